From an optimization exercise on the open Yosys and OpenROAD flow, aimed at small area; shortcuts taken in it are not production practice.
Only simulation tests tie the RTL to the original design; equivalence was not proved.
Runs are listed by start time; runs that overlapped did not see each other's results, and the first one shown may already differ from the original design.
The series may have gaps, and a smaller design here may also do less where the tests do not look.
Power and IR drop assume default switching activity.

--- flow/constraint.sdc ---
create_clock -name core_clock -period 10.0 [get_ports {clk}]
set_input_delay 2.0000 -clock core_clock [delete_from_list [all_inputs] [get_ports {clk}]]
set_output_delay 2.0000 -clock core_clock [all_outputs]
set_load 0.01 [all_outputs]
--- flow/design.v ---
`timescale 1ns / 1ps
module CurrentSensor(input clk1,
input rst,
input KS_Circuit_out,
input KS_Circuit_outer,
	input btn,
	input indusensor,
	input indie,
	input turner,
	input superturner,
	input indusoff,
   output IN_1,
	output IN_2,
	output IN_3,
	output IN_4,
	output reg rotation,
	output reg tune
	);
	reg  temp_IN1;
	reg  temp_IN2;
	reg  temp_IN3;
	reg  temp_IN4;
	reg  [25:0] x;
	reg  flag;
	reg jaja;
	reg [27:0] jeje;
	reg flaga;
	reg figi;
	reg [19:0] counter;
	reg [25:0] conte;
  assign IN_2=temp_IN2;
  assign IN_1=temp_IN1;
  assign IN_3=temp_IN3;
  assign IN_4=temp_IN4;
always @ (posedge clk1) 
if (rst) begin
	x<=0;
	flag<=0;
	flaga<=0;
	jaja<=0;
	jeje<=0;
	figi<=0;
	temp_IN1<=0;
	temp_IN2<=0;
	temp_IN3<=0;
	temp_IN4<=1;
	conte <=0;
	rotation<=0;
	tune<=0;
	counter<=0;
end else
begin
	 if ((KS_Circuit_out==0)&&(KS_Circuit_outer==0))   
	  flag<=0;
	 else if((KS_Circuit_out==1)||(KS_Circuit_outer==1))
	 begin
	 if (conte==45000) 
	 begin
		flag<=1;
		conte<=0;
	end
    else if(conte<45000)
	 begin
		flag<=0;
		conte<= conte +1;
		end
	end
	 if ((indusensor==0)&&(indie==0))
	 figi<=0;
	 else if ((indusensor==1)||(indie==1))
	 begin
	 if (counter==1000)
	 begin
	 counter<=0;
		if (indusoff==1)
				 begin
					figi<=0;
				end
		else if (indusoff==0)
					begin
						figi<=1;
					end
	end
    else if(counter<1000)
	 begin
		figi<=0;
		counter<= counter +1;
		end
	end
	 if (figi==1) 
	 begin 		
	 jaja<=1;
	 jeje<=28'd1;
		end
	 else if (figi==0) 
	 begin
		if (jaja==0)
		jeje<=0;
		else if (jaja>0)
		jaja<=jaja+0;
	end
 if (jaja==0)
 begin
		if (flag==1) begin
		   if (x<=26'd49_999)
							begin 	 
							temp_IN1 <=1;
							temp_IN2 <=1;
							temp_IN4 <=1;
			            temp_IN3 <=1;
						   x<=x+1;
							flag<=1;
							end
	     else if (x==26'd49_999) 
	     begin
			flag<=0;
			x<=0;
			end
	 end
 else if (flag==0)
	begin  
		if (turner==0)
		  begin
			 temp_IN1 <=1;
			 temp_IN2 <=0;
			 temp_IN4 <=1;
			temp_IN3 <=0;
	       x<=0;
			 tune<=0;
		  end
	else if (turner ==1)
		begin
			if (superturner==0)  
			begin
			temp_IN1 <=0;
			 temp_IN2 <=1;
			 temp_IN4 <=1;
			temp_IN3 <=0;
	       x<=0;
			end
			else if (superturner==1)  
			begin
			temp_IN1 <=1;
			 temp_IN2 <=0;
			 temp_IN4 <=0;
			temp_IN3 <=1;
	       x<=0;
			end
     end
   end	
end
else  if (jaja>0)
begin	
	if (jeje==1)  
		flaga<=1;		
	else if (jeje==28'd250000)  
	flaga<=0;
		 if (flaga==1)
		 begin  
		temp_IN1 <=1;
		temp_IN2 <=1;
		temp_IN4 <=1;
		temp_IN3 <=1;
		 jeje<=jeje+1;
		 end
		 else if(flaga==0)
		 begin      
		 flaga<=1;
		 jeje<=1;
		 end		
end
if (btn==1)
begin
jaja<=0;
jeje<=0;
tune<=1;
 rotation<=1; 
end
else if (btn==0)
rotation<=0;
end
	endmodule
	`timescale 1ns / 1ps
	module Frequency_Counter( 
	input clk4,
	input rst,
	input freq,
	input freq1,
	input [16:0] angle,
	input rotation,
	output LED1,
	output LED2,
	output LED3,
	output LED4,
	output LED5,
	output LED6,
	output LED7,
	output LED8,
	output RED,
	output BLUE,
	output GREEN,
	output PWMout_L,
	output PWMout_R,
	output reg holder,
	output reg [16:0] lock,
	output reg turner,
	output reg superturner,
	output reg indusoff
		 );
	 reg tempLED1;
	 reg tempLED2;
	 reg tempLED3;
	 reg tempLED4;
	 reg tempLED5;
	 reg tempLED6;
	 reg tempLED7;
	 reg tempLED8;
	 reg currentvalue;
	 reg prevalue;
	 reg [15:0]count;
	 reg [3:0] ref_cnt;
	 reg [23:0] refer;
	 reg flag;
	 reg [3:0]count9;
	 reg [3:0]count10;
	 reg [3:0]count11;
	 reg [3:0]count12;
	 reg [2:0]count99;
	 reg [2:0]count100;
	 reg [2:0]count110;
	 reg [2:0]count120;
	 reg currentvalue1;
	 reg prevalue1;
	 reg [15:0]count1;
	 reg flag1;
	 reg [3:0]count9k;
	 reg [3:0]count10k;
	 reg [3:0]count11k;
	 reg [3:0]count12k;
	 reg [2:0]count99k;
	 reg [2:0]count100k;
	 reg [2:0]count110k;
	 reg [2:0]count120k;
	 reg [15:0] width_l;
	 reg [15:0] width_r;
	 reg  tempPWM_L;
	 reg  tempPWM_R;
	 reg [15:0] counter;
	 reg flaga;
	 reg [27:0] delay;
	 reg stopfreq;
	 reg stopfreq1;
	 reg [27:0] timer;
	 reg speedo;
	 reg [2:0] countRED;
	 reg [2:0] countBLUE;
	 reg [2:0] countGREEN;
	 reg tempRED;
	 reg tempBLUE;
	 reg tempGREEN;
	 reg [27:0] countLED;
	 reg [8:0] spot;
	 assign LED1=tempLED1;
	 assign LED2=tempLED2;
	 assign LED3=tempLED3;
	 assign LED4=tempLED4;
	 assign LED5=tempLED5;
	 assign LED6=tempLED6;
	 assign LED7=tempLED7;
	 assign LED8=tempLED8;
	 always @ (posedge clk4)
	 if (rst) begin
	  width_l<=0;
		width_r<=0;
     tempPWM_L<=0;
	 tempPWM_R<=0;	
	 tempLED1 <=0;
	 tempLED2 <=0;
	 tempLED3 <=0;
	 tempLED4 <=0;
	 tempLED5 <=0;
	 tempLED6 <=0;
	 tempLED7 <=0;
	 tempLED8 <=0;
	 currentvalue<=0;
	 prevalue <=0;
	 count <=0;
	 flag<=1;
	 flaga<=0;
	 ref_cnt<=0;
	 refer<=0;
	 count9<=0;
	 count10<=0;
	 count11<=0;
	 count12<=0;
	 count99<=0;
	 count100<=0;
	 count110<=0;
	 count120<=0;
	 currentvalue1<=0;
	 prevalue1 <=0;
	 count1 <=0;
	 flag1<=1;
	 count9k<=0;
	 count10k<=0;
	 count11k<=0;
	 count12k<=0;
	 count99k<=0;
	 count100k<=0;
	 count110k<=0;
	 count120k<=0;
	 delay<=0;
	 counter<=0;
	 stopfreq<=0;
	 stopfreq1<=0;
	 lock<=0;
	speedo<=0;
	timer<=0;
countRED<=0;
countBLUE<=0;
countGREEN<=0;
countLED<=0;
tempRED<=0;
tempGREEN<=0;
tempBLUE<=0;
spot<=0;
	 holder<=0;
	 turner<=0;
	 superturner<=0;
	 indusoff<=0;
	 end else
	 begin
	 if (freq==1)
	 begin
	    if (stopfreq==1)
			 begin
			 currentvalue<=0;
			 end
	    else if (stopfreq==0)
				begin
					currentvalue<=1;
				end
	end
	else if (freq==0)
	begin
	 currentvalue<=0;
	end
	if (freq1==1)
	 begin
	    if (stopfreq1==1)
			 begin
			 currentvalue1<=0;
			 end
	    else if (stopfreq1==0)
				begin
					currentvalue1<=1;
				end
	end
	else if (freq==0)
	begin
	 currentvalue1<=0;
	end
		if ((currentvalue==0)&&(prevalue==0)) begin  
			count<=0;
			prevalue<=currentvalue;
			flag<=1;
			end
		else if ((currentvalue==1)&&(prevalue==1)) begin  
			prevalue<=currentvalue;
			flag<=1;
			end
		else if ((prevalue==0)&&(currentvalue==1)) begin  
		prevalue<=currentvalue;
		flag<=1;
		end
		else if ((prevalue==1)&&(currentvalue==0)) begin  
		count<=count+0;
		prevalue<=currentvalue;
		flag<=0;
		end
	if (flag==0) begin
		 if (count>5559) begin  
		 tempLED1 <=0;
		 tempLED2 <=0;
		 tempLED3 <=0;
		 tempLED4 <=0;
		 count<=0;
		 end
		 else if((count<=5559)&&(count>5552))begin  
		 tempLED1 <=1;
		 tempLED2 <=0;
		 tempLED3 <=0;
		 tempLED4 <=0;
			stopfreq1<=1;
		 count<=0;
		 count9<=count9+1;
		 end
		  else if((count<=5552)&&(count>5003))begin  
		 tempLED1 <=0;
		 tempLED2 <=0;
		 tempLED3 <=0;
		 tempLED4 <=0;
		 count<=0;
		 end
		 else if((count<=5003)&&(count>4998)) begin  
		 tempLED1 <=1;
		 tempLED2 <=1;
		 tempLED3 <=0;
		 tempLED4 <=0;
			stopfreq1<=1;
		 count<=0;
		  count10<=count10+1;
		 end
		 else if((count<=4998)&&(count>4548)) begin  
		  tempLED1 <=0;
		 tempLED2 <=0;
		 tempLED3 <=0;
		 tempLED4 <=0;
		 count<=0;
		 end
		 else if((count<=4548)&&(count>4543)) begin  
		 tempLED1 <=1;
		 tempLED2 <=1;
		 tempLED3 <=1;
		 tempLED4 <=0;
			stopfreq1<=1;
		 count<=0;
		  count11<=count11+1;
		 end
		 else if((count<=4543)&&(count>4168)) begin  
		  tempLED1 <=0;
		 tempLED2 <=0;
		 tempLED3 <=0;
		 tempLED4 <=0;
		 count<=0;
		 end
		 else if((count<=4168)&&(count>3845)) begin  
		 tempLED1 <=1;
		 tempLED2 <=1;
		 tempLED3 <=1;
		 tempLED4 <=1;
		stopfreq1<=1;
		 count<=0;
		  count12<=count12+1;
		 end
		 else if (count<=3845) begin  
		 tempLED1 <=0;
		 tempLED2 <=0;
		 tempLED3 <=0;
		 tempLED4 <=0;
		 count<=0;
		 end
		 end
	else if (flag==1)
		count<=count+1;
if (count9==4) begin
	count99<=count99+1;
	stopfreq1<=1;
	count9<=0;
	ref_cnt<=ref_cnt+1;
	end
else if (count10==4) begin
	count100<=count100+1;
	count10<=0;
		stopfreq1<=1;
	ref_cnt<=ref_cnt+1;
	end
else if (count11==4) begin
	count110<=count110+1;
	count11<=0;
		stopfreq1<=1;
	ref_cnt<=ref_cnt+1;
	end
else if (count12==4) begin
	count120<=count120+1;
	count12<=0;
	ref_cnt<=ref_cnt+1;
		stopfreq1<=1;
	end
if (ref_cnt==5) begin  
		refer<=100000;
		ref_cnt<=0;
		end
if (refer>0) begin  
	 refer<=refer-1;
	 	stopfreq1<=1;
		stopfreq<=1;
			 if ((count99>count100)&&(count99>count110)&&(count99>count120))
			 begin
			 tempLED5 <=1;
			 speedo<=0;
			 countBLUE<=countBLUE+1;
			 spot<=spot+1;
			 end
			else if ((count100>count99)&&(count100>count110)&&(count100>count120))
		  begin
		 tempLED6 <=1;
		 speedo<=0;
		 countRED<=countRED+1;
		 spot<=spot+1;
			end
			else if ((count110>count99)&&(count110>count100)&&(count110>count120))
		begin
		 tempLED7 <=1;
		 speedo<=0;
		 countGREEN<=countGREEN+1;
		 spot<=spot+1;
		 end
			else if ((count120>count99)&&(count120>count110)&&(count120>count100))
			begin
		 tempLED8 <=1;
		 speedo<=0;
		 end
		 			else if ((count99k>count100k)&&(count99k>count110k)&&(count99k>count120k))
					begin
					speedo<=1;
			 tempLED5 <=1;
			 end
			else if ((count100k>count99k)&&(count100k>count110k)&&(count100k>count120k))
		  begin
		 tempLED6 <=1;
		 speedo<=1;
		 end
			else if ((count110k>count99k)&&(count110k>count100k)&&(count110k>count120k))
		begin
		 tempLED7 <=1;
		 speedo<=1;
		 end
			else if ((count120k>count99k)&&(count120k>count110k)&&(count120k>count100k))
			begin
		 tempLED8 <=1;
			speedo<=1;
			end
end
else if (refer==0)
begin
count99<=0;
	 count100<=0;
	 count110<=0;
	 count120<=0;
	 count99k<=0;
	 count100k<=0;
	 count110k<=0;
	 count120k<=0;
	 tempLED5 <=0;
	 tempLED6 <=0;
	 tempLED7 <=0;
	 tempLED8 <=0;
end
	if ((currentvalue1==0)&&(prevalue1==0)) begin  
			count1<=0;
			prevalue1<=currentvalue1;
			flag1<=1;
			end
		else if ((currentvalue1==1)&&(prevalue1==1)) begin  
			prevalue1<=currentvalue1;
			flag1<=1;
			end
		else if ((prevalue1==0)&&(currentvalue1==1)) begin  
		prevalue1<=currentvalue1;
		flag1<=1;
		end
		else if ((prevalue1==1)&&(currentvalue1==0)) begin  
		count1<=count1+0;
		prevalue1<=currentvalue1;
		flag1<=0;
		end
	if (flag1==0) begin
		 if (count1>5559) begin  
		 tempLED1 <=0;
		 tempLED2 <=0;
		 tempLED3 <=0;
		 tempLED4 <=0;
		 count<=0;
		 end
		 else if((count1<=5559)&&(count1>5552))begin  
		 tempLED1 <=1;
		 tempLED2 <=0;
		 tempLED3 <=0;
		 tempLED4 <=0;
			stopfreq<=1;
		 count1<=0;
		 count9k<=count9k+1;
		 end
		  else if((count1<=5552)&&(count1>5003))begin  
		 tempLED1 <=0;
		 tempLED2 <=0;
		 tempLED3 <=0;
		 tempLED4 <=0;
		 count1<=0;
		 end
		 else if((count1<=5003)&&(count1>4998)) begin  
		 tempLED1 <=1;
		 tempLED2 <=1;
		 tempLED3 <=0;
		 tempLED4 <=0;
			stopfreq<=1;
		 count1<=0;
		  count10k<=count10k+1;
		 end
		 else if((count1<=4998)&&(count1>4548)) begin  
		  tempLED1 <=0;
		 tempLED2 <=0;
		 tempLED3 <=0;
		 tempLED4 <=0;
		 count1<=0;
		 end
		 else if((count1<=4548)&&(count1>4543)) begin  
		 tempLED1 <=1;
		 tempLED2 <=1;
		 tempLED3 <=1;
		 tempLED4 <=0;
		stopfreq<=1;
		 count1<=0;
		  count11k<=count11k+1;
		 end
		 else if((count1<=4543)&&(count1>4168)) begin  
		  tempLED1 <=0;
		 tempLED2 <=0;
		 tempLED3 <=0;
		 tempLED4 <=0;
		 count1<=0;
		 end
		 else if((count1<=4168)&&(count1>3845)) begin  
		 tempLED1 <=1;
		 tempLED2 <=1;
		 tempLED3 <=1;
		 tempLED4 <=1;
			stopfreq<=1;
		 count1<=0;
		  count12k<=count12k+1;
		 end
		 else if (count1<=3845) begin  
		 tempLED1 <=0;
		 tempLED2 <=0;
		 tempLED3 <=0;
		 tempLED4 <=0;
		 count1<=0;
		 end
		 end
	else if (flag1==1)
		count1<=count1+1;
if (count9k==10) begin
	count99k<=count99k+1;
	count9k<=0;
	stopfreq<=1;
	ref_cnt<=ref_cnt+1;
	end
else if (count10k==10) begin
	count100k<=count100k+1;
	count10k<=0;
	stopfreq<=1;
	ref_cnt<=ref_cnt+1;
	end
else if (count11k==10) begin
	count110k<=count110k+1;
	count11k<=0;
	stopfreq<=1;
	ref_cnt<=ref_cnt+1;
	end
else if (count12k==10) begin
	count120k<=count120k+1;
	count12k<=0;
	stopfreq<=1;
	ref_cnt<=ref_cnt+1;
	end
 if (rotation==1)
 begin
 flaga<=1;
 tempLED5<=1;
 speedo<=1;
 delay<=0;
 holder<=0;
 end
if ((tempLED5==1)||(tempLED6==1)||(tempLED7==1)||(tempLED8==1)||(flaga==1)) 
begin
flaga<=1;
holder<=1;
stopfreq<=1;
stopfreq1<=1;
end
else 
begin
flaga<=0;
holder<=0;
stopfreq<=0;
stopfreq1<=0;
end
			counter<=counter+1;			
			if(counter<width_l)
			tempPWM_L <=1;
			else
			tempPWM_L <=0;
	if(counter<width_r)
	tempPWM_R <=1;
	else
	tempPWM_R <=0;
if (flaga==1)  
begin
		  if (angle<=23000)  
				  begin
				  if (speedo==1)
						timer<=90000;
				 else if (speedo==0)
						timer<=100000;
					if ((delay<timer)&&(timer==90000))
						begin
							delay<=delay+1;
							width_l<=50000;
							width_r<=63000;
							flaga<=1;
							holder<=1;
							stopfreq<=1;
							stopfreq1<=1;
							lock<=angle;
							turner<=1;
							superturner<=0;
						end
					else	if ((delay<timer)&&(timer==100000))
						begin
							delay<=delay+1;
							width_l<=63000;
							width_r<=50000;
							flaga<=1;
							holder<=1;
							stopfreq<=1;
							stopfreq1<=1;
							lock<=angle;
							turner<=1;
							superturner<=1;
						end
					else if (delay>=timer)
								begin
								delay<=0;
					flaga<=0;
					holder<=1;
					stopfreq<=0;
					stopfreq1<=0;
					lock<=75002;
					turner<=0;
					superturner<=0;
							end
			 end
	else if (angle==28778)  
				  begin
				  if (speedo==1)
						timer<=90000;
				 else if (speedo==0)
						timer<=88889;
					if ((delay<timer)&&(timer==90000))
						begin
							delay<=delay+1;
							width_l<=50000;
							width_r<=63000;
							flaga<=1;
							holder<=1;
							stopfreq<=1;
							stopfreq1<=1;
							lock<=angle;
							turner<=1;
							superturner<=0;
						end
					else	if ((delay<timer)&&(timer==88889))
						begin
							delay<=delay+1;
							width_l<=63000;
							width_r<=50000;
							flaga<=1;
							holder<=1;
							stopfreq<=1;
							stopfreq1<=1;
							lock<=angle;
							turner<=1;
							superturner<=1;
						end
					else if (delay>=timer)
								begin
								delay<=0;
					flaga<=0;
					holder<=1;
					stopfreq<=0;
					stopfreq1<=0;
					lock<=75002;
					turner<=0;
					superturner<=0;
							end
			 end
	else if (angle==34556)  
				  begin
				  if (speedo==1)
						timer<=90000;
				 else if (speedo==0)
						timer<=77778;
					if ((delay<timer)&&(timer==90000))
						begin
							delay<=delay+1;
							width_l<=50000;
							width_r<=63000;
							flaga<=1;
							holder<=1;
							stopfreq<=1;
							stopfreq1<=1;
							lock<=angle;
							turner<=1;
							superturner<=0;
						end
					else	if ((delay<timer)&&(timer==77778))
						begin
							delay<=delay+1;
							width_l<=63000;
							width_r<=50000;
							flaga<=1;
							holder<=1;
							stopfreq<=1;
							stopfreq1<=1;
							lock<=angle;
							turner<=1;
							superturner<=1;
						end
					else if (delay>=timer)
								begin
								delay<=0;
					flaga<=0;
					holder<=1;
					stopfreq<=0;
					stopfreq1<=0;
					lock<=75002;
					turner<=0;
					superturner<=0;
							end
			 end
	else if (angle==40334)  
				  begin
				    if (speedo==1)
						timer<=120000;
				 else if (speedo==0)
						timer<=66667;
					if (delay<timer) 
						begin
							delay<=delay+1;
							width_l<=63000;
							width_r<=50000;
							flaga<=1;
							holder<=1;
							stopfreq<=1;
							stopfreq1<=1;
							lock<=angle;
							turner<=1;
							superturner<=1;
						end
					else if (delay>=timer)
					begin
					delay<=0;
					flaga<=0;
					holder<=1;
					stopfreq<=0;
					stopfreq1<=0;
					lock<=75002;
					turner<=0;
					superturner<=0;
					end
			 end
	else if (angle==46112)  
				  begin
				  if (speedo==1)
						timer<=130000;
				 else if (speedo==0)
						timer<=55556;
					if (delay<timer) 
						begin
							delay<=delay+1;
							width_l<=63000;
							width_r<=50000;
							flaga<=1;
							holder<=1;
							stopfreq<=1;
							stopfreq1<=1;
							lock<=angle;
							turner<=1;
							superturner<=1;
						end
					else if (delay>=timer)
					begin
					delay<=0;
					flaga<=0;
					holder<=1;
					stopfreq<=0;
					stopfreq1<=0;
					lock<=75002;
					turner<=0;
					superturner<=0;
					end
			 end
else if (angle==51890)  
				  begin
				   if (speedo==1)
						timer<=140000;
				 else if (speedo==0)
						timer<=44444;
				if (delay<timer) 
						begin
							delay<=delay+1;
							width_l<=63000;
							width_r<=50000;
							flaga<=1;
							holder<=1;
							stopfreq<=1;
							stopfreq1<=1;
							lock<=angle;
							turner<=1;
							superturner<=1;
						end
					else if (delay>=timer)
					begin
					delay<=0;
					flaga<=0;
					holder<=1;
					stopfreq<=0;
					stopfreq1<=0;
					lock<=75002;
					turner<=0;
					superturner<=0;
					end
			 end
else if (angle==57668)  
				  begin
				   if (speedo==1)
						timer<=150000;
				 else if (speedo==0)
						timer<=33333;
				  if (delay<timer) 
						begin
							delay<=delay+1;
							width_l<=63000;
							width_r<=50000;
							flaga<=1;
							holder<=1;
							stopfreq<=1;
							stopfreq1<=1;
							lock<=angle;
							turner<=1;
							superturner<=1;
						end
					else if (delay>=timer)
					begin
					delay<=0;
					flaga<=0;
					holder<=1;
					stopfreq<=0;
					stopfreq1<=0;
					lock<=75002;
					turner<=0;
					superturner<=0;
					end
			 end
else if (angle==63446)  
				  begin
				  if (speedo==1)
						timer<=160000;
				 else if (speedo==0)
						timer<=22222;
					if (delay<timer) 
						begin
							delay<=delay+1;
							width_l<=63000;
							width_r<=50000;
							flaga<=1;
							holder<=1;
							stopfreq<=1;
							stopfreq1<=1;
							lock<=angle;
							turner<=1;
							superturner<=1;
						end
					else if (delay>=timer)
					begin
					delay<=0;
					flaga<=0;
					holder<=1;
					stopfreq<=0;
					stopfreq1<=0;
					lock<=75002;
					turner<=0;
					superturner<=0;
					end
			 end
else if (angle==69224)  
				  begin
				  if (speedo==1)
						timer<=180000;
				 else if (speedo==0)
						timer<=11111;
					if (delay<timer) 
						begin
							delay<=delay+1;
							width_l<=63000;
							width_r<=50000;
							flaga<=1;
							holder<=1;
							stopfreq<=1;
							stopfreq1<=1;
							lock<=angle;
							turner<=1;
							superturner<=1;
						end
					else if (delay>=timer)
					begin
					delay<=0;
					flaga<=0;
					holder<=1;
					stopfreq<=0;
					stopfreq1<=0;
					lock<=75002;
					turner<=0;
					superturner<=0;
					end
			 end
    else if ((angle>74900)&&(angle<75200))  
		begin
					if (speedo==1)
						timer<=180000;
				 else if (speedo==0)
						timer<=90000;
					if ((delay<timer)&&(timer==180000))
						begin
							delay<=delay+1;
							width_l<=50000;
							width_r<=63000;
							flaga<=1;
							holder<=1;
							stopfreq<=1;
							stopfreq1<=1;
							lock<=angle;
							turner<=1;
					     superturner<=1;
						  indusoff<=1;
						end
					else	if ((delay<timer)&&(timer==90000))
						begin
							delay<=delay+1;
							width_l<=36000;
							width_r<=36000;
							flaga<=1;
							holder<=1;
							stopfreq<=0;
							stopfreq1<=1;
							lock<=angle;
							turner<=0;
					    superturner<=0;
						end
					else if (delay>=timer)
								begin
								delay<=0;
					flaga<=0;
					holder<=0;
					stopfreq<=0;
					stopfreq1<=0;
					turner<=0;
					indusoff<=0;
					superturner<=0;
							end
	end
		else if (angle==80780)  
				  begin
				  if (speedo==1)
						timer<=140000;
				 else if (speedo==0)
						timer<=11111;
					if (delay<timer) 
						begin
							delay<=delay+1;
							width_l<=50000;
							width_r<=63000;
							flaga<=1;
							holder<=1;
							stopfreq<=1;
							stopfreq1<=1;
							lock<=angle;
							turner<=1;
					    superturner<=0;
						end
					else if (delay>=timer)
					begin
					delay<=0;
					flaga<=0;
					holder<=1;
					stopfreq<=0;
					stopfreq1<=0;
					lock<=75002;
					turner<=0;
					superturner<=0;
					end
			 end
		else if (angle==86558)  
				  begin
				  if (speedo==1)
						timer<=130000;
				 else if (speedo==0)
						timer<=22222;
					if (delay<timer) 
						begin
							delay<=delay+1;
							width_l<=50000;
							width_r<=63000;
							flaga<=1;
							holder<=1;
							stopfreq<=1;
							stopfreq1<=1;
							lock<=angle;
							turner<=1;
					      superturner<=0;
						end
					else if (delay>=timer)
					begin
					delay<=0;
					flaga<=0;
					holder<=1;
					stopfreq<=0;
					stopfreq1<=0;
					lock<=75002;
					turner<=0;
					superturner<=0;
					end
			 end
		else if (angle==92336)  
				  begin
				  if (speedo==1)
						timer<=120000;
				 else if (speedo==0)
						timer<=33333;
					if (delay<timer) 
						begin
							delay<=delay+1;
							width_l<=50000;
							width_r<=63000;
							flaga<=1;
							holder<=1;
							stopfreq<=1;
							stopfreq1<=1;
							lock<=angle;
							turner<=1;
					superturner<=0;
						end
					else if (delay>=timer)
					begin
					lock<=75002;
					delay<=0;
					flaga<=0;
					holder<=1;
					stopfreq<=0;
					stopfreq1<=0;
					turner<=0;
					superturner<=0;
					end
			 end
	else if (angle==98114)  
				  begin
				    if (speedo==1)
						timer<=110000;
				 else if (speedo==0)
						timer<=44444;
					if (delay<timer) 
						begin
							delay<=delay+1;
							width_l<=50000;
							width_r<=63000;
							flaga<=1;
							holder<=1;
							stopfreq<=1;
							stopfreq1<=1;
							lock<=angle;
							turner<=1;
					superturner<=0;
						end
					else if (delay>=timer)
					begin
					delay<=0;
					flaga<=0;
					holder<=1;
					stopfreq<=0;
					stopfreq1<=0;
					lock<=75002;
					turner<=0;
					superturner<=0;
					end
			 end
	else if (angle==103892)  
				  begin
				  if (speedo==1)
						timer<=100000;
				 else if (speedo==0)
						timer<=55556;
					if (delay<timer) 
						begin
							delay<=delay+1;
							width_l<=50000;
							width_r<=63000;
							flaga<=1;
							holder<=1;
							stopfreq<=1;
							stopfreq1<=1;
							lock<=angle;
							turner<=1;
					superturner<=0;
						end
					else if (delay>=timer)
					begin
					delay<=0;
					flaga<=0;
					holder<=1;
					stopfreq<=0;
					stopfreq1<=0;
					lock<=75002;
					turner<=0;
					superturner<=0;
					end
			 end
		else if (angle==109670)  
				  begin
				  if (speedo==1)
						timer<=95000;
				 else if (speedo==0)
						timer<=66667;
					if (delay<timer) 
						begin
							delay<=delay+1;
							width_l<=50000;
							width_r<=63000;
							flaga<=1;
							holder<=1;
							stopfreq<=1;
							stopfreq1<=1;
							lock<=angle;
							turner<=1;
					superturner<=0;
						end
					else if (delay>=timer)
					begin
					delay<=0;
					flaga<=0;
					holder<=1;
					stopfreq<=0;
					stopfreq1<=0;
					lock<=75002;
					turner<=0;
					superturner<=0;
					end
			 end
			else if (angle==115448)  
				  begin
				  if (speedo==1)
						timer<=90000;
				 else if (speedo==0)
						timer<=77778;
					if ((delay<timer)&&(timer==90000))
						begin
							delay<=delay+1;
							width_l<=63000;
							width_r<=50000;
							flaga<=1;
							holder<=1;
							stopfreq<=1;
							stopfreq1<=1;
							lock<=angle;
							turner<=1;
					superturner<=1;
						end
					else	if ((delay<timer)&&(timer==77778))
						begin
							delay<=delay+1;
							width_l<=50000;
							width_r<=63000;
							flaga<=1;
							holder<=1;
							stopfreq<=1;
							stopfreq1<=1;
							lock<=angle;
							turner<=1;
					superturner<=0;
						end
					else if (delay>=timer)
								begin
								delay<=0;
					flaga<=0;
					holder<=1;
					stopfreq<=0;
					stopfreq1<=0;
					lock<=75002;
					turner<=0;
					superturner<=0;
							end
			 end
else if (angle==121226)  
				  begin
				    if (speedo==1)
						timer<=90000;
				 else if (speedo==0)
						timer<=88889;
					if ((delay<timer)&&(timer==90000))
						begin
							delay<=delay+1;
							width_l<=63000;
							width_r<=50000;
							flaga<=1;
							holder<=1;
							stopfreq<=1;
							stopfreq1<=1;
							lock<=angle;
							turner<=1;
					superturner<=0;
						end
					else	if ((delay<timer)&&(timer==88889))
						begin
							delay<=delay+1;
							width_l<=50000;
							width_r<=63000;
							flaga<=1;
							holder<=1;
							stopfreq<=1;
							stopfreq1<=1;
							lock<=angle;
							turner<=1;
					superturner<=1;
						end
					else if (delay>=timer)
								begin
								delay<=0;
					flaga<=0;
					holder<=1;
					stopfreq<=0;
					stopfreq1<=0;
					lock<=75002;
					turner<=0;
					superturner<=0;
							end
			 end
		else if (angle>=127000)  
		begin
				if (speedo==1)
						timer<=90000;
				 else if (speedo==0)
						timer<=100000;
					if ((delay<timer)&&(timer==90000))
						begin
							delay<=delay+1;
							width_l<=63000;
							width_r<=50000;
							flaga<=1;
							holder<=1;
							stopfreq<=1;
							stopfreq1<=1;		
							lock<=angle;
						end
					else	if ((delay<timer)&&(timer==100000))
						begin
							delay<=delay+1;
							width_l<=50000;
							width_r<=63000;
							flaga<=1;
							holder<=1;
							stopfreq<=1;
							stopfreq1<=1;
							lock<=angle;
							turner<=1;
					superturner<=0;
						end
					else if (delay>=timer)
								begin
								delay<=0;
					flaga<=0;
					holder<=1;
					stopfreq<=0;
					stopfreq1<=0;
					lock<=75002;
					turner<=0;
					superturner<=0;
							end
		end
end
else if (flaga==0)
begin
holder<=0;
width_l<=0;
width_r<=0;
turner<=0;
superturner<=0;
end
if (spot==100)
countLED<=250000;
if (countLED>0)
begin 
countLED<=countLED-1;
if ((countRED>countGREEN)&&(countRED>countBLUE))
begin
tempRED<=1;
tempGREEN<=0;
tempBLUE<=0;
end
else if ((countBLUE>countRED)&&(countBLUE>countGREEN))
begin
tempRED<=0;
tempGREEN<=0;
tempBLUE<=1;
end
else if((countGREEN>countRED)&&(countGREEN>countBLUE))
begin
tempRED<=0;
tempGREEN<=1;
tempBLUE<=0;
end
end
else if(count==0)
begin
tempRED<=0;
tempGREEN<=0;
tempBLUE<=0;
countRED<=0;
countGREEN<=0;
countBLUE<=0;
spot<=0;
end
end
assign PWMout_L= tempPWM_L;
assign PWMout_R= tempPWM_R;
assign RED=tempRED;
assign GREEN=tempGREEN;
assign BLUE=tempBLUE;
endmodule
`timescale 1ns / 1ps
module Servo_Motor_PWM(
input clk3,
input rst,
input holder,
input tune,
input [16:0] lock,
output PWM_servo,
output reg [16:0] angle
	 );
	 reg [19:0] counter;
	 reg PWM;
   reg [26:0] val;
	reg flag;
	 assign PWM_servo= PWM;  
	 always @ (posedge clk3)
	 if (rst) begin
	 angle<=23000;
	 val<=0;
	 flag<=1;
	 counter<=0;
	 PWM<=0;
	 end else
	 begin
	 counter<=counter+1;
	 if (counter==1000000)  
		counter<=0;
	if (angle>=127000)  
		flag<=0;		
	else if (angle<=23000)  
	flag<=1;
if (holder==0) 
begin	
	if (val==30000)
	begin  
	    val<=0;
		 if (flag==1) 
		 begin 
		if (tune==0)
		 angle<=angle+5778;
		else if (tune==1)
		angle<=75002; 
		end
		 else if(flag==0)
		 begin
		 if (tune==0)
		 angle<=23000;
		else if (tune==1)
		angle<=75002; 
		end
	end
	else if (val<30000) 
	begin  
		 if (tune==0)
		 val<=val+1;
		else if (tune==1)
		begin
		angle<=75002;
		val<=0; 
		end
	end
end
else if (holder==1)
begin
if (tune==0)
begin
val<=0;
angle<=lock;
end
else if (tune==1)
begin
val<=0;
angle<=75002;
end
end
	if(counter<angle)
			PWM <=1;
			else
			PWM <=0;
		end
	endmodule
`timescale 1ns / 1ps
module Motor(
	input clk,
	input rst,
	input KS_Circuit_out1,
	input KS_Circuit_out2,
	input btn3,
	input freq1,
	input freq,
	input indus,
	input indie,
	output PWM_out_L,
	output PWM_out_R,
	output GREEN,
	output RED,
	output BLUE,
	output IN1,
	output IN2,
	output IN3,
	output IN4,
	output servo,
	output LD1,
	output LD2,
	output LD3,
	output LD4,
	output LD5,
	output LD6,
	output LD7,
	output LD8
	);
wire [16:0] angleval;
wire hold;
wire [16:0] locker;
wire turner;
wire superturner;
wire rotation;
wire indusoff;
wire tune;
CurrentSensor inst(.clk1(clk), .rst(rst), .KS_Circuit_out(KS_Circuit_out1), .KS_Circuit_outer(KS_Circuit_out2), .btn(btn3), .indusensor(indus), .indie(indie), .turner(turner), .superturner(superturner) , .indusoff(indusoff), .IN_1(IN1), .IN_2(IN2), .IN_3(IN3), .IN_4(IN4), .rotation(rotation), .tune(tune));	
Servo_Motor_PWM inst2( .clk3(clk), .rst(rst), .holder(hold), .tune(tune), .lock(locker),  .PWM_servo(servo), .angle(angleval));
Frequency_Counter inst3(.clk4(clk), .rst(rst), .freq(freq), .freq1(freq1), .angle(angleval), .rotation(rotation), .LED1(LD1), .LED2(LD2), .LED3(LD3), .LED4(LD4), .LED5(LD5), .LED6(LD6), .LED7(LD7), .LED8(LD8), .RED(RED), .BLUE(BLUE), .GREEN(GREEN), .PWMout_L(PWM_out_L), .PWMout_R(PWM_out_R), .holder(hold), .lock(locker), .turner(turner), .superturner(superturner), .indusoff(indusoff));
endmodule
--- flow/run.sh ---
#!/bin/bash
# synth_recipe.tcl (not shown) runs the flow's synth.tcl, then flattens the netlist and writes it again
# the make line also repeats each setting of config.mk as NAME=value (left out here)
make -C /OpenROAD-flow-scripts/flow DESIGN_CONFIG=/design/flow/config.mk WORK_HOME=/design/flow/orfs CLKGATE_MAP_FILE= SYNTH_SCRIPT=/design/flow/synth_recipe.tcl finish
--- flow/config.mk ---
export PLATFORM = sky130hd
export DESIGN_NAME = Motor
export DESIGN_NICKNAME = Motor
export VERILOG_FILES = /design/flow/design.v
export SDC_FILE = /design/flow/constraint.sdc
export NUM_CORES = 4
export LEC_CHECK = 0
export CAP_MARGIN = 20
export CORE_MARGIN = 2
export CORE_UTILIZATION = 40
export SLEW_MARGIN = 20
==> results by group, run 1 <==
Run status
  – Status: complete, no violations

Hold path
  – Hold Path Depth: 2
  – HP Class: register to register
  – Hold Path End: inst3.width_r[2]
  – Hold path start: inst3.width_r[2]

Synthesis
  – Avg Inst Size Synth: 7.53 sq um
  – Top post-synthesis cells by area: dfxtp_1 (31%), nor2_1 (7.1%), ha_1 (7.0%)
  – Post-Synthesis Cells: 4045
  – Synth Cell Area: 30500 sq um
  – FF+latch count, synth: 475
  – Seq/Total Area, Yosys: 31.2%
  – Cell taking the most area after synthesis: dfxtp_1
  – Syn Nets: 4225
  – Synth top area share: 31.2%
  – Synth async-reset ratio: 0%
  – Number of flops mapped to enable cells by yosys: 0
  – Netlist cell types: 93
  – Synthesis Warnings: 3
  – Predominant post-synthesis flop cell: dfxtp_1

Drt
  – Number of DRC markers in iteration 0: 3089
  – # DRC: 0
  – Routed wl met2: 45000 um
  – DRT antenna net count: 0
  – DRT Pass-1 Iters: 6
  – Routed length per instance: 21.4 um
  – Metal-1 WL: 46100 um
  – Via-per-instance ratio: 6.09
  – Total wire length: 107000 um
  – Detail Route met3 WL: 10500 um
  – Via count: 30515
  – Top layer in use: met5

Global route
  – GRT Residual Overflow: 0
  – Vias in the first global route: 28984
  – Largest net degree at the start of global routing: 81
  – Tot GR Track Use: 26.8%
  – First-pass GRT wire length: 167000 um
  – Antenna violations before repair: 3

Critical path
  – Crit path launch: inst3.delay[5]
  – CP max stage delay: 840 ps
  – CP Buf/Inv Count: 1
  – Slowest stage cell, crit path: a21oi_1
  – CP arrival: 5180 ps
  – Crit Reg-Reg Startpoint: inst3.delay[5]
  – Reg-to-reg slack, setup: 5270 ps
  – CP cell instances: ha_1, a21oi_1, o21ai_0, a221oi_1, a21o_1, nand3_1, buf_4, a21oi_1, o21ai_0, o211ai_1, a22o_1, o21ai_0
  – Crit path required time: 10450 ps
  – FF-to-FF path depth: 12
  – R2r endpoint: inst3.delay[17]
  – Max FO, Critical Path: 32
  – Critical Path Source Type: register
  – Cell family with most CP delay: compound AO/OA/AOI/OAI gates
  – Top cell by count, worst path: o21ai_0
  – CP endpoint kind: register
  – Crit Path Class: register to register

Pwr
  – Comb pwr share: 29.7%
  – Flop pwr share: 35.0%
  – Sw Ratio: 37.2%
  – VDD IR max: 180 uV
  – Switching pwr: 2.31 mW
  – Pint: 3.90 mW
  – Pwr Total: 6.22 mW
  – Leak: 12.7 nW
  – Clk pwr share: 35.4%
  – Power Dens Cells: 185 nW/um^2

Clocking
  – Clock Sinks: 475
  – Num CTS Buffers: 55
  – CTS Hold Bufs: 0
  – Clock slew at reported path FFs: 70 ps
  – Cts repair resizes: 0
  – TritonCTS clock tree: yes
  – CTS H-tree depth: 2
  – Clock Latency Late Sink: 660 ps
  – Postcts setup bufs: 0
  – CTS Root Cell: clkbuf_16
  – Clock tree buffer depth: 3

Floorplan
  – # rows: 101
  – Core area: 75700 sq um
  – Num ports: 27
  – Die X: 280 um
  – Die Y: 280 um
  – DIE AREA: 78400 sq um
  – Initial core utilization: 40.3%

STA
  – Max Slew Vio Count: 0
  – Tightest Pin Transition: 1210 ps
  – Tmin final: 4730 ps
  – Setup TNS: 0 ps
  – Setup violations, final: 0
  – Fin crit share: 47.3%
  – Max Freq: 0.211 GHz
  – Clock Skew: 39.8 ps
  – Unrepaired setup endpoints after global routing: false
  – Rel. slew slack: 18.4%
  – Final hold vios: 0

Final layout
  – Area growth syn-to-layout: 10.5%
  – Register area: 9510 sq um
  – Most frequent cells in the layout: nor2_1 (578), dfxtp_1 (475), nand2_1 (298), a21oi_1 (290), o21ai_0 (237)
  – Fillers: 7623
  – Multi-input gate area: 19600 sq um
  – Layout Nets: 4163
  – Most common cell after layout, fill and taps aside: nor2_1
  – Layout cells sized above 1: 5.49%

Place
  – Port-buffer cells: 26
  – GP Congestion: 1.05
  – DP HPWL: 75800 um

Flow run
  – Max Cap Violations: 0
per-layer routing:
layer / vias to the layer above / track usage [%]
li1: 14484 / -
met1: 14192 / 35.3
met2: 1441 / 40.5
met3: 396 / 6.80
met4: 2 / 13.6
met5: - / 0
synthesized netlist by cell type (15+ instances only):
cell type / n
and3_1: 97
and2_1: 40
nor2b_1: 37
nand2b_1: 58
nand2_1: 299
xnor2_1: 91
mux2i_1: 39
nand3_1: 168
inv_1: 165
or4_1: 29
and4_1: 23
clkbuf_1: 166
a21oi_1: 290
a211oi_1: 54
a21o_1: 39
nor4_1: 68
or2_2: 19
or3_1: 52
xor2_1: 115
dfxtp_1: 475
o211ai_1: 51
a31oi_1: 39
o21ai_0: 239
ha_1: 171
buf_1: 22
o21a_1: 21
a221oi_1: 15
nor2_1: 578
nor3_1: 151
nand4_1: 86
buf_2: 19
nand3b_1: 25
o22ai_1: 18
a22oi_1: 37
logic make-up (layout without fill, tap and decap cells):
logic type,count (synthesis),in the layout,synth area share (%)
simple gates,1799,1799,29.5
compound gates,974,974,20.1
flops,475,475,31.2
buf+inv,375,357,4.70
xor+xnor,206,206,5.92
fa+ha+maj,171,171,7.02
mux,45,45,1.50
other cells,0,2,0
worst max path at each step:
stage,to,cells after the start,slack [ps]
after detailed placement,inst3.width_l[11],13,5570
after CTS,inst3.delay[4],13,5490
final,inst3.delay[17],12,5270
after global placement,inst3.delay[8],13,5570
after floorplan,inst.counter[8],10,6470
after global routing,inst3.delay[17],13,5050
through the flow:
step | hold WS (ps) | instances | setup WS (ps) | util (%) | instance area, sq um
floorplan | 372 | 4045 | 6470 | - | 30500
global placement | 438 | 4904 | 5570 | 41.9 | 31700
detailed placement | 439 | 4904 | 5570 | 41.9 | 31700
CTS | 453 | 5005 | 5490 | 44.5 | 33700
global route | 466 | 5005 | 5050 | 44.5 | 33700
finish | 446 | 5007 | 5270 | 44.5 | 33700
sequential cells by signal (all words and copies together) (netlist names), 17 cells and up:
signal	cells
inst.jeje	28
inst3.refer	24
inst2.angle	17
inst.x	26
inst2.val	27
inst3.countLED	28
inst3.delay	28
inst3.lock	17
inst2.counter	20
inst.counter	20
inst3.timer	18
inst.conte	26
worst min-delay path: stages, from the launching register on:
cell	delay (ps)
dfxtp_1	300
inv_1	60
nor3_1	50
layout make-up:
type                    count  share of cell area, %
repair buffers             89                   2.18
clock inverters            33                   1.47
diodes                      2                 0.0149
flip-flops and latches    475                   28.2
inverters                 167                   1.86
multi-input cells        3195                   58.2
well taps                 978                   3.63
clock buffers              68                   4.38
power groups by stage:
| stage | clock (mW) | combinational (mW) | sequential, mW |
|---|---|---|---|
| 5_1_grt | 2.32 | 1.98 | 2.19 |
| 2_1_floorplan | 0 | 1.27 | 2.14 |
| 6_report | 2.20 | 1.84 | 2.17 |
| 4_1_cts | 2.25 | 1.77 | 2.17 |
| 3_5_place_dp | 0 | 1.77 | 2.21 |
| 3_3_place_gp | 0 | 1.76 | 2.20 |
==> run 2: changes to the inputs <==
==> flow/design.v (replaced) <==
`timescale 1ns / 1ps
module CurrentSensor(input clk1,
input rst,
input KS_Circuit_out,
input KS_Circuit_outer,
	input btn,
	input indusensor,
	input indie,
	input turner,
	input superturner,
	input indusoff,
   output IN_1,
	output IN_2,
	output IN_3,
	output IN_4,
	output reg rotation,
	output reg tune
	);
	reg  temp_IN1;
	reg  temp_IN2;
	reg  temp_IN3;
	reg  temp_IN4;
	reg  [15:0] x;        
	reg  flag;
	reg  jaja;
	reg  [17:0] jeje;     
	reg  flaga;
	reg  figi;
	reg  [9:0] counter;   
	reg  [15:0] conte;    
  assign IN_2=temp_IN2;
  assign IN_1=temp_IN1;
  assign IN_3=temp_IN3;
  assign IN_4=temp_IN4;
always @ (posedge clk1)
if (rst) begin
	x<=0;
	flag<=0;
	flaga<=0;
	jaja<=0;
	jeje<=0;
	figi<=0;
	temp_IN1<=0;
	temp_IN2<=0;
	temp_IN3<=0;
	temp_IN4<=1;
	conte <=0;
	rotation<=0;
	tune<=0;
	counter<=0;
end else begin
	if (!KS_Circuit_out && !KS_Circuit_outer)
		flag<=0;
	else if (conte==16'd45000) begin
		flag<=1;
		conte<=0;
	end else begin
		flag<=0;
		conte<=conte+1'b1;
	end
	if (!indusensor && !indie)
		figi<=0;
	else if (counter==10'd1000) begin
		counter<=0;
		figi<=!indusoff;
	end else begin
		figi<=0;
		counter<=counter+1'b1;
	end
	if (figi) begin
		jaja<=1;
		jeje<=18'd1;
	end else if (!jaja)
		jeje<=0;
	if (!jaja) begin
		if (flag) begin
			if (x<=16'd49999) begin
				temp_IN1<=1;
				temp_IN2<=1;
				temp_IN4<=1;
				temp_IN3<=1;
				x<=x+1'b1;
				flag<=1;
			end
		end else begin
			x<=0;
			if (!turner) begin
				temp_IN1<=1;
				temp_IN2<=0;
				temp_IN4<=1;
				temp_IN3<=0;
				tune<=0;
			end else if (!superturner) begin
				temp_IN1<=0;
				temp_IN2<=1;
				temp_IN4<=1;
				temp_IN3<=0;
			end else begin
				temp_IN1<=1;
				temp_IN2<=0;
				temp_IN4<=0;
				temp_IN3<=1;
			end
		end
	end else begin
		if (jeje==18'd1)
			flaga<=1;
		else if (jeje==18'd250000)
			flaga<=0;
		if (flaga) begin
			temp_IN1<=1;
			temp_IN2<=1;
			temp_IN4<=1;
			temp_IN3<=1;
			jeje<=jeje+1'b1;
		end else begin
			flaga<=1;
			jeje<=18'd1;
		end
	end
	if (btn) begin
		jaja<=0;
		jeje<=0;
		tune<=1;
		rotation<=1;
	end else
		rotation<=0;
end
endmodule
`timescale 1ns / 1ps
module Frequency_Counter(
	input clk4,
	input rst,
	input freq,
	input freq1,
	input ang_a,
	input [4:0] ang_j,
	input rotation,
	output LED1,
	output LED2,
	output LED3,
	output LED4,
	output LED5,
	output LED6,
	output LED7,
	output LED8,
	output RED,
	output BLUE,
	output GREEN,
	output PWMout_L,
	output PWMout_R,
	output reg holder,
	output reg lock_a,
	output reg [4:0] lock_j,
	output reg turner,
	output reg superturner,
	output reg indusoff
	);
	reg tempLED1, tempLED2, tempLED3, tempLED4;
	reg tempLED5, tempLED6, tempLED7, tempLED8;
	reg currentvalue;
	reg prevalue;
	reg [15:0] count;
	reg flag;
	reg [3:0] count9, count10, count11, count12;
	reg [2:0] count99, count100, count110, count120;
	reg currentvalue1;
	reg prevalue1;
	reg [15:0] count1;
	reg flag1;
	reg [3:0] count9k, count10k, count11k, count12k;
	reg [2:0] count99k, count100k, count110k, count120k;
	reg [3:0] ref_cnt;
	reg [16:0] refer;       
	reg [1:0] wsel;
	reg tempPWM_L;
	reg tempPWM_R;
	reg [15:0] counter;
	reg flaga;
	reg [17:0] delay;       
	reg stopfreq;
	reg stopfreq1;
	reg [4:0] timer;
	reg speedo;
	reg [2:0] countRED;
	reg [2:0] countBLUE;
	reg [2:0] countGREEN;
	reg tempRED;
	reg tempBLUE;
	reg tempGREEN;
	reg [17:0] countLED;    
	reg [8:0] spot;
	assign LED1=tempLED1;
	assign LED2=tempLED2;
	assign LED3=tempLED3;
	assign LED4=tempLED4;
	assign LED5=tempLED5;
	assign LED6=tempLED6;
	assign LED7=tempLED7;
	assign LED8=tempLED8;
	assign PWMout_L=tempPWM_L;
	assign PWMout_R=tempPWM_R;
	assign RED=tempRED;
	assign GREEN=tempGREEN;
	assign BLUE=tempBLUE;
	localparam [4:0] T_0=0, T_11111=1, T_22222=2, T_33333=3, T_44444=4,
		T_55556=5, T_66667=6, T_77778=7, T_88889=8, T_90000=9, T_95000=10,
		T_100000=11, T_110000=12, T_120000=13, T_130000=14, T_140000=15,
		T_150000=16, T_160000=17, T_180000=18;
	reg [17:0] tval;
	always @* begin
		case (timer)
			T_11111:  tval = 18'd11111;
			T_22222:  tval = 18'd22222;
			T_33333:  tval = 18'd33333;
			T_44444:  tval = 18'd44444;
			T_55556:  tval = 18'd55556;
			T_66667:  tval = 18'd66667;
			T_77778:  tval = 18'd77778;
			T_88889:  tval = 18'd88889;
			T_90000:  tval = 18'd90000;
			T_95000:  tval = 18'd95000;
			T_100000: tval = 18'd100000;
			T_110000: tval = 18'd110000;
			T_120000: tval = 18'd120000;
			T_130000: tval = 18'd130000;
			T_140000: tval = 18'd140000;
			T_150000: tval = 18'd150000;
			T_160000: tval = 18'd160000;
			T_180000: tval = 18'd180000;
			default:  tval = 18'd0;
		endcase
	end
	wire run = delay < tval;
	reg [4:0] cls;
	always @* begin
		if (ang_a) begin
			if (ang_j>=5'd3 && ang_j<=5'd21) cls = ang_j - 5'd3;
			else cls = 5'd31;
		end else begin
			if (ang_j<=5'd3) cls = 5'd0;
			else if (ang_j==5'd13) cls = 5'd9;
			else if (ang_j==5'd22) cls = 5'd18;
			else cls = 5'd31;
		end
	end
	reg [4:0] t1, t0;
	always @* begin
		case (cls)
			5'd0:  begin t1=T_90000;  t0=T_100000; end
			5'd1:  begin t1=T_90000;  t0=T_88889;  end
			5'd2:  begin t1=T_90000;  t0=T_77778;  end
			5'd3:  begin t1=T_120000; t0=T_66667;  end
			5'd4:  begin t1=T_130000; t0=T_55556;  end
			5'd5:  begin t1=T_140000; t0=T_44444;  end
			5'd6:  begin t1=T_150000; t0=T_33333;  end
			5'd7:  begin t1=T_160000; t0=T_22222;  end
			5'd8:  begin t1=T_180000; t0=T_11111;  end
			5'd9:  begin t1=T_180000; t0=T_90000;  end
			5'd10: begin t1=T_140000; t0=T_11111;  end
			5'd11: begin t1=T_130000; t0=T_22222;  end
			5'd12: begin t1=T_120000; t0=T_33333;  end
			5'd13: begin t1=T_110000; t0=T_44444;  end
			5'd14: begin t1=T_100000; t0=T_55556;  end
			5'd15: begin t1=T_95000;  t0=T_66667;  end
			5'd16: begin t1=T_90000;  t0=T_77778;  end
			5'd17: begin t1=T_90000;  t0=T_88889;  end
			default: begin t1=T_90000; t0=T_100000; end
		endcase
	end
	wire twoway = (cls<=5'd2) || (cls>=5'd16 && cls<=5'd18);
	wire hit1 = run && (timer==t1);
	wire hit0 = run && (timer==t0);
	wire act = tempLED5 | tempLED6 | tempLED7 | tempLED8 | flaga;
	always @ (posedge clk4)
	if (rst) begin
		wsel<=0;
		tempPWM_L<=0;
		tempPWM_R<=0;
		tempLED1<=0;
		tempLED2<=0;
		tempLED3<=0;
		tempLED4<=0;
		tempLED5<=0;
		tempLED6<=0;
		tempLED7<=0;
		tempLED8<=0;
		currentvalue<=0;
		prevalue<=0;
		count<=0;
		flag<=1;
		flaga<=0;
		ref_cnt<=0;
		refer<=0;
		count9<=0;
		count10<=0;
		count11<=0;
		count12<=0;
		count99<=0;
		count100<=0;
		count110<=0;
		count120<=0;
		currentvalue1<=0;
		prevalue1<=0;
		count1<=0;
		flag1<=1;
		count9k<=0;
		count10k<=0;
		count11k<=0;
		count12k<=0;
		count99k<=0;
		count100k<=0;
		count110k<=0;
		count120k<=0;
		delay<=0;
		counter<=0;
		stopfreq<=0;
		stopfreq1<=0;
		lock_a<=0;
		lock_j<=0;
		speedo<=0;
		timer<=T_0;
		countRED<=0;
		countBLUE<=0;
		countGREEN<=0;
		countLED<=0;
		tempRED<=0;
		tempGREEN<=0;
		tempBLUE<=0;
		spot<=0;
		holder<=0;
		turner<=0;
		superturner<=0;
		indusoff<=0;
	end else begin
		currentvalue <= freq & ~stopfreq;
		if (freq1)
			currentvalue1 <= ~stopfreq1;
		else if (!freq)
			currentvalue1 <= 0;
		prevalue <= currentvalue;
		flag <= ~(prevalue & ~currentvalue);
		if (!flag) begin
			count <= 0;
			if (count>16'd5559) begin
				{tempLED1,tempLED2,tempLED3,tempLED4} <= 4'b0000;
			end else if (count>16'd5552) begin
				{tempLED1,tempLED2,tempLED3,tempLED4} <= 4'b1000;
				count9<=count9+1'b1;
			end else if (count>16'd5003) begin
				{tempLED1,tempLED2,tempLED3,tempLED4} <= 4'b0000;
			end else if (count>16'd4998) begin
				{tempLED1,tempLED2,tempLED3,tempLED4} <= 4'b1100;
				count10<=count10+1'b1;
			end else if (count>16'd4548) begin
				{tempLED1,tempLED2,tempLED3,tempLED4} <= 4'b0000;
			end else if (count>16'd4543) begin
				{tempLED1,tempLED2,tempLED3,tempLED4} <= 4'b1110;
				count11<=count11+1'b1;
			end else if (count>16'd4168) begin
				{tempLED1,tempLED2,tempLED3,tempLED4} <= 4'b0000;
			end else if (count>16'd3845) begin
				{tempLED1,tempLED2,tempLED3,tempLED4} <= 4'b1111;
				count12<=count12+1'b1;
			end else begin
				{tempLED1,tempLED2,tempLED3,tempLED4} <= 4'b0000;
			end
		end else
			count <= count+1'b1;
		if (count9==4'd4) begin
			count99<=count99+1'b1;
			count9<=0;
			ref_cnt<=ref_cnt+1'b1;
		end else if (count10==4'd4) begin
			count100<=count100+1'b1;
			count10<=0;
			ref_cnt<=ref_cnt+1'b1;
		end else if (count11==4'd4) begin
			count110<=count110+1'b1;
			count11<=0;
			ref_cnt<=ref_cnt+1'b1;
		end else if (count12==4'd4) begin
			count120<=count120+1'b1;
			count12<=0;
			ref_cnt<=ref_cnt+1'b1;
		end
		if (ref_cnt==4'd5) begin
			refer<=17'd100000;
			ref_cnt<=0;
		end
		if (refer!=0) begin
			refer<=refer-1'b1;
			if ((count99>count100)&&(count99>count110)&&(count99>count120)) begin
				tempLED5<=1;
				speedo<=0;
				countBLUE<=countBLUE+1'b1;
				spot<=spot+1'b1;
			end else if ((count100>count99)&&(count100>count110)&&(count100>count120)) begin
				tempLED6<=1;
				speedo<=0;
				countRED<=countRED+1'b1;
				spot<=spot+1'b1;
			end else if ((count110>count99)&&(count110>count100)&&(count110>count120)) begin
				tempLED7<=1;
				speedo<=0;
				countGREEN<=countGREEN+1'b1;
				spot<=spot+1'b1;
			end else if ((count120>count99)&&(count120>count110)&&(count120>count100)) begin
				tempLED8<=1;
				speedo<=0;
			end else if ((count99k>count100k)&&(count99k>count110k)&&(count99k>count120k)) begin
				speedo<=1;
				tempLED5<=1;
			end else if ((count100k>count99k)&&(count100k>count110k)&&(count100k>count120k)) begin
				tempLED6<=1;
				speedo<=1;
			end else if ((count110k>count99k)&&(count110k>count100k)&&(count110k>count120k)) begin
				tempLED7<=1;
				speedo<=1;
			end else if ((count120k>count99k)&&(count120k>count110k)&&(count120k>count100k)) begin
				tempLED8<=1;
				speedo<=1;
			end
		end else begin
			count99<=0;
			count100<=0;
			count110<=0;
			count120<=0;
			count99k<=0;
			count100k<=0;
			count110k<=0;
			count120k<=0;
			tempLED5<=0;
			tempLED6<=0;
			tempLED7<=0;
			tempLED8<=0;
		end
		prevalue1 <= currentvalue1;
		flag1 <= ~(prevalue1 & ~currentvalue1);
		if (!currentvalue1 && !prevalue1)
			count1 <= 0;
		if (!flag1) begin
			if (count1>16'd5559) begin
				{tempLED1,tempLED2,tempLED3,tempLED4} <= 4'b0000;
				count <= 0;
			end else if (count1>16'd5552) begin
				{tempLED1,tempLED2,tempLED3,tempLED4} <= 4'b1000;
				count1<=0;
				count9k<=count9k+1'b1;
			end else if (count1>16'd5003) begin
				{tempLED1,tempLED2,tempLED3,tempLED4} <= 4'b0000;
				count1<=0;
			end else if (count1>16'd4998) begin
				{tempLED1,tempLED2,tempLED3,tempLED4} <= 4'b1100;
				count1<=0;
				count10k<=count10k+1'b1;
			end else if (count1>16'd4548) begin
				{tempLED1,tempLED2,tempLED3,tempLED4} <= 4'b0000;
				count1<=0;
			end else if (count1>16'd4543) begin
				{tempLED1,tempLED2,tempLED3,tempLED4} <= 4'b1110;
				count1<=0;
				count11k<=count11k+1'b1;
			end else if (count1>16'd4168) begin
				{tempLED1,tempLED2,tempLED3,tempLED4} <= 4'b0000;
				count1<=0;
			end else if (count1>16'd3845) begin
				{tempLED1,tempLED2,tempLED3,tempLED4} <= 4'b1111;
				count1<=0;
				count12k<=count12k+1'b1;
			end else begin
				{tempLED1,tempLED2,tempLED3,tempLED4} <= 4'b0000;
				count1<=0;
			end
		end else
			count1 <= count1+1'b1;
		if (count9k==4'd10) begin
			count99k<=count99k+1'b1;
			count9k<=0;
			ref_cnt<=ref_cnt+1'b1;
		end else if (count10k==4'd10) begin
			count100k<=count100k+1'b1;
			count10k<=0;
			ref_cnt<=ref_cnt+1'b1;
		end else if (count11k==4'd10) begin
			count110k<=count110k+1'b1;
			count11k<=0;
			ref_cnt<=ref_cnt+1'b1;
		end else if (count12k==4'd10) begin
			count120k<=count120k+1'b1;
			count12k<=0;
			ref_cnt<=ref_cnt+1'b1;
		end
		if (rotation) begin
			tempLED5<=1;
			speedo<=1;
			delay<=0;
		end
		flaga<=act;
		holder<=act;
		stopfreq<=act;
		stopfreq1<=act;
		counter<=counter+1'b1;
		case (wsel)
			2'd1: begin tempPWM_L <= counter<16'd50000; tempPWM_R <= counter<16'd63000; end
			2'd2: begin tempPWM_L <= counter<16'd63000; tempPWM_R <= counter<16'd50000; end
			2'd3: begin tempPWM_L <= counter<16'd36000; tempPWM_R <= counter<16'd36000; end
			default: begin tempPWM_L <= 0; tempPWM_R <= 0; end
		endcase
		if (flaga) begin
			if (cls!=5'd31) begin
				timer <= speedo ? t1 : t0;
				if (!run) begin
					delay<=0;
					flaga<=0;
					stopfreq<=0;
					stopfreq1<=0;
					turner<=0;
					superturner<=0;
					if (cls==5'd9) begin
						holder<=0;
						indusoff<=0;
					end else begin
						holder<=1;
						lock_a<=1;
						lock_j<=5'd12;
					end
				end else if (!twoway && cls!=5'd9) begin
					delay<=delay+1'b1;
					flaga<=1;
					holder<=1;
					stopfreq<=1;
					stopfreq1<=1;
					lock_a<=ang_a;
					lock_j<=ang_j;
					turner<=1;
					if (cls<=5'd8) begin
						wsel<=2'd2;
						superturner<=1;
					end else begin
						wsel<=2'd1;
						superturner<=0;
					end
				end else if (hit1 || hit0) begin
					delay<=delay+1'b1;
					flaga<=1;
					holder<=1;
					stopfreq1<=1;
					lock_a<=ang_a;
					lock_j<=ang_j;
					stopfreq<=1;
					case (cls)
						5'd9: if (hit1) begin
							wsel<=2'd1; turner<=1; superturner<=1; indusoff<=1;
						end else begin
							wsel<=2'd3; turner<=0; superturner<=0; stopfreq<=0;
						end
						5'd16: if (hit1) begin
							wsel<=2'd2; turner<=1; superturner<=1;
						end else begin
							wsel<=2'd1; turner<=1; superturner<=0;
						end
						5'd17: if (hit1) begin
							wsel<=2'd2; turner<=1; superturner<=0;
						end else begin
							wsel<=2'd1; turner<=1; superturner<=1;
						end
						5'd18: if (hit1) begin
							wsel<=2'd2;
						end else begin
							wsel<=2'd1; turner<=1; superturner<=0;
						end
						default: if (hit1) begin    
							wsel<=2'd1; turner<=1; superturner<=0;
						end else begin
							wsel<=2'd2; turner<=1; superturner<=1;
						end
					endcase
				end
			end
		end else begin
			holder<=0;
			wsel<=0;
			turner<=0;
			superturner<=0;
		end
		if (spot==9'd100)
			countLED<=18'd250000;
		if (countLED!=0) begin
			countLED<=countLED-1'b1;
			if ((countRED>countGREEN)&&(countRED>countBLUE)) begin
				tempRED<=1;
				tempGREEN<=0;
				tempBLUE<=0;
			end else if ((countBLUE>countRED)&&(countBLUE>countGREEN)) begin
				tempRED<=0;
				tempGREEN<=0;
				tempBLUE<=1;
			end else if ((countGREEN>countRED)&&(countGREEN>countBLUE)) begin
				tempRED<=0;
				tempGREEN<=1;
				tempBLUE<=0;
			end
		end else if (count==0) begin
			tempRED<=0;
			tempGREEN<=0;
			tempBLUE<=0;
			countRED<=0;
			countGREEN<=0;
			countBLUE<=0;
			spot<=0;
		end
	end
endmodule
`timescale 1ns / 1ps
module Servo_Motor_PWM(
input clk3,
input rst,
input holder,
input tune,
input lock_a,
input [4:0] lock_j,
output PWM_servo,
output reg ang_a,
output reg [4:0] ang_j
	 );
	reg [7:0] cnt_m;    
	reg [12:0] cnt_r;   
	reg PWM;
	reg [14:0] val;     
	reg flag;
	assign PWM_servo = PWM;
	always @ (posedge clk3)
	if (rst) begin
		ang_a<=1;
		ang_j<=5'd3;
		val<=0;
		flag<=1;
		cnt_m<=0;
		cnt_r<=0;
		PWM<=0;
	end else begin
		if (cnt_m==8'd173 && cnt_r==13'd406) begin
			cnt_m<=0;
			cnt_r<=0;
		end else if (cnt_r==13'd5777) begin
			cnt_m<=cnt_m+1'b1;
			cnt_r<=0;
		end else
			cnt_r<=cnt_r+1'b1;
		if (ang_a ? (ang_j==5'd21) : (ang_j==5'd22))
			flag<=0;
		else if (ang_a ? (ang_j==5'd3) : (ang_j<=5'd3))
			flag<=1;
		if (holder || tune)
			val<=0;
		else if (val==15'd30000)
			val<=0;
		else
			val<=val+1'b1;
		if (tune) begin
			ang_a<=1;
			ang_j<=5'd12;
		end else if (holder) begin
			ang_a<=lock_a;
			ang_j<=lock_j;
		end else if (val==15'd30000) begin
			if (flag)
				ang_j<=ang_j+1'b1;
			else begin
				ang_a<=1;
				ang_j<=5'd3;
			end
		end
		PWM <= (cnt_m < {3'b000, ang_j}) ||
		       (ang_a && cnt_m == {3'b000, ang_j} && cnt_r < 13'd5666);
	end
endmodule
`timescale 1ns / 1ps
module Motor(
	input clk,
	input rst,
	input KS_Circuit_out1,
	input KS_Circuit_out2,
	input btn3,
	input freq1,
	input freq,
	input indus,
	input indie,
	output PWM_out_L,
	output PWM_out_R,
	output GREEN,
	output RED,
	output BLUE,
	output IN1,
	output IN2,
	output IN3,
	output IN4,
	output servo,
	output LD1,
	output LD2,
	output LD3,
	output LD4,
	output LD5,
	output LD6,
	output LD7,
	output LD8
	);
wire ang_a;
wire [4:0] ang_j;
wire hold;
wire lock_a;
wire [4:0] lock_j;
wire turner;
wire superturner;
wire rotation;
wire indusoff;
wire tune;
CurrentSensor inst(.clk1(clk), .rst(rst), .KS_Circuit_out(KS_Circuit_out1), .KS_Circuit_outer(KS_Circuit_out2), .btn(btn3), .indusensor(indus), .indie(indie), .turner(turner), .superturner(superturner), .indusoff(indusoff), .IN_1(IN1), .IN_2(IN2), .IN_3(IN3), .IN_4(IN4), .rotation(rotation), .tune(tune));
Servo_Motor_PWM inst2(.clk3(clk), .rst(rst), .holder(hold), .tune(tune), .lock_a(lock_a), .lock_j(lock_j), .PWM_servo(servo), .ang_a(ang_a), .ang_j(ang_j));
Frequency_Counter inst3(.clk4(clk), .rst(rst), .freq(freq), .freq1(freq1), .ang_a(ang_a), .ang_j(ang_j), .rotation(rotation), .LED1(LD1), .LED2(LD2), .LED3(LD3), .LED4(LD4), .LED5(LD5), .LED6(LD6), .LED7(LD7), .LED8(LD8), .RED(RED), .BLUE(BLUE), .GREEN(GREEN), .PWMout_L(PWM_out_L), .PWMout_R(PWM_out_R), .holder(hold), .lock_a(lock_a), .lock_j(lock_j), .turner(turner), .superturner(superturner), .indusoff(indusoff));
endmodule
==> results by group, run 2 <==
Place
  – Port-buffer cells: 26 (unchanged)
  – DP HPWL: 30100 um (-60%)
  – Placed cell areas: 19800 sq um (-38%)
  – Pre-CTS setup slack: 5200 ps (-368 ps)
  – GP Congestion: 0.865 (-18%)

STA
  – Tightest Pin Transition: 994 ps (-219 ps)
  – Final hold vios: 0 (unchanged)
  – Max Slew Vio Count: 0 (unchanged)
  – Rel. slew slack: 33.3% (+15 points)
  – Max Freq: 0.204 GHz (-3.4%)
  – Tmin final: 4900 ps (+168 ps)
  – Unrepaired setup endpoints after global routing: false
  – Fin crit share: 49.0% (+1.7 points)
  – Setup violations, final: 0 (unchanged)
  – Setup ws final: 5100 ps (-168 ps)
  – Clock Skew: 17.5 ps (-22.4 ps)
  – Setup TNS: 0 ps (unchanged)

Critical path
  – Critical Path Stages: 14 (+2)
  – CP arrival: 5340 ps (+160 ps)
  – Top cell by count, worst path: ha_1
  – Crit path launch: inst2.ang_j[0]
  – Critical Path Source Type: register
  – Cell family with most CP delay: compound AO/OA/AOI/OAI gates
  – CP max stage delay: 740 ps (-100 ps)
  – Max FO, Critical Path: 12 (-63%)
  – R2r endpoint: inst3.tval[12]
  – Slowest stage cell, crit path: a32oi_1
  – Crit Reg-Reg Startpoint: inst2.ang_j[0]
  – CP cell instances: ha_1, nand3b_1, a21bo_1, a32oi_1, o21ai_1, a32o_1, nor3_1, o22ai_1, nor2_1, inv_1, ha_1, nand2_1, a31o_1, or3_1
  – CP endpoint kind: register
  – CP Buf/Inv Count: 1 (unchanged)
  – Crit path required time: 10440 ps (about the same)
  – Reg-to-reg slack, setup: 5100 ps (-170 ps)
  – Crit Path Class: register to register
  – FF-to-FF path depth: 14 (+2)
  – Crit path capture: inst3.tval[12]

Final layout
  – Most common cell after layout, fill and taps aside: nor2_1
  – Layout Nets: 2484 (-40%)
  – Most frequent cells in the layout: nor2_1 (360), dfxtp_1 (350), nand2_1 (181), ha_1 (139), a21oi_1 (127)
  – Layout cells sized above 1: 5.45% (-0.033 points)
  – Finished Core Util: 45.3% (+0.85 points)
  – Design Area, Final: 21200 sq um (-37%)
  – Ant diodes: 0 (-2)
  – Multi-input gate area: 11200 sq um (-43%)
  – Area growth syn-to-layout: 11.2%
  – Register area: 7010 sq um (-26%)
  – Fillers: 4575 (-40%)

Drt
  – Routed length per instance: 14.3 um (-33%)
  – Via count: 15962 (-48%)
  – # DRC: 0 (unchanged)
  – Total wire length: 42600 um (-60%)
  – DRT antenna net count: 0 (unchanged)
  – Number of DRC markers in iteration 0: 984 (-68%)
  – DRT Pass-1 Iters: 5 (-1)
  – Via-per-instance ratio: 5.37 (-12%)

Synthesis
  – Top post-synthesis cells by area: dfxtp_1 (37%), ha_1 (9.1%), nor2_1 (7.1%)
  – Commonest cells post-synth: nor2_1 (360), dfxtp_1 (350), nand2_1 (181), ha_1 (139), a21oi_1 (127)
  – Post-synthesis adder-cell area fraction: 9.13% (+2.1 points)
  – Synth Area in Compound Gates: 13.4% (-6.7 points)
  – Largest family of logic cells by synthesized area: simple AND/OR/NAND/NOR gates
  – Avg Inst Size Synth: 8.13 sq um (+8.0%)
  – Post-Synthesis Cells: 2343 (-42%)
  – Syn Nets: 2491 (-41%)
  – Predominant post-synthesis flop cell: dfxtp_1
  – Number of flops mapped to enable cells by yosys: 0 (unchanged)
  – Netlist cell types: 88 (-5.4%)
  – Synth async-reset ratio: 0% (unchanged)
  – XOR/XNOR share of the synthesized area: 8.18% (+2.3 points)
  – Top-count cell post-synth: nor2_1
  – FF+latch count, synth: 350 (-26%)
  – Synthesis Warnings: 3 (unchanged)
  – Cell taking the most area after synthesis: dfxtp_1
  – Post-Synth Simple-Gate Area: 26.5% (-3.0 points)
  – Mux cell area share after synthesis: 1.52% (+0.021 points)
  – Synth top area share: 36.8% (+5.6 points)
  – Synth Cell Area: 19100 sq um (-37%)
  – Seq/Total Area, Yosys: 36.8% (+5.6 points)

Floorplan
  – Die X: 222 um (-21%)
  – Die Y: 222 um (-21%)
  – # rows: 79 (-22%)
  – Initial core utilization: 40.8% (+0.50 points)
  – Core area: 46800 sq um (-38%)
  – DIE AREA: 49400 sq um (-37%)
  – Num ports: 27 (unchanged)

Clocking
  – Clock tree buffer depth: 3 (unchanged)
  – Clock slew at reported path FFs: 60 ps (about the same)
  – Postcts setup bufs: 0 (unchanged)
  – TritonCTS clock tree: yes
  – Clock Sinks: 350 (-26%)
  – CTS Root Cell: clkbuf_16
  – Num CTS Buffers: 42 (-24%)
  – Cts repair resizes: 0 (unchanged)
  – Clock Latency Late Sink: 570 ps (-90 ps)
  – CTS Hold Bufs: 0 (unchanged)
  – CTS H-tree depth: 2 (unchanged)

Hold path
  – HP Class: register to register

Pwr
  – VDD IR max: 112 uV (-38%)
  – Power Dens Cells: 180 nW/um^2 (-2.8%)
  – Pwr Total: 3.80 mW (-39%)
  – Leak: 8.05 nW (-36%)

Global route
  – Antenna violations before repair: 0 (-3)
  – Largest net degree at the start of global routing: 79 (-2.5%)
  – GRT Residual Overflow: 0 (unchanged)
  – First-pass GRT wire length: 72400 um (-57%)
  – Vias in the first global route: 15204 (-48%)
  – Tot GR Track Use: 17.1% (-9.7 points)

Flow run
  – Max Cap Violations: 0 (unchanged)

Run status
  – Status: complete, no violations
==> run 2: changes by cell type after synthesis, moves of 72 or more <==
cell      previous run  this run
a21oi_1            290       127
nor3_1             151        79
o21ai_0            239        92
nor2_1             578       360
nand2_1            299       181
dfxtp_1            475       350
clkbuf_1           166        77
==> run 2: logic make-up (layout without fill, tap and decap cells) <==
group,after synthesis,count (layout)
buffers and inverters,218,240
multiplexers,27,27
XOR/XNOR,178,178
AO/OA/AOI/OAI,395,395
AND/OR/NAND/NOR,1036,1036
adder cells (fa/ha/maj),139,139
flip-flops,350,350
==> run 2: how the worst min path moves through the flow <==
stage,depth (start not counted),startpoint,slack [ps],end
6_report,1,inst3.prevalue,360,inst3.flag
5_1_grt,1,inst3.prevalue,400,inst3.flag
4_1_cts,1,inst3.prevalue,370,inst3.flag
3_5_place_dp,1,inst3.prevalue,360,inst3.flag
3_3_place_gp,1,inst3.prevalue,350,inst3.flag
2_1_floorplan,1,inst3.prevalue,340,inst3.flag
==> run 2: stage by stage <==
step | hold slack, ps | cells
2_1_floorplan | 343 | 2343
3_3_place_gp | 353 | 2899
3_5_place_dp | 357 | 2899
4_1_cts | 372 | 2972
5_1_grt | 395 | 2972
6_report | 364 | 2972
==> run 2: cell type report <==
cell class | instances | share of cell area (%)
Clock buffer | 60 | 5.85
Clock inverter | 13 | 0.644
Inverter | 128 | 2.27
Multi-Input combinational cell | 1775 | 52.9
Sequential cell | 350 | 33.1
Tap cell | 607 | 3.58
Timing Repair Buffer | 39 | 1.68
==> run 2: power breakdown <==
part	internal [mW]	switching, mW
logic	0.281	0.440
clock network	0.914	0.605
registers	1.48	0.0797
==> run 2: routing by layer <==
metal,part of all wire [%],track usage [%]
met1,48,22.2
met2,45,28.6
met3,4.4,3.19
met4,2.4,5.41
met5,0,0
==> run 3: changes to the inputs <==
--- a/flow/config.mk
+++ b/flow/config.mk
@@ -8,4 +8,5 @@
 export CAP_MARGIN = 20
 export CORE_MARGIN = 2
 export CORE_UTILIZATION = 40
+export CTS_BUF_LIST = sky130_fd_sc_hd__clkbuf_4
 export SLEW_MARGIN = 20
==> results by group, run 3 <==
STA
  – Tightest Pin Transition: 992 ps (-2.12 ps)
  – Fin crit share: 49.1% (about the same)
  – Max Slew Vio Count: 0 (unchanged)
  – Final hold vios: 0 (unchanged)
  – Setup TNS: 0 ps (unchanged)
  – Setup violations, final: 0 (unchanged)
  – Unrepaired setup endpoints after global routing: false
  – Rel. slew slack: 33.4% (+0.14 points)
  – Tmin final: 4910 ps (+4.80 ps)
  – Clock Skew: 46.0 ps (+28.5 ps)
  – Hold slack: 365 ps (+1.00 ps)
  – Max Freq: 0.204 GHz (about the same)

Synthesis
  – Post-synthesis adder-cell area fraction: 9.13% (unchanged)
  – Avg Inst Size Synth: 8.13 sq um (unchanged)
  – Commonest cells post-synth: nor2_1 (360), dfxtp_1 (350), nand2_1 (181), ha_1 (139), a21oi_1 (127)
  – Predominant post-synthesis flop cell: dfxtp_1
  – Largest family of logic cells by synthesized area: simple AND/OR/NAND/NOR gates
  – Post-Synthesis Cells: 2343 (unchanged)
  – Syn Nets: 2491 (unchanged)
  – Top post-synthesis cells by area: dfxtp_1 (37%), ha_1 (9.1%), nor2_1 (7.1%)
  – XOR/XNOR share of the synthesized area: 8.18% (unchanged)
  – Cell taking the most area after synthesis: dfxtp_1
  – Post-Synth Simple-Gate Area: 26.5% (unchanged)
  – Netlist cell types: 88 (unchanged)
  – Seq/Total Area, Yosys: 36.8% (unchanged)
  – FF+latch count, synth: 350 (unchanged)
  – Synth top area share: 36.8% (unchanged)
  – Number of flops mapped to enable cells by yosys: 0 (unchanged)
  – Mux cell area share after synthesis: 1.52% (unchanged)
  – Top-count cell post-synth: nor2_1
  – Synth Cell Area: 19100 sq um (unchanged)
  – Synthesis Warnings: 3 (unchanged)
  – Synth async-reset ratio: 0% (unchanged)
  – Synth Area in Compound Gates: 13.4% (unchanged)

Pwr
  – Pwr Total: 3.57 mW (-6.2%)
  – Power Dens Cells: 170 nW/um^2 (-5.5%)
  – Comb pwr share: 20.2% (+1.3 points)
  – Flop pwr share: 43.8% (+2.7 points)
  – Leak: 8.10 nW (+0.53%)
  – Clk pwr share: 36.0% (-3.9 points)
  – Sw Ratio: 31.8% (+2.2 points)
  – Pint: 2.43 mW (-9.1%)
  – VDD IR max: 71.9 uV (-36%)
  – Switching pwr: 1.14 mW (+0.97%)

Critical path
  – Crit Path Class: register to register
  – CP cell instances: ha_1, nand3b_1, a21bo_1, a32oi_1, o21ai_1, a32o_1, nor3_1, o22ai_1, nor2_1, inv_1, ha_1, nand2_1, a31o_1, or3_1
  – Cell family with most CP delay: compound AO/OA/AOI/OAI gates
  – CP endpoint kind: register
  – Slowest stage cell, crit path: a32oi_1
  – Crit path required time: 10700 ps (+260 ps)
  – Max FO, Critical Path: 12 (unchanged)
  – CP arrival: 5600 ps (+260 ps)
  – CP Buf/Inv Count: 1 (unchanged)
  – Critical Path Source Type: register
  – CP max stage delay: 750 ps (about the same)
  – Top cell by count, worst path: ha_1

Global route
  – Largest net degree at the start of global routing: 79 (unchanged)
  – Antenna violations before repair: 2 (+2)
  – Tot GR Track Use: 17.4% (+0.33 points)
  – GRT Residual Overflow: 0 (unchanged)
  – First-pass GRT wire length: 73500 um (+1.6%)
  – Vias in the first global route: 15731 (+3.5%)

Drt
  – Total wire length: 43000 um (+0.98%)
  – DRT antenna net count: 0 (unchanged)
  – # DRC: 0 (unchanged)
  – Routed length per instance: 14.0 um (-2.4%)
  – Via count: 16345 (+2.4%)
  – DRT Pass-1 Iters: 5 (unchanged)
  – Number of DRC markers in iteration 0: 897 (-8.8%)
  – Via-per-instance ratio: 5.32 (-1.0%)

Clocking
  – Clock tree buffer depth: 3 (unchanged)
  – Clock slew at reported path FFs: 70 ps (about the same)
  – CTS Root Cell: clkbuf_4
  – Num CTS Buffers: 97 (+130%)
  – CTS Hold Bufs: 0 (unchanged)
  – CTS H-tree depth: 3 (+1)
  – Clock Latency Late Sink: 830 ps (+260 ps)
  – Cts repair resizes: 0 (unchanged)
  – Postcts setup bufs: 0 (unchanged)
  – TritonCTS clock tree: yes
  – Clock Sinks: 350 (unchanged)

Floorplan
  – Core area: 46800 sq um (unchanged)
  – Die Y: 222 um (unchanged)
  – Num ports: 27 (unchanged)
  – Initial core utilization: 40.8% (unchanged)
  – # rows: 79 (unchanged)
  – Die X: 222 um (unchanged)
  – DIE AREA: 49400 sq um (unchanged)

Final layout
  – Most common cell after layout, fill and taps aside: nor2_1
  – Area growth syn-to-layout: 10.5%
  – Most frequent cells in the layout: nor2_1 (360), dfxtp_1 (350), nand2_1 (181), clkbuf_4 (140), ha_1 (139)
  – Fillers: 4682 (+2.3%)
  – Layout cells sized above 1: 8.81% (+3.4 points)
  – Layout Nets: 2539 (+2.2%)

Hold path
  – HP Class: register to register

Place
  – Port-buffer cells: 26 (unchanged)
  – DP HPWL: 30100 um (unchanged)
  – GP Congestion: 0.865 (unchanged)

Run status
  – Status: complete, no violations

Flow run
  – Max Cap Violations: 0 (unchanged)
==> run 3: cell counts after synthesis <==
No cell type changed its count.
==> run 3: worst paths after layout <==
kind,from,to,slack [ps],cells past startpoint
worst max-delay path,inst2.ang_j[0],inst3.tval[12],5090,14
worst min-delay path,inst3.prevalue,inst3.flag,360,1
worst min register to register,inst3.prevalue,inst3.flag,360,1
worst max register to register,inst2.ang_j[0],inst3.tval[12],5090,14
==> run 3: stage by stage <==
stage | std cells | setup slack (ps) | util [%] | cell area [sq um]
after floorplan | 2343 | 5970 | - | 19100
after global placement | 2899 | 5230 | 42.4 | 19800
after detailed placement | 2899 | 5200 | 42.4 | 19800
after CTS | 3071 | 5180 | 45.0 | 21000
after global routing | 3075 | 4680 | 45.0 | 21000
final | 3075 | 5090 | 45.0 | 21000
==> run 3: worst register-to-register path, cell delays in order (launching register included) <==
cell and delay, ps:
dfxtp_1 430, ha_1 410, nand3b_1 280, a21bo_1 270, a32oi_1 750, o21ai_1 140
a32o_1 340, nor3_1 220, o22ai_1 250, nor2_1 420, inv_1 180, ha_1 460
nand2_1 80, a31o_1 230, or3_1 340
==> run 3: power groups by stage <==
stage                     sequential, mW  combinational (mW)  clock, mW
after floorplan                     1.57               0.568          0
after global placement              1.59               0.706          0
after detailed placement            1.59               0.717          0
after CTS                           1.56               0.721       1.35
after global routing                1.58               0.810       1.43
final                               1.56               0.721       1.29
==> run 3: logic make-up (layout without fill, tap and decap cells) <==
| group | Yosys count | in the layout |
|---|---|---|
| compound gates | 395 | 395 |
| xor+xnor | 178 | 178 |
| fa+ha+maj | 139 | 139 |
| buf+inv | 218 | 339 |
| flops | 350 | 350 |
| mux | 27 | 27 |
| other cells | 0 | 4 |
| simple gates | 1036 | 1036 |
==> run 3: metal layers <==
layer  GRT usage, %  wire (um)  vias up
li1               -          -     8336
met3           3.99       1990       90
met1           22.0      20300     7610
met4           7.00       1070        0
met5              0          0        -
met2           28.7      19600      309
==> run 3: final cells by class <==
type / instances / area (sq um) / share of cell area, %
Clock inverter: 32 / 171 / 0.814
Timing Repair Buffer: 39 / 355 / 1.69
Inverter: 128 / 480 / 2.28
Antenna cell: 4 / 10.0 / 0.0476
Tap cell: 607 / 759 / 3.61
Clock buffer: 140 / 1050 / 4.99
Sequential cell: 350 / 7010 / 33.3
Multi-Input combinational cell: 1775 / 11200 / 53.3
==> run 4: changes to the inputs <==
--- a/flow/config.mk
+++ b/flow/config.mk
@@ -8,5 +8,6 @@
 export CAP_MARGIN = 20
 export CORE_MARGIN = 2
 export CORE_UTILIZATION = 40
-export CTS_BUF_LIST = sky130_fd_sc_hd__clkbuf_4
+export CTS_BUF_LIST = sky130_fd_sc_hd__clkbuf_8
+export CTS_CLUSTER_SIZE = 30
 export SLEW_MARGIN = 20
==> results by group, run 4 <==
Run status
  – Status: complete, no violations

Drt
  – Via-per-instance ratio: 5.35 (+0.57%)
  – DRT Pass-1 Iters: 5 (unchanged)
  – # DRC: 0 (unchanged)
  – Routed length per instance: 14.2 um (+1.7%)
  – Via count: 16086 (-1.6%)
  – DRT antenna net count: 0 (unchanged)
  – Total wire length: 42800 um (-0.46%)
  – Number of DRC markers in iteration 0: 893 (-0.45%)

STA
  – Unrepaired setup endpoints after global routing: false
  – Tmin final: 4930 ps (+21.8 ps)
  – Max Freq: 0.203 GHz (-0.44%)
  – Final hold vios: 0 (unchanged)
  – Setup TNS: 0 ps (unchanged)
  – Fin crit share: 49.3% (+0.22 points)
  – Rel. slew slack: 34.6% (+1.2 points)
  – Clock Skew: 40.0 ps (-6.03 ps)
  – Hold slack: 364 ps (-1.35 ps)
  – Setup violations, final: 0 (unchanged)
  – Max Slew Vio Count: 0 (unchanged)
  – Setup ws final: 5070 ps (-21.8 ps)
  – Tightest Pin Transition: 980 ps (-11.9 ps)

Critical path
  – CP cell instances: ha_1, nand3b_1, a21bo_1, a32oi_1, o21ai_1, a32o_1, nor3_1, o22ai_1, nor2_1, inv_1, ha_1, nand2_1, a31o_1, or3_1
  – CP endpoint kind: register
  – Top cell by count, worst path: ha_1
  – CP Buf/Inv Count: 1 (unchanged)
  – CP arrival: 5430 ps (-170 ps)
  – Crit path required time: 10500 ps (-200 ps)
  – Critical Path Source Type: register
  – Slowest stage cell, crit path: a32oi_1
  – Max FO, Critical Path: 12 (unchanged)
  – CP max stage delay: 750 ps (about the same)
  – Crit Path Class: register to register
  – Cell family with most CP delay: compound AO/OA/AOI/OAI gates

Clocking
  – Clock Sinks: 350 (unchanged)
  – Cts repair resizes: 0 (unchanged)
  – Clock tree buffer depth: 3 (unchanged)
  – TritonCTS clock tree: yes
  – Clock slew at reported path FFs: 60 ps (about the same)
  – Clock Latency Late Sink: 640 ps (-190 ps)
  – Postcts setup bufs: 0 (unchanged)
  – CTS H-tree depth: 3 (unchanged)
  – CTS Root Cell: clkbuf_8
  – CTS Hold Bufs: 0 (unchanged)
  – Num CTS Buffers: 66 (-32%)

Floorplan
  – DIE AREA: 49400 sq um (unchanged)
  – Initial core utilization: 40.8% (unchanged)
  – # rows: 79 (unchanged)
  – Core area: 46800 sq um (unchanged)
  – Die Y: 222 um (unchanged)
  – Die X: 222 um (unchanged)
  – Num ports: 27 (unchanged)

Synthesis
  – Cell taking the most area after synthesis: dfxtp_1
  – Predominant post-synthesis flop cell: dfxtp_1
  – Synth async-reset ratio: 0% (unchanged)
  – Netlist cell types: 88 (unchanged)
  – Commonest cells post-synth: nor2_1 (360), dfxtp_1 (350), nand2_1 (181), ha_1 (139), a21oi_1 (127)
  – Top post-synthesis cells by area: dfxtp_1 (37%), ha_1 (9.1%), nor2_1 (7.1%)
  – Top-count cell post-synth: nor2_1
  – FF+latch count, synth: 350 (unchanged)
  – Synthesis Warnings: 3 (unchanged)
  – Seq/Total Area, Yosys: 36.8% (unchanged)
  – Avg Inst Size Synth: 8.13 sq um (unchanged)
  – Synth top area share: 36.8% (unchanged)
  – Post-Synthesis Cells: 2343 (unchanged)
  – Syn Nets: 2491 (unchanged)
  – Number of flops mapped to enable cells by yosys: 0 (unchanged)
  – Synth Cell Area: 19100 sq um (unchanged)

Final layout
  – Layout cells sized above 1: 6.33% (-2.5 points)
  – Layout Nets: 2508 (-1.2%)
  – Finished Core Util: 45.0% (about the same)
  – Ant diodes: 0 (-4)
  – Most common cell after layout, fill and taps aside: nor2_1
  – Area growth syn-to-layout: 10.5% (about the same)
  – Most frequent cells in the layout: nor2_1 (360), dfxtp_1 (350), nand2_1 (181), inv_1 (147), ha_1 (139)

Place
  – Pre-CTS setup slack: 5200 ps (unchanged)
  – GP Congestion: 0.865 (unchanged)
  – Port-buffer cells: 26 (unchanged)
  – DP HPWL: 30100 um (unchanged)

Hold path
  – HP Class: register to register

Pwr
  – Leak: 8.09 nW (about the same)
  – VDD IR max: 89.2 uV (+24%)
  – Power Dens Cells: 172 nW/um^2 (+1.2%)

Global route
  – Vias in the first global route: 15445 (-1.8%)
  – Tot GR Track Use: 17.4% (-0.050 points)
  – First-pass GRT wire length: 73200 um (-0.43%)
  – Antenna violations before repair: 0 (-2)
  – GRT Residual Overflow: 0 (unchanged)
  – Largest net degree at the start of global routing: 79 (unchanged)

Flow run
  – Max Cap Violations: 0 (unchanged)
run 4: cell counts after synthesis:
Identical to the previous run, type by type.
run 4: final timing paths:
| check | from | endpoint | slack, ps | cells past startpoint |
|---|---|---|---|---|
| max | inst2.ang_j[0] | inst3.tval[12] | 5070 | 14 |
| min | inst3.prevalue | inst3.flag | 360 | 1 |
| max reg2reg | inst2.ang_j[0] | inst3.tval[12] | 5070 | 14 |
| min reg2reg | inst3.prevalue | inst3.flag | 360 | 1 |
run 4: layout make-up:
class / count / area, sq um
clock buffer: 80 / 1100
clock inverter: 30 / 141
fill: 4613 / 25700
inverter: 128 / 480
multi-input combinational: 1775 / 11200
sequential: 350 / 7010
tap: 607 / 759
timing repair buffer: 39 / 355
run 4: layer usage:
layer / routed length (um) / vias up / GRT usage (%)
li1: - / 8204 / -
met1: 20400 / 7498 / 22.3
met2: 19200 / 284 / 28.4
met3: 1860 / 100 / 3.76
met4: 1260 / 0 / 6.93
met5: 0 / - / 0
run 4: metrics by stage:
step / std cells / power, mW / cell area [sq um]
after floorplan: 2343 / 2.13 / 19100
after global placement: 2899 / 2.30 / 19800
after detailed placement: 2899 / 2.31 / 19800
after CTS: 3009 / 3.67 / 21000
after global routing: 3009 / 3.83 / 21100
final: 3009 / 3.61 / 21100
run 4: worst reg2reg max path: cells and delay by family (launching register included):
family	cells	cell delay (ps)
AOI/OAI and AO/OA	6	1970
adders and majority gates	2	870
buffers and inverters	1	180
DFF	1	430
and+or+nand+nor	5	1330
run 4: cells by family (layout without fill, tap and decap cells):
kind of cell | after synthesis | in the layout | share of synthesized area [%]
xor gates and xnor gates | 178 | 178 | 8.18
AOI/OAI and AO/OA | 395 | 395 | 13.4
buffers and inverters | 218 | 277 | 4.45
muxes | 27 | 27 | 1.52
adders and majority gates | 139 | 139 | 9.13
DFF | 350 | 350 | 36.8
and+or+nand+nor | 1036 | 1036 | 26.5
run 4: where the power goes:
group | switching [mW] | internal (mW)
clock | 0.607 | 0.720
sequential | 0.0804 | 1.49
combinational | 0.441 | 0.281
total | 1.13 | 2.49
==> run 5: changes to the inputs <==
--- a/flow/design.v
+++ b/flow/design.v
@@ -20,70 +20,78 @@
 	reg  temp_IN2;
 	reg  temp_IN3;
 	reg  temp_IN4;
-	reg  [15:0] x;        
+	reg  [15:0] x;
 	reg  flag;
 	reg  jaja;
-	reg  [17:0] jeje;     
+	reg  [17:0] jeje;
 	reg  flaga;
 	reg  figi;
-	reg  [9:0] counter;   
-	reg  [15:0] conte;    
+	reg  [9:0] counter;
+	reg  [15:0] conte;
+	localparam [15:0] X_0 = 16'h0001, X_50000 = 16'h7b11;
+	localparam [17:0] J_0 = 18'h00001, J_1 = 18'h00002, J_250000 = 18'h16385;
+	localparam [9:0]  C_0 = 10'h001, C_1000 = 10'h3ac;
+	localparam [15:0] K_0 = 16'h0001, K_45000 = 16'h38c2;
+	wire [15:0] x_inc     = {x[14:0], x[15]^x[14]^x[12]^x[3]};
+	wire [17:0] jeje_inc  = {jeje[16:0], jeje[17]^jeje[10]};
+	wire [9:0]  cnt_inc   = {counter[8:0], counter[9]^counter[6]};
+	wire [15:0] conte_inc = {conte[14:0], conte[15]^conte[14]^conte[12]^conte[3]};
   assign IN_2=temp_IN2;
   assign IN_1=temp_IN1;
   assign IN_3=temp_IN3;
   assign IN_4=temp_IN4;
 always @ (posedge clk1)
 if (rst) begin
-	x<=0;
+	x<=X_0;
 	flag<=0;
 	flaga<=0;
 	jaja<=0;
-	jeje<=0;
+	jeje<=J_0;
 	figi<=0;
 	temp_IN1<=0;
 	temp_IN2<=0;
 	temp_IN3<=0;
 	temp_IN4<=1;
-	conte <=0;
+	conte<=K_0;
 	rotation<=0;
 	tune<=0;
-	counter<=0;
+	counter<=C_0;
 end else begin
 	if (!KS_Circuit_out && !KS_Circuit_outer)
 		flag<=0;
-	else if (conte==16'd45000) begin
+	else if (conte==K_45000) begin
 		flag<=1;
-		conte<=0;
+		conte<=K_0;
 	end else begin
 		flag<=0;
-		conte<=conte+1'b1;
+		conte<=conte_inc;
 	end
 	if (!indusensor && !indie)
 		figi<=0;
-	else if (counter==10'd1000) begin
-		counter<=0;
+	else if (counter==C_1000) begin
+		counter<=C_0;
 		figi<=!indusoff;
 	end else begin
 		figi<=0;
-		counter<=counter+1'b1;
+		counter<=cnt_inc;
 	end
 	if (figi) begin
 		jaja<=1;
-		jeje<=18'd1;
+		jeje<=J_1;
 	end else if (!jaja)
-		jeje<=0;
+		jeje<=J_0;
 	if (!jaja) begin
 		if (flag) begin
-			if (x<=16'd49999) begin
+			if (x!=X_50000) begin
 				temp_IN1<=1;
 				temp_IN2<=1;
 				temp_IN4<=1;
 				temp_IN3<=1;
-				x<=x+1'b1;
+				x<=x_inc;
 				flag<=1;
 			end
 		end else begin
-			x<=0;
+			x<=X_0;
 			if (!turner) begin
 				temp_IN1<=1;
 				temp_IN2<=0;
@@ -103,24 +111,24 @@
 			end
 		end
 	end else begin
-		if (jeje==18'd1)
+		if (jeje==J_1)
 			flaga<=1;
-		else if (jeje==18'd250000)
+		else if (jeje==J_250000)
 			flaga<=0;
 		if (flaga) begin
 			temp_IN1<=1;
 			temp_IN2<=1;
 			temp_IN4<=1;
 			temp_IN3<=1;
-			jeje<=jeje+1'b1;
+			jeje<=jeje_inc;
 		end else begin
 			flaga<=1;
-			jeje<=18'd1;
+			jeje<=J_1;
 		end
 	end
 	if (btn) begin
 		jaja<=0;
-		jeje<=0;
+		jeje<=J_0;
 		tune<=1;
 		rotation<=1;
 	end else
@@ -162,7 +170,7 @@
 	reg prevalue;
 	reg [15:0] count;
 	reg flag;
-	reg [3:0] count9, count10, count11, count12;
+	reg [2:0] count9, count10, count11, count12;
 	reg [2:0] count99, count100, count110, count120;
 	reg currentvalue1;
 	reg prevalue1;
@@ -172,6 +180,8 @@
 	reg [2:0] count99k, count100k, count110k, count120k;
 	reg [3:0] ref_cnt;
 	reg [16:0] refer;       
+	localparam [16:0] RF_TOP = 17'h00001, RF_0 = 17'h1f979;
+	wire [16:0] refer_dec = {refer[15:0], refer[16]^refer[13]};
 	reg [1:0] wsel;
 	reg tempPWM_L;
 	reg tempPWM_R;
@@ -189,6 +199,8 @@
 	reg tempBLUE;
 	reg tempGREEN;
 	reg [17:0] countLED;    
+	localparam [17:0] CL_TOP = 18'h00001, CL_0 = 18'h16385;
+	wire [17:0] countLED_dec = {countLED[16:0], countLED[17]^countLED[10]};
 	reg [8:0] spot;
 	assign LED1=tempLED1;
 	assign LED2=tempLED2;
@@ -291,7 +303,7 @@
 		flag<=1;
 		flaga<=0;
 		ref_cnt<=0;
-		refer<=0;
+		refer<=RF_0;
 		count9<=0;
 		count10<=0;
 		count11<=0;
@@ -323,7 +335,7 @@
 		countRED<=0;
 		countBLUE<=0;
 		countGREEN<=0;
-		countLED<=0;
+		countLED<=CL_0;
 		tempRED<=0;
 		tempGREEN<=0;
 		tempBLUE<=0;
@@ -367,29 +379,29 @@
 			end
 		end else
 			count <= count+1'b1;
-		if (count9==4'd4) begin
+		if (count9==3'd4) begin
 			count99<=count99+1'b1;
 			count9<=0;
 			ref_cnt<=ref_cnt+1'b1;
-		end else if (count10==4'd4) begin
+		end else if (count10==3'd4) begin
 			count100<=count100+1'b1;
 			count10<=0;
 			ref_cnt<=ref_cnt+1'b1;
-		end else if (count11==4'd4) begin
+		end else if (count11==3'd4) begin
 			count110<=count110+1'b1;
 			count11<=0;
 			ref_cnt<=ref_cnt+1'b1;
-		end else if (count12==4'd4) begin
+		end else if (count12==3'd4) begin
 			count120<=count120+1'b1;
 			count12<=0;
 			ref_cnt<=ref_cnt+1'b1;
 		end
 		if (ref_cnt==4'd5) begin
-			refer<=17'd100000;
+			refer<=RF_TOP;
 			ref_cnt<=0;
 		end
-		if (refer!=0) begin
-			refer<=refer-1'b1;
+		if (refer!=RF_0) begin
+			refer<=refer_dec;
 			if ((count99>count100)&&(count99>count110)&&(count99>count120)) begin
 				tempLED5<=1;
 				speedo<=0;
@@ -585,9 +597,9 @@
 			superturner<=0;
 		end
 		if (spot==9'd100)
-			countLED<=18'd250000;
-		if (countLED!=0) begin
-			countLED<=countLED-1'b1;
+			countLED<=CL_TOP;
+		if (countLED!=CL_0) begin
+			countLED<=countLED_dec;
 			if ((countRED>countGREEN)&&(countRED>countBLUE)) begin
 				tempRED<=1;
 				tempGREEN<=0;
@@ -626,45 +638,54 @@
 	 );
 	reg [7:0] cnt_m;    
 	reg [12:0] cnt_r;   
+	reg r_lo;
 	reg PWM;
 	reg [14:0] val;     
+	localparam [12:0] R_0 = 13'h0001, R_406 = 13'h0bb3, R_5665 = 13'h0eec, R_5777 = 13'h128d;
+	localparam [14:0] V_0 = 15'h0001, V_30000 = 15'h2fd5;
+	wire [12:0] r_inc = {cnt_r[11:0], cnt_r[12]^cnt_r[3]^cnt_r[2]^cnt_r[0]};
+	wire [14:0] v_inc = {val[13:0], val[14]^val[13]};
 	reg flag;
 	assign PWM_servo = PWM;
 	always @ (posedge clk3)
 	if (rst) begin
 		ang_a<=1;
 		ang_j<=5'd3;
-		val<=0;
+		val<=V_0;
 		flag<=1;
 		cnt_m<=0;
-		cnt_r<=0;
+		cnt_r<=R_0;
+		r_lo<=1;
 		PWM<=0;
 	end else begin
-		if (cnt_m==8'd173 && cnt_r==13'd406) begin
+		if (cnt_m==8'd173 && cnt_r==R_406) begin
 			cnt_m<=0;
-			cnt_r<=0;
-		end else if (cnt_r==13'd5777) begin
+			cnt_r<=R_0;
+			r_lo<=1;
+		end else if (cnt_r==R_5777) begin
 			cnt_m<=cnt_m+1'b1;
-			cnt_r<=0;
-		end else
-			cnt_r<=cnt_r+1'b1;
+			cnt_r<=R_0;
+			r_lo<=1;
+		end else begin
+			cnt_r<=r_inc;
+			if (cnt_r==R_5665)
+				r_lo<=0;
+		end
 		if (ang_a ? (ang_j==5'd21) : (ang_j==5'd22))
 			flag<=0;
 		else if (ang_a ? (ang_j==5'd3) : (ang_j<=5'd3))
 			flag<=1;
-		if (holder || tune)
-			val<=0;
-		else if (val==15'd30000)
-			val<=0;
+		if (holder || tune || val==V_30000)
+			val<=V_0;
 		else
-			val<=val+1'b1;
+			val<=v_inc;
 		if (tune) begin
 			ang_a<=1;
 			ang_j<=5'd12;
 		end else if (holder) begin
 			ang_a<=lock_a;
 			ang_j<=lock_j;
-		end else if (val==15'd30000) begin
+		end else if (val==V_30000) begin
 			if (flag)
 				ang_j<=ang_j+1'b1;
 			else begin
@@ -673,7 +694,7 @@
 			end
 		end
 		PWM <= (cnt_m < {3'b000, ang_j}) ||
-		       (ang_a && cnt_m == {3'b000, ang_j} && cnt_r < 13'd5666);
+		       (ang_a && cnt_m == {3'b000, ang_j} && r_lo);
 	end
 endmodule
 `timescale 1ns / 1ps
--- a/flow/config.mk
+++ b/flow/config.mk
@@ -8,6 +8,5 @@
 export CAP_MARGIN = 20
 export CORE_MARGIN = 2
 export CORE_UTILIZATION = 40
-export CTS_BUF_LIST = sky130_fd_sc_hd__clkbuf_8
-export CTS_CLUSTER_SIZE = 30
+export CTS_BUF_LIST = sky130_fd_sc_hd__clkbuf_4
 export SLEW_MARGIN = 20
==> results by group, run 5 <==
Global route
  – GRT Residual Overflow: 0 (unchanged)
  – Tot GR Track Use: 18.6% (+1.2 points)
  – First-pass GRT wire length: 73000 um (-0.22%)
  – Largest net degree at the start of global routing: 84 (+6.3%)
  – Vias in the first global route: 15097 (-2.3%)
  – Antenna violations before repair: 1 (+1)

Floorplan
  – Initial core utilization: 40.6% (-0.15 points)
  – DIE AREA: 46700 sq um (-5.5%)
  – Core area: 44300 sq um (-5.2%)
  – Num ports: 27 (unchanged)
  – Die Y: 216 um (-2.8%)
  – # rows: 77 (-2.5%)
  – Die X: 216 um (-2.8%)

STA
  – Tightest Pin Transition: 1060 ps (+78.8 ps)
  – Tmin final: 5380 ps (+453 ps)
  – Fin crit share: 53.8% (+4.5 points)
  – Max Freq: 0.186 GHz (-8.4%)
  – Max Slew Vio Count: 0 (unchanged)
  – Clock Skew: 68.3 ps (+28.3 ps)
  – Final hold vios: 0 (unchanged)
  – Setup ws final: 4620 ps (-453 ps)
  – Unrepaired setup endpoints after global routing: false
  – Rel. slew slack: 29.1% (-5.5 points)
  – Setup TNS: 0 ps (unchanged)
  – Setup violations, final: 0 (unchanged)

Final layout
  – Layout cells sized above 1: 9.19% (+2.9 points)
  – Most frequent cells in the layout: dfxtp_1 (346), nor2_1 (227), nand2_1 (219), clkbuf_4 (129), ha_1 (128)
  – Finished Core Util: 44.7% (-0.33 points)
  – Multi-input gate area: 10200 sq um (-8.9%)
  – Fillers: 4458 (-3.4%)
  – Area growth syn-to-layout: 10.1%
  – Register area: 6950 sq um (-0.84%)
  – Layout Nets: 2329 (-7.1%)
  – Most common cell after layout, fill and taps aside: dfxtp_1

Pwr
  – Comb pwr share: 15.0% (-5.0 points)
  – Pint: 2.24 mW (-10%)
  – Power Dens Cells: 161 nW/um^2 (-6.0%)
  – Leak: 7.58 nW (-6.3%)
  – Flop pwr share: 46.4% (+3.1 points)
  – Clk pwr share: 38.6% (+1.9 points)
  – VDD IR max: 67.3 uV (-25%)
  – Switching pwr: 0.962 mW (-15%)
  – Sw Ratio: 30.1% (-1.2 points)

Clocking
  – Clock Latency Late Sink: 820 ps (+180 ps)
  – Clock tree buffer depth: 3 (unchanged)
  – Clock Sinks: 347 (-0.86%)
  – CTS Hold Bufs: 0 (unchanged)
  – CTS Root Cell: clkbuf_4
  – Cts repair resizes: 0 (unchanged)
  – Num CTS Buffers: 94 (+42%)
  – CTS H-tree depth: 3 (unchanged)
  – Clock slew at reported path FFs: 60 ps (about the same)
  – Postcts setup bufs: 0 (unchanged)
  – TritonCTS clock tree: yes

Critical path
  – CP cell instances: inv_1, ha_1, nor2b_1, a21oi_1, o2111a_1, nor2_1, inv_1, ha_1, and4_4, or4_1, a222oi_1, nand3_1, o211ai_2, nand2_1, o221a_2
  – CP arrival: 6080 ps (+650 ps)
  – Max FO, Critical Path: 18 (+6)
  – Slowest stage cell, crit path: dfxtp_1
  – Cell family with most CP delay: simple AND/OR/NAND/NOR gates
  – CP Buf/Inv Count: 2 (+1)
  – FF-to-FF path depth: 15 (+1)
  – Crit path capture: inst3.lock_j[3]
  – Crit path launch: inst2.ang_j[1]
  – CP endpoint kind: register
  – Critical Path Stages: 15 (+1)
  – Crit path required time: 10700 ps (+200 ps)
  – Critical Path Source Type: register
  – R2r endpoint: inst3.lock_j[3]
  – Reg-to-reg slack, setup: 4620 ps (-450 ps)
  – CP max stage delay: 590 ps (-160 ps)
  – Crit Path Class: register to register
  – Crit Reg-Reg Startpoint: inst2.ang_j[1]

Drt
  – # DRC: 0 (unchanged)
  – Routed length per instance: 15.1 um (+6.0%)
  – DRT Pass-1 Iters: 6 (+1)
  – Total wire length: 43100 um (+0.68%)
  – Via-per-instance ratio: 5.42 (+1.4%)
  – Via count: 15485 (-3.7%)
  – Number of DRC markers in iteration 0: 1061 (+19%)
  – DRT antenna net count: 0 (unchanged)

Place
  – Pre-CTS setup slack: 4800 ps (-403 ps)
  – GP Congestion: 0.882 (+1.9%)
  – DP HPWL: 29800 um (-1.0%)
  – Port-buffer cells: 26 (unchanged)

Synthesis
  – Largest family of logic cells by synthesized area: simple AND/OR/NAND/NOR gates
  – FF+latch count, synth: 347 (-0.86%)
  – Synthesis Warnings: 3 (unchanged)
  – Number of flops mapped to enable cells by yosys: 0 (unchanged)
  – Synth async-reset ratio: 0% (unchanged)
  – XOR/XNOR share of the synthesized area: 4.48% (-3.7 points)
  – Cell taking the most area after synthesis: dfxtp_1
  – Top post-synthesis cells by area: dfxtp_1 (39%), ha_1 (8.9%), nor2_1 (4.8%)
  – Post-synthesis adder-cell area fraction: 8.90% (-0.23 points)
  – Synth Cell Area: 18000 sq um (-5.6%)
  – Synth top area share: 38.6% (+1.8 points)
  – Syn Nets: 2304 (-7.5%)
  – Post-Synth Simple-Gate Area: 24.9% (-1.6 points)
  – Top-count cell post-synth: dfxtp_1
  – Predominant post-synthesis flop cell: dfxtp_1
  – Post-Synthesis Cells: 2167 (-7.5%)
  – Commonest cells post-synth: dfxtp_1 (347), nor2_1 (228), nand2_1 (219), ha_1 (128), a21oi_1 (120)
  – Netlist cell types: 94 (+6.8%)
  – Mux cell area share after synthesis: 1.55% (+0.027 points)
  – Seq/Total Area, Yosys: 38.6% (+1.8 points)
  – Synth Area in Compound Gates: 16.9% (+3.5 points)
  – Avg Inst Size Synth: 8.30 sq um (+2.1%)

Run status
  – Status: complete, no violations

Flow run
  – Max Cap Violations: 0 (unchanged)

Hold path
  – HP Class: register to register
run 5: cell count changes in the layout (fill, tap and decap cells not counted), moves of 25 or more:
cell and change:
clkbuf_8 -80, inv_1 -39, nor2_1 -133, xnor2_1 -33, clkinv_1 +25, clkbuf_4 +129
xor2_1 -53, nand3_1 -39, nand2_1 +38
run 5: per-layer routing:
layer	GRT usage [%]	up-vias	share of wire, %
met5	0	-	0
met4	7.28	0	2.2
met3	3.31	79	4.6
met2	29.9	340	45
met1	24.8	7272	48
li1	-	7794	-
run 5: power by group through the flow:
stage	Combinational, mW	Sequential (mW)	Clock (mW)
after floorplan	0.368	1.49	0
after global placement	0.470	1.51	0
after detailed placement	0.473	1.51	0
after CTS	0.476	1.48	1.29
after global routing	0.532	1.49	1.37
final	0.481	1.48	1.23
run 5: per-stage QoR:
step | hold slack, ps | power, mW | std cells | instance area [sq um]
6_report | 379 | 3.20 | 2857 | 19800
3_5_place_dp | 357 | 1.99 | 2688 | 18600
2_1_floorplan | 343 | 1.86 | 2167 | 18000
4_1_cts | 377 | 3.25 | 2856 | 19800
5_1_grt | 392 | 3.39 | 2857 | 19800
3_3_place_gp | 354 | 1.98 | 2688 | 18600
run 5: logic make-up after synthesis:
family,count (synthesis)
and+or+nand+nor,895
xor gates and xnor gates,92
muxes,27
adders and majority gates,128
DFF,347
buffers and inverters,216
AOI/OAI and AO/OA,462
run 5: worst min-delay path by stage:
stage                              start          to  slack [ps]  cells past startpoint
after floorplan           inst3.prevalue  inst3.flag         340                      1
after global placement    inst3.prevalue  inst3.flag         350                      1
after detailed placement  inst3.prevalue  inst3.flag         360                      1
after CTS                 inst3.prevalue  inst3.flag         380                      1
after global routing      inst3.prevalue  inst3.flag         390                      1
final                     inst3.prevalue  inst3.flag         380                      1
run 5: area by class of cell:
class / count / area share [%]
sequential: 347 / 35.1
timing repair buffer: 35 / 1.66
tap: 592 / 3.74
clock buffer: 129 / 4.89
multi-input combinational: 1604 / 51.6
inverter: 110 / 2.08
clock inverter: 39 / 0.991
antenna: 1 / 0.0126
==> run 6: changes to the inputs <==
==> flow/flow/run.sh (new file) <==
#!/bin/bash
set -euo pipefail
bash standard.sh "CTS_ARGS=-sink_clustering_enable -repair_clock_nets -dont_use_dummy_load -buf_list sky130_fd_sc_hd__clkbuf_4" finish > make_finish.log 2>&1
==> flow/standard.sh (new file) <==
#!/bin/bash
# synth_recipe.tcl (not shown) runs the flow's synth.tcl, then flattens the netlist and writes it again
# the make line also repeats each setting of config.mk as NAME=value (left out here)
make -C /OpenROAD-flow-scripts/flow DESIGN_CONFIG=/design/flow/config.mk WORK_HOME=/design/flow/orfs CLKGATE_MAP_FILE= SYNTH_SCRIPT=/design/flow/synth_recipe.tcl "${@:-finish}"
--- a/flow/config.mk
+++ b/flow/config.mk
@@ -8,5 +8,4 @@
 export CAP_MARGIN = 20
 export CORE_MARGIN = 2
 export CORE_UTILIZATION = 40
-export CTS_BUF_LIST = sky130_fd_sc_hd__clkbuf_4
 export SLEW_MARGIN = 20
removed: flow/run.sh
==> results by group, run 6 <==
Run status
  – Status: complete, no violations

Final layout
  – Fin cells: 2783 (-2.6%)
  – Area growth syn-to-layout: 7.56%
  – Fillers: 4467 (+0.20%)
  – Most common cell after layout, fill and taps aside: dfxtp_1
  – Design Area, Final: 19400 sq um (-2.3%)
  – Layout cells sized above 1: 7.26% (-1.9 points)
  – Most frequent cells in the layout: dfxtp_1 (346), nor2_1 (227), nand2_1 (219), ha_1 (128), a21oi_1 (120)
  – Layout Nets: 2329 (unchanged)

Pwr
  – Power Dens Cells: 150 nW/um^2 (-7.1%)
  – Leak: 7.31 nW (-3.5%)
  – VDD IR max: 56.6 uV (-16%)

STA
  – Tmin final: 5300 ps (-82.7 ps)
  – Fin crit share: 53.0% (-0.83 points)
  – Max Slew Vio Count: 0 (unchanged)
  – Setup violations, final: 0 (unchanged)
  – Clock Skew: 91.1 ps (+22.8 ps)
  – Tightest Pin Transition: 1080 ps (+18.4 ps)
  – Max Freq: 0.189 GHz (+1.6%)
  – Setup TNS: 0 ps (unchanged)
  – Unrepaired setup endpoints after global routing: false
  – Rel. slew slack: 27.9% (-1.2 points)
  – Final hold vios: 0 (unchanged)

Global route
  – Vias in the first global route: 14914 (-1.2%)
  – Largest net degree at the start of global routing: 84 (unchanged)
  – First-pass GRT wire length: 72400 um (-0.79%)
  – Antenna violations before repair: 1 (unchanged)
  – Tot GR Track Use: 18.4% (-0.14 points)
  – GRT Residual Overflow: 0 (unchanged)

Synthesis
  – Syn Nets: 2304 (unchanged)
  – Post-Synthesis Cells: 2167 (unchanged)
  – Top post-synthesis cells by area: dfxtp_1 (39%), ha_1 (8.9%), nor2_1 (4.8%)
  – Synth Cell Area: 18000 sq um (unchanged)
  – Synth top area share: 38.6% (unchanged)
  – Cell taking the most area after synthesis: dfxtp_1
  – Synthesis Warnings: 3 (unchanged)
  – Predominant post-synthesis flop cell: dfxtp_1
  – Netlist cell types: 94 (unchanged)
  – Number of flops mapped to enable cells by yosys: 0 (unchanged)
  – Synth async-reset ratio: 0% (unchanged)
  – Seq/Total Area, Yosys: 38.6% (unchanged)
  – Avg Inst Size Synth: 8.30 sq um (unchanged)
  – Top-count cell post-synth: dfxtp_1
  – Commonest cells post-synth: dfxtp_1 (347), nor2_1 (228), nand2_1 (219), ha_1 (128), a21oi_1 (120)
  – FF+latch count, synth: 347 (unchanged)

Hold path
  – HP Class: register to register

Drt
  – DRT Pass-1 Iters: 6 (unchanged)
  – Detail Route met3 WL: 2100 um (+6.6%)
  – Routed length per instance: 15.3 um (+1.8%)
  – Number of DRC markers in iteration 0: 1173 (+11%)
  – Total wire length: 42700 um (-0.84%)
  – Via count: 15350 (-0.87%)
  – # DRC: 0 (unchanged)
  – DRT antenna net count: 0 (unchanged)
  – Metal-1 WL: 20600 um (-1.1%)
  – Top layer in use: met4
  – Routed wl met2: 19000 um (-1.8%)
  – Via-per-instance ratio: 5.52 (+1.8%)

Floorplan
  – Num ports: 27 (unchanged)
  – Initial core utilization: 40.6% (unchanged)
  – Die X: 216 um (unchanged)
  – # rows: 77 (unchanged)
  – DIE AREA: 46700 sq um (unchanged)
  – Core area: 44300 sq um (unchanged)
  – Die Y: 216 um (unchanged)

Critical path
  – Crit Reg-Reg Startpoint: inst2.ang_j[1]
  – FF-to-FF path depth: 15 (unchanged)
  – Crit path capture: inst3.lock_j[3]
  – Crit path required time: 10680 ps (-20 ps)
  – Critical Path Source Type: register
  – Max FO, Critical Path: 18 (unchanged)
  – CP arrival: 5980 ps (-100 ps)
  – Reg-to-reg slack, setup: 4700 ps (+80 ps)
  – R2r endpoint: inst3.lock_j[3]
  – Crit Path Class: register to register
  – CP endpoint kind: register
  – Crit path launch: inst2.ang_j[1]

Clocking
  – Postcts setup bufs: 0 (unchanged)
  – Cts repair resizes: 0 (unchanged)
  – Clock tree buffer depth: 3 (unchanged)
  – TritonCTS clock tree: yes
  – Num CTS Buffers: 94 (unchanged)
  – Clock Sinks: 347 (unchanged)
  – Clock slew at reported path FFs: 60 ps (about the same)
  – CTS H-tree depth: 3 (unchanged)
  – CTS Root Cell: clkbuf_4
  – CTS Hold Bufs: 0 (unchanged)
  – Clock Latency Late Sink: 800 ps (-20 ps)

Place
  – DP HPWL: 29800 um (unchanged)
  – GP Congestion: 0.882 (unchanged)
  – Placed cell areas: 18600 sq um (unchanged)
  – Inst Count DP: 2688 (unchanged)
  – Port-buffer cells: 26 (unchanged)

Flow run
  – Max Cap Violations: 0 (unchanged)
-- run 6: metrics by stage --
stage	hold slack (ps)	utilization, %	total power [mW]	setup WS [ps]
after floorplan	343	-	1.86	5910
after global placement	354	42.1	1.98	4930
after detailed placement	357	42.1	1.99	4800
after CTS	366	43.7	2.95	4730
after global routing	375	43.7	3.08	4250
final	361	43.7	2.90	4700
-- run 6: cell families (layout without fill, tap and decap cells) --
family	count (synthesis)	count (layout)	share of synthesized area [%]
AND/OR/NAND/NOR	895	895	24.9
AO/OA/AOI/OAI	462	462	16.9
flip-flops	347	347	38.6
buffers and inverters	216	239	4.67
adder cells (fa/ha/maj)	128	128	8.90
XOR/XNOR	92	92	4.48
multiplexers	27	27	1.55
other	0	1	0
-- run 6: area by class of cell --
type                    instances  area (sq um)  share of cell area, %
flip-flops and latches        347          6950                   35.9
well taps                     592           741                   3.83
multi-input cells            1604         10200                   52.8
diodes                          1          2.50                 0.0129
inverters                     110           413                   2.13
clock buffers                  94           706                   3.65
repair buffers                 35           329                   1.70
-- run 6: worst min-delay path by stage --
stage | startpoint | endpoint | cells after the start
2_1_floorplan | inst3.prevalue | inst3.flag | 1
3_3_place_gp | inst3.prevalue | inst3.flag | 1
3_5_place_dp | inst3.prevalue | inst3.flag | 1
4_1_cts | inst3.prevalue | inst3.flag | 1
5_1_grt | inst3.prevalue | inst3.flag | 1
6_report | inst3.prevalue | inst3.flag | 1
-- run 6: routing by layer --
| layer | vias up | global-route usage [%] |
|---|---|---|
| met3 | 77 | 3.54 |
| met1 | 7198 | 24.6 |
| met4 | 0 | 7.44 |
| met2 | 359 | 29.3 |
| met5 | - | 0 |
| li1 | 7716 | - |
-- run 6: worst max-delay path, cell delays in order, from the launching register on --
cell,delay [ps]
dfxtp_1,560
inv_1,160
ha_1,260
nor2b_1,280
a21oi_1,170
o2111a_1,300
nor2_1,410
inv_1,220
ha_1,340
and4_4,190
or4_1,390
a222oi_1,510
nand3_1,280
o211ai_2,370
nand2_1,370
o221a_2,360
-- run 6: report_power, final --
group | internal, mW | switching, mW | leakage (nW)
sequential | 1.44 | 0.0456 | 2.82
combinational | 0.171 | 0.311 | 4.06
clock | 0.423 | 0.514 | 0.432
==> run 7: changes to the inputs <==
==> flow/flow/run.sh (replaced) <==
#!/bin/bash
set -euo pipefail
bash standard.sh "CTS_ARGS=-sink_clustering_enable -repair_clock_nets -dont_use_dummy_load -buf_list sky130_fd_sc_hd__clkbuf_8 -sink_clustering_size 20 -sink_clustering_max_diameter 60" finish > make_finish.log 2>&1
==> results by group, run 7 <==
STA
  – Setup violations, final: 0 (unchanged)
  – Setup TNS: 0 ps (unchanged)
  – Max Freq: 0.188 GHz (-0.46%)
  – Tightest Pin Transition: 1080 ps (+5.15 ps)
  – Unrepaired setup endpoints after global routing: false
  – Tmin final: 5320 ps (+24.4 ps)
  – Clock Skew: 76.6 ps (-14.5 ps)
  – Fin crit share: 53.2% (+0.24 points)
  – Max Slew Vio Count: 0 (unchanged)
  – Rel. slew slack: 27.6% (-0.34 points)
  – Final hold vios: 0 (unchanged)

Global route
  – Antenna violations before repair: 0 (-1)
  – Tot GR Track Use: 17.9% (-0.52 points)
  – GRT Residual Overflow: 0 (unchanged)
  – First-pass GRT wire length: 71200 um (-1.7%)
  – Vias in the first global route: 14441 (-3.2%)
  – Largest net degree at the start of global routing: 84 (unchanged)

Final layout
  – Most frequent cells in the layout: dfxtp_1 (346), nor2_1 (227), nand2_1 (219), ha_1 (128), a21oi_1 (120)
  – Layout cells sized above 1: 4.47% (-2.8 points)
  – Ant diodes: 0 (-1)
  – Area growth syn-to-layout: 5.92%
  – Layout Nets: 2265 (-2.7%)
  – Finished Core Util: 43.0% (-0.67 points)
  – Most common cell after layout, fill and taps aside: dfxtp_1

Critical path
  – CP arrival: 5870 ps (-110 ps)
  – Slowest stage cell, crit path: dfxtp_1
  – Critical Path Source Type: register
  – CP max stage delay: 580 ps (+20 ps)
  – Crit Path Class: register to register
  – Max FO, Critical Path: 18 (unchanged)
  – CP endpoint kind: register
  – Cell family with most CP delay: simple AND/OR/NAND/NOR gates
  – CP cell instances: inv_1, ha_1, nor2b_1, a21oi_1, o2111a_1, nor2_1, inv_1, ha_1, and4_4, or4_1, a222oi_1, nand3_1, o211ai_2, nand2_1, o221a_2
  – CP Buf/Inv Count: 2 (unchanged)
  – Crit path required time: 10550 ps (-130 ps)

Clocking
  – Cts repair resizes: 0 (unchanged)
  – Clock slew at reported path FFs: 120 ps (+60 ps)
  – Clock tree buffer depth: 3 (unchanged)
  – CTS Hold Bufs: 0 (unchanged)
  – CTS Root Cell: clkbuf_8
  – Num CTS Buffers: 30 (-68%)
  – Clock Latency Late Sink: 640 ps (-160 ps)
  – CTS H-tree depth: 1 (-2)
  – TritonCTS clock tree: yes
  – Postcts setup bufs: 0 (unchanged)
  – Clock Sinks: 347 (unchanged)

Synthesis
  – Synth async-reset ratio: 0% (unchanged)
  – Predominant post-synthesis flop cell: dfxtp_1
  – Post-Synthesis Cells: 2167 (unchanged)
  – Top post-synthesis cells by area: dfxtp_1 (39%), ha_1 (8.9%), nor2_1 (4.8%)
  – Synth top area share: 38.6% (unchanged)
  – Netlist cell types: 94 (unchanged)
  – Avg Inst Size Synth: 8.30 sq um (unchanged)
  – FF+latch count, synth: 347 (unchanged)
  – Commonest cells post-synth: dfxtp_1 (347), nor2_1 (228), nand2_1 (219), ha_1 (128), a21oi_1 (120)
  – Synth Cell Area: 18000 sq um (unchanged)
  – Top-count cell post-synth: dfxtp_1
  – Syn Nets: 2304 (unchanged)
  – Synthesis Warnings: 3 (unchanged)
  – Number of flops mapped to enable cells by yosys: 0 (unchanged)
  – Cell taking the most area after synthesis: dfxtp_1
  – Seq/Total Area, Yosys: 38.6% (unchanged)

Pwr
  – VDD IR max: 79.4 uV (+40%)
  – Power Dens Cells: 140 nW/um^2 (-6.4%)
  – Leak: 7.10 nW (-3.0%)

Floorplan
  – Die Y: 216 um (unchanged)
  – Core area: 44300 sq um (unchanged)
  – DIE AREA: 46700 sq um (unchanged)
  – Die X: 216 um (unchanged)
  – # rows: 77 (unchanged)
  – Initial core utilization: 40.6% (unchanged)
  – Num ports: 27 (unchanged)

Drt
  – Routed length per instance: 15.5 um (+0.90%)
  – DRT Pass-1 Iters: 5 (-1)
  – # DRC: 0 (unchanged)
  – DRT antenna net count: 0 (unchanged)
  – Via count: 15024 (-2.1%)
  – Total wire length: 42100 um (-1.5%)
  – Via-per-instance ratio: 5.53 (+0.22%)
  – Number of DRC markers in iteration 0: 1137 (-3.1%)

Place
  – Port-buffer cells: 26 (unchanged)
  – DP HPWL: 29800 um (unchanged)
  – GP Congestion: 0.882 (unchanged)

Run status
  – Status: complete, no violations

Hold path
  – HP Class: register to register

Flow run
  – Max Cap Violations: 0 (unchanged)
run 7: cell counts after synthesis:
Identical to the previous run, type by type.
run 7: worst paths after layout:
| kind | from | endpoint | depth (start not counted) | slack (ps) |
|---|---|---|---|---|
| setup / recovery | inst2.ang_j[1] | inst3.lock_j[2] | 15 | 4680 |
| hold / removal | inst3.stopfreq | inst3.currentvalue | 1 | 390 |
| setup reg to reg | inst2.ang_j[1] | inst3.lock_j[2] | 15 | 4680 |
| hold reg to reg | inst3.stopfreq | inst3.currentvalue | 1 | 390 |
run 7: cell type report:
cell class	instances	area, sq um
Timing Repair Buffer	35	329
Clock buffer	30	413
Inverter	110	413
Sequential cell	347	6950
Multi-Input combinational cell	1604	10200
Fill cell	4451	25300
Tap cell	592	741
run 7: metrics by stage:
| stage | setup WS [ps] | cells | instance area, sq um | power, mW | hold WS [ps] |
|---|---|---|---|---|---|
| 2_1_floorplan | 5910 | 2167 | 18000 | 1.86 | 343 |
| 3_3_place_gp | 4930 | 2688 | 18600 | 1.98 | 354 |
| 3_5_place_dp | 4800 | 2688 | 18600 | 1.99 | 357 |
| 4_1_cts | 4720 | 2718 | 19100 | 2.71 | 396 |
| 5_1_grt | 4230 | 2718 | 19100 | 2.83 | 416 |
| 6_report | 4680 | 2718 | 19100 | 2.68 | 391 |
run 7: worst register-to-register path, cell delays in order, from the launching register on:
cell and delay (ps):
dfxtp_1 580, inv_1 160, ha_1 250, nor2b_1 280, a21oi_1 180, o2111a_1 300, nor2_1 410, inv_1 220
ha_1 340, and4_4 190, or4_1 400, a222oi_1 510, nand3_1 290, o211ai_2 380, nand2_1 370, o221a_2 370
run 7: logic make-up (layout without fill, tap and decap cells):
logic type               Yosys count  after routing  share of synthesized area [%]
adder cells (fa/ha/maj)          128            128                           8.90
multiplexers                      27             27                           1.55
buffers and inverters            216            175                           4.67
XOR/XNOR                          92             92                           4.48
AND/OR/NAND/NOR                  895            895                           24.9
AO/OA/AOI/OAI                    462            462                           16.9
flip-flops                       347            347                           38.6
run 7: where the power goes:
part | internal (mW) | switching (mW) | leakage (nW)
Sequential | 1.44 | 0.0457 | 2.82
Combinational | 0.171 | 0.311 | 4.06
Clock | 0.266 | 0.446 | 0.216
Total | 1.87 | 0.803 | 7.10
run 7: routing by layer:
layer	vias up	part of all wire (%)	track usage [%]
met3	55	4.0	2.16
met2	277	45	29.3
met4	0	2.1	5.02
met5	-	0	0
li1	7560	-	-
met1	7132	49	24.8
==> run 8: changes to the inputs <==
==> flow/flow/run.sh (replaced) <==
#!/bin/bash
set -euo pipefail
bash standard.sh "CTS_ARGS=-sink_clustering_enable -repair_clock_nets -dont_use_dummy_load -buf_list sky130_fd_sc_hd__clkbuf_16 -sink_clustering_size 30 -sink_clustering_max_diameter 80" finish > make_finish.log 2>&1
==> results by group, run 8 <==
Final layout
  – Most frequent cells in the layout: dfxtp_1 (346), nor2_1 (227), nand2_1 (219), ha_1 (128), a21oi_1 (120)
  – Layout cells sized above 1: 4.11% (-0.36 points)
  – Layout Nets: 2257 (-0.35%)
  – Fillers: 4441 (-0.22%)
  – Most common cell after layout, fill and taps aside: dfxtp_1
  – Ant diodes: 0 (unchanged)
  – Area growth syn-to-layout: 6.68%
  – Finished Core Util: 43.3% (+0.31 points)

Synthesis
  – Synth Cell Area: 18000 sq um (unchanged)
  – Top-count cell post-synth: dfxtp_1
  – Synthesis Warnings: 3 (unchanged)
  – Seq/Total Area, Yosys: 38.6% (unchanged)
  – FF+latch count, synth: 347 (unchanged)
  – Avg Inst Size Synth: 8.30 sq um (unchanged)
  – Commonest cells post-synth: dfxtp_1 (347), nor2_1 (228), nand2_1 (219), ha_1 (128), a21oi_1 (120)
  – Synth top area share: 38.6% (unchanged)
  – Synth async-reset ratio: 0% (unchanged)
  – Predominant post-synthesis flop cell: dfxtp_1
  – Netlist cell types: 94 (unchanged)
  – Syn Nets: 2304 (unchanged)
  – Number of flops mapped to enable cells by yosys: 0 (unchanged)
  – Post-Synthesis Cells: 2167 (unchanged)
  – Top post-synthesis cells by area: dfxtp_1 (39%), ha_1 (8.9%), nor2_1 (4.8%)
  – Cell taking the most area after synthesis: dfxtp_1

Place
  – DP HPWL: 29800 um (unchanged)
  – Port-buffer cells: 26 (unchanged)
  – GP Congestion: 0.882 (unchanged)

Global route
  – GRT Residual Overflow: 0 (unchanged)
  – First-pass GRT wire length: 70900 um (-0.52%)
  – Antenna violations before repair: 0 (unchanged)
  – Most crowded layer after global routing: met2
  – Met2 Resource Use GR: 29.1% (-0.25 points)
  – M3 GR Usage: 1.84% (-0.32 points)
  – Largest net degree at the start of global routing: 84 (unchanged)
  – Tot GR Track Use: 17.8% (-0.12 points)
  – Vias in the first global route: 14306 (-0.93%)
  – Met1 Usage GRT: 25.0% (+0.14 points)

Critical path
  – CP Buf/Inv Count: 2 (unchanged)
  – Crit path required time: 10410 ps (-140 ps)
  – CP max stage delay: 570 ps (about the same)
  – CP cell instances: inv_1, ha_1, nor2b_1, a21oi_1, o2111a_1, nor2_1, inv_1, ha_1, and4_4, or4_1, a222oi_1, nand3_1, o211ai_2, nand2_1, o221a_2
  – Critical Path Source Type: register
  – Max FO, Critical Path: 18 (unchanged)
  – CP arrival: 5740 ps (-130 ps)
  – Cell family with most CP delay: simple AND/OR/NAND/NOR gates
  – Crit Path Class: register to register
  – Slowest stage cell, crit path: dfxtp_1
  – CP endpoint kind: register

STA
  – Tmin final: 5330 ps (+9.85 ps)
  – Fin crit share: 53.3% (+0.099 points)
  – Setup violations, final: 0 (unchanged)
  – Max Freq: 0.188 GHz (-0.18%)
  – Clock Skew: 33.6 ps (-43.0 ps)
  – Max Slew Vio Count: 0 (unchanged)
  – Hold slack: 376 ps (-15.2 ps)
  – Unrepaired setup endpoints after global routing: false
  – Tightest Pin Transition: 1090 ps (+8.49 ps)
  – Rel. slew slack: 27.0% (-0.57 points)
  – Setup TNS: 0 ps (unchanged)
  – Final hold vios: 0 (unchanged)

Drt
  – Total wire length: 41800 um (-0.81%)
  – DRT antenna net count: 0 (unchanged)
  – Routed length per instance: 15.4 um (-0.52%)
  – Via count: 14932 (-0.61%)
  – Via-per-instance ratio: 5.51 (-0.32%)
  – Number of DRC markers in iteration 0: 1158 (+1.8%)
  – # DRC: 0 (unchanged)
  – DRT Pass-1 Iters: 5 (unchanged)

Clocking
  – Num CTS Buffers: 22 (-27%)
  – Clock slew at reported path FFs: 80 ps (-40 ps)
  – TritonCTS clock tree: yes
  – Clock tree buffer depth: 3 (unchanged)
  – Clock Latency Late Sink: 540 ps (-100 ps)
  – Cts repair resizes: 0 (unchanged)
  – CTS Hold Bufs: 0 (unchanged)
  – CTS H-tree depth: 1 (unchanged)
  – CTS Root Cell: clkbuf_16
  – Postcts setup bufs: 0 (unchanged)
  – Clock Sinks: 347 (unchanged)

Pwr
  – Pwr Total: 2.81 mW (+4.8%)
  – Leak: 7.15 nW (+0.78%)
  – VDD IR max: 92.1 uV (+16%)
  – Power Dens Cells: 146 nW/um^2 (+4.1%)

Floorplan
  – Initial core utilization: 40.6% (unchanged)
  – Die Y: 216 um (unchanged)
  – Num ports: 27 (unchanged)
  – Die X: 216 um (unchanged)
  – Core area: 44300 sq um (unchanged)
  – # rows: 77 (unchanged)
  – DIE AREA: 46700 sq um (unchanged)

Flow run
  – Max Cap Violations: 0 (unchanged)

Run status
  – Status: complete, no violations

Hold path
  – HP Class: register to register
run 8: worst paths after layout:
kind                                startpoint         endpoint  slack, ps  cells past startpoint
worst max-delay path            inst2.ang_j[1]  inst3.lock_j[3]       4670                     15
worst min-delay path            inst3.prevalue       inst3.flag        380                      1
worst max register to register  inst2.ang_j[1]  inst3.lock_j[3]       4670                     15
worst min register to register  inst3.prevalue       inst3.flag        380                      1
run 8: worst register-to-register path, cell delays in order (launching register included):
cell	delay, ps
dfxtp_1	570
inv_1	160
ha_1	260
nor2b_1	280
a21oi_1	180
o2111a_1	300
nor2_1	410
inv_1	220
ha_1	340
and4_4	190
or4_1	400
a222oi_1	510
nand3_1	280
o211ai_2	380
nand2_1	370
o221a_2	370
run 8: cell families after synthesis:
group	Yosys count	synth area share, %
compound gates	462	16.9
fa+ha+maj	128	8.90
xor+xnor	92	4.48
buf+inv	216	4.67
simple gates	895	24.9
mux	27	1.55
flops	347	38.6
run 8: where the power goes:
part | total, mW | internal, mW | switching, mW | leakage [nW]
clock network | 0.842 | 0.391 | 0.451 | 0.271
registers | 1.48 | 1.44 | 0.0456 | 2.82
logic | 0.481 | 0.171 | 0.310 | 4.06
total | 2.81 | 2.00 | 0.807 | 7.15
run 8: routing by layer:
metal	part of all wire [%]	wire length (um)	vias up
li1	-	-	7549
met1	49	20400	7061
met2	45	18800	262
met3	3.9	1620	60
met4	2.2	904	0
met5	0	0	-
run 8: stage by stage:
step | cell area [sq um] | worst slack, ps | std cells
6_report | 19200 | 4670 | 2710
5_1_grt | 19200 | 4260 | 2710
4_1_cts | 19200 | 4730 | 2710
3_5_place_dp | 18600 | 4800 | 2688
3_3_place_gp | 18600 | 4930 | 2688
2_1_floorplan | 18000 | 5910 | 2167
run 8: cell type report:
| cell class | instances | area (sq um) | area share [%] |
|---|---|---|---|
| Multi-Input combinational cell | 1604 | 10200 | 53.2 |
| Sequential cell | 347 | 6950 | 36.2 |
| Tap cell | 592 | 741 | 3.86 |
| Clock buffer | 22 | 551 | 2.87 |
| Inverter | 110 | 413 | 2.15 |
| Timing Repair Buffer | 35 | 329 | 1.71 |
==> run 9: changes to the inputs <==
==> flow/flow/run.sh (replaced) <==
#!/bin/bash
set -euo pipefail
bash standard.sh "CTS_ARGS=-sink_clustering_enable -repair_clock_nets -dont_use_dummy_load -buf_list {sky130_fd_sc_hd__clkbuf_4 sky130_fd_sc_hd__clkbuf_8} -sink_clustering_size 20 -sink_clustering_max_diameter 60" finish > make_finish.log 2>&1
==> results by group, run 9 <==
Run status
  – Status: complete, no violations

Critical path
  – CP Buf/Inv Count: 2 (unchanged)
  – CP max stage delay: 580 ps (about the same)
  – Crit Reg-Reg Startpoint: inst2.ang_j[1]
  – CP arrival: 5870 ps (+130 ps)
  – Crit Path Class: register to register
  – Cell family with most CP delay: simple AND/OR/NAND/NOR gates
  – R2r endpoint: inst3.lock_j[2]
  – Max FO, Critical Path: 18 (unchanged)
  – Crit path required time: 10550 ps (+140 ps)
  – Reg-to-reg slack, setup: 4680 ps (about the same)
  – Slowest stage cell, crit path: dfxtp_1
  – Critical Path Source Type: register
  – FF-to-FF path depth: 15 (unchanged)
  – CP endpoint kind: register
  – CP cell instances: inv_1, ha_1, nor2b_1, a21oi_1, o2111a_1, nor2_1, inv_1, ha_1, and4_4, or4_1, a222oi_1, nand3_1, o211ai_2, nand2_1, o221a_2

Global route
  – Tot GR Track Use: 17.9% (+0.12 points)
  – Largest net degree at the start of global routing: 84 (unchanged)
  – Vias in the first global route: 14441 (+0.94%)
  – First-pass GRT wire length: 71200 um (+0.53%)
  – Antenna violations before repair: 0 (unchanged)
  – GRT Residual Overflow: 0 (unchanged)

Synthesis
  – Seq/Total Area, Yosys: 38.6% (unchanged)
  – Top-count cell post-synth: dfxtp_1
  – Avg Inst Size Synth: 8.30 sq um (unchanged)
  – Commonest cells post-synth: dfxtp_1 (347), nor2_1 (228), nand2_1 (219), ha_1 (128), a21oi_1 (120)
  – Synthesis Warnings: 3 (unchanged)
  – Netlist cell types: 94 (unchanged)
  – Top post-synthesis cells by area: dfxtp_1 (39%), ha_1 (8.9%), nor2_1 (4.8%)
  – Number of flops mapped to enable cells by yosys: 0 (unchanged)
  – Synth top area share: 38.6% (unchanged)
  – Post-Synthesis Cells: 2167 (unchanged)
  – Synth Cell Area: 18000 sq um (unchanged)
  – Predominant post-synthesis flop cell: dfxtp_1
  – Syn Nets: 2304 (unchanged)
  – Cell taking the most area after synthesis: dfxtp_1
  – Synth async-reset ratio: 0% (unchanged)
  – FF+latch count, synth: 347 (unchanged)

Clocking
  – Postcts setup bufs: 0 (unchanged)
  – Cts repair resizes: 0 (unchanged)
  – Num CTS Buffers: 30 (+36%)
  – Clock Latency Late Sink: 640 ps (+100 ps)
  – Clock Sinks: 347 (unchanged)
  – TritonCTS clock tree: yes
  – CTS H-tree depth: 1 (unchanged)
  – CTS Root Cell: clkbuf_8
  – Clock slew at reported path FFs: 120 ps (+40 ps)
  – Clock tree buffer depth: 3 (unchanged)
  – CTS Hold Bufs: 0 (unchanged)

Floorplan
  – Initial core utilization: 40.6% (unchanged)
  – Num ports: 27 (unchanged)
  – Die X: 216 um (unchanged)
  – Die Y: 216 um (unchanged)
  – # rows: 77 (unchanged)
  – DIE AREA: 46700 sq um (unchanged)
  – Core area: 44300 sq um (unchanged)

STA
  – Setup TNS: 0 ps (unchanged)
  – Final hold vios: 0 (unchanged)
  – Fin crit share: 53.2% (-0.099 points)
  – Clock Skew: 76.6 ps (+43.0 ps)
  – Unrepaired setup endpoints after global routing: false
  – Max Freq: 0.188 GHz (+0.19%)
  – Tightest Pin Transition: 1080 ps (-8.49 ps)
  – Rel. slew slack: 27.6% (+0.57 points)
  – Tmin final: 5320 ps (-9.85 ps)
  – Setup violations, final: 0 (unchanged)
  – Max Slew Vio Count: 0 (unchanged)

Final layout
  – Layout cells sized above 1: 4.47% (+0.36 points)
  – Layout Nets: 2265 (+0.35%)
  – Most frequent cells in the layout: dfxtp_1 (346), nor2_1 (227), nand2_1 (219), ha_1 (128), a21oi_1 (120)
  – Most common cell after layout, fill and taps aside: dfxtp_1
  – Fin cells: 2718 (+0.30%)
  – Ant diodes: 0 (unchanged)
  – Area growth syn-to-layout: 5.92%

Hold path
  – Hold Path Depth: 1 (unchanged)
  – Hold path start: inst3.stopfreq
  – Hold Path End: inst3.currentvalue
  – HP Class: register to register

Place
  – Port-buffer cells: 26 (unchanged)
  – GP Congestion: 0.882 (unchanged)
  – Inst Count DP: 2688 (unchanged)
  – DP HPWL: 29800 um (unchanged)

Pwr
  – VDD IR max: 79.4 uV (-14%)
  – Power Dens Cells: 140 nW/um^2 (-3.9%)
  – Leak: 7.10 nW (-0.77%)

Drt
  – Via count: 15024 (+0.62%)
  – Via-per-instance ratio: 5.53 (+0.32%)
  – Number of DRC markers in iteration 0: 1137 (-1.8%)
  – # DRC: 0 (unchanged)
  – DRT antenna net count: 0 (unchanged)
  – Routed length per instance: 15.5 um (+0.52%)
  – Total wire length: 42100 um (+0.82%)
  – DRT Pass-1 Iters: 5 (unchanged)

Flow run
  – Max Cap Violations: 0 (unchanged)
[run 9: cell counts after synthesis]
Identical to the previous run, type by type.
[run 9: worst register-to-register path, delay by kind of cell (launching register included)]
kind / cells / cell delay, ps
compound gates: 5 / 1740
fa+ha+maj: 2 / 590
buf+inv: 2 / 380
flops: 1 / 580
simple gates: 6 / 1940
[run 9: cells by family (layout without fill, tap and decap cells)]
family          after synthesis  after routing  synth area share [%]
mux                          27             27                  1.55
xor+xnor                     92             92                  4.48
buf+inv                     216            175                  4.67
flops                       347            347                  38.6
simple gates                895            895                  24.9
fa+ha+maj                   128            128                  8.90
compound gates              462            462                  16.9
[run 9: final cells by class]
type                    count  area [sq um]
clock buffers              30           413
fillers                  4451         25300
inverters                 110           413
multi-input cells        1604         10200
flip-flops and latches    347          6950
well taps                 592           741
repair buffers             35           329
[run 9: worst max path at each step]
| stage | from | endpoint | slack (ps) | depth (start not counted) |
|---|---|---|---|---|
| after floorplan | inst2.ang_j[1] | inst3.delay[16] | 5910 | 17 |
| after CTS | inst2.ang_j[1] | inst3.lock_j[2] | 4720 | 15 |
| after detailed placement | inst2.ang_j[1] | inst3.lock_a | 4800 | 15 |
| after global routing | inst2.ang_j[1] | inst3.lock_j[2] | 4230 | 15 |
| after global placement | inst2.ang_j[1] | inst3.lock_j[2] | 4930 | 15 |
| final | inst2.ang_j[1] | inst3.lock_j[2] | 4680 | 15 |
[run 9: power by group]
| part | internal [mW] | switching (mW) |
|---|---|---|
| Sequential | 1.44 | 0.0457 |
| Combinational | 0.171 | 0.311 |
| Clock | 0.266 | 0.446 |
[run 9: per-layer routing]
metal	track usage [%]	wire (um)	share of wire, %	up-vias
met1	24.8	20600	49	7132
met4	5.02	879	2.1	0
met3	2.16	1700	4.0	55
met5	0	0	0	-
li1	-	-	-	7560
met2	29.3	19000	45	277
[run 9: through the flow]
step | total power, mW | setup slack (ps) | hold slack [ps] | area (sq um) | utilization, %
floorplan | 1.86 | 5910 | 343 | 18000 | -
global placement | 1.98 | 4930 | 354 | 18600 | 42.1
detailed placement | 1.99 | 4800 | 357 | 18600 | 42.1
CTS | 2.71 | 4720 | 396 | 19100 | 43.0
global route | 2.83 | 4230 | 416 | 19100 | 43.0
finish | 2.68 | 4680 | 391 | 19100 | 43.0
==> run 10: changes to the inputs <==
==> flow/flow/run.sh (replaced) <==
#!/bin/bash
set -euo pipefail
bash standard.sh "CTS_ARGS=-sink_clustering_enable -repair_clock_nets -dont_use_dummy_load -buf_list sky130_fd_sc_hd__clkbuf_8 -sink_clustering_size 16 -sink_clustering_max_diameter 50" finish > make_finish.log 2>&1
==> results by group, run 10 <==
Pwr
  – VDD IR max: 76.8 uV (-3.3%)
  – Leak: 7.18 nW (+1.1%)
  – Power Dens Cells: 146 nW/um^2 (+4.1%)

Synthesis
  – Synth Cell Area: 18000 sq um (unchanged)
  – Commonest cells post-synth: dfxtp_1 (347), nor2_1 (228), nand2_1 (219), ha_1 (128), a21oi_1 (120)
  – Netlist cell types: 94 (unchanged)
  – Predominant post-synthesis flop cell: dfxtp_1
  – Seq/Total Area, Yosys: 38.6% (unchanged)
  – Synth async-reset ratio: 0% (unchanged)
  – Synth top area share: 38.6% (unchanged)
  – Syn Nets: 2304 (unchanged)
  – Synthesis Warnings: 3 (unchanged)
  – Top post-synthesis cells by area: dfxtp_1 (39%), ha_1 (8.9%), nor2_1 (4.8%)
  – Top-count cell post-synth: dfxtp_1
  – Cell taking the most area after synthesis: dfxtp_1
  – Avg Inst Size Synth: 8.30 sq um (unchanged)
  – Post-Synthesis Cells: 2167 (unchanged)
  – FF+latch count, synth: 347 (unchanged)
  – Number of flops mapped to enable cells by yosys: 0 (unchanged)

Global route
  – First-pass GRT wire length: 71500 um (+0.43%)
  – Vias in the first global route: 14451 (+0.069%)
  – Antenna violations before repair: 0 (unchanged)
  – Tot GR Track Use: 18.2% (+0.30 points)
  – GRT Residual Overflow: 0 (unchanged)
  – Largest net degree at the start of global routing: 84 (unchanged)

Hold path
  – Hold Path Depth: 1 (unchanged)
  – HP Class: register to register

Place
  – DP HPWL: 29800 um (unchanged)
  – GP Congestion: 0.882 (unchanged)
  – Port-buffer cells: 26 (unchanged)
  – Placed cell areas: 18600 sq um (unchanged)

Floorplan
  – Core area: 44300 sq um (unchanged)
  – Initial core utilization: 40.6% (unchanged)
  – Die Y: 216 um (unchanged)
  – Num ports: 27 (unchanged)
  – Die X: 216 um (unchanged)
  – # rows: 77 (unchanged)
  – DIE AREA: 46700 sq um (unchanged)

Clocking
  – TritonCTS clock tree: yes
  – Clock slew at reported path FFs: 90 ps (-30 ps)
  – Clock Latency Late Sink: 620 ps (-20 ps)
  – Postcts setup bufs: 0 (unchanged)
  – Cts repair resizes: 0 (unchanged)
  – Num CTS Buffers: 41 (+37%)
  – Clock Sinks: 347 (unchanged)
  – CTS H-tree depth: 2 (+1)
  – CTS Root Cell: clkbuf_8
  – Clock tree buffer depth: 3 (unchanged)
  – CTS Hold Bufs: 0 (unchanged)

STA
  – Fin crit share: 53.3% (about the same)
  – Setup TNS: 0 ps (unchanged)
  – Setup violations, final: 0 (unchanged)
  – Rel. slew slack: 27.7% (+0.19 points)
  – Tightest Pin Transition: 1080 ps (-2.85 ps)
  – Max Slew Vio Count: 0 (unchanged)
  – Clock Skew: 60.7 ps (-15.9 ps)
  – Unrepaired setup endpoints after global routing: false
  – Max Freq: 0.188 GHz (about the same)
  – Tmin final: 5330 ps (+3.17 ps)
  – Final hold vios: 0 (unchanged)

Drt
  – Total wire length: 42400 um (+0.77%)
  – Routed length per instance: 15.5 um (+0.36%)
  – Via-per-instance ratio: 5.53 (about the same)
  – Via count: 15089 (+0.43%)
  – DRT antenna net count: 0 (unchanged)
  – # DRC: 0 (unchanged)
  – DRT Pass-1 Iters: 6 (+1)
  – Number of DRC markers in iteration 0: 1098 (-3.4%)

Final layout
  – Area growth syn-to-layout: 6.76%
  – Layout cells sized above 1: 4.96% (+0.49 points)
  – Layout Nets: 2276 (+0.49%)
  – Design Area, Final: 19200 sq um (+0.79%)
  – Multi-input gate area: 10200 sq um (unchanged)
  – Register area: 6950 sq um (unchanged)
  – Most frequent cells in the layout: dfxtp_1 (346), nor2_1 (227), nand2_1 (219), ha_1 (128), a21oi_1 (120)
  – Fillers: 4447 (-0.090%)
  – Most common cell after layout, fill and taps aside: dfxtp_1
  – Ant diodes: 0 (unchanged)

Critical path
  – Critical Path Source Type: register
  – Slowest stage cell, crit path: dfxtp_1
  – CP endpoint kind: register
  – Max FO, Critical Path: 18 (unchanged)
  – CP cell instances: inv_1, ha_1, nor2b_1, a21oi_1, o2111a_1, nor2_1, inv_1, ha_1, and4_4, or4_1, a222oi_1, nand3_1, o211ai_2, nand2_1, o221a_2
  – CP max stage delay: 570 ps (about the same)
  – Crit path required time: 10490 ps (-60 ps)
  – Crit Path Class: register to register
  – CP arrival: 5810 ps (-60 ps)
  – FF-to-FF path depth: 15 (unchanged)

Flow run
  – Max Cap Violations: 0 (unchanged)

Run status
  – Status: complete, no violations
==> run 10: cell types whose count changed in the layout (fill, tap and decap cells not counted), sizes merged <==
cell,previous run,this run
clkbuf,30,41
==> run 10: logic make-up after synthesis <==
group	after synthesis	share of synthesized area (%)
and+or+nand+nor	895	24.9
AOI/OAI and AO/OA	462	16.9
DFF	347	38.6
buffers and inverters	216	4.67
adders and majority gates	128	8.90
xor gates and xnor gates	92	4.48
muxes	27	1.55
==> run 10: where the power goes <==
group	switching, mW	leakage, nW	total (mW)	internal (mW)
combinational	0.311	4.06	0.482	0.171
sequential	0.0457	2.82	1.48	1.44
clock	0.480	0.295	0.844	0.364
==> run 10: final cells by class <==
cell class	instances	area share, %
multi-input cells	1604	53.2
clock buffers	41	2.94
inverters	110	2.15
flip-flops and latches	347	36.2
well taps	592	3.86
repair buffers	35	1.71
==> run 10: through the flow <==
stage	std cells	setup WS (ps)	total power, mW	util [%]	hold WS [ps]
after CTS	2729	4690	2.84	43.3	361
after global routing	2729	4220	2.96	43.4	375
after detailed placement	2688	4800	1.99	42.1	357
final	2729	4670	2.81	43.4	362
after global placement	2688	4930	1.98	42.1	354
after floorplan	2167	5910	1.86	-	343
==> run 10: metal layers <==
| layer | vias up | global-route usage (%) | share of wire (%) |
|---|---|---|---|
| li1 | 7583 | - | - |
| met1 | 7126 | 24.9 | 48 |
| met2 | 301 | 29.3 | 45 |
| met3 | 79 | 3.31 | 4.7 |
| met4 | 0 | 5.46 | 2.5 |
| met5 | - | 0 | 0 |
==> run 10: worst paths after layout <==
check / from / endpoint / slack, ps
setup / recovery: inst2.ang_j[1] / inst3.lock_j[3] / 4670
hold / removal: inst3.prevalue / inst3.flag / 360
setup reg to reg: inst2.ang_j[1] / inst3.lock_j[3] / 4670
hold reg to reg: inst3.prevalue / inst3.flag / 360
==> run 10: worst max-delay path: cells and delay by family (launching register included) <==
family / cells / cell delay, ps
AOI/OAI and AO/OA: 5 / 1710
adders and majority gates: 2 / 600
buffers and inverters: 2 / 380
DFF: 1 / 570
and+or+nand+nor: 6 / 1920
==> run 11: changes to the inputs <==
==> flow/flow/run.sh (replaced) <==
#!/bin/bash
# The standard layout (standard.sh: standard synthesis, floorplan, place,
# CTS, route, finish), with only the clock tree synthesis arguments changed:
# clkbuf_8 buffers, sink clusters of at most 20 flip-flops within 60 um, and
# no dummy loads. make's full output goes to make_finish.log; ORFS keeps each
# step's own log under orfs/logs/.
set -euo pipefail
bash standard.sh "CTS_ARGS=-sink_clustering_enable -repair_clock_nets -dont_use_dummy_load -buf_list sky130_fd_sc_hd__clkbuf_8 -sink_clustering_size 20 -sink_clustering_max_diameter 60" finish > make_finish.log 2>&1
==> results by group, run 11 <==
Run status
  – Status: complete, no violations

Clocking
  – TritonCTS clock tree: yes
  – Cts repair resizes: 0 (unchanged)
  – CTS Hold Bufs: 0 (unchanged)
  – Clock Latency Late Sink: 640 ps (+20 ps)
  – Clock Sinks: 347 (unchanged)
  – Postcts setup bufs: 0 (unchanged)
  – Clock tree buffer depth: 3 (unchanged)
  – Clock slew at reported path FFs: 120 ps (+30 ps)
  – CTS Root Cell: clkbuf_8
  – Num CTS Buffers: 30 (-27%)
  – CTS H-tree depth: 1 (-1)

Drt
  – DRT antenna net count: 0 (unchanged)
  – Total wire length: 42100 um (-0.76%)
  – Number of DRC markers in iteration 0: 1137 (+3.6%)
  – DRT Pass-1 Iters: 5 (-1)
  – Via-per-instance ratio: 5.53 (about the same)
  – # DRC: 0 (unchanged)
  – Routed length per instance: 15.5 um (-0.36%)
  – Via count: 15024 (-0.43%)

Final layout
  – Multi-input gate area: 10200 sq um (unchanged)
  – Most frequent cells in the layout: dfxtp_1 (346), nor2_1 (227), nand2_1 (219), ha_1 (128), a21oi_1 (120)
  – Layout cells sized above 1: 4.47% (-0.49 points)
  – Ant diodes: 0 (unchanged)
  – Register area: 6950 sq um (unchanged)
  – Fillers: 4451 (+0.090%)
  – Most common cell after layout, fill and taps aside: dfxtp_1
  – Layout Nets: 2265 (-0.48%)
  – Area growth syn-to-layout: 5.92%

Floorplan
  – Die Y: 216 um (unchanged)
  – Initial core utilization: 40.6% (unchanged)
  – Die X: 216 um (unchanged)
  – Num ports: 27 (unchanged)
  – Core area: 44300 sq um (unchanged)
  – # rows: 77 (unchanged)
  – DIE AREA: 46700 sq um (unchanged)

Synthesis
  – Number of flops mapped to enable cells by yosys: 0 (unchanged)
  – Synth async-reset ratio: 0% (unchanged)
  – Cell taking the most area after synthesis: dfxtp_1
  – Syn Nets: 2304 (unchanged)
  – Top-count cell post-synth: dfxtp_1
  – Top post-synthesis cells by area: dfxtp_1 (39%), ha_1 (8.9%), nor2_1 (4.8%)
  – Synthesis Warnings: 3 (unchanged)
  – Synth top area share: 38.6% (unchanged)
  – Commonest cells post-synth: dfxtp_1 (347), nor2_1 (228), nand2_1 (219), ha_1 (128), a21oi_1 (120)
  – Predominant post-synthesis flop cell: dfxtp_1
  – Avg Inst Size Synth: 8.30 sq um (unchanged)
  – Seq/Total Area, Yosys: 38.6% (unchanged)
  – Synth Cell Area: 18000 sq um (unchanged)
  – Post-Synthesis Cells: 2167 (unchanged)
  – Netlist cell types: 94 (unchanged)
  – FF+latch count, synth: 347 (unchanged)

Critical path
  – CP endpoint kind: register
  – FF-to-FF path depth: 15 (unchanged)
  – Slowest stage cell, crit path: dfxtp_1
  – Critical Path Stages: 15 (unchanged)
  – CP arrival: 5870 ps (+60 ps)
  – CP max stage delay: 580 ps (about the same)
  – Crit path required time: 10550 ps (+60 ps)
  – Critical Path Source Type: register
  – Crit Path Class: register to register
  – CP Buf/Inv Count: 2 (unchanged)
  – CP cell instances: inv_1, ha_1, nor2b_1, a21oi_1, o2111a_1, nor2_1, inv_1, ha_1, and4_4, or4_1, a222oi_1, nand3_1, o211ai_2, nand2_1, o221a_2
  – Max FO, Critical Path: 18 (unchanged)
  – Cell family with most CP delay: simple AND/OR/NAND/NOR gates

Global route
  – First-pass GRT wire length: 71200 um (-0.42%)
  – GRT Residual Overflow: 0 (unchanged)
  – Antenna violations before repair: 0 (unchanged)
  – Vias in the first global route: 14441 (-0.069%)
  – Largest net degree at the start of global routing: 84 (unchanged)
  – Tot GR Track Use: 17.9% (-0.30 points)

STA
  – Tmin final: 5320 ps (-3.17 ps)
  – Setup TNS: 0 ps (unchanged)
  – Unrepaired setup endpoints after global routing: false
  – Fin crit share: 53.2% (about the same)
  – Final hold vios: 0 (unchanged)
  – Setup violations, final: 0 (unchanged)
  – Rel. slew slack: 27.6% (-0.19 points)
  – Clock Skew: 76.6 ps (+15.9 ps)
  – Tightest Pin Transition: 1080 ps (+2.85 ps)
  – Max Slew Vio Count: 0 (unchanged)
  – Max Freq: 0.188 GHz (about the same)
  – Hold slack: 391 ps (+29.4 ps)

Flow run
  – Max Cap Violations: 0 (unchanged)

Hold path
  – Hold Path Depth: 1 (unchanged)
  – HP Class: register to register

Pwr
  – Pwr Total: 2.68 mW (-4.7%)
  – Power Dens Cells: 140 nW/um^2 (-4.0%)
  – Leak: 7.10 nW (-1.1%)
  – VDD IR max: 79.4 uV (+3.4%)

Place
  – DP HPWL: 29800 um (unchanged)
  – Port-buffer cells: 26 (unchanged)
  – GP Congestion: 0.882 (unchanged)
==> run 11: cell count changes in the layout (fill, tap and decap cells not counted), sizes merged <==
cell,change
clkbuf,-11
==> run 11: layout make-up <==
cell class | count | area share [%]
tap | 592 | 3.89
inverter | 110 | 2.17
timing repair buffer | 35 | 1.73
sequential | 347 | 36.5
multi-input combinational | 1604 | 53.6
clock buffer | 30 | 2.17
==> run 11: worst paths after layout <==
kind / from / slack, ps / end
worst max register to register: inst2.ang_j[1] / 4680 / inst3.lock_j[2]
worst min-delay path: inst3.stopfreq / 390 / inst3.currentvalue
worst min register to register: inst3.stopfreq / 390 / inst3.currentvalue
worst max-delay path: inst2.ang_j[1] / 4680 / inst3.lock_j[2]
==> run 11: kinds of logic after synthesis <==
logic type | Yosys count | share of synthesized area, %
simple gates | 895 | 24.9
compound gates | 462 | 16.9
flops | 347 | 38.6
buf+inv | 216 | 4.67
fa+ha+maj | 128 | 8.90
xor+xnor | 92 | 4.48
mux | 27 | 1.55
==> run 11: layer usage <==
| metal | global-route usage, % | share of wire, % | vias up |
|---|---|---|---|
| met3 | 2.16 | 4.0 | 55 |
| li1 | - | - | 7560 |
| met2 | 29.3 | 45 | 277 |
| met4 | 5.02 | 2.1 | 0 |
| met1 | 24.8 | 49 | 7132 |
| met5 | 0 | 0 | - |
==> run 11: stage by stage <==
stage / instance area, sq um / setup slack (ps) / util [%] / instances
floorplan: 18000 / 5910 / - / 2167
global placement: 18600 / 4930 / 42.1 / 2688
detailed placement: 18600 / 4800 / 42.1 / 2688
CTS: 19100 / 4720 / 43.0 / 2718
global route: 19100 / 4230 / 43.0 / 2718
finish: 19100 / 4680 / 43.0 / 2718
==> run 11: report_power, final <==
group          switching (mW)  internal [mW]
registers              0.0457           1.44
clock network           0.446          0.266
logic                   0.311          0.171
total                   0.803           1.87
==> run 12: changes to the inputs <==
--- a/flow/config.mk
+++ b/flow/config.mk
@@ -7,5 +7,6 @@
 export LEC_CHECK = 0
 export CAP_MARGIN = 20
 export CORE_MARGIN = 2
-export CORE_UTILIZATION = 40
+export CORE_UTILIZATION = 65
+export PLACE_DENSITY = 0.75
 export SLEW_MARGIN = 20
==> results by group, run 12 <==
Run status
  – Status: complete, no violations

Synthesis
  – Synth Cell Area: 18000 sq um (unchanged)
  – Commonest cells post-synth: dfxtp_1 (347), nor2_1 (228), nand2_1 (219), ha_1 (128), a21oi_1 (120)
  – Cell taking the most area after synthesis: dfxtp_1
  – Post-Synth Simple-Gate Area: 24.9% (unchanged)
  – XOR/XNOR share of the synthesized area: 4.48% (unchanged)
  – Avg Inst Size Synth: 8.30 sq um (unchanged)
  – Post-synthesis adder-cell area fraction: 8.90% (unchanged)
  – Seq/Total Area, Yosys: 38.6% (unchanged)
  – FF+latch count, synth: 347 (unchanged)
  – Post-Synthesis Cells: 2167 (unchanged)
  – Netlist cell types: 94 (unchanged)
  – Synth Area in Compound Gates: 16.9% (unchanged)
  – Number of flops mapped to enable cells by yosys: 0 (unchanged)
  – Top-count cell post-synth: dfxtp_1
  – Synth async-reset ratio: 0% (unchanged)
  – Top post-synthesis cells by area: dfxtp_1 (39%), ha_1 (8.9%), nor2_1 (4.8%)
  – Mux cell area share after synthesis: 1.55% (unchanged)
  – Syn Nets: 2304 (unchanged)
  – Synthesis Warnings: 3 (unchanged)
  – Predominant post-synthesis flop cell: dfxtp_1
  – Synth top area share: 38.6% (unchanged)
  – Largest family of logic cells by synthesized area: simple AND/OR/NAND/NOR gates

Pwr
  – Pwr Total: 2.64 mW (-1.4%)
  – Leak: 7.09 nW (about the same)
  – VDD IR max: 106 uV (+34%)
  – Power Dens Cells: 141 nW/um^2 (+0.15%)

Floorplan
  – Num ports: 27 (unchanged)
  – # rows: 60 (-22%)
  – Die Y: 170 um (-21%)
  – Core area: 27100 sq um (-39%)
  – Initial core utilization: 66.4% (+26 points)
  – Die X: 170 um (-21%)
  – DIE AREA: 29000 sq um (-38%)

Critical path
  – Reg-to-reg slack, setup: 4710 ps (+30 ps)
  – Max FO, Critical Path: 18 (unchanged)
  – CP endpoint kind: register
  – Crit path required time: 10460 ps (-90 ps)
  – Critical Path Source Type: register
  – CP arrival: 5750 ps (-120 ps)
  – Crit Path Class: register to register

Final layout
  – Most common cell after layout, fill and taps aside: dfxtp_1
  – Area growth syn-to-layout: 4.32%
  – Layout cells sized above 1: 4.38% (-0.092 points)
  – Layout Nets: 2264 (-0.044%)
  – Most frequent cells in the layout: dfxtp_1 (347), nor2_1 (228), nand2_1 (219), ha_1 (128), a21oi_1 (120)
  – Ant diodes: 0 (unchanged)
  – Design Area, Final: 18800 sq um (-1.5%)

Global route
  – Antenna violations before repair: 0 (unchanged)
  – M3 GR Usage: 3.65% (+1.5 points)
  – Met1 Usage GRT: 35.9% (+11 points)
  – Most crowded layer after global routing: met2
  – Met2 Resource Use GR: 45.5% (+16 points)
  – Vias in the first global route: 13934 (-3.5%)
  – Largest net degree at the start of global routing: 114 (+36%)
  – Tot GR Track Use: 26.9% (+9.0 points)
  – GRT Residual Overflow: 0 (unchanged)
  – First-pass GRT wire length: 66000 um (-7.3%)

Drt
  – DRT Pass-1 Iters: 7 (+2)
  – Total wire length: 39100 um (-7.2%)
  – # DRC: 0 (unchanged)
  – Number of DRC markers in iteration 0: 932 (-18%)
  – Routed length per instance: 15.6 um (+1.0%)
  – Via count: 14937 (-0.58%)
  – DRT antenna net count: 0 (unchanged)
  – Via-per-instance ratio: 5.98 (+8.2%)

Place
  – Pre-CTS setup slack: 4910 ps (+116 ps)
  – GP Congestion: 0.910 (+3.2%)
  – Placed cell areas: 18400 sq um (-1.5%)
  – DP HPWL: 27700 um (-7.1%)
  – Port-buffer cells: 26 (unchanged)

STA
  – Setup ws final: 4710 ps (+34.0 ps)
  – Max Slew Vio Count: 0 (unchanged)
  – Fin crit share: 52.9% (-0.34 points)
  – Unrepaired setup endpoints after global routing: false
  – Max Freq: 0.189 GHz (+0.64%)
  – Clock Skew: 71.4 ps (-5.16 ps)
  – Setup violations, final: 0 (unchanged)
  – Tightest Pin Transition: 1060 ps (-24.7 ps)
  – Tmin final: 5290 ps (-34.0 ps)
  – Setup TNS: 0 ps (unchanged)
  – Final hold vios: 0 (unchanged)
  – Rel. slew slack: 29.2% (+1.7 points)
  – Hold slack: 374 ps (-17.3 ps)

Flow run
  – Max Cap Violations: 0 (unchanged)

Clocking
  – CTS Root Cell: clkbuf_8
  – Clock tree buffer depth: 3 (unchanged)
  – Num CTS Buffers: 29 (-3.3%)
  – CTS Hold Bufs: 0 (unchanged)
  – Clock Sinks: 347 (unchanged)
  – Postcts setup bufs: 0 (unchanged)
  – TritonCTS clock tree: yes
  – CTS H-tree depth: 1 (unchanged)
  – Cts repair resizes: 0 (unchanged)
  – Clock slew at reported path FFs: 100 ps (-20 ps)
  – Clock Latency Late Sink: 620 ps (-20 ps)

Hold path
  – HP Class: register to register
[run 12: cell counts after synthesis]
Identical to the previous run, type by type.
[run 12: worst paths after layout]
path	startpoint	to	depth (start not counted)
min	inst3.prevalue	inst3.flag	1
max	inst2.ang_j[1]	inst3.lock_a	15
max reg2reg	inst2.ang_j[1]	inst3.lock_a	15
min reg2reg	inst3.prevalue	inst3.flag	1
[run 12: layer usage]
layer  wire length, um  vias up
met5                 0        -
met4               976        0
met3              1800       84
met2             18100      322
met1             18100     6958
li1                  -     7573
[run 12: cell type report]
| cell class | instances | area (sq um) |
|---|---|---|
| Clock buffer | 29 | 399 |
| Multi-Input combinational cell | 1604 | 10200 |
| Fill cell | 2287 | 8330 |
| Sequential cell | 347 | 6950 |
| Timing Repair Buffer | 35 | 329 |
| Tap cell | 372 | 465 |
| Inverter | 110 | 413 |
[run 12: kinds of logic (layout without fill, tap and decap cells)]
kind of cell | after synthesis | in the layout
adders and majority gates | 128 | 128
buffers and inverters | 216 | 174
and+or+nand+nor | 895 | 895
muxes | 27 | 27
xor gates and xnor gates | 92 | 92
AOI/OAI and AO/OA | 462 | 462
DFF | 347 | 347
[run 12: critical path: stages (launching register included)]
cell and delay, ps:
dfxtp_1 570, inv_1 160, ha_1 260, nor2b_1 280, a21oi_1 170, o2111a_1 310
nor2_1 420, inv_1 210, ha_1 340, and4_4 190, or4_1 390, a222oi_1 530
nand3_1 290, o211ai_2 370, nand2_1 320, o221a_2 350
[run 12: power breakdown]
| group | leakage, nW | internal [mW] | switching, mW |
|---|---|---|---|
| sequential | 2.82 | 1.44 | 0.0466 |
| clock | 0.209 | 0.257 | 0.423 |
| combinational | 4.06 | 0.171 | 0.305 |
| total | 7.09 | 1.87 | 0.775 |
[run 12: through the flow]
step,utilization [%],instances
after detailed placement,67.8,2468
after floorplan,-,2167
final,69.3,2497
after global placement,67.8,2468
after CTS,69.2,2497
after global routing,69.3,2497
==> run 13: changes to the inputs <==
--- a/flow/design.v
+++ b/flow/design.v
@@ -187,10 +187,11 @@
 	reg tempPWM_R;
 	reg [15:0] counter;
 	reg flaga;
-	reg [17:0] delay;       
+	reg [5:0] dly_q;        
+	reg [12:0] dly_r;       
 	reg stopfreq;
 	reg stopfreq1;
-	reg [4:0] timer;
+	reg [5:0] timer;
 	reg speedo;
 	reg [2:0] countRED;
 	reg [2:0] countBLUE;
@@ -215,35 +216,22 @@
 	assign RED=tempRED;
 	assign GREEN=tempGREEN;
 	assign BLUE=tempBLUE;
-	localparam [4:0] T_0=0, T_11111=1, T_22222=2, T_33333=3, T_44444=4,
-		T_55556=5, T_66667=6, T_77778=7, T_88889=8, T_90000=9, T_95000=10,
-		T_100000=11, T_110000=12, T_120000=13, T_130000=14, T_140000=15,
-		T_150000=16, T_160000=17, T_180000=18;
-	reg [17:0] tval;
+	localparam [5:0] T_0=0, T_11111=2, T_22222=4, T_33333=6, T_44444=8, T_55556=11, T_66667=13, T_77778=15, T_88889=17, T_90000=18, T_95000=19, T_100000=20, T_110000=22, T_120000=24, T_130000=26, T_140000=28, T_150000=30, T_160000=32, T_180000=36;
+	reg rlt;
 	always @* begin
 		case (timer)
-			T_11111:  tval = 18'd11111;
-			T_22222:  tval = 18'd22222;
-			T_33333:  tval = 18'd33333;
-			T_44444:  tval = 18'd44444;
-			T_55556:  tval = 18'd55556;
-			T_66667:  tval = 18'd66667;
-			T_77778:  tval = 18'd77778;
-			T_88889:  tval = 18'd88889;
-			T_90000:  tval = 18'd90000;
-			T_95000:  tval = 18'd95000;
-			T_100000: tval = 18'd100000;
-			T_110000: tval = 18'd110000;
-			T_120000: tval = 18'd120000;
-			T_130000: tval = 18'd130000;
-			T_140000: tval = 18'd140000;
-			T_150000: tval = 18'd150000;
-			T_160000: tval = 18'd160000;
-			T_180000: tval = 18'd180000;
-			default:  tval = 18'd0;
+			T_11111: rlt = (dly_r < 13'd1111);
+			T_22222: rlt = (dly_r < 13'd2222);
+			T_33333: rlt = (dly_r < 13'd3333);
+			T_44444: rlt = (dly_r < 13'd4444);
+			T_55556: rlt = (dly_r < 13'd556);
+			T_66667: rlt = (dly_r < 13'd1667);
+			T_77778: rlt = (dly_r < 13'd2778);
+			T_88889: rlt = (dly_r < 13'd3889);
+			default: rlt = 1'b0;
 		endcase
 	end
-	wire run = delay < tval;
+	wire run = (dly_q < timer) || (dly_q == timer && rlt);
 	reg [4:0] cls;
 	always @* begin
 		if (ang_a) begin
@@ -256,7 +244,7 @@
 			else cls = 5'd31;
 		end
 	end
-	reg [4:0] t1, t0;
+	reg [5:0] t1, t0;
 	always @* begin
 		case (cls)
 			5'd0:  begin t1=T_90000;  t0=T_100000; end
@@ -324,7 +312,7 @@
 		count100k<=0;
 		count110k<=0;
 		count120k<=0;
-		delay<=0;
+		begin dly_q<=0; dly_r<=0; end
 		counter<=0;
 		stopfreq<=0;
 		stopfreq1<=0;
@@ -506,7 +494,7 @@
 		if (rotation) begin
 			tempLED5<=1;
 			speedo<=1;
-			delay<=0;
+			begin dly_q<=0; dly_r<=0; end
 		end
 		flaga<=act;
 		holder<=act;
@@ -523,7 +511,7 @@
 			if (cls!=5'd31) begin
 				timer <= speedo ? t1 : t0;
 				if (!run) begin
-					delay<=0;
+					begin dly_q<=0; dly_r<=0; end
 					flaga<=0;
 					stopfreq<=0;
 					stopfreq1<=0;
@@ -538,7 +526,7 @@
 						lock_j<=5'd12;
 					end
 				end else if (!twoway && cls!=5'd9) begin
-					delay<=delay+1'b1;
+					begin if (dly_r==13'd4999) begin dly_q<=dly_q+1'b1; dly_r<=0; end else begin dly_q<=dly_q; dly_r<=dly_r+1'b1; end end
 					flaga<=1;
 					holder<=1;
 					stopfreq<=1;
@@ -554,7 +542,7 @@
 						superturner<=0;
 					end
 				end else if (hit1 || hit0) begin
-					delay<=delay+1'b1;
+					begin if (dly_r==13'd4999) begin dly_q<=dly_q+1'b1; dly_r<=0; end else begin dly_q<=dly_q; dly_r<=dly_r+1'b1; end end
 					flaga<=1;
 					holder<=1;
 					stopfreq1<=1;
--- a/flow/config.mk
+++ b/flow/config.mk
@@ -7,6 +7,5 @@
 export LEC_CHECK = 0
 export CAP_MARGIN = 20
 export CORE_MARGIN = 2
-export CORE_UTILIZATION = 65
-export PLACE_DENSITY = 0.75
+export CORE_UTILIZATION = 40
 export SLEW_MARGIN = 20
==> results by group, run 13 <==
Critical path
  – Crit Reg-Reg Startpoint: inst2.ang_j[0]
  – Crit Path Class: register to register
  – CP endpoint kind: register
  – FF-to-FF path depth: 15 (unchanged)
  – Top cell by count, worst path: ha_1
  – CP arrival: 5740 ps (about the same)
  – R2r endpoint: inst3.dly_q[2]
  – Max FO, Critical Path: 21 (+3)
  – CP max stage delay: 570 ps (about the same)
  – Crit path launch: inst2.ang_j[0]
  – Crit path required time: 10480 ps (+20 ps)
  – Reg-to-reg slack, setup: 4750 ps (+30 ps)
  – CP cell instances: ha_1, or4_4, o21ai_1, a211oi_1, or2_2, inv_1, ha_1, a21oi_1, o32ai_1, a22oi_1, xnor2_1, nand4_4, o21a_1, or4_1, a31oi_1
  – Slowest stage cell, crit path: or4_1
  – Critical Path Source Type: register

Floorplan
  – DIE AREA: 45800 sq um (+58%)
  – Num ports: 27 (unchanged)
  – Initial core utilization: 40.7% (-26 points)
  – Die X: 214 um (+26%)
  – Core area: 43400 sq um (+60%)
  – # rows: 76 (+27%)
  – Die Y: 214 um (+26%)

Synthesis
  – Synth top area share: 37.5% (-1.1 points)
  – Synth Area in Compound Gates: 16.3% (-0.62 points)
  – Largest family of logic cells by synthesized area: simple AND/OR/NAND/NOR gates
  – Number of flops mapped to enable cells by yosys: 0 (unchanged)
  – Commonest cells post-synth: dfxtp_1 (331), nor2_1 (235), nand2_1 (205), a21oi_1 (130), ha_1 (115)
  – Synth async-reset ratio: 0% (unchanged)
  – Cell taking the most area after synthesis: dfxtp_1
  – Mux cell area share after synthesis: 1.93% (+0.38 points)
  – Syn Nets: 2244 (-2.6%)
  – Synth Cell Area: 17700 sq um (-1.9%)
  – Predominant post-synthesis flop cell: dfxtp_1
  – Post-Synth Simple-Gate Area: 26.5% (+1.6 points)
  – Top-count cell post-synth: dfxtp_1
  – Seq/Total Area, Yosys: 37.5% (-1.1 points)
  – Netlist cell types: 103 (+9.6%)
  – Post-synthesis adder-cell area fraction: 8.15% (-0.75 points)
  – FF+latch count, synth: 331 (-4.6%)
  – Avg Inst Size Synth: 8.33 sq um (+0.26%)
  – Top post-synthesis cells by area: dfxtp_1 (38%), ha_1 (8.2%), nor2_1 (5.0%)
  – XOR/XNOR share of the synthesized area: 4.76% (+0.29 points)
  – Synthesis Warnings: 3 (unchanged)
  – Post-Synthesis Cells: 2120 (-2.2%)

Drt
  – Routed length per instance: 15.5 um (-0.77%)
  – # DRC: 0 (unchanged)
  – Via-per-instance ratio: 5.50 (-8.0%)
  – DRT antenna net count: 0 (unchanged)
  – Via count: 14682 (-1.7%)
  – Number of DRC markers in iteration 0: 1047 (+12%)
  – DRT Pass-1 Iters: 5 (-2)
  – Total wire length: 41400 um (+6.0%)

Pwr
  – Leak: 6.97 nW (-1.7%)
  – Clk pwr share: 29.3% (+3.5 points)
  – Flop pwr share: 52.8% (-3.4 points)
  – Power Dens Cells: 141 nW/um^2 (+0.11%)
  – Comb pwr share: 17.9% (about the same)
  – Pint: 1.84 mW (-1.4%)
  – Switching pwr: 0.803 mW (+3.6%)
  – VDD IR max: 66.6 uV (-37%)
  – Sw Ratio: 30.4% (+1.0 points)

Final layout
  – Layout Nets: 2209 (-2.4%)
  – Fillers: 4376 (+91%)
  – Top flop regs: inst.jeje: 18 flops, inst3.countLED: 18 flops, inst3.refer: 17 flops
  – Finished Core Util: 43.3% (-26 points)
  – Ant diodes: 0 (unchanged)
  – Design Area, Final: 18800 sq um (about the same)
  – Area growth syn-to-layout: 6.32%
  – Most common cell after layout, fill and taps aside: dfxtp_1
  – Most frequent cells in the layout: dfxtp_1 (331), nor2_1 (234), nand2_1 (205), a21oi_1 (130), ha_1 (115)
  – Layout cells sized above 1: 4.80% (+0.42 points)

STA
  – Tmin final: 5250 ps (-34.6 ps)
  – Final hold vios: 0 (unchanged)
  – Setup violations, final: 0 (unchanged)
  – Max Freq: 0.190 GHz (+0.66%)
  – Setup TNS: 0 ps (unchanged)
  – Max Slew Vio Count: 0 (unchanged)
  – Tightest Pin Transition: 1040 ps (-13.8 ps)
  – Unrepaired setup endpoints after global routing: false
  – Clock Skew: 88.2 ps (+16.7 ps)
  – Rel. slew slack: 30.1% (+0.92 points)
  – Fin crit share: 52.5% (-0.35 points)

Global route
  – Most crowded layer after global routing: met2
  – Met1 Usage GRT: 24.6% (-11 points)
  – First-pass GRT wire length: 69500 um (+5.3%)
  – Met2 Resource Use GR: 28.1% (-17 points)
  – Tot GR Track Use: 17.9% (-9.0 points)
  – M3 GR Usage: 3.43% (-0.22 points)
  – Antenna violations before repair: 0 (unchanged)
  – Vias in the first global route: 13918 (-0.11%)
  – GRT Residual Overflow: 0 (unchanged)
  – Largest net degree at the start of global routing: 60 (-47%)

Place
  – DP HPWL: 29100 um (+5.2%)
  – Port-buffer cells: 26 (unchanged)
  – GP Congestion: 0.875 (-3.9%)
  – Placed cell areas: 18300 sq um (-0.55%)

Hold path
  – HP Class: register to register
  – Hold path start: inst3.prevalue
  – Hold Path End: inst3.flag
  – Hold Path Depth: 1 (unchanged)

Clocking
  – TritonCTS clock tree: yes
  – Clock Latency Late Sink: 620 ps (about the same)
  – Clock slew at reported path FFs: 110 ps (about the same)
  – Clock Sinks: 331 (-4.6%)
  – CTS Root Cell: clkbuf_8
  – Clock tree buffer depth: 3 (unchanged)
  – Cts repair resizes: 0 (unchanged)
  – Postcts setup bufs: 0 (unchanged)
  – CTS H-tree depth: 2 (+1)
  – CTS Hold Bufs: 0 (unchanged)
  – Num CTS Buffers: 36 (+24%)

Run status
  – Status: complete, no violations

Flow run
  – Max Cap Violations: 0 (unchanged)
==> run 13: cells by family after synthesis <==
family / count (synthesis)
adders and majority gates: 115
AOI/OAI and AO/OA: 420
buffers and inverters: 209
DFF: 331
and+or+nand+nor: 916
xor gates and xnor gates: 96
muxes: 33
==> run 13: cell type report <==
type	count	area, sq um	share of cell area (%)
timing repair buffer	38	352	1.87
tap	585	732	3.90
inverter	98	368	1.96
multi-input combinational	1580	10200	54.3
clock buffer	36	495	2.64
sequential	331	6630	35.3
==> run 13: power groups by stage <==
stage	Sequential, mW	Combinational (mW)	Clock (mW)
after floorplan	1.40	0.379	0
after global placement	1.42	0.464	0
after detailed placement	1.43	0.464	0
after CTS	1.40	0.466	0.814
after global routing	1.40	0.515	0.863
final	1.40	0.472	0.774
==> run 13: how the worst max path moves through the flow <==
| stage | endpoint | slack, ps | depth (start not counted) |
|---|---|---|---|
| floorplan | inst3.dly_q[1] | 5930 | 20 |
| global route | inst3.dly_q[2] | 4380 | 16 |
| CTS | inst3.dly_q[2] | 4770 | 15 |
| global placement | inst3.dly_q[2] | 4870 | 15 |
| finish | inst3.dly_q[2] | 4750 | 15 |
| detailed placement | inst3.dly_q[2] | 4800 | 15 |
==> run 13: per-stage QoR <==
step	hold slack [ps]	setup slack (ps)	total power [mW]	std cells
after floorplan	343	5930	1.78	2120
after global placement	352	4870	1.89	2632
after CTS	407	4770	2.67	2668
after detailed placement	360	4800	1.89	2632
final	398	4750	2.64	2668
after global routing	418	4380	2.78	2668
==> run 13: per-layer routing <==
layer | wire [um] | part of all wire, %
met1 | 20100 | 49
met2 | 18300 | 44
met3 | 1980 | 4.8
met4 | 1090 | 2.6
met5 | 0 | 0
==> run 13: critical path, delay by kind of cell, from the launching register on <==
| kind | cells | cell delay (ps) |
|---|---|---|
| and+or+nand+nor | 4 | 1760 |
| AOI/OAI and AO/OA | 7 | 1490 |
| xor gates and xnor gates | 1 | 380 |
| DFF | 1 | 480 |
| buffers and inverters | 1 | 180 |
| adders and majority gates | 2 | 860 |
==> run 14: changes to the inputs <==
==> flow/flow/run.sh (replaced) <==
#!/bin/bash
# The standard layout (standard.sh: standard synthesis, floorplan, place,
# CTS, route, finish) with two arguments changed: the port buffers are buf_1
# cells, and clock tree synthesis uses clkbuf_8 buffers, sink clusters of at
# most 20 flip-flops within 60 um, and no dummy loads. make's full output goes
# to make_finish.log; ORFS keeps each step's own log under orfs/logs/.
set -euo pipefail
bash standard.sh \
  "BUFFER_PORTS_ARGS=-buffer_cell sky130_fd_sc_hd__buf_1" \
  "CTS_ARGS=-sink_clustering_enable -repair_clock_nets -dont_use_dummy_load -buf_list sky130_fd_sc_hd__clkbuf_8 -sink_clustering_size 20 -sink_clustering_max_diameter 60" \
  finish > make_finish.log 2>&1
==> results by group, run 14 <==
Global route
  – Antenna violations before repair: 0 (unchanged)
  – Tot GR Track Use: 17.7% (-0.20 points)
  – First-pass GRT wire length: 70100 um (+0.74%)
  – Largest net degree at the start of global routing: 62 (+3.3%)
  – Vias in the first global route: 14071 (+1.1%)
  – GRT Residual Overflow: 0 (unchanged)

STA
  – Rel. slew slack: 30.4% (+0.31 points)
  – Fin crit share: 53.6% (+1.1 points)
  – Max Slew Vio Count: 0 (unchanged)
  – Max Freq: 0.186 GHz (-2.1%)
  – Unrepaired setup endpoints after global routing: false
  – Setup violations, final: 0 (unchanged)
  – Hold slack: 400 ps (+2.31 ps)
  – Setup TNS: 0 ps (unchanged)
  – Final hold vios: 0 (unchanged)
  – Tmin final: 5360 ps (+110 ps)
  – Tightest Pin Transition: 1040 ps (-4.58 ps)
  – Clock Skew: 77.9 ps (-10.2 ps)

Drt
  – DRT antenna net count: 0 (unchanged)
  – Number of DRC markers in iteration 0: 1001 (-4.4%)
  – Total wire length: 41400 um (about the same)
  – Detail Route met3 WL: 1670 um (-16%)
  – # DRC: 0 (unchanged)
  – Metal-1 WL: 20100 um (-0.21%)
  – DRT Pass-1 Iters: 6 (+1)
  – Routed length per instance: 15.6 um (+0.27%)
  – Via count: 14762 (+0.54%)
  – Routed wl met2: 18900 um (+3.6%)
  – Via-per-instance ratio: 5.55 (+0.77%)
  – Top layer in use: met4

Floorplan
  – # rows: 76 (unchanged)
  – Die Y: 214 um (unchanged)
  – Initial core utilization: 40.7% (unchanged)
  – DIE AREA: 45800 sq um (unchanged)
  – Core area: 43400 sq um (unchanged)
  – Die X: 214 um (unchanged)
  – Num ports: 27 (unchanged)

Clocking
  – CTS H-tree depth: 1 (-1)
  – Cts repair resizes: 0 (unchanged)
  – Clock Latency Late Sink: 640 ps (+20 ps)
  – Postcts setup bufs: 0 (unchanged)
  – Clock Sinks: 331 (unchanged)
  – TritonCTS clock tree: yes
  – Clock tree buffer depth: 3 (unchanged)
  – Clock slew at reported path FFs: 120 ps (about the same)
  – CTS Hold Bufs: 0 (unchanged)
  – CTS Root Cell: clkbuf_8
  – Num CTS Buffers: 30 (-17%)

Critical path
  – CP endpoint kind: register
  – Crit path required time: 10490 ps (about the same)
  – Critical Path Source Type: register
  – Crit Path Class: register to register
  – Max FO, Critical Path: 21 (unchanged)
  – CP arrival: 5850 ps (+110 ps)

Pwr
  – Comb pwr share: 18.4% (+0.5 points)
  – Sw Ratio: 30.3% (-0.032 points)
  – Power Dens Cells: 138 nW/um^2 (-2.0%)
  – Flop pwr share: 54.7% (+1.9 points)
  – Clk pwr share: 27.0% (-2.3 points)
  – Pint: 1.78 mW (-3.3%)
  – Leak: 6.87 nW (-1.5%)
  – Switching pwr: 0.775 mW (-3.4%)
  – VDD IR max: 84.7 uV (+27%)

Final layout
  – Ant diodes: 0 (unchanged)
  – Layout Nets: 2203 (-0.27%)
  – Most frequent cells in the layout: dfxtp_1 (331), nor2_1 (234), nand2_1 (205), a21oi_1 (130), ha_1 (115)
  – Layout cells sized above 1: 4.53% (-0.28 points)
  – Finished Core Util: 42.7% (-0.56 points)
  – Most common cell after layout, fill and taps aside: dfxtp_1
  – Area growth syn-to-layout: 4.95%
  – Top flop regs: inst.jeje: 18 flops, inst3.countLED: 18 flops, inst3.refer: 17 flops
  – Design Area, Final: 18500 sq um (-1.3%)
  – Fillers: 4400 (+0.55%)

Place
  – DP HPWL: 29700 um (+2.1%)
  – Placed cell areas: 18100 sq um (-0.90%)
  – Port-buffer cells: 26 (unchanged)
  – GP Congestion: 0.884 (+0.97%)

Synthesis
  – Predominant post-synthesis flop cell: dfxtp_1
  – Synth Cell Area: 17700 sq um (unchanged)
  – Synth top area share: 37.5% (unchanged)
  – Avg Inst Size Synth: 8.33 sq um (unchanged)
  – Number of flops mapped to enable cells by yosys: 0 (unchanged)
  – FF+latch count, synth: 331 (unchanged)
  – Cell taking the most area after synthesis: dfxtp_1
  – Synth async-reset ratio: 0% (unchanged)
  – Post-Synthesis Cells: 2120 (unchanged)
  – Netlist cell types: 103 (unchanged)
  – Top post-synthesis cells by area: dfxtp_1 (38%), ha_1 (8.2%), nor2_1 (5.0%)
  – Top-count cell post-synth: dfxtp_1
  – Seq/Total Area, Yosys: 37.5% (unchanged)
  – Commonest cells post-synth: dfxtp_1 (331), nor2_1 (235), nand2_1 (205), a21oi_1 (130), ha_1 (115)
  – Synthesis Warnings: 3 (unchanged)
  – Syn Nets: 2244 (unchanged)

Flow run
  – Max Cap Violations: 0 (unchanged)

Run status
  – Status: complete, no violations

Hold path
  – HP Class: register to register
-- run 14: cell counts after synthesis --
Identical to the previous run, type by type.
-- run 14: cell type report --
type | count | area [sq um] | area share [%]
multi-input combinational | 1580 | 10200 | 55.0
clock buffer | 30 | 413 | 2.23
tap | 585 | 732 | 3.95
timing repair buffer | 38 | 191 | 1.03
sequential | 331 | 6630 | 35.8
inverter | 98 | 368 | 1.99
-- run 14: per-layer routing --
| layer | vias to the layer above | track usage, % |
|---|---|---|
| met5 | - | 0 |
| met4 | 0 | 4.68 |
| met3 | 63 | 1.82 |
| met2 | 298 | 29.1 |
| met1 | 7002 | 24.7 |
| li1 | 7399 | - |
-- run 14: worst paths after layout --
check                 startpoint                 end  slack, ps  cells past startpoint
hold reg to reg   inst3.stopfreq  inst3.currentvalue        400                      1
setup reg to reg  inst2.ang_j[1]      inst3.dly_q[2]       4640                     15
hold / removal    inst3.stopfreq  inst3.currentvalue        400                      1
setup / recovery  inst2.ang_j[1]      inst3.dly_q[2]       4640                     15
-- run 14: logic make-up (layout without fill, tap and decap cells) --
group	count (synthesis)	after routing	synth area share, %
and+or+nand+nor	916	916	26.5
DFF	331	331	37.5
AOI/OAI and AO/OA	420	420	16.3
buffers and inverters	209	166	4.78
xor gates and xnor gates	96	96	4.76
adders and majority gates	115	115	8.15
muxes	33	33	1.93
-- run 14: per-stage QoR --
stage	setup slack [ps]	std cells	power (mW)
after detailed placement	4730	2632	1.89
final	4640	2662	2.56
after global routing	4300	2662	2.68
after CTS	4660	2662	2.58
after floorplan	5930	2120	1.78
after global placement	4850	2632	1.89
-- run 14: power by group through the flow --
stage,Sequential [mW],Combinational [mW],Clock [mW]
floorplan,1.40,0.379,0
global placement,1.42,0.463,0
detailed placement,1.43,0.463,0
CTS,1.40,0.465,0.721
global route,1.40,0.513,0.765
finish,1.40,0.470,0.689
-- run 14: critical path, stage by stage, from the launching register on --
cell	delay (ps)
dfxtp_1	480
ha_1	420
or4_4	510
o21ai_1	210
a211oi_1	90
or2_2	420
inv_1	200
ha_1	440
a21oi_1	80
o32ai_1	310
a22oi_1	180
xnor2_1	350
nand4_4	260
o21a_1	520
or4_1	570
a31oi_1	160
==> run 15: changes to the inputs <==
--- a/flow/flow/run.sh
+++ b/flow/flow/run.sh
@@ -8,4 +8,5 @@
 bash standard.sh \
   "BUFFER_PORTS_ARGS=-buffer_cell sky130_fd_sc_hd__buf_1" \
   "CTS_ARGS=-sink_clustering_enable -repair_clock_nets -dont_use_dummy_load -buf_list sky130_fd_sc_hd__clkbuf_8 -sink_clustering_size 20 -sink_clustering_max_diameter 60" \
+  "RECOVER_POWER=100" \
   finish > make_finish.log 2>&1
==> results by group, run 15 <==
Run status
  – Status: failed layout checks
  – Layout check faults: max-capacitance violations, max-slew violations

Global route
  – Antenna violations before repair: 0 (unchanged)
  – GRT Residual Overflow: 0 (unchanged)
  – Met2 Resource Use GR: 29.1% (unchanged)
  – Most crowded layer after global routing: met2
  – Tot GR Track Use: 17.7% (unchanged)
  – Largest net degree at the start of global routing: 62 (unchanged)
  – Met1 Usage GRT: 24.7% (unchanged)
  – M3 GR Usage: 1.82% (unchanged)
  – First-pass GRT wire length: 70100 um (unchanged)
  – Vias in the first global route: 14071 (unchanged)

Critical path
  – Crit path launch: rst
  – Crit Reg-Reg Startpoint: inst2.ang_j[1]
  – Max FO, Critical Path: 61 (+190%)
  – CP arrival: 7450 ps (+1600 ps)
  – CP endpoint kind: register
  – Critical Path Source Type: input port
  – Crit path required time: 10490 ps (about the same)
  – Crit Path Class: input port to register
  – FF-to-FF path depth: 13 (-2)

STA
  – Setup TNS: 0 ps (unchanged)
  – Max Freq: 0.144 GHz (-23%)
  – Setup ws final: 3040 ps (-1590 ps)
  – Fin crit share: 69.6% (+16 points)
  – Clock Skew: 78.1 ps (+0.115 ps)
  – Tmin final: 6960 ps (+1590 ps)
  – Tightest Pin Transition: 3060 ps (+2020 ps)
  – Rel. slew slack: -104% (-130 points)
  – Final hold vios: 0 (unchanged)
  – Unrepaired setup endpoints after global routing: false
  – Setup violations, final: 0 (unchanged)
  – Max Slew Vio Count: 170 (+170)

Clocking
  – CTS Root Cell: clkbuf_8
  – CTS H-tree depth: 1 (unchanged)
  – CTS Hold Bufs: 0 (unchanged)
  – Num CTS Buffers: 30 (unchanged)
  – TritonCTS clock tree: yes
  – Clock tree buffer depth: 3 (unchanged)
  – Postcts setup bufs: 0 (unchanged)
  – Clock Sinks: 331 (unchanged)
  – Cts repair resizes: 0 (unchanged)
  – Clock slew at reported path FFs: 120 ps (about the same)
  – Clock Latency Late Sink: 640 ps (about the same)

Final layout
  – Most common cell after layout, fill and taps aside: dfxtp_1
  – Area growth syn-to-layout: 4.66%
  – Layout cells sized above 1: 4.00% (-0.53 points)
  – Top flop regs: inst.jeje: 18 flops, inst3.countLED: 18 flops, inst3.refer: 17 flops
  – Ant diodes: 0 (unchanged)
  – Most frequent cells in the layout: dfxtp_1 (331), nor2_1 (234), nand2_1 (205), a21oi_1 (130), ha_1 (115)
  – Layout Nets: 2203 (unchanged)
  – Fin cells: 2662 (unchanged)
  – Fillers: 4404 (+0.091%)

Pwr
  – VDD IR max: 84.8 uV (+0.10%)
  – Pwr Total: 2.55 mW (-0.38%)
  – Power Dens Cells: 138 nW/um^2 (-0.10%)
  – Leak: 6.82 nW (-0.63%)

Synthesis
  – Top-count cell post-synth: dfxtp_1
  – Number of flops mapped to enable cells by yosys: 0 (unchanged)
  – Synth top area share: 37.5% (unchanged)
  – Commonest cells post-synth: dfxtp_1 (331), nor2_1 (235), nand2_1 (205), a21oi_1 (130), ha_1 (115)
  – FF+latch count, synth: 331 (unchanged)
  – Netlist cell types: 103 (unchanged)
  – Predominant post-synthesis flop cell: dfxtp_1
  – Cell taking the most area after synthesis: dfxtp_1
  – Post-Synthesis Cells: 2120 (unchanged)
  – Avg Inst Size Synth: 8.33 sq um (unchanged)
  – Seq/Total Area, Yosys: 37.5% (unchanged)
  – Synth Cell Area: 17700 sq um (unchanged)
  – Top post-synthesis cells by area: dfxtp_1 (38%), ha_1 (8.2%), nor2_1 (5.0%)
  – Syn Nets: 2244 (unchanged)
  – Synthesis Warnings: 3 (unchanged)
  – Synth async-reset ratio: 0% (unchanged)

Floorplan
  – # rows: 76 (unchanged)
  – Initial core utilization: 40.7% (unchanged)
  – Core area: 43400 sq um (unchanged)
  – Die Y: 214 um (unchanged)
  – Die X: 214 um (unchanged)
  – DIE AREA: 45800 sq um (unchanged)
  – Num ports: 27 (unchanged)

Hold path
  – HP Class: register to register
  – Hold path start: inst3.stopfreq
  – Hold Path Depth: 1 (unchanged)

Drt
  – # DRC: 0 (unchanged)
  – DRT Pass-1 Iters: 5 (-1)
  – Number of DRC markers in iteration 0: 930 (-7.1%)
  – Via-per-instance ratio: 5.55 (about the same)
  – DRT antenna net count: 0 (unchanged)
  – Total wire length: 41400 um (-0.11%)
  – Routed length per instance: 15.6 um (-0.11%)
  – Via count: 14774 (+0.081%)

Place
  – DP HPWL: 29700 um (unchanged)
  – Port-buffer cells: 26 (unchanged)
  – GP Congestion: 0.884 (unchanged)
  – Inst Count DP: 2632 (unchanged)
  – Pre-CTS setup slack: 4730 ps (unchanged)

Flow run
  – Max Cap Violations: 3 (+3)
==> run 15: layout make-up <==
| type | count | area (sq um) | share of cell area (%) |
|---|---|---|---|
| multi-input combinational | 1580 | 10200 | 55.0 |
| sequential | 331 | 6630 | 35.9 |
| tap | 585 | 732 | 3.96 |
| clock buffer | 30 | 413 | 2.24 |
| inverter | 98 | 368 | 1.99 |
| timing repair buffer | 38 | 173 | 0.935 |
==> run 15: power by group <==
part	leakage, nW	internal, mW	switching (mW)	total (mW)
registers	2.69	1.35	0.0462	1.40
clock network	0.216	0.266	0.423	0.689
logic	3.92	0.160	0.300	0.460
total	6.82	1.78	0.769	2.55
==> run 15: stage by stage <==
step	hold slack (ps)	util, %	instance area (sq um)
4_1_cts	405	42.7	18500
6_report	401	42.6	18500
2_1_floorplan	343	-	17700
3_3_place_gp	383	41.7	18100
3_5_place_dp	387	41.7	18100
5_1_grt	416	42.6	18500
==> run 15: critical path, cell delays in order <==
cell	delay (ps)
clkbuf_1	2090
clkbuf_1	2010
nor2_1	770
and3_1	450
==> run 15: cell families after synthesis <==
logic type	Yosys count	share of synthesized area (%)
DFF	331	37.5
muxes	33	1.93
and+or+nand+nor	916	26.5
buffers and inverters	209	4.78
xor gates and xnor gates	96	4.76
adders and majority gates	115	8.15
AOI/OAI and AO/OA	420	16.3
==> run 15: worst paths after layout <==
check / slack [ps] / to
worst min register to register: 400 / inst3.currentvalue
worst max-delay path: 3040 / inst2.val[13]
worst max register to register: 3770 / inst3.dly_q[4]
worst min-delay path: 400 / inst3.currentvalue
==> run 15: metal layers <==
metal  vias to the layer above  wire length [um]
met3                        62              1770
met1                      7015             19900
met4                         0               768
met5                         -                 0
li1                       7401                 -
met2                       296             18900
==> run 16: changes to the inputs <==
--- a/flow/flow/run.sh
+++ b/flow/flow/run.sh
@@ -7,6 +7,5 @@
 set -euo pipefail
 bash standard.sh \
   "BUFFER_PORTS_ARGS=-buffer_cell sky130_fd_sc_hd__buf_1" \
-  "CTS_ARGS=-sink_clustering_enable -repair_clock_nets -dont_use_dummy_load -buf_list sky130_fd_sc_hd__clkbuf_8 -sink_clustering_size 20 -sink_clustering_max_diameter 60" \
-  "RECOVER_POWER=100" \
+  "CTS_ARGS=-sink_clustering_enable -repair_clock_nets -dont_use_dummy_load -buf_list sky130_fd_sc_hd__clkbuf_8 -sink_clustering_size 24 -sink_clustering_max_diameter 50" \
   finish > make_finish.log 2>&1
==> results by group, run 16 <==
Final layout
  – Layout Nets: 2212 (+0.41%)
  – Layout cells sized above 1: 4.94% (+0.94 points)
  – Fin cells: 2671 (+0.34%)
  – Most frequent cells in the layout: dfxtp_1 (331), nor2_1 (234), nand2_1 (205), a21oi_1 (130), ha_1 (115)
  – Area growth syn-to-layout: 5.65%
  – Ant diodes: 0 (unchanged)
  – Fillers: 4396 (-0.18%)
  – Most common cell after layout, fill and taps aside: dfxtp_1
  – Top flop regs: inst.jeje: 18 flops, inst3.countLED: 18 flops, inst3.refer: 17 flops

Pwr
  – Flop pwr share: 52.5% (-2.4 points)
  – Switching pwr: 0.799 mW (+3.9%)
  – Pwr Total: 2.66 mW (+4.5%)
  – Clk pwr share: 29.8% (+2.7 points)
  – Comb pwr share: 17.7% (-0.4 points)
  – Power Dens Cells: 143 nW/um^2 (+3.5%)
  – Pint: 1.86 mW (+4.7%)
  – VDD IR max: 88.9 uV (+4.8%)
  – Leak: 6.93 nW (+1.6%)
  – Sw Ratio: 30.0% (-0.18 points)

Synthesis
  – Synth top area share: 37.5% (unchanged)
  – Cell taking the most area after synthesis: dfxtp_1
  – Top post-synthesis cells by area: dfxtp_1 (38%), ha_1 (8.2%), nor2_1 (5.0%)
  – Commonest cells post-synth: dfxtp_1 (331), nor2_1 (235), nand2_1 (205), a21oi_1 (130), ha_1 (115)
  – Synth Cell Area: 17700 sq um (unchanged)
  – Synth async-reset ratio: 0% (unchanged)
  – Number of flops mapped to enable cells by yosys: 0 (unchanged)
  – Seq/Total Area, Yosys: 37.5% (unchanged)
  – Syn Nets: 2244 (unchanged)
  – FF+latch count, synth: 331 (unchanged)
  – Avg Inst Size Synth: 8.33 sq um (unchanged)
  – Synthesis Warnings: 3 (unchanged)
  – Post-Synthesis Cells: 2120 (unchanged)
  – Top-count cell post-synth: dfxtp_1
  – Netlist cell types: 103 (unchanged)
  – Predominant post-synthesis flop cell: dfxtp_1

Critical path
  – Crit path launch: inst2.ang_j[0]
  – Crit Reg-Reg Startpoint: inst2.ang_j[0]
  – Top cell by count, worst path: ha_1
  – CP arrival: 5840 ps (-1610 ps)
  – FF-to-FF path depth: 15 (+2)
  – Max FO, Critical Path: 21 (-66%)
  – Crit path required time: 10470 ps (-20 ps)
  – Critical Path Source Type: register
  – R2r endpoint: inst3.dly_q[2]
  – Reg-to-reg slack, setup: 4630 ps (+860 ps)
  – Crit path capture: inst3.dly_q[2]
  – CP endpoint kind: register
  – CP cell instances: ha_1, or4_4, o21ai_1, a211oi_1, or2_2, inv_1, ha_1, a21oi_1, o32ai_1, a22oi_1, xnor2_1, nand4_4, o21a_1, or4_1, a31oi_1
  – Crit Path Class: register to register
  – Slowest stage cell, crit path: or4_1
  – CP max stage delay: 570 ps (-1520 ps)

Drt
  – Top layer in use: met4
  – Detail Route met3 WL: 1690 um (-4.5%)
  – Total wire length: 41600 um (+0.43%)
  – Metal-1 WL: 20100 um (+0.89%)
  – Via count: 14783 (+0.061%)
  – DRT antenna net count: 0 (unchanged)
  – Routed length per instance: 15.6 um (about the same)
  – Routed wl met2: 18800 um (-0.46%)
  – Via-per-instance ratio: 5.53 (-0.28%)
  – DRT Pass-1 Iters: 5 (unchanged)
  – # DRC: 0 (unchanged)
  – Number of DRC markers in iteration 0: 949 (+2.0%)

Place
  – GP Congestion: 0.884 (unchanged)
  – DP HPWL: 29700 um (unchanged)
  – Inst Count DP: 2632 (unchanged)
  – Port-buffer cells: 26 (unchanged)

Clocking
  – CTS H-tree depth: 2 (+1)
  – Clock tree buffer depth: 3 (unchanged)
  – Postcts setup bufs: 0 (unchanged)
  – CTS Hold Bufs: 0 (unchanged)
  – Clock Latency Late Sink: 630 ps (about the same)
  – CTS Root Cell: clkbuf_8
  – Cts repair resizes: 0 (unchanged)
  – Num CTS Buffers: 39 (+30%)
  – Clock Sinks: 331 (unchanged)
  – Clock slew at reported path FFs: 70 ps (-50 ps)
  – TritonCTS clock tree: yes

STA
  – Max Slew Vio Count: 0 (-100%)
  – Setup TNS: 0 ps (unchanged)
  – Final hold vios: 0 (unchanged)
  – Hold slack: 343 ps (-58.4 ps)
  – Tmin final: 5370 ps (-1590 ps)
  – Max Freq: 0.186 GHz (+30%)
  – Setup violations, final: 0 (unchanged)
  – Unrepaired setup endpoints after global routing: false
  – Fin crit share: 53.7% (-16 points)
  – Clock Skew: 86.7 ps (+8.69 ps)
  – Rel. slew slack: 30.2% (+130 points)
  – Tightest Pin Transition: 1040 ps (-2020 ps)

Run status
  – Status: complete, no violations

Floorplan
  – Die X: 214 um (unchanged)
  – # rows: 76 (unchanged)
  – Core area: 43400 sq um (unchanged)
  – Num ports: 27 (unchanged)
  – DIE AREA: 45800 sq um (unchanged)
  – Initial core utilization: 40.7% (unchanged)
  – Die Y: 214 um (unchanged)

Flow run
  – Max Cap Violations: 0 (-3)

Global route
  – Tot GR Track Use: 18.0% (+0.32 points)
  – Largest net degree at the start of global routing: 62 (unchanged)
  – GRT Residual Overflow: 0 (unchanged)
  – Vias in the first global route: 14089 (+0.13%)
  – First-pass GRT wire length: 70400 um (+0.51%)
  – Antenna violations before repair: 0 (unchanged)

Hold path
  – HP Class: register to register
run 16: cell count changes in the layout (fill, tap and decap cells not counted), moves of 2 or more:
cell,previous run,this run
and2_1,15,36
and2_0,21,0
o21ai_1,4,6
o21ai_0,76,74
clkbuf_8,30,39
clkbuf_1,5,0
buf_4,8,12
run 16: per-layer routing:
layer | vias up | global-route usage, %
met1 | 7040 | 24.8
li1 | 7409 | -
met2 | 264 | 29.0
met4 | 0 | 5.30
met5 | - | 0
met3 | 70 | 2.89
run 16: area by class of cell:
class                      instances  area (sq um)  share of cell area [%]
multi-input combinational       1580         10200                    54.7
sequential                       331          6630                    35.5
clock buffer                      39           537                    2.88
inverter                          98           368                    1.97
tap                              585           732                    3.93
timing repair buffer              38           191                    1.03
run 16: critical path, delay by kind of cell, from the launching register on:
kind                     cells  cell delay, ps
adder cells (fa/ha/maj)      2             900
AND/OR/NAND/NOR              4            1760
flip-flops                   1             490
XOR/XNOR                     1             350
buffers and inverters        1             190
AO/OA/AOI/OAI                7            1550
run 16: worst min path at each step:
stage / startpoint / endpoint / cells after the start
global route: inst3.stopfreq / inst3.currentvalue / 1
floorplan: inst3.prevalue / inst3.flag / 1
global placement: inst3.stopfreq / inst3.currentvalue / 1
finish: inst3.stopfreq / inst3.currentvalue / 1
CTS: inst3.stopfreq / inst3.currentvalue / 1
detailed placement: inst3.prevalue / inst3.flag / 1
run 16: cells by family (layout without fill, tap and decap cells):
kind of cell	Yosys count	in the layout	share of synthesized area (%)
AO/OA/AOI/OAI	420	420	16.3
XOR/XNOR	96	96	4.76
adder cells (fa/ha/maj)	115	115	8.15
buffers and inverters	209	175	4.78
flip-flops	331	331	37.5
multiplexers	33	33	1.93
AND/OR/NAND/NOR	916	916	26.5
run 16: stage by stage:
step | util (%) | setup slack (ps) | instance area, sq um
floorplan | - | 5930 | 17700
global placement | 41.7 | 4850 | 18100
detailed placement | 41.7 | 4730 | 18100
CTS | 43.0 | 4680 | 18600
global route | 43.0 | 4310 | 18600
finish | 43.0 | 4630 | 18600
run 16: power groups by stage:
stage / sequential, mW / combinational [mW] / clock, mW
2_1_floorplan: 1.40 / 0.379 / 0
4_1_cts: 1.40 / 0.465 / 0.834
6_report: 1.40 / 0.471 / 0.792
3_5_place_dp: 1.43 / 0.463 / 0
3_3_place_gp: 1.42 / 0.463 / 0
5_1_grt: 1.40 / 0.514 / 0.881
==> run 17: changes to the inputs <==
--- a/flow/flow/run.sh
+++ b/flow/flow/run.sh
@@ -7,5 +7,5 @@
 set -euo pipefail
 bash standard.sh \
   "BUFFER_PORTS_ARGS=-buffer_cell sky130_fd_sc_hd__buf_1" \
-  "CTS_ARGS=-sink_clustering_enable -repair_clock_nets -dont_use_dummy_load -buf_list sky130_fd_sc_hd__clkbuf_8 -sink_clustering_size 24 -sink_clustering_max_diameter 50" \
+  "CTS_ARGS=-sink_clustering_enable -repair_clock_nets -dont_use_dummy_load -buf_list sky130_fd_sc_hd__clkbuf_4 -sink_clustering_size 8 -sink_clustering_max_diameter 40" \
   finish > make_finish.log 2>&1
==> results by group, run 17 <==
Drt
  – Routed length per instance: 15.6 um (+0.11%)
  – Via count: 14915 (+0.89%)
  – Number of DRC markers in iteration 0: 893 (-5.9%)
  – DRT antenna net count: 0 (unchanged)
  – DRT Pass-1 Iters: 5 (unchanged)
  – Total wire length: 42000 um (+0.89%)
  – # DRC: 0 (unchanged)
  – Via-per-instance ratio: 5.54 (+0.11%)

Clocking
  – Clock tree buffer depth: 3 (unchanged)
  – Clock Sinks: 331 (unchanged)
  – CTS H-tree depth: 2 (unchanged)
  – TritonCTS clock tree: yes
  – Clock Latency Late Sink: 800 ps (+170 ps)
  – Postcts setup bufs: 0 (unchanged)
  – Clock slew at reported path FFs: 90 ps (+20 ps)
  – CTS Hold Bufs: 0 (unchanged)
  – CTS Root Cell: clkbuf_4
  – Num CTS Buffers: 58 (+49%)
  – Cts repair resizes: 0 (unchanged)

STA
  – Final hold vios: 0 (unchanged)
  – Max Freq: 0.186 GHz (-0.16%)
  – Setup violations, final: 0 (unchanged)
  – Hold slack: 350 ps (+7.15 ps)
  – Fin crit share: 53.7% (+0.087 points)
  – Rel. slew slack: 29.8% (-0.42 points)
  – Tightest Pin Transition: 1050 ps (+6.30 ps)
  – Max Slew Vio Count: 0 (unchanged)
  – Setup TNS: 0 ps (unchanged)
  – Tmin final: 5370 ps (+8.72 ps)
  – Clock Skew: 83.3 ps (-3.48 ps)
  – Unrepaired setup endpoints after global routing: false

Final layout
  – Most frequent cells in the layout: dfxtp_1 (331), nor2_1 (234), nand2_1 (205), a21oi_1 (130), ha_1 (115)
  – Area growth syn-to-layout: 5.10%
  – Layout Nets: 2231 (+0.86%)
  – Layout cells sized above 1: 5.80% (+0.86 points)
  – Top flop regs: inst.jeje: 18 flops, inst3.countLED: 18 flops, inst3.refer: 17 flops
  – Most common cell after layout, fill and taps aside: dfxtp_1

Pwr
  – Leak: 6.92 nW (-0.20%)
  – VDD IR max: 69.8 uV (-21%)
  – Power Dens Cells: 139 nW/um^2 (-2.5%)

Flow run
  – Max Cap Violations: 0 (unchanged)

Floorplan
  – DIE AREA: 45800 sq um (unchanged)
  – Die Y: 214 um (unchanged)
  – Core area: 43400 sq um (unchanged)
  – Die X: 214 um (unchanged)
  – Num ports: 27 (unchanged)
  – # rows: 76 (unchanged)
  – Initial core utilization: 40.7% (unchanged)

Critical path
  – Crit Path Class: register to register
  – Critical Path Source Type: register
  – Crit path required time: 10660 ps (+190 ps)
  – CP endpoint kind: register
  – CP arrival: 6040 ps (+200 ps)
  – Max FO, Critical Path: 21 (unchanged)

Synthesis
  – Syn Nets: 2244 (unchanged)
  – Top post-synthesis cells by area: dfxtp_1 (38%), ha_1 (8.2%), nor2_1 (5.0%)
  – Synth async-reset ratio: 0% (unchanged)
  – Mux cell area share after synthesis: 1.93% (unchanged)
  – Synth Cell Area: 17700 sq um (unchanged)
  – Largest family of logic cells by synthesized area: simple AND/OR/NAND/NOR gates
  – XOR/XNOR share of the synthesized area: 4.76% (unchanged)
  – Synth top area share: 37.5% (unchanged)
  – Post-Synthesis Cells: 2120 (unchanged)
  – Synthesis Warnings: 3 (unchanged)
  – Avg Inst Size Synth: 8.33 sq um (unchanged)
  – Post-synthesis adder-cell area fraction: 8.15% (unchanged)
  – FF+latch count, synth: 331 (unchanged)
  – Post-Synth Simple-Gate Area: 26.5% (unchanged)
  – Number of flops mapped to enable cells by yosys: 0 (unchanged)
  – Top-count cell post-synth: dfxtp_1
  – Predominant post-synthesis flop cell: dfxtp_1
  – Netlist cell types: 103 (unchanged)
  – Synth Area in Compound Gates: 16.3% (unchanged)
  – Cell taking the most area after synthesis: dfxtp_1
  – Commonest cells post-synth: dfxtp_1 (331), nor2_1 (235), nand2_1 (205), a21oi_1 (130), ha_1 (115)
  – Seq/Total Area, Yosys: 37.5% (unchanged)

Place
  – DP HPWL: 29700 um (unchanged)
  – GP Congestion: 0.884 (unchanged)
  – Port-buffer cells: 26 (unchanged)

Global route
  – Vias in the first global route: 14241 (+1.1%)
  – Antenna violations before repair: 2 (+2)
  – First-pass GRT wire length: 70700 um (+0.41%)
  – GRT Residual Overflow: 0 (unchanged)
  – Largest net degree at the start of global routing: 62 (unchanged)
  – Tot GR Track Use: 18.1% (+0.067 points)

Run status
  – Status: complete, no violations

Hold path
  – HP Class: register to register
## run 17: path summary, 6_finish.rpt
| check | start | endpoint | slack (ps) | depth (start not counted) |
|---|---|---|---|---|
| min reg2reg | inst3.stopfreq | inst3.currentvalue | 350 | 1 |
| max | inst2.ang_j[0] | inst3.dly_q[2] | 4630 | 15 |
| max reg2reg | inst2.ang_j[0] | inst3.dly_q[2] | 4630 | 15 |
| min | inst3.stopfreq | inst3.currentvalue | 350 | 1 |
## run 17: per-layer routing
metal	share of wire (%)	GRT usage (%)	up-vias	routed length (um)
met4	2.2	5.21	0	932
met3	4.7	3.40	79	1980
li1	-	-	7485	-
met2	45	29.1	310	18900
met1	48	24.6	7041	20100
met5	0	0	-	0
## run 17: power breakdown
group	switching [mW]	internal, mW	total, mW
sequential	0.0463	1.35	1.40
combinational	0.308	0.164	0.472
clock	0.449	0.263	0.712
## run 17: worst max-delay path: stages (launching register included)
cell,delay [ps]
dfxtp_1,490
ha_1,460
or4_4,510
o21ai_1,210
a211oi_1,90
or2_2,420
inv_1,200
ha_1,440
a21oi_1,80
o32ai_1,300
a22oi_1,180
xnor2_1,350
nand4_4,260
o21a_1,530
or4_1,570
a31oi_1,160
## run 17: kinds of logic after synthesis
| kind of cell | after synthesis |
|---|---|
| AND/OR/NAND/NOR | 916 |
| AO/OA/AOI/OAI | 420 |
| flip-flops | 331 |
| buffers and inverters | 209 |
| adder cells (fa/ha/maj) | 115 |
| XOR/XNOR | 96 |
| multiplexers | 33 |
## run 17: layout make-up
cell class | count | area [sq um]
Clock buffer | 58 | 435
Multi-Input combinational cell | 1580 | 10200
Antenna cell | 2 | 5.00
Tap cell | 585 | 732
Timing Repair Buffer | 38 | 191
Inverter | 98 | 368
Sequential cell | 331 | 6630
Fill cell | 4411 | 24800
## run 17: stage by stage
stage	power (mW)	instance area (sq um)	cells	setup WS, ps	util (%)
5_1_grt	2.72	18600	2692	4340	42.8
4_1_cts	2.61	18500	2690	4700	42.7
6_report	2.58	18600	2692	4630	42.8
3_3_place_gp	1.89	18100	2632	4850	41.7
3_5_place_dp	1.89	18100	2632	4730	41.7
2_1_floorplan	1.78	17700	2120	5930	-
==> run 18: changes to the inputs <==
--- a/flow/design.v
+++ b/flow/design.v
@@ -177,7 +177,7 @@
 	reg [15:0] count1;
 	reg flag1;
 	reg [3:0] count9k, count10k, count11k, count12k;
-	reg [2:0] count99k, count100k, count110k, count120k;
+	reg [1:0] count99k, count100k, count110k, count120k;
 	reg [3:0] ref_cnt;
 	reg [16:0] refer;       
 	localparam [16:0] RF_TOP = 17'h00001, RF_0 = 17'h1f979;
--- a/flow/flow/run.sh
+++ b/flow/flow/run.sh
@@ -7,5 +7,5 @@
 set -euo pipefail
 bash standard.sh \
   "BUFFER_PORTS_ARGS=-buffer_cell sky130_fd_sc_hd__buf_1" \
-  "CTS_ARGS=-sink_clustering_enable -repair_clock_nets -dont_use_dummy_load -buf_list sky130_fd_sc_hd__clkbuf_4 -sink_clustering_size 8 -sink_clustering_max_diameter 40" \
+  "CTS_ARGS=-sink_clustering_enable -repair_clock_nets -dont_use_dummy_load -buf_list sky130_fd_sc_hd__clkbuf_8 -sink_clustering_size 20 -sink_clustering_max_diameter 60" \
   finish > make_finish.log 2>&1
==> results by group, run 18 <==
Synthesis
  – Syn Nets: 2179 (-2.9%)
  – Commonest cells post-synth: dfxtp_1 (327), nor2_1 (240), nand2_1 (203), a21oi_1 (121), ha_1 (105)
  – Cell taking the most area after synthesis: dfxtp_1
  – Synth async-reset ratio: 0% (unchanged)
  – Predominant post-synthesis flop cell: dfxtp_1
  – Number of flops mapped to enable cells by yosys: 0 (unchanged)
  – Synthesis Warnings: 3 (unchanged)
  – Avg Inst Size Synth: 8.25 sq um (-0.96%)
  – FF+latch count, synth: 327 (-1.2%)
  – Post-Synthesis Cells: 2065 (-2.6%)
  – Synth top area share: 38.4% (+0.90 points)
  – Top post-synthesis cells by area: dfxtp_1 (38%), ha_1 (7.7%), nor2_1 (5.3%)
  – Netlist cell types: 93 (-9.7%)
  – Synth Cell Area: 17000 sq um (-3.5%)
  – Top-count cell post-synth: dfxtp_1
  – Seq/Total Area, Yosys: 38.4% (+0.90 points)

Floorplan
  – Die X: 210 um (-1.7%)
  – # rows: 75 (-1.3%)
  – Die Y: 210 um (-1.7%)
  – DIE AREA: 44200 sq um (-3.5%)
  – Initial core utilization: 40.6% (-0.11 points)
  – Num ports: 27 (unchanged)
  – Core area: 41900 sq um (-3.3%)

Critical path
  – CP max stage delay: 820 ps (+250 ps)
  – Critical Path Source Type: register
  – CP endpoint kind: register
  – CP arrival: 5960 ps (-80 ps)
  – Slowest stage cell, crit path: a21oi_1
  – Crit path required time: 10550 ps (-110 ps)
  – CP cell instances: ha_1, or3_1, o211ai_1, a31oi_1, ha_1, o221a_2, a211oi_2, or3_1, a2111o_1, o41a_1, a21oi_1, o21ai_0, a31oi_1
  – Crit Path Class: register to register
  – Max FO, Critical Path: 11 (-48%)
  – Crit Reg-Reg Startpoint: inst2.ang_j[0]
  – Crit path launch: inst2.ang_j[0]

Hold path
  – HP Class: register to register
  – Hold path start: inst3.stopfreq

Clocking
  – Postcts setup bufs: 0 (unchanged)
  – Num CTS Buffers: 30 (-48%)
  – TritonCTS clock tree: yes
  – CTS Hold Bufs: 0 (unchanged)
  – Clock Latency Late Sink: 650 ps (-150 ps)
  – CTS H-tree depth: 1 (-1)
  – Clock slew at reported path FFs: 100 ps (about the same)
  – Cts repair resizes: 0 (unchanged)
  – CTS Root Cell: clkbuf_8
  – Clock tree buffer depth: 3 (unchanged)
  – Clock Sinks: 327 (-1.2%)

STA
  – Tmin final: 5410 ps (+39.6 ps)
  – Setup TNS: 0 ps (unchanged)
  – Tightest Pin Transition: 1000 ps (-48.1 ps)
  – Max Slew Vio Count: 0 (unchanged)
  – Fin crit share: 54.1% (+0.40 points)
  – Clock Skew: 63.6 ps (-19.7 ps)
  – Max Freq: 0.185 GHz (-0.73%)
  – Unrepaired setup endpoints after global routing: false
  – Rel. slew slack: 32.8% (+3.0 points)
  – Hold slack: 353 ps (+3.53 ps)
  – Final hold vios: 0 (unchanged)
  – Setup violations, final: 0 (unchanged)

Global route
  – First-pass GRT wire length: 66600 um (-5.9%)
  – Largest net degree at the start of global routing: 60 (-3.2%)
  – Antenna violations before repair: 0 (-2)
  – GRT Residual Overflow: 0 (unchanged)
  – Tot GR Track Use: 17.7% (-0.35 points)
  – Vias in the first global route: 13504 (-5.2%)

Drt
  – Via count: 14285 (-4.2%)
  – Number of DRC markers in iteration 0: 991 (+11%)
  – DRT antenna net count: 0 (unchanged)
  – Total wire length: 39500 um (-5.7%)
  – # DRC: 0 (unchanged)
  – DRT Pass-1 Iters: 7 (+2)
  – Via-per-instance ratio: 5.56 (+0.44%)
  – Routed length per instance: 15.4 um (-1.2%)

Final layout
  – Layout Nets: 2143 (-3.9%)
  – Fin cells: 2567 (-4.6%)
  – Top flop regs: inst.jeje: 18 flops, inst3.countLED: 18 flops, inst3.refer: 17 flops
  – Layout cells sized above 1: 4.14% (-1.7 points)
  – Finished Core Util: 42.6% (-0.13 points)
  – Area growth syn-to-layout: 5.06% (about the same)
  – Most frequent cells in the layout: dfxtp_1 (327), nor2_1 (239), nand2_1 (203), a21oi_1 (121), ha_1 (105)
  – Most common cell after layout, fill and taps aside: dfxtp_1

Pwr
  – Pwr Total: 2.44 mW (-5.4%)
  – Leak: 6.53 nW (-5.7%)
  – Power Dens Cells: 136 nW/um^2 (-1.9%)
  – VDD IR max: 84.7 uV (+21%)

Place
  – Inst Count DP: 2536 (-3.6%)
  – GP Congestion: 0.870 (-1.5%)
  – DP HPWL: 28000 um (-5.7%)
  – Port-buffer cells: 26 (unchanged)

Flow run
  – Max Cap Violations: 0 (unchanged)

Run status
  – Status: complete, no violations
## run 18: changes by cell type after synthesis, moves of 9 or more
cell	before	now
mux2i_1	27	17
and3_1	54	32
xnor2_1	53	63
a21oi_1	130	121
or3_1	16	28
and2_1	36	50
ha_1	115	105
o211ai_1	6	17
## run 18: path summary, 6_finish.rpt
check / endpoint / slack, ps / cells past startpoint
max: inst3.dly_r[6] / 4590 / 13
min: inst3.currentvalue / 350 / 1
max reg2reg: inst3.dly_r[6] / 4590 / 13
min reg2reg: inst3.currentvalue / 350 / 1
## run 18: critical path, delay by kind of cell, from the launching register on
kind,cells,cell delay (ps)
AO/OA/AOI/OAI,9,3360
adder cells (fa/ha/maj),2,780
flip-flops,1,610
AND/OR/NAND/NOR,2,580
## run 18: kinds of logic (layout without fill, tap and decap cells)
| family | count (synthesis) | in the layout | synth area share (%) |
|---|---|---|---|
| AO/OA/AOI/OAI | 416 | 416 | 16.7 |
| AND/OR/NAND/NOR | 900 | 900 | 26.4 |
| multiplexers | 19 | 19 | 1.13 |
| adder cells (fa/ha/maj) | 105 | 105 | 7.72 |
| XOR/XNOR | 100 | 100 | 5.14 |
| buffers and inverters | 198 | 160 | 4.46 |
| flip-flops | 327 | 327 | 38.4 |
| other | 0 | 1 | 0 |
## run 18: report_power, final
| group | switching [mW] | internal [mW] | total, mW | leakage (nW) |
|---|---|---|---|---|
| Clock | 0.428 | 0.265 | 0.693 | 0.216 |
| Combinational | 0.244 | 0.138 | 0.382 | 3.66 |
| Sequential | 0.0361 | 1.33 | 1.37 | 2.65 |
| Total | 0.708 | 1.73 | 2.44 | 6.53 |
## run 18: stage by stage
stage | area [sq um] | setup WS [ps]
3_5_place_dp | 17500 | 4750
4_1_cts | 17900 | 4710
2_1_floorplan | 17000 | 5820
5_1_grt | 17900 | 4220
6_report | 17900 | 4590
3_3_place_gp | 17500 | 4840
## run 18: area by class of cell
type,instances,area [sq um]
Fill cell,4163,24100
Antenna cell,1,2.50
Tap cell,539,674
Timing Repair Buffer,32,146
Clock buffer,30,413
Multi-Input combinational cell,1540,9740
Inverter,98,368
Sequential cell,327,6550
## run 18: routing by layer
layer  global-route usage, %  wire, um  part of all wire, %  up-vias
li1                        -         -                    -     7209
met1                    24.0     18900                   48     6758
met2                    29.4     18100                   46      248
met3                    2.43      1530                  3.9       70
met4                    5.06      1030                  2.6        0
met5                       0         0                    0        -
==> run 19: changes to the inputs <==
--- a/flow/design.v
+++ b/flow/design.v
@@ -190,7 +190,6 @@
 	reg [5:0] dly_q;        
 	reg [12:0] dly_r;       
 	reg stopfreq;
-	reg stopfreq1;
 	reg [5:0] timer;
 	reg speedo;
 	reg [2:0] countRED;
@@ -272,6 +271,27 @@
 	wire hit1 = run && (timer==t1);
 	wire hit0 = run && (timer==t0);
 	wire act = tempLED5 | tempLED6 | tempLED7 | tempLED8 | flaga;
+	wire stopfreq1 = flaga;
+	wire valid = cls!=5'd31;
+	wire c9 = cls==5'd9;
+	wire oneway = valid && !twoway && !c9;
+	wire done = flaga && valid && !run;                  
+	wire go = flaga && valid && run && (oneway || hit1 || hit0);   
+	reg [1:0] go_wsel;
+	reg go_turner, go_super;
+	always @* begin
+		go_turner = 1'b1;
+		if (oneway) begin
+			go_wsel = (cls<=5'd8) ? 2'd2 : 2'd1;
+			go_super = cls<=5'd8;
+		end else case (cls)
+			5'd9:  begin go_wsel = hit1 ? 2'd1 : 2'd3; go_turner = hit1; go_super = hit1; end
+			5'd16: begin go_wsel = hit1 ? 2'd2 : 2'd1; go_super = hit1; end
+			5'd17: begin go_wsel = hit1 ? 2'd2 : 2'd1; go_super = ~hit1; end
+			5'd18: begin go_wsel = hit1 ? 2'd2 : 2'd1; go_super = 1'b0; end
+			default: begin go_wsel = hit1 ? 2'd1 : 2'd2; go_super = ~hit1; end   
+		endcase
+	end
 	always @ (posedge clk4)
 	if (rst) begin
 		wsel<=0;
@@ -315,7 +335,6 @@
 		begin dly_q<=0; dly_r<=0; end
 		counter<=0;
 		stopfreq<=0;
-		stopfreq1<=0;
 		lock_a<=0;
 		lock_j<=0;
 		speedo<=0;
@@ -494,12 +513,7 @@
 		if (rotation) begin
 			tempLED5<=1;
 			speedo<=1;
-			begin dly_q<=0; dly_r<=0; end
 		end
-		flaga<=act;
-		holder<=act;
-		stopfreq<=act;
-		stopfreq1<=act;
 		counter<=counter+1'b1;
 		case (wsel)
 			2'd1: begin tempPWM_L <= counter<16'd50000; tempPWM_R <= counter<16'd63000; end
@@ -507,82 +521,45 @@
 			2'd3: begin tempPWM_L <= counter<16'd36000; tempPWM_R <= counter<16'd36000; end
 			default: begin tempPWM_L <= 0; tempPWM_R <= 0; end
 		endcase
-		if (flaga) begin
-			if (cls!=5'd31) begin
-				timer <= speedo ? t1 : t0;
-				if (!run) begin
-					begin dly_q<=0; dly_r<=0; end
-					flaga<=0;
-					stopfreq<=0;
-					stopfreq1<=0;
-					turner<=0;
-					superturner<=0;
-					if (cls==5'd9) begin
-						holder<=0;
-						indusoff<=0;
-					end else begin
-						holder<=1;
-						lock_a<=1;
-						lock_j<=5'd12;
-					end
-				end else if (!twoway && cls!=5'd9) begin
-					begin if (dly_r==13'd4999) begin dly_q<=dly_q+1'b1; dly_r<=0; end else begin dly_q<=dly_q; dly_r<=dly_r+1'b1; end end
-					flaga<=1;
-					holder<=1;
-					stopfreq<=1;
-					stopfreq1<=1;
-					lock_a<=ang_a;
-					lock_j<=ang_j;
-					turner<=1;
-					if (cls<=5'd8) begin
-						wsel<=2'd2;
-						superturner<=1;
-					end else begin
-						wsel<=2'd1;
-						superturner<=0;
-					end
-				end else if (hit1 || hit0) begin
-					begin if (dly_r==13'd4999) begin dly_q<=dly_q+1'b1; dly_r<=0; end else begin dly_q<=dly_q; dly_r<=dly_r+1'b1; end end
-					flaga<=1;
-					holder<=1;
-					stopfreq1<=1;
-					lock_a<=ang_a;
-					lock_j<=ang_j;
-					stopfreq<=1;
-					case (cls)
-						5'd9: if (hit1) begin
-							wsel<=2'd1; turner<=1; superturner<=1; indusoff<=1;
-						end else begin
-							wsel<=2'd3; turner<=0; superturner<=0; stopfreq<=0;
-						end
-						5'd16: if (hit1) begin
-							wsel<=2'd2; turner<=1; superturner<=1;
-						end else begin
-							wsel<=2'd1; turner<=1; superturner<=0;
-						end
-						5'd17: if (hit1) begin
-							wsel<=2'd2; turner<=1; superturner<=0;
-						end else begin
-							wsel<=2'd1; turner<=1; superturner<=1;
-						end
-						5'd18: if (hit1) begin
-							wsel<=2'd2;
-						end else begin
-							wsel<=2'd1; turner<=1; superturner<=0;
-						end
-						default: if (hit1) begin    
-							wsel<=2'd1; turner<=1; superturner<=0;
-						end else begin
-							wsel<=2'd2; turner<=1; superturner<=1;
-						end
-					endcase
-				end
-			end
-		end else begin
-			holder<=0;
+		flaga <= flaga ? ~done : act;
+		stopfreq <= flaga ? ~(done | (go & c9 & ~hit1)) : act;
+		holder <= flaga & ~(done & c9);
+		if (flaga && valid)
+			timer <= speedo ? t1 : t0;
+		if (go) begin
+			if (dly_r==13'd4999) begin
+				dly_q<=dly_q+1'b1;
+				dly_r<=0;
+			end else
+				dly_r<=dly_r+1'b1;
+		end else if (done || rotation) begin
+			dly_q<=0;
+			dly_r<=0;
+		end
+		if (go) begin
+			lock_a<=ang_a;
+			lock_j<=ang_j;
+		end else if (done && !c9) begin
+			lock_a<=1;
+			lock_j<=5'd12;
+		end
+		if (go && c9 && hit1)
+			indusoff<=1;
+		else if (done && c9)
+			indusoff<=0;
+		if (!flaga) begin
 			wsel<=0;
 			turner<=0;
 			superturner<=0;
+		end else if (done) begin
+			turner<=0;
+			superturner<=0;
+		end else if (go) begin
+			wsel<=go_wsel;
+			if (!(cls==5'd18 && hit1)) begin
+				turner<=go_turner;
+				superturner<=go_super;
+			end
 		end
 		if (spot==9'd100)
 			countLED<=CL_TOP;
==> results by group, run 19 <==
Floorplan
  – # rows: 75 (unchanged)
  – Initial core utilization: 40.5% (-0.076 points)
  – Die X: 210 um (-0.20%)
  – Num ports: 27 (unchanged)
  – DIE AREA: 44100 sq um (-0.40%)
  – Die Y: 210 um (-0.20%)
  – Core area: 41900 sq um (-0.22%)

Final layout
  – Finished Core Util: 42.4% (-0.21 points)
  – Design Area, Final: 17800 sq um (-0.71%)
  – Layout cells sized above 1: 4.37% (+0.23 points)
  – Area growth syn-to-layout: 4.75%
  – Layout Nets: 2127 (-0.75%)
  – Most common cell after layout, fill and taps aside: dfxtp_1
  – Top flop regs: inst.jeje: 18 flops, inst3.countLED: 18 flops, inst3.refer: 17 flops
  – Most frequent cells in the layout: dfxtp_1 (327), nor2_1 (256), nand2_1 (190), a21oi_1 (122), inv_1 (113)
  – Fin cells: 2553 (-0.55%)

Drt
  – Routed length per instance: 14.8 um (-3.8%)
  – DRT Pass-1 Iters: 5 (-2)
  – Via-per-instance ratio: 5.48 (-1.5%)
  – Total wire length: 37900 um (-4.3%)
  – Number of DRC markers in iteration 0: 966 (-2.5%)
  – DRT antenna net count: 0 (unchanged)
  – Via count: 13988 (-2.1%)
  – # DRC: 0 (unchanged)

STA
  – Unrepaired setup endpoints after global routing: false
  – Hold slack: 400 ps (+46.6 ps)
  – Clock Skew: 69.4 ps (+5.82 ps)
  – Tmin final: 5510 ps (+92.1 ps)
  – Fin crit share: 55.1% (+0.92 points)
  – Setup ws final: 4490 ps (-92.1 ps)
  – Setup violations, final: 0 (unchanged)
  – Setup TNS: 0 ps (unchanged)
  – Max Slew Vio Count: 0 (unchanged)
  – Rel. slew slack: 28.5% (-4.3 points)
  – Tightest Pin Transition: 1050 ps (+44.0 ps)
  – Final hold vios: 0 (unchanged)
  – Max Freq: 0.182 GHz (-1.7%)

Synthesis
  – Cell taking the most area after synthesis: dfxtp_1
  – Syn Nets: 2162 (-0.78%)
  – Number of flops mapped to enable cells by yosys: 0 (unchanged)
  – Commonest cells post-synth: dfxtp_1 (327), nor2_1 (256), nand2_1 (190), a21oi_1 (122), inv_1 (113)
  – Seq/Total Area, Yosys: 38.6% (+0.16 points)
  – Synth Cell Area: 17000 sq um (-0.41%)
  – Top post-synthesis cells by area: dfxtp_1 (39%), ha_1 (7.6%), nor2_1 (5.7%)
  – Post-Synthesis Cells: 2050 (-0.73%)
  – Synth top area share: 38.6% (+0.16 points)
  – Top-count cell post-synth: dfxtp_1
  – Netlist cell types: 94 (+1.1%)
  – Synthesis Warnings: 3 (unchanged)
  – FF+latch count, synth: 327 (unchanged)
  – Predominant post-synthesis flop cell: dfxtp_1
  – Avg Inst Size Synth: 8.27 sq um (+0.32%)
  – Synth async-reset ratio: 0% (unchanged)

Flow run
  – Max Cap Violations: 0 (unchanged)

Pwr
  – VDD IR max: 57.4 uV (-32%)
  – Power Dens Cells: 133 nW/um^2 (-2.4%)
  – Pwr Total: 2.37 mW (-3.1%)
  – Leak: 6.54 nW (+0.22%)

Clocking
  – Clock tree buffer depth: 3 (unchanged)
  – CTS Root Cell: clkbuf_8
  – CTS H-tree depth: 1 (unchanged)
  – CTS Hold Bufs: 0 (unchanged)
  – TritonCTS clock tree: yes
  – Clock slew at reported path FFs: 110 ps (about the same)
  – Clock Latency Late Sink: 630 ps (-20 ps)
  – Cts repair resizes: 0 (unchanged)
  – Num CTS Buffers: 30 (unchanged)
  – Clock Sinks: 327 (unchanged)
  – Postcts setup bufs: 0 (unchanged)

Run status
  – Status: complete, no violations

Global route
  – Tot GR Track Use: 17.1% (-0.64 points)
  – Antenna violations before repair: 1 (+1)
  – First-pass GRT wire length: 64300 um (-3.4%)
  – Vias in the first global route: 13129 (-2.8%)
  – GRT Residual Overflow: 0 (unchanged)
  – Largest net degree at the start of global routing: 58 (-3.3%)

Critical path
  – CP cell instances: inv_1, ha_1, o21bai_1, o21ai_1, a21boi_0, a22oi_1, inv_1, ha_1, nand3_1, a211oi_1, or4_1, nor4_1, nand3_1, a21oi_2, or4b_1, o221ai_1
  – CP Buf/Inv Count: 2 (+2)
  – CP max stage delay: 640 ps (-180 ps)
  – CP endpoint kind: register
  – Critical Path Source Type: register
  – Crit Path Class: register to register
  – Slowest stage cell, crit path: a21oi_2
  – Crit path required time: 10510 ps (-40 ps)
  – CP arrival: 6010 ps (+50 ps)
  – Max FO, Critical Path: 13 (+2)
  – Cell family with most CP delay: compound AO/OA/AOI/OAI gates

Place
  – Inst Count DP: 2521 (-0.59%)
  – DP HPWL: 27000 um (-3.5%)
  – Port-buffer cells: 26 (unchanged)
  – Placed cell areas: 17300 sq um (-0.72%)
  – GP Congestion: 0.905 (+4.0%)
  – Pre-CTS setup slack: 4610 ps (-137 ps)

Hold path
  – HP Class: register to register
[run 19: metal layers]
metal  wire length, um  global-route usage, %  vias to the layer above
met5                 0                      0                        -
met2             17400                   28.8                      205
met3              1200                   1.98                       51
met1             18500                   23.1                     6643
met4               766                   4.70                        0
li1                  -                      -                     7089
[run 19: cells by family (layout without fill, tap and decap cells)]
logic type      Yosys count  in the layout  share of synthesized area, %
other cells               0              1                             0
compound gates          403            403                          16.0
buf+inv                 218            181                          5.31
simple gates            880            880                          26.1
xor+xnor                 99             99                          5.16
mux                      20             20                          1.20
flops                   327            327                          38.6
fa+ha+maj               103            103                          7.60
[run 19: where the power goes]
part	leakage [nW]	total (mW)	switching [mW]	internal, mW
clock network	0.216	0.683	0.417	0.266
registers	2.65	1.36	0.0344	1.33
logic	3.67	0.319	0.202	0.118
total	6.54	2.37	0.653	1.71
[run 19: worst paths after layout]
kind | start | to | slack, ps | cells past startpoint
setup / recovery | inst2.ang_j[1] | inst3.dly_r[8] | 4490 | 16
hold / removal | inst3.stopfreq | inst3.currentvalue | 400 | 1
setup reg to reg | inst2.ang_j[1] | inst3.dly_r[8] | 4490 | 16
hold reg to reg | inst3.stopfreq | inst3.currentvalue | 400 | 1
[run 19: cell type report]
cell class	instances	area, sq um
fillers	4149	24100
inverters	114	428
repair buffers	37	184
diodes	1	2.50
clock buffers	30	413
well taps	539	674
flip-flops and latches	327	6550
multi-input cells	1505	9520
==> run 20: changes to the inputs <==
--- a/flow/design.v
+++ b/flow/design.v
@@ -386,19 +386,19 @@
 			end
 		end else
 			count <= count+1'b1;
-		if (count9==3'd4) begin
+		if (count9[2]) begin    
 			count99<=count99+1'b1;
 			count9<=0;
 			ref_cnt<=ref_cnt+1'b1;
-		end else if (count10==3'd4) begin
+		end else if (count10[2]) begin    
 			count100<=count100+1'b1;
 			count10<=0;
 			ref_cnt<=ref_cnt+1'b1;
-		end else if (count11==3'd4) begin
+		end else if (count11[2]) begin    
 			count110<=count110+1'b1;
 			count11<=0;
 			ref_cnt<=ref_cnt+1'b1;
-		end else if (count12==3'd4) begin
+		end else if (count12[2]) begin    
 			count120<=count120+1'b1;
 			count12<=0;
 			ref_cnt<=ref_cnt+1'b1;
@@ -493,19 +493,19 @@
 			end
 		end else
 			count1 <= count1+1'b1;
-		if (count9k==4'd10) begin
+		if (count9k[3] && count9k[1]) begin    
 			count99k<=count99k+1'b1;
 			count9k<=0;
 			ref_cnt<=ref_cnt+1'b1;
-		end else if (count10k==4'd10) begin
+		end else if (count10k[3] && count10k[1]) begin    
 			count100k<=count100k+1'b1;
 			count10k<=0;
 			ref_cnt<=ref_cnt+1'b1;
-		end else if (count11k==4'd10) begin
+		end else if (count11k[3] && count11k[1]) begin    
 			count110k<=count110k+1'b1;
 			count11k<=0;
 			ref_cnt<=ref_cnt+1'b1;
-		end else if (count12k==4'd10) begin
+		end else if (count12k[3] && count12k[1]) begin    
 			count120k<=count120k+1'b1;
 			count12k<=0;
 			ref_cnt<=ref_cnt+1'b1;
@@ -527,7 +527,7 @@
 		if (flaga && valid)
 			timer <= speedo ? t1 : t0;
 		if (go) begin
-			if (dly_r==13'd4999) begin
+			if (&{dly_r[12], dly_r[9:7], dly_r[2:0]}) begin    
 				dly_q<=dly_q+1'b1;
 				dly_r<=0;
 			end else
@@ -623,7 +623,7 @@
 		r_lo<=1;
 		PWM<=0;
 	end else begin
-		if (cnt_m==8'd173 && cnt_r==R_406) begin
+		if (&{cnt_m[7], cnt_m[5], cnt_m[3:2], cnt_m[0]} && cnt_r==R_406) begin    
 			cnt_m<=0;
 			cnt_r<=R_0;
 			r_lo<=1;
==> results by group, run 20 <==
Drt
  – Metal-1 WL: 18100 um (-2.0%)
  – DRT antenna net count: 0 (unchanged)
  – Routed length per instance: 15.1 um (+1.8%)
  – Number of DRC markers in iteration 0: 866 (-10%)
  – Via count: 13836 (-1.1%)
  – Top layer in use: met4
  – Detail Route met3 WL: 1580 um (+32%)
  – Via-per-instance ratio: 5.47 (-0.23%)
  – # DRC: 0 (unchanged)
  – Total wire length: 38200 um (+0.92%)
  – Routed wl met2: 17400 um (about the same)
  – DRT Pass-1 Iters: 5 (unchanged)

Pwr
  – Pwr Total: 2.41 mW (+1.7%)
  – Flop pwr share: 56.8% (-0.8 points)
  – Sw Ratio: 28.4% (+0.75 points)
  – VDD IR max: 111 uV (+94%)
  – Pint: 1.72 mW (+0.64%)
  – Leak: 6.58 nW (+0.59%)
  – Power Dens Cells: 136 nW/um^2 (+2.4%)
  – Switching pwr: 0.683 mW (+4.5%)
  – Clk pwr share: 28.6% (-0.3 points)
  – Comb pwr share: 14.5% (+1.0 points)

Synthesis
  – Post-Synthesis Cells: 2039 (-0.54%)
  – Synth top area share: 38.9% (+0.30 points)
  – Seq/Total Area, Yosys: 38.9% (+0.30 points)
  – Avg Inst Size Synth: 8.25 sq um (-0.23%)
  – Cell taking the most area after synthesis: dfxtp_1
  – Netlist cell types: 87 (-7.4%)
  – Number of flops mapped to enable cells by yosys: 0 (unchanged)
  – Predominant post-synthesis flop cell: dfxtp_1
  – Synth async-reset ratio: 0% (unchanged)
  – FF+latch count, synth: 327 (unchanged)
  – Syn Nets: 2142 (-0.93%)
  – Commonest cells post-synth: dfxtp_1 (327), nor2_1 (239), nand2_1 (188), a21oi_1 (125), ha_1 (94)
  – Top-count cell post-synth: dfxtp_1
  – Synthesis Warnings: 3 (unchanged)
  – Top post-synthesis cells by area: dfxtp_1 (39%), ha_1 (7.0%), nor2_1 (5.3%)
  – Synth Cell Area: 16800 sq um (-0.77%)

Critical path
  – Top cell by count, worst path: ha_1
  – CP cell instances: ha_1, o21ba_4, a21oi_1, o211ai_1, inv_1, ha_1, a21boi_0, mux2i_1, o21ai_0, xnor2_1, o2111ai_1, o21ai_2, nand2_2, nor4_1, mux2_2
  – Slowest stage cell, crit path: dfxtp_1
  – Crit Reg-Reg Startpoint: inst2.ang_j[0]
  – Max FO, Critical Path: 16 (+3)
  – CP max stage delay: 650 ps (about the same)
  – CP arrival: 5620 ps (-390 ps)
  – Cell family with most CP delay: compound AO/OA/AOI/OAI gates
  – CP Buf/Inv Count: 1 (-1)
  – Crit path required time: 10530 ps (+20 ps)
  – Critical Path Source Type: register
  – FF-to-FF path depth: 15 (-1)
  – R2r endpoint: inst3.dly_q[0]
  – Reg-to-reg slack, setup: 4910 ps (+410 ps)
  – CP endpoint kind: register
  – Crit Path Class: register to register

Clocking
  – Clock Sinks: 327 (unchanged)
  – Clock tree buffer depth: 3 (unchanged)
  – CTS Root Cell: clkbuf_8
  – TritonCTS clock tree: yes
  – CTS H-tree depth: 1 (unchanged)
  – Postcts setup bufs: 0 (unchanged)
  – Num CTS Buffers: 30 (unchanged)
  – Cts repair resizes: 0 (unchanged)
  – Clock slew at reported path FFs: 100 ps (about the same)
  – CTS Hold Bufs: 0 (unchanged)
  – Clock Latency Late Sink: 630 ps (about the same)

STA
  – Tmin final: 5090 ps (-412 ps)
  – Clock Skew: 49.4 ps (-20.0 ps)
  – Setup violations, final: 0 (unchanged)
  – Tightest Pin Transition: 1030 ps (-18.1 ps)
  – Setup ws final: 4910 ps (+412 ps)
  – Max Freq: 0.196 GHz (+8.1%)
  – Rel. slew slack: 31.4% (+2.9 points)
  – Fin crit share: 50.9% (-4.1 points)
  – Unrepaired setup endpoints after global routing: false
  – Final hold vios: 0 (unchanged)
  – Setup TNS: 0 ps (unchanged)
  – Max Slew Vio Count: 0 (unchanged)

Floorplan
  – DIE AREA: 43700 sq um (-0.75%)
  – Die X: 209 um (-0.38%)
  – # rows: 75 (unchanged)
  – Num ports: 27 (unchanged)
  – Initial core utilization: 40.3% (-0.22 points)
  – Core area: 41800 sq um (-0.22%)
  – Die Y: 209 um (-0.38%)

Place
  – DP HPWL: 27000 um (-0.16%)
  – Placed cell areas: 17200 sq um (-0.69%)
  – Port-buffer cells: 26 (unchanged)
  – GP Congestion: 0.929 (+2.7%)
  – Pre-CTS setup slack: 5000 ps (+386 ps)

Final layout
  – Finished Core Util: 42.3% (-0.19 points)
  – Layout Nets: 2097 (-1.4%)
  – Most frequent cells in the layout: dfxtp_1 (327), nor2_1 (237), nand2_1 (188), a21oi_1 (124), ha_1 (94)
  – Most common cell after layout, fill and taps aside: dfxtp_1
  – Area growth syn-to-layout: 4.85% (about the same)
  – Layout cells sized above 1: 4.27% (-0.10 points)
  – Top flop regs: inst.jeje: 18 flops, inst3.countLED: 18 flops, inst3.refer: 17 flops
  – Design Area, Final: 17600 sq um (-0.68%)
  – Ant diodes: 0 (-1)

Hold path
  – Hold Path Depth: 1 (unchanged)
  – Hold Path End: inst3.flag
  – HP Class: register to register
  – Hold path start: inst3.prevalue

Flow run
  – Max Cap Violations: 0 (unchanged)

Run status
  – Status: complete, no violations

Global route
  – Tot GR Track Use: 17.1% (+0.038 points)
  – Largest net degree at the start of global routing: 114 (+97%)
  – GRT Residual Overflow: 0 (unchanged)
  – Antenna violations before repair: 0 (-1)
  – Vias in the first global route: 13087 (-0.32%)
  – First-pass GRT wire length: 63700 um (-0.94%)
==> run 20: cell types whose count changed in the layout (fill, tap and decap cells not counted), moves of 11 or more <==
cell,change
inv_1,-22
o22ai_1,-12
o21ai_0,+13
o21a_1,+11
a211oi_1,-14
nor2_1,-19
and2_1,+24
a211o_1,+13
and3_1,-14
==> run 20: worst max path at each step <==
stage / from / to / slack [ps] / cells after the start
global placement: inst2.ang_j[1] / inst3.dly_r[5] / 5170 / 15
finish: inst2.ang_j[0] / inst3.dly_q[0] / 4910 / 15
detailed placement: inst2.ang_j[1] / inst3.dly_q[0] / 5000 / 15
floorplan: inst2.ang_j[1] / inst3.dly_q[2] / 5900 / 16
CTS: inst2.ang_j[1] / inst3.dly_q[0] / 4960 / 15
global route: inst2.ang_j[1] / inst3.dly_r[6] / 4630 / 15
==> run 20: power by group through the flow <==
stage,clock [mW],sequential (mW),combinational (mW)
after floorplan,0,1.38,0.283
after global placement,0,1.40,0.345
after detailed placement,0,1.40,0.343
after CTS,0.727,1.37,0.345
after global routing,0.772,1.37,0.385
final,0.688,1.37,0.350
==> run 20: worst reg2reg max path, cell delays in order (launching register included) <==
cell	delay (ps)
dfxtp_1	650
ha_1	340
o21ba_4	200
a21oi_1	300
o211ai_1	380
inv_1	220
ha_1	270
a21boi_0	490
mux2i_1	150
o21ai_0	320
xnor2_1	160
o2111ai_1	190
o21ai_2	280
nand2_2	250
nor4_1	550
mux2_2	270
==> run 20: stage by stage <==
| stage | hold slack, ps | std cells |
|---|---|---|
| 4_1_cts | 381 | 2531 |
| 6_report | 377 | 2531 |
| 3_3_place_gp | 347 | 2501 |
| 2_1_floorplan | 343 | 2039 |
| 5_1_grt | 404 | 2531 |
| 3_5_place_dp | 357 | 2501 |
==> run 20: cells by family after synthesis <==
kind of cell	after synthesis	share of synthesized area (%)
buffers and inverters	198	4.59
adders and majority gates	94	6.99
xor gates and xnor gates	94	4.89
AOI/OAI and AO/OA	406	16.0
and+or+nand+nor	895	27.1
DFF	327	38.9
muxes	25	1.53
==> run 20: area by class of cell <==
cell class	count	area (sq um)
fill	4141	24100
multi-input combinational	1514	9530
sequential	327	6550
tap	539	674
clock buffer	30	413
inverter	92	345
timing repair buffer	29	136
==> run 20: layer usage <==
layer	vias up	global-route usage, %
li1	7050	-
met1	6438	22.6
met2	271	28.9
met3	77	2.48
met4	0	5.22
met5	-	0
==> run 21: changes to the inputs <==
--- a/flow/flow/run.sh
+++ b/flow/flow/run.sh
@@ -7,5 +7,5 @@
 set -euo pipefail
 bash standard.sh \
   "BUFFER_PORTS_ARGS=-buffer_cell sky130_fd_sc_hd__buf_1" \
-  "CTS_ARGS=-sink_clustering_enable -repair_clock_nets -dont_use_dummy_load -buf_list sky130_fd_sc_hd__clkbuf_8 -sink_clustering_size 20 -sink_clustering_max_diameter 60" \
+  "CTS_ARGS=-sink_clustering_enable -repair_clock_nets -dont_use_dummy_load -buf_list sky130_fd_sc_hd__clkbuf_4 -sink_clustering_size 8 -sink_clustering_max_diameter 40" \
   finish > make_finish.log 2>&1
==> results by group, run 21 <==
Synthesis
  – Avg Inst Size Synth: 8.25 sq um (unchanged)
  – Number of flops mapped to enable cells by yosys: 0 (unchanged)
  – Synth Cell Area: 16800 sq um (unchanged)
  – Syn Nets: 2142 (unchanged)
  – Post-Synthesis Cells: 2039 (unchanged)
  – Cell taking the most area after synthesis: dfxtp_1
  – Synth top area share: 38.9% (unchanged)
  – Seq/Total Area, Yosys: 38.9% (unchanged)
  – Predominant post-synthesis flop cell: dfxtp_1
  – Synth async-reset ratio: 0% (unchanged)
  – Top-count cell post-synth: dfxtp_1
  – Netlist cell types: 87 (unchanged)
  – Synthesis Warnings: 3 (unchanged)
  – Commonest cells post-synth: dfxtp_1 (327), nor2_1 (239), nand2_1 (188), a21oi_1 (125), ha_1 (94)
  – Top post-synthesis cells by area: dfxtp_1 (39%), ha_1 (7.0%), nor2_1 (5.3%)
  – FF+latch count, synth: 327 (unchanged)

Place
  – DP HPWL: 27000 um (unchanged)
  – Port-buffer cells: 26 (unchanged)
  – Inst Count DP: 2501 (unchanged)
  – Pre-CTS setup slack: 5000 ps (unchanged)
  – GP Congestion: 0.929 (unchanged)

STA
  – Fin crit share: 51.4% (+0.47 points)
  – Clock Skew: 71.1 ps (+21.8 ps)
  – Final hold vios: 0 (unchanged)
  – Tightest Pin Transition: 1030 ps (+1.70 ps)
  – Max Freq: 0.195 GHz (-0.91%)
  – Setup violations, final: 0 (unchanged)
  – Max Slew Vio Count: 0 (unchanged)
  – Setup ws final: 4860 ps (-47.0 ps)
  – Unrepaired setup endpoints after global routing: false
  – Setup TNS: 0 ps (unchanged)
  – Tmin final: 5140 ps (+47.0 ps)
  – Rel. slew slack: 31.3% (-0.11 points)

Critical path
  – CP endpoint kind: register
  – CP arrival: 5810 ps (+190 ps)
  – Critical Path Source Type: register
  – Crit Path Class: register to register
  – Max FO, Critical Path: 16 (unchanged)
  – Crit path required time: 10660 ps (+130 ps)
  – Top cell by count, worst path: ha_1
  – Slowest stage cell, crit path: dfxtp_1
  – CP cell instances: ha_1, o21ba_4, a21oi_1, o211ai_1, inv_1, ha_1, a21boi_0, mux2i_1, o21ai_0, xnor2_1, o2111ai_1, o21ai_2, nand2_2, nor4_1, mux2_2
  – CP max stage delay: 650 ps (about the same)

Global route
  – Antenna violations before repair: 2 (+2)
  – First-pass GRT wire length: 64200 um (+0.78%)
  – Tot GR Track Use: 17.4% (+0.30 points)
  – Largest net degree at the start of global routing: 114 (unchanged)
  – Vias in the first global route: 13300 (+1.6%)
  – GRT Residual Overflow: 0 (unchanged)

Run status
  – Status: complete, no violations

Pwr
  – VDD IR max: 72.8 uV (-35%)
  – Power Dens Cells: 137 nW/um^2 (+0.32%)
  – Leak: 6.63 nW (+0.71%)

Final layout
  – Layout cells sized above 1: 5.55% (+1.3 points)
  – Area growth syn-to-layout: 4.98%
  – Top flop regs: inst.jeje: 18 flops, inst3.countLED: 18 flops, inst3.refer: 17 flops
  – Fin cells: 2561 (+1.2%)
  – Layout Nets: 2124 (+1.3%)
  – Fillers: 4154 (+0.31%)
  – Most common cell after layout, fill and taps aside: dfxtp_1
  – Most frequent cells in the layout: dfxtp_1 (327), nor2_1 (237), nand2_1 (188), a21oi_1 (124), ha_1 (94)

Clocking
  – Clock Latency Late Sink: 770 ps (+140 ps)
  – Cts repair resizes: 0 (unchanged)
  – TritonCTS clock tree: yes
  – Num CTS Buffers: 57 (+90%)
  – Clock slew at reported path FFs: 90 ps (about the same)
  – CTS H-tree depth: 2 (+1)
  – Clock Sinks: 327 (unchanged)
  – CTS Hold Bufs: 0 (unchanged)
  – Clock tree buffer depth: 3 (unchanged)
  – CTS Root Cell: clkbuf_4
  – Postcts setup bufs: 0 (unchanged)

Hold path
  – HP Class: register to register

Floorplan
  – DIE AREA: 43700 sq um (unchanged)
  – Die X: 209 um (unchanged)
  – Num ports: 27 (unchanged)
  – # rows: 75 (unchanged)
  – Core area: 41800 sq um (unchanged)
  – Die Y: 209 um (unchanged)
  – Initial core utilization: 40.3% (unchanged)

Flow run
  – Max Cap Violations: 0 (unchanged)

Drt
  – Via count: 13928 (+0.66%)
  – # DRC: 0 (unchanged)
  – Via-per-instance ratio: 5.44 (-0.51%)
  – Number of DRC markers in iteration 0: 851 (-1.7%)
  – DRT Pass-1 Iters: 5 (unchanged)
  – DRT antenna net count: 0 (unchanged)
  – Total wire length: 38400 um (+0.40%)
  – Routed length per instance: 15.0 um (-0.78%)
[run 21: changes by cell type in the layout (fill, tap and decap cells not counted)]
cell,previous run,this run
diode_2,0,3
clkbuf_4,1,58
clkbuf_8,30,0
[run 21: final cells by class]
type | instances | area [sq um] | area share (%)
Multi-Input combinational cell | 1514 | 9530 | 53.9
Timing Repair Buffer | 29 | 136 | 0.772
Antenna cell | 3 | 7.51 | 0.0425
Clock buffer | 57 | 428 | 2.42
Inverter | 92 | 345 | 1.95
Sequential cell | 327 | 6550 | 37.1
Tap cell | 539 | 674 | 3.82
[run 21: per-stage QoR]
stage | power, mW | hold WS (ps) | area, sq um | util [%]
finish | 2.42 | 373 | 17700 | 42.3
global placement | 1.74 | 347 | 17200 | 41.2
CTS | 2.46 | 377 | 17600 | 42.3
floorplan | 1.66 | 343 | 16800 | -
detailed placement | 1.74 | 357 | 17200 | 41.2
global route | 2.55 | 385 | 17700 | 42.3
[run 21: critical path, delay by kind of cell, from the launching register on]
family / cells / cell delay [ps]
AOI/OAI and AO/OA: 7 / 2160
and+or+nand+nor: 2 / 810
DFF: 1 / 650
adders and majority gates: 2 / 610
muxes: 2 / 410
buffers and inverters: 1 / 230
xor gates and xnor gates: 1 / 160
[run 21: report_power, final]
group | switching [mW] | internal, mW
Combinational | 0.221 | 0.128
Clock | 0.442 | 0.259
Sequential | 0.0374 | 1.33
Total | 0.700 | 1.72
[run 21: cells by family after synthesis]
logic type,count (synthesis),share of synthesized area [%]
AOI/OAI and AO/OA,406,16.0
adders and majority gates,94,6.99
xor gates and xnor gates,94,4.89
and+or+nand+nor,895,27.1
DFF,327,38.9
muxes,25,1.53
buffers and inverters,198,4.59
[run 21: worst paths after layout]
path / start / end / slack [ps] / depth (start not counted)
max: inst2.ang_j[0] / inst3.dly_q[0] / 4860 / 15
min: inst3.prevalue / inst3.flag / 370 / 1
max reg2reg: inst2.ang_j[0] / inst3.dly_q[0] / 4860 / 15
min reg2reg: inst3.prevalue / inst3.flag / 370 / 1
[run 21: layer usage]
layer  track usage (%)  vias up  wire length, um
met2              28.8      299            17400
met5                 0        -                0
met3              3.38       86             1890
met4              6.50        0             1050
met1              22.5     6423            18000
li1                  -     7120                -
==> run 22: changes to the inputs <==
--- a/flow/design.v
+++ b/flow/design.v
@@ -164,7 +164,7 @@
 	output reg superturner,
 	output reg indusoff
 	);
-	reg tempLED1, tempLED2, tempLED3, tempLED4;
+	reg [2:0] lvl;
 	reg tempLED5, tempLED6, tempLED7, tempLED8;
 	reg currentvalue;
 	reg prevalue;
@@ -177,7 +177,7 @@
 	reg [15:0] count1;
 	reg flag1;
 	reg [3:0] count9k, count10k, count11k, count12k;
-	reg [1:0] count99k, count100k, count110k, count120k;
+	reg [2:0] count99k, count100k, count110k, count120k;
 	reg [3:0] ref_cnt;
 	reg [16:0] refer;       
 	localparam [16:0] RF_TOP = 17'h00001, RF_0 = 17'h1f979;
@@ -202,10 +202,10 @@
 	localparam [17:0] CL_TOP = 18'h00001, CL_0 = 18'h16385;
 	wire [17:0] countLED_dec = {countLED[16:0], countLED[17]^countLED[10]};
 	reg [8:0] spot;
-	assign LED1=tempLED1;
-	assign LED2=tempLED2;
-	assign LED3=tempLED3;
-	assign LED4=tempLED4;
+	assign LED1=lvl!=3'd0;
+	assign LED2=lvl[2] | lvl[1];
+	assign LED3=lvl[2] | (lvl[1] & lvl[0]);
+	assign LED4=lvl[2];
 	assign LED5=tempLED5;
 	assign LED6=tempLED6;
 	assign LED7=tempLED7;
@@ -297,10 +297,7 @@
 		wsel<=0;
 		tempPWM_L<=0;
 		tempPWM_R<=0;
-		tempLED1<=0;
-		tempLED2<=0;
-		tempLED3<=0;
-		tempLED4<=0;
+		lvl<=0;
 		tempLED5<=0;
 		tempLED6<=0;
 		tempLED7<=0;
@@ -362,27 +359,27 @@
 		if (!flag) begin
 			count <= 0;
 			if (count>16'd5559) begin
-				{tempLED1,tempLED2,tempLED3,tempLED4} <= 4'b0000;
+				lvl <= 3'd0;
 			end else if (count>16'd5552) begin
-				{tempLED1,tempLED2,tempLED3,tempLED4} <= 4'b1000;
+				lvl <= 3'd1;
 				count9<=count9+1'b1;
 			end else if (count>16'd5003) begin
-				{tempLED1,tempLED2,tempLED3,tempLED4} <= 4'b0000;
+				lvl <= 3'd0;
 			end else if (count>16'd4998) begin
-				{tempLED1,tempLED2,tempLED3,tempLED4} <= 4'b1100;
+				lvl <= 3'd2;
 				count10<=count10+1'b1;
 			end else if (count>16'd4548) begin
-				{tempLED1,tempLED2,tempLED3,tempLED4} <= 4'b0000;
+				lvl <= 3'd0;
 			end else if (count>16'd4543) begin
-				{tempLED1,tempLED2,tempLED3,tempLED4} <= 4'b1110;
+				lvl <= 3'd3;
 				count11<=count11+1'b1;
 			end else if (count>16'd4168) begin
-				{tempLED1,tempLED2,tempLED3,tempLED4} <= 4'b0000;
+				lvl <= 3'd0;
 			end else if (count>16'd3845) begin
-				{tempLED1,tempLED2,tempLED3,tempLED4} <= 4'b1111;
+				lvl <= 3'd4;
 				count12<=count12+1'b1;
 			end else begin
-				{tempLED1,tempLED2,tempLED3,tempLED4} <= 4'b0000;
+				lvl <= 3'd0;
 			end
 		end else
 			count <= count+1'b1;
@@ -460,35 +457,35 @@
 			count1 <= 0;
 		if (!flag1) begin
 			if (count1>16'd5559) begin
-				{tempLED1,tempLED2,tempLED3,tempLED4} <= 4'b0000;
+				lvl <= 3'd0;
 				count <= 0;
 			end else if (count1>16'd5552) begin
-				{tempLED1,tempLED2,tempLED3,tempLED4} <= 4'b1000;
+				lvl <= 3'd1;
 				count1<=0;
 				count9k<=count9k+1'b1;
 			end else if (count1>16'd5003) begin
-				{tempLED1,tempLED2,tempLED3,tempLED4} <= 4'b0000;
+				lvl <= 3'd0;
 				count1<=0;
 			end else if (count1>16'd4998) begin
-				{tempLED1,tempLED2,tempLED3,tempLED4} <= 4'b1100;
+				lvl <= 3'd2;
 				count1<=0;
 				count10k<=count10k+1'b1;
 			end else if (count1>16'd4548) begin
-				{tempLED1,tempLED2,tempLED3,tempLED4} <= 4'b0000;
+				lvl <= 3'd0;
 				count1<=0;
 			end else if (count1>16'd4543) begin
-				{tempLED1,tempLED2,tempLED3,tempLED4} <= 4'b1110;
+				lvl <= 3'd3;
 				count1<=0;
 				count11k<=count11k+1'b1;
 			end else if (count1>16'd4168) begin
-				{tempLED1,tempLED2,tempLED3,tempLED4} <= 4'b0000;
+				lvl <= 3'd0;
 				count1<=0;
 			end else if (count1>16'd3845) begin
-				{tempLED1,tempLED2,tempLED3,tempLED4} <= 4'b1111;
+				lvl <= 3'd4;
 				count1<=0;
 				count12k<=count12k+1'b1;
 			end else begin
-				{tempLED1,tempLED2,tempLED3,tempLED4} <= 4'b0000;
+				lvl <= 3'd0;
 				count1<=0;
 			end
 		end else
--- a/flow/flow/run.sh
+++ b/flow/flow/run.sh
@@ -1,8 +1,8 @@
 #!/bin/bash
 # The standard layout (standard.sh: standard synthesis, floorplan, place,
 # CTS, route, finish) with two arguments changed: the port buffers are buf_1
-# cells, and clock tree synthesis uses clkbuf_8 buffers, sink clusters of at
-# most 20 flip-flops within 60 um, and no dummy loads. make's full output goes
+# cells, and clock tree synthesis uses clkbuf_4 buffers, sink clusters of at
+# most 8 flip-flops within 40 um, and no dummy loads. make's full output goes
 # to make_finish.log; ORFS keeps each step's own log under orfs/logs/.
 set -euo pipefail
 bash standard.sh \
==> results by group, run 22 <==
STA
  – Clock Skew: 93.9 ps (+22.8 ps)
  – Setup violations, final: 0 (unchanged)
  – Tmin final: 5050 ps (-91.6 ps)
  – Max Slew Vio Count: 0 (unchanged)
  – Final hold vios: 0 (unchanged)
  – Setup TNS: 0 ps (unchanged)
  – Rel. slew slack: 30.7% (-0.63 points)
  – Fin crit share: 50.5% (-0.92 points)
  – Hold slack: 393 ps (+20.8 ps)
  – Max Freq: 0.198 GHz (+1.8%)
  – Unrepaired setup endpoints after global routing: false
  – Tightest Pin Transition: 1030 ps (+2.97 ps)

Synthesis
  – Netlist cell types: 87 (unchanged)
  – Post-Synthesis Cells: 2037 (-0.098%)
  – Synth Cell Area: 16900 sq um (+0.28%)
  – Synthesis Warnings: 3 (unchanged)
  – Avg Inst Size Synth: 8.28 sq um (+0.37%)
  – Top-count cell post-synth: dfxtp_1
  – Commonest cells post-synth: dfxtp_1 (330), nor2_1 (221), nand2_1 (206), a21oi_1 (126), ha_1 (104)
  – Number of flops mapped to enable cells by yosys: 0 (unchanged)
  – Predominant post-synthesis flop cell: dfxtp_1
  – Synth async-reset ratio: 0% (unchanged)
  – Top post-synthesis cells by area: dfxtp_1 (39%), ha_1 (7.7%), nor2_1 (4.9%)
  – Syn Nets: 2150 (+0.37%)
  – Seq/Total Area, Yosys: 39.2% (+0.25 points)
  – Synth top area share: 39.2% (+0.25 points)
  – Cell taking the most area after synthesis: dfxtp_1
  – FF+latch count, synth: 330 (+0.92%)

Clocking
  – CTS Hold Bufs: 0 (unchanged)
  – Clock slew at reported path FFs: 90 ps (about the same)
  – CTS H-tree depth: 2 (unchanged)
  – Clock Sinks: 330 (+0.92%)
  – Num CTS Buffers: 56 (-1.8%)
  – TritonCTS clock tree: yes
  – Clock tree buffer depth: 3 (unchanged)
  – Cts repair resizes: 0 (unchanged)
  – CTS Root Cell: clkbuf_4
  – Clock Latency Late Sink: 810 ps (+40 ps)
  – Postcts setup bufs: 0 (unchanged)

Critical path
  – Critical Path Stages: 17 (+2)
  – CP Buf/Inv Count: 3 (+2)
  – CP arrival: 5740 ps (-70 ps)
  – Slowest stage cell, crit path: or4_1
  – FF-to-FF path depth: 17 (+2)
  – Max FO, Critical Path: 15 (-1)
  – Crit Path Class: register to register
  – CP endpoint kind: register
  – CP max stage delay: 570 ps (-80 ps)
  – Reg-to-reg slack, setup: 4950 ps (+90 ps)
  – R2r endpoint: inst3.dly_q[4]
  – Crit Reg-Reg Startpoint: inst2.ang_j[1]
  – Cell family with most CP delay: compound AO/OA/AOI/OAI gates
  – Top cell by count, worst path: inv_1
  – Critical Path Source Type: register
  – CP cell instances: inv_1, ha_1, o21ba_2, a21oi_1, o21ai_0, nand2_1, inv_1, ha_1, inv_1, o311ai_1, o311a_1, o2111ai_1, nor4_4, a311o_2, nand2_2, or4_1, a21oi_1
  – Crit path required time: 10690 ps (+30 ps)

Final layout
  – Multi-input gate area: 9500 sq um (-0.32%)
  – Register area: 6610 sq um (+0.92%)
  – Fillers: 4167 (+0.31%)
  – Most frequent cells in the layout: dfxtp_1 (330), nor2_1 (220), nand2_1 (206), a21oi_1 (126), ha_1 (104)
  – Top flop regs: inst.jeje: 18 flops, inst3.countLED: 18 flops, inst3.refer: 17 flops
  – Layout Nets: 2135 (+0.52%)
  – Layout cells sized above 1: 5.25% (-0.30 points)
  – Design Area, Final: 17700 sq um (+0.13%)
  – Area growth syn-to-layout: 4.83%
  – Most common cell after layout, fill and taps aside: dfxtp_1
  – Finished Core Util: 42.4% (+0.054 points)

Global route
  – Antenna violations before repair: 2 (unchanged)
  – Tot GR Track Use: 17.2% (-0.26 points)
  – Vias in the first global route: 12993 (-2.3%)
  – GRT Residual Overflow: 0 (unchanged)
  – First-pass GRT wire length: 63600 um (-1.0%)
  – Largest net degree at the start of global routing: 57 (-50%)

Drt
  – Via-per-instance ratio: 5.47 (+0.57%)
  – Via count: 14007 (+0.57%)
  – # DRC: 0 (unchanged)
  – DRT antenna net count: 0 (unchanged)
  – Total wire length: 37700 um (-1.7%)
  – Number of DRC markers in iteration 0: 871 (+2.4%)
  – DRT Pass-1 Iters: 5 (unchanged)
  – Routed length per instance: 14.7 um (-1.7%)

Place
  – DP HPWL: 26200 um (-2.9%)
  – GP Congestion: 0.907 (-2.3%)
  – Port-buffer cells: 26 (unchanged)
  – Placed cell areas: 17300 sq um (+0.23%)

Floorplan
  – # rows: 75 (unchanged)
  – Die X: 209 um (+0.13%)
  – Num ports: 27 (unchanged)
  – Initial core utilization: 40.4% (+0.11 points)
  – Die Y: 209 um (+0.13%)
  – Core area: 41800 sq um (unchanged)
  – DIE AREA: 43800 sq um (+0.27%)

Run status
  – Status: complete, no violations

Hold path
  – Hold path start: inst3.prevalue
  – Hold Path End: inst3.flag
  – Hold Path Depth: 1 (unchanged)
  – HP Class: register to register

Pwr
  – Leak: 6.61 nW (-0.26%)
  – Power Dens Cells: 141 nW/um^2 (+2.7%)
  – Pwr Total: 2.49 mW (+2.8%)
  – VDD IR max: 82.2 uV (+13%)

Flow run
  – Max Cap Violations: 0 (unchanged)
-- run 22: cells by family after synthesis --
group	after synthesis	share of synthesized area [%]
simple gates	895	26.7
compound gates	390	15.1
flops	330	39.2
buf+inv	192	4.60
fa+ha+maj	104	7.71
xor+xnor	102	5.29
mux	24	1.45
-- run 22: layout make-up --
type	count	share of cell area, %
diodes	2	0.0283
clock buffers	56	2.38
inverters	84	1.78
multi-input cells	1515	53.7
flip-flops and latches	330	37.3
well taps	539	3.81
repair buffers	35	0.955
-- run 22: how the worst max path moves through the flow --
| stage | startpoint | endpoint | slack, ps |
|---|---|---|---|
| 6_report | inst2.ang_j[1] | inst3.dly_q[4] | 4950 |
| 5_1_grt | inst2.ang_j[1] | inst3.dly_q[3] | 4600 |
| 4_1_cts | inst2.ang_j[1] | inst3.dly_q[4] | 5030 |
| 3_5_place_dp | inst2.ang_j[1] | inst3.dly_q[4] | 5080 |
| 3_3_place_gp | inst2.ang_j[1] | inst3.dly_q[4] | 5230 |
| 2_1_floorplan | inst2.ang_j[1] | inst3.dly_q[3] | 5930 |
-- run 22: stage by stage --
stage          setup WS (ps)  std cells
2_1_floorplan           5930       2037
3_3_place_gp            5230       2503
3_5_place_dp            5080       2503
4_1_cts                 5030       2559
5_1_grt                 4600       2561
6_report                4950       2561
-- run 22: worst register-to-register path, cell delays in order (launching register included) --
cell and delay, ps:
dfxtp_1 560, inv_1 130, ha_1 230, o21ba_2 280, a21oi_1 90, o21ai_0 450, nand2_1 250, inv_1 210
ha_1 310, inv_1 100, o311ai_1 280, o311a_1 210, o2111ai_1 160, nor4_4 460, a311o_2 280, nand2_2 220
or4_1 580, a21oi_1 150
-- run 22: metal layers --
metal | wire [um] | GRT usage [%] | up-vias
li1 | - | - | 7136
met1 | 18800 | 23.8 | 6527
met2 | 16300 | 26.9 | 283
met3 | 1670 | 3.29 | 61
met4 | 905 | 5.47 | 0
met5 | 0 | 0 | -
-- run 22: power breakdown --
| group | total (mW) | leakage [nW] | internal [mW] | switching [mW] |
|---|---|---|---|---|
| Sequential | 1.39 | 2.68 | 1.35 | 0.0418 |
| Clock | 0.699 | 0.258 | 0.254 | 0.445 |
| Combinational | 0.399 | 3.67 | 0.145 | 0.254 |
| Total | 2.49 | 6.61 | 1.75 | 0.741 |

-- static timing again, ports no longer ideal --
The results above use ideal ports. As a check the final layouts listed here were re-extracted and re-timed, cells and wires unchanged. Step 1: set_driving_cell puts a clkbuf_16 on clk and a buf_2 on each other input, an assumption about the parent block. Step 2 moves the port delays by t, midway between the first and last clock arrival at a register: inputs arrive t later, outputs are due t later. That takes back most of the time a late clock gives input paths. Three values: ideal, step 1, step 2; two values: the first two.
run | shift t [ns] | setup slack, ns | worst setup path after step 2 | latest minus earliest clock arrival (ns) | pins driven straight from the clock port
run 1 | 0.707 | 5.267 / 5.267 / 5.267 | register to register | 0.040 / 0.040 | 1
run 2 | 0.618 | 5.099 / 5.099 / 5.099 | register to register | 0.018 / 0.018 | 1
run 3 | 0.850 | 5.094 / 5.094 / 5.094 | register to register | 0.050 / 0.050 | 1
run 4 | 0.669 | 5.072 / 5.072 / 5.072 | register to register | 0.040 / 0.040 | 1
run 5 | 0.836 | 4.619 / 4.619 / 4.619 | register to register | 0.081 / 0.081 | 1
run 6 | 0.794 | 4.702 / 4.702 / 4.702 | register to register | 0.096 / 0.096 | 1
run 7 | 0.660 | 4.678 / 4.678 / 4.678 | register to register | 0.079 / 0.078 | 1
run 8 | 0.587 | 4.668 / 4.668 / 4.668 | register to register | 0.035 / 0.035 | 1
run 9 | 0.660 | 4.678 / 4.678 / 4.678 | register to register | 0.079 / 0.078 | 1
run 10 | 0.650 | 4.675 / 4.675 / 4.675 | register to register | 0.074 / 0.074 | 1
run 11 | 0.660 | 4.678 / 4.678 / 4.678 | register to register | 0.079 / 0.078 | 1
run 12 | 0.633 | 4.712 / 4.712 / 4.712 | register to register | 0.075 / 0.075 | 1
run 13 | 0.623 | 4.746 / 4.746 / 4.746 | register to register | 0.088 / 0.089 | 1
run 14 | 0.652 | 4.636 / 4.636 / 4.636 | register to register | 0.083 / 0.083 | 1
run 15 | 0.651 | 3.043 / 3.037 / 2.386 | input to register | 0.083 / 0.083 | 1
run 16 | 0.631 | 4.634 / 4.634 / 4.634 | register to register | 0.093 / 0.094 | 1
run 17 | 0.812 | 4.626 / 4.626 / 4.626 | register to register | 0.087 / 0.086 | 1
run 18 | 0.661 | 4.586 / 4.586 / 4.586 | register to register | 0.073 / 0.073 | 1
run 19 | 0.647 | 4.494 / 4.494 / 4.494 | register to register | 0.072 / 0.072 | 1
run 20 | 0.661 | 4.906 / 4.906 / 4.906 | register to register | 0.052 / 0.052 | 1
run 21 | 0.788 | 4.859 / 4.859 / 4.859 | register to register | 0.074 / 0.074 | 1
run 22 | 0.805 | 4.951 / 4.951 / 4.951 | register to register | 0.097 / 0.096 | 1
The setup slack of run 15, which loses most, moves by -0.006 ns with the drivers and by -0.657 ns with both steps.
